Source: an optimization exercise on an open RTL-to-GDS flow (aim: small area). Production flows keep margins and buffers that such runs may drop. The RTL was checked by simulation tests, not by an equivalence proof against the original design. Runs are listed by start time; runs that overlapped did not see each other's results, and the first one shown may already differ from the original design. The series may have gaps, and a smaller design here may also do less where the tests do not look. The clock cells of runs 12 and 13 come from the design's own scripts or RTL, not from TritonCTS. The clock input has no modelled driver; a real chip could not lean on it and would need a root buffer or a full tree. No activity file was given, so power comes from the tool's default toggle rates.

==> design.v <==
module Clk200kHzGenerator(
    input clk_100MHz,
    input rst,
    output tick_200kHz
    );
    localparam DIV = 2;    
    reg [1:0] counter;
    reg clk_reg;
    always @(posedge clk_100MHz) begin
        if (rst) begin
            counter <= 0;
            clk_reg <= 1'b1;
        end
        else if(counter == DIV) begin
            counter <= 0;
            clk_reg <= ~clk_reg;
        end
        else
            counter <= counter + 1;
    end
    assign tick_200kHz = (counter == DIV) & ~clk_reg;
endmodule
module Temperature(
    input clk,
    input tick_200kHz,
    input reset,
    input SDA_in,
    output SDA_out,
    output SCL,
    output [7:0] temp,
    output SDA_dir
    );
    reg [3:0] counter;
    reg clk_reg;
    always @(posedge clk)
        if(reset) begin
            counter <= 4'b0;
            clk_reg <= 1'b1;
        end
        else if(tick_200kHz) begin
            if(counter == 9) begin
                counter <= 4'b0;
                clk_reg <= ~clk_reg;
            end
            else
                counter <= counter + 1;
        end
    assign SCL = clk_reg;
    parameter [7:0] sensor_address_read = 8'b1001_0111;
    reg [7:0] tMSB;
    reg [7:0] tLSB;
    reg ack_bit;
    reg [11:0] count;
    reg [7:0] temp_data;
    localparam [4:0] POWER_UP   = 5'h00,
                     START      = 5'h01, 
                     SEND_ADDR6 = 5'h02,
                     SEND_ADDR5 = 5'h03,
                     SEND_ADDR4 = 5'h04,
                     SEND_ADDR3 = 5'h05,
                     SEND_ADDR2 = 5'h06,
                     SEND_ADDR1 = 5'h07,
                     SEND_ADDR0 = 5'h08,
                     SEND_RW    = 5'h09,
                     REC_ACK    = 5'h0A,
                     REC_MSB7   = 5'h0B,
                     REC_MSB6   = 5'h0C,
                     REC_MSB5   = 5'h0D,
                     REC_MSB4   = 5'h0E,
                     REC_MSB3   = 5'h0F,
                     REC_MSB2   = 5'h10,
                     REC_MSB1   = 5'h11,
                     REC_MSB0   = 5'h12,
                     SEND_ACK   = 5'h13,
                     REC_LSB7   = 5'h14,
                     REC_LSB6   = 5'h15,
                     REC_LSB5   = 5'h16,
                     REC_LSB4   = 5'h17,
                     REC_LSB3   = 5'h18,
                     REC_LSB2   = 5'h19,
                     REC_LSB1   = 5'h1A,
                     REC_LSB0   = 5'h1B,
                     NACK        = 5'h1C;
     reg [4:0] state_reg;
    wire i_bit = SDA_in;
     always @(posedge clk) begin
        if(reset) begin
            state_reg <= POWER_UP;
            count <= 12'd0;
            ack_bit <= 1'b1;
            tMSB <= 8'b0;
            tLSB <= 8'b0;
        end
        else if(tick_200kHz) begin
            count <= count + 1;
            case(state_reg)
                POWER_UP: begin
                    if(count == 12'd1999)
                        state_reg <= START;
                end
                START: begin
                    if(count == 12'd2004)
                        ack_bit <= 1'b0;
                    if(count == 12'd2013)
                        state_reg <= SEND_ADDR6;
                end
                SEND_ADDR6: begin
                    ack_bit <= sensor_address_read[7];
                    if(count == 12'd2033)
                        state_reg <= SEND_ADDR5;
                end
                SEND_ADDR5: begin
                    ack_bit <= sensor_address_read[6];
                    if(count == 12'd2053)
                        state_reg <= SEND_ADDR4;
                end
                SEND_ADDR4: begin
                    ack_bit <= sensor_address_read[5];
                    if(count == 12'd2073)
                        state_reg <= SEND_ADDR3;
                end
                SEND_ADDR3: begin
                    ack_bit <= sensor_address_read[4];
                    if(count == 12'd2093)
                        state_reg <= SEND_ADDR2;
                end
                SEND_ADDR2: begin
                    ack_bit <= sensor_address_read[3];
                    if(count == 12'd2113)
                        state_reg <= SEND_ADDR1;
                end
                SEND_ADDR1: begin
                    ack_bit <= sensor_address_read[2];
                    if(count == 12'd2133)
                        state_reg <= SEND_ADDR0;
                end
                SEND_ADDR0: begin
                    ack_bit <= sensor_address_read[1];
                    if(count == 12'd2153)
                        state_reg <= SEND_RW;
                end
                SEND_RW: begin
                    ack_bit <= sensor_address_read[0];
                    if(count == 12'd2169)
                        state_reg <= REC_ACK;
                end
                REC_ACK: begin
                    if(count == 12'd2189)
                        state_reg <= REC_MSB7;
                end
                REC_MSB7: begin
                    tMSB[7] <= i_bit;
                    if(count == 12'd2209)
                        state_reg <= REC_MSB6;
                end
                REC_MSB6: begin
                    tMSB[6] <= i_bit;
                    if(count == 12'd2229)
                        state_reg <= REC_MSB5;
                end
                REC_MSB5: begin
                    tMSB[5] <= i_bit;
                    if(count == 12'd2249)
                        state_reg <= REC_MSB4;
                end
                REC_MSB4: begin
                    tMSB[4] <= i_bit;
                    if(count == 12'd2269)
                        state_reg <= REC_MSB3;
                end
                REC_MSB3: begin
                    tMSB[3] <= i_bit;
                    if(count == 12'd2289)
                        state_reg <= REC_MSB2;
                end
                REC_MSB2: begin
                    tMSB[2] <= i_bit;
                    if(count == 12'd2309)
                        state_reg <= REC_MSB1;
                end
                REC_MSB1: begin
                    tMSB[1] <= i_bit;
                    if(count == 12'd2329)
                        state_reg <= REC_MSB0;
                end
                REC_MSB0: begin
                    tMSB[0] <= i_bit;
                    if(count == 12'd2349)
                        state_reg <= SEND_ACK;
                end
                SEND_ACK: begin
                    if(count == 12'd2369)
                        state_reg <= REC_LSB7;
                end
                REC_LSB7: begin
                    tLSB[7] <= i_bit;
                    if(count == 12'd2389)
                        state_reg <= REC_LSB6;
                end
                REC_LSB6: begin
                    tLSB[6] <= i_bit;
                    if(count == 12'd2409)
                        state_reg <= REC_LSB5;
                end
                REC_LSB5: begin
                    tLSB[5] <= i_bit;
                    if(count == 12'd2429)
                        state_reg <= REC_LSB4;
                end
                REC_LSB4: begin
                    tLSB[4] <= i_bit;
                    if(count == 12'd2449)
                        state_reg <= REC_LSB3;
                end
                REC_LSB3: begin
                    tLSB[3] <= i_bit;
                    if(count == 12'd2469)
                        state_reg <= REC_LSB2;
                end
                REC_LSB2: begin
                    tLSB[2] <= i_bit;
                    if(count == 12'd2489)
                        state_reg <= REC_LSB1;
                end
                REC_LSB1: begin
                    tLSB[1] <= i_bit;
                    if(count == 12'd2509)
                        state_reg <= REC_LSB0;
                end
                REC_LSB0: begin
                    tLSB[0] <= i_bit;
                    if(count == 12'd2529)
                        state_reg <= NACK;
                end
                NACK: begin
                    if(count == 12'd2559) begin
                        count <= 12'd2000;
                        state_reg <= START;
       	            end
                end
            endcase
        end
    end
    always @(posedge clk)
        if(reset)
            temp_data <= 8'b0;
        else if(tick_200kHz && state_reg == NACK)
            temp_data <= {tMSB[6:0], tLSB[7]};
    assign SDA_dir = (state_reg == POWER_UP || state_reg == START || state_reg == SEND_ADDR6 || state_reg == SEND_ADDR5 ||
                      state_reg == SEND_ADDR4 || state_reg == SEND_ADDR3 || state_reg == SEND_ADDR2 || state_reg == SEND_ADDR1 ||
                      state_reg == SEND_ADDR0 || state_reg == SEND_RW || state_reg == SEND_ACK || state_reg == NACK) ? 1:0;
    assign SDA_out = ack_bit;
    assign temp = temp_data;
endmodule
module sound(
    input clk,            
    input rst,
    input enable,         
    output reg buzzer     
);
    localparam SND_DIV = 149;    
    reg [7:0] counter;    
    reg [26:0] timer;     
    reg clk_2hz;          
    reg [31:0] state;     
    reg [31:0] count;     
    wire tick_2hz = (counter == SND_DIV) & ~clk_2hz;
    always @(posedge clk) begin
        if (rst) begin
            counter <= 0;
            clk_2hz <= 0;
        end else if (counter == SND_DIV) begin
            counter <= 0;
            clk_2hz <= ~clk_2hz;
        end else begin
            counter <= counter + 1;
        end
    end
    always @(posedge clk) begin
        if (rst) begin
            buzzer <= 0;
            state <= 0;
            timer <= 0;
            count <= 0;
        end else if (tick_2hz) begin
        if (enable) begin
            case (state)
                0: begin
                    buzzer <= 0;
                    timer <= 0;
                    count <= 0;
                    state <= 1;
                end
                1: begin
                    if (timer < 1) begin
                        buzzer <= 1;
                        timer <= timer + 1;
                    end else begin
                        timer <= 0;
                        buzzer <= 0;
                        state <= 2;
                        count <= count + 1;
                    end
                end
                2: begin
                    if (timer < 1) begin
                        timer <= timer + 1;
                    end else if (count == 3) begin
                        timer <= 0;
                        state <= 3;
                    end else begin
                        timer <= 0;
                        state <= 1;
                    end
                end
                3: begin
                    buzzer <= 0;
                    state <= 4;
                end
                default: begin
                    state <= 3;
                end
            endcase
        end else begin
            buzzer <= 0;
            state <= 0;
            timer <= 0;
            count <= 0;
        end
        end
    end
endmodule
module seg7_digit(input [3:0] d, output reg [6:0] seg);
always @(*)
    case(d)
        4'b0000: seg = 7'b1000000;  
        4'b0001: seg = 7'b1111001;  
        4'b0010: seg = 7'b0100100;  
        4'b0011: seg = 7'b0110000;  
        4'b0100: seg = 7'b0011001;  
        4'b0101: seg = 7'b0010010;  
        4'b0110: seg = 7'b0000010;  
        4'b0111: seg = 7'b1111000;  
        4'b1000: seg = 7'b0000000;  
        4'b1001: seg = 7'b0010000;  
        default: seg = 7'b1111111;  
    endcase
endmodule
module display_7seg_timer(sel, minutes, seconds, mode, temp_data, AN, DP, display);
   input [2:0] sel;
   input [5:0] minutes, seconds;
   input [1:0] mode;
   input [7:0] temp_data;           
   output reg [7:0] AN;
   output DP;
   output reg [6:0] display;
   wire [3:0] min_D1, min_D0, sec_D1, sec_D0, temp_D0, temp_D1;
   wire [6:0] display_min_D1, display_min_D0, display_sec_D1, display_sec_D0, display_temp_D0, display_temp_D1;
   reg [6:0] display_words_3, display_words_0;
    assign temp_D1 = temp_data / 10;            
    assign temp_D0 = temp_data % 10;            
    assign min_D1 = minutes / 10;  
    assign min_D0 = minutes % 10;  
    assign sec_D1 = seconds / 10;
    assign sec_D0 = seconds % 10;
    assign DP = 1'b1;
    seg7_digit u_min_D1(min_D1, display_min_D1);
    seg7_digit u_min_D0(min_D0, display_min_D0);
    seg7_digit u_sec_D1(sec_D1, display_sec_D1);
    seg7_digit u_sec_D0(sec_D0, display_sec_D0);
    seg7_digit u_temp_D1(temp_D1, display_temp_D1);
    seg7_digit u_temp_D0(temp_D0, display_temp_D0);
always @(*)
    begin
        case(mode)
            2'b01 : display_words_3 = 7'b1000111;  
            2'b10 : display_words_3 = 7'b0101011;  
            2'b11 : display_words_3 = 7'b0001001;  
            default : display_words_3 = 7'b0111111;
        endcase
        case(mode)
            2'b00 : display_words_0 = 7'b0111111;
            default : display_words_0 = 7'b0011100;  
        endcase
    end
always@(*)
    begin
        case(sel)
            3'b000: begin display = display_sec_D0;  AN = 8'b11111110; end
            3'b001: begin display = display_sec_D1;  AN = 8'b11111101; end
            3'b010: begin display = display_min_D0;  AN = 8'b11111011; end
            3'b011: begin display = display_min_D1;  AN = 8'b11110111; end
            3'b100: begin display = display_words_0; AN = 8'b11101111; end
            3'b101: begin display = display_temp_D0; AN = 8'b11011111; end
            3'b110: begin display = display_temp_D1; AN = 8'b10111111; end
            default: begin display = display_words_3; AN = 8'b01111111; end
        endcase
    end
endmodule
module min_sec_down_counter(pizza, potato, start, rst, clk, tick_1Hz, load_minutes, load_seconds, minutes, seconds, timerEnd);
input pizza;
input potato;
input start;  
input rst;
input clk;
input tick_1Hz;
input [5:0] load_minutes, load_seconds;  
output reg [5:0] minutes, seconds;
output reg timerEnd;
reg [31:0] i;  
reg [5:0] m1, s1;
always @(*)
    begin
        m1 = minutes;
        s1 = seconds;
        if(i == 0)
            begin
                if(pizza)    
                    m1 = load_minutes + 6'b000010;
                else if(potato)  
                    m1 = load_minutes + 6'b000101;
                else
                    m1 = load_minutes;
                s1 = load_seconds;
            end
    end
always @(posedge clk)
    begin
    if (rst)
        begin
            minutes <= 0;
            seconds <= 0;
            timerEnd <= 0;
            i <= 0;
        end
    else if (tick_1Hz)
        begin
        timerEnd <= 0;
        minutes <= m1;
        seconds <= s1;
        if(start)  
            begin
            if(m1 == 0 && s1 == 0)  
                begin
                    i <= 0;
                    timerEnd <= 1;  
                end
            else if(s1 == 6'b000000)  
                begin
                    seconds <= 6'b111011;  
                    minutes <= m1 - 1;  
                    i <= i + 2;
                end
            else
                begin
                    seconds <= s1 - 1;  
                    i <= i + 1;
                end
            end
        end
    end
endmodule
module counter_refresh(clk, rst, en, select);
input clk, rst, en;
output reg [2:0] select;
always @(posedge clk)
    if (rst)
        select <= 0;
    else if (en)  
        select <= select + 1;  
endmodule
module clk_frequency_change(clk, rst, tick_1Hz, tick_400Hz);
input clk, rst;
output tick_1Hz, tick_400Hz;
localparam SEC_HALF = 600;
localparam REF_HALF = 20;
reg clk_1Hz, clk_400Hz;
reg [9:0] counter1;
reg [4:0] counter2;
always@(posedge clk)  
    begin
    if (rst)
        begin
            counter1 <= 0;
            counter2 <= 0;
            clk_1Hz <= 0;
            clk_400Hz <= 0;
        end
    else
        begin
        counter1 <= counter1 + 1;
        counter2 <= counter2 + 1;
        if (counter1 == SEC_HALF)
            begin
                clk_1Hz <= ~clk_1Hz;  
                counter1 <= 0;   
            end
        if (counter2 == REF_HALF)
            begin
                clk_400Hz <= ~clk_400Hz;  
                counter2 <= 0;   
            end
        end
    end
assign tick_1Hz = (counter1 == SEC_HALF) & ~clk_1Hz;
assign tick_400Hz = (counter2 == REF_HALF) & ~clk_400Hz;
endmodule
module top_7seg_master(
    input sys_clk,
    input [1:0] mode,
    input rst,
    input [5:0] load_minutes,
    input [5:0] load_seconds,
    input start,
    input idle,
    input [7:0] temp_data,           
    input pizza,
    input potato,
    output [7:0] AN,
    output [6:0] display,
    output DP,
    output [5:0] minutes,
    output [5:0] seconds,
    output timerEnd
    );
wire tick_1Hz, tick_400Hz;
wire [2:0] sel;
clk_frequency_change slowerClock(sys_clk, rst, tick_1Hz, tick_400Hz);
counter_refresh refreshCounter(sys_clk, rst, tick_400Hz, sel);  
min_sec_down_counter timerCounter(pizza, potato, start, rst, sys_clk, tick_1Hz, load_minutes, load_seconds, minutes, seconds, timerEnd);
display_7seg_timer timerDisplay(sel, minutes, seconds, mode, temp_data, AN, DP, display);
endmodule
module foursixteendecoder(
    input [3:0]I,
    input start,
    input idle,
    input [1:0] mode,
    output [15:0]LED
    );
reg [15:0] tmp;
always @ (*)
begin
    if (start == 1'b1)
        begin
            case(I)
                4'b0000: tmp = 16'b0000000000000001;
                4'b0001: tmp = 16'b0000000000000010;
                4'b0010: tmp = 16'b0000000000000100;
                4'b0011: tmp = 16'b0000000000001000;
                4'b0100: tmp = 16'b0000000000010000;
                4'b0101: tmp = 16'b0000000000100000;
                4'b0110: tmp = 16'b0000000001000000;
                4'b0111: tmp = 16'b0000000010000000;
                4'b1000: tmp = 16'b0000000100000000;
                4'b1001: tmp = 16'b0000001000000000;
                4'b1010: tmp = 16'b0000010000000000;
                4'b1011: tmp = 16'b0000100000000000;
                4'b1100: tmp = 16'b0001000000000000;
                4'b1101: tmp = 16'b0010000000000000;
                4'b1110: tmp = 16'b0100000000000000;
                4'b1111: tmp = 16'b1000000000000000;
              default: tmp = 16'b0000000000000000;
            endcase
        end
    else
        begin
            case(mode)
                2'b01: tmp = 16'b0000000000000001;  
                2'b10: tmp = 16'b0000000000000011;  
                2'b11: tmp = 16'b0000000000000111;  
              default: tmp = 16'b0001111111111000;
            endcase
        end
end
assign LED = tmp;
endmodule
module udalt_counter(
    input Clk,
    input reset,en,
    output [3:0]count
    );
    reg [3:0]temp;
    reg UD;  
    always @(posedge Clk)
    begin
    if(reset)
        begin
        UD <= 1'b0;
        temp <= 4'd0;
        end
    else
        begin
        if(en)
            begin
            if(UD)
                begin
                if(temp > 4'd0)
                temp <= temp - 1;
                else
                    begin
                    UD <= 1'b0;
                    temp <= temp + 1;
                    end
                end
            else
                begin
                if(temp < 4'd15)
                temp <= temp + 1;
                else
                    begin
                    UD <= 1'b1;
                    temp <= temp - 1;
                    end
                end
            end
        end
    end
    assign count = temp;
endmodule
module mux_32to1(
    input [7:0]c,
    input [4:0]sw,
    output o
    );
    assign o = c[sw[2:0]];
endmodule
module sys_counter(
    input Clk,Rst,En,
    output [7:0]count
    );
    reg [7:0]temp;
    always @(posedge Clk)
    begin
    if(Rst)
    temp <= 8'd0;
    else
        if(En)
        temp <= temp + 8'd1;
    end
    assign count = temp;
endmodule
module clock_manage(
    input sys_clk,rst,en,
    input [4:0]sw,
    output out_clk
    );
    wire [7:0]inClk;
    sys_counter a(.Clk(sys_clk),.Rst(rst),.En(en),.count(inClk));
    mux_32to1 b(.c(inClk),.sw(sw),.o(out_clk));
endmodule
module led_mode_select(
    input [1:0]mode,
    output reg [4:0]compareNUM
    );
    always @(*)  
    begin
        case(mode)
        2'b01: compareNUM = 5'd7;  
        2'b10: compareNUM = 5'd6;  
        2'b11: compareNUM = 5'd5;  
        default: compareNUM = 5'd6;
        endcase
    end
endmodule
module top_LED_master(
    input sys_clk, sys_rst,
    input mini_rst,
    input start, idle,
    input [1:0]mode,  
    output [15:0]LED  
    );
    wire [4:0]compareSW;  
    wire out_clk;
    reg out_clk_q;
    led_mode_select A(.mode(mode),.compareNUM(compareSW));  
    clock_manage B(.sys_clk(sys_clk),.rst(sys_rst),.en(1'b1),.sw(compareSW),.out_clk(out_clk));  
    always @(posedge sys_clk)
        if (sys_rst) out_clk_q <= 1'b0;
        else out_clk_q <= out_clk;
    wire [3:0]i;
    udalt_counter C(.Clk(sys_clk),.reset(mini_rst),.en(out_clk & ~out_clk_q),.count(i));
    foursixteendecoder D(.I(i),.mode(mode),.start(start),.idle(idle),.LED(LED));
endmodule
module btn_mode_select(
    input clk,           
    input rst,           
    input start,         
    input idle,          
    input btn_up,        
    input btn_dwn,       
    output [1:0] mode    
    );
reg [1:0] modereg;                
reg [2:0] state;         
reg [2:0] next_state;    
assign mode = modereg;
always @ (posedge clk)           
begin
    if (rst)                     
        state <= 3'b010;         
    else if (idle)               
        state <= next_state;      
end
always @ (*)        
begin
next_state = state;
case (state)                                 
    3'b010:                                 
      begin
            if (btn_up)                          
                next_state = 3'b100;              
            else if (btn_dwn)                    
                next_state = 3'b001;               
      end
    3'b100:                                   
      begin
            if (btn_up)                          
                next_state = 3'b001;               
            else if (btn_dwn)                    
                next_state = 3'b010;            
      end
    3'b001:                                    
      begin
            if (btn_up)                          
                next_state = 3'b010;            
            else if (btn_dwn)                    
                next_state = 3'b100;              
      end
    default: next_state = 3'b010;
endcase
end
always @(*)                      
begin
case (state)                         
    3'b001: modereg = 2'b01;              
    3'b010: modereg = 2'b10;           
    3'b100: modereg = 2'b11;             
    default: modereg = 2'b10;
endcase
end
endmodule
module btn_start_button(
    input clk,               
    input rst,               
    input btn_start,         
    input timerEnd,          
    output start,            
    output idle              
    );
reg startreg;           
reg idlereg;            
always @ (posedge clk)           
begin
    if (rst)                         
        begin
            startreg <= 'b0;            
            idlereg <= 'b1;
        end
    else if (btn_start)          
        begin
            startreg <= ~startreg;       
            idlereg <= ~idlereg;
        end
    if (timerEnd)                
        begin
            startreg <= 'b0;        
            idlereg <= 'b1;
        end
end
assign start = startreg;
assign idle = idlereg;
endmodule
module edge_detector(
input clk,
    input rst,
    input level,
    output p_edge, n_edge, _edge
    );
reg state;
reg next_state;
parameter s0 = 0;
parameter s1 = 1;
always @(posedge clk)
begin
    if(rst)
        state <= s0;
    else
        state <= next_state;
end
always @(*)
begin
    case(state)
        s0:
            begin
                if(level)
                    next_state = s1;
                else
                    next_state = s0;
            end
        s1:
            begin
                if(level)
                    next_state = s1;
                else
                    next_state = s0;
            end
      default: next_state = s0;
    endcase
end
assign p_edge = (state == 0) & level;
assign n_edge = (state == s1) & ~level;
assign _edge = p_edge | n_edge;
endmodule
module timer_parameter #(parameter FINAL_VALUE = 1999999)(
    input clk,
    input rst,
    input en,
    output done
    );
    localparam BITS = $clog2(FINAL_VALUE);
reg [BITS - 1:0] Q_reg, Q_next;
always @ (posedge clk)
begin
    if (rst)
        Q_reg <= 'b0;
    else if(en)
        Q_reg <= Q_next;
    else
        Q_reg <= Q_reg;
end
assign done = Q_reg == FINAL_VALUE;
always @(*)
    Q_next = done? 'b0: Q_reg + 1;
endmodule
module debouncer_delayed_fsm(
    input clk,
    input rst,
    input noisy,
    input timer_done,
    output timer_reset,
    output debounced
    );
reg [1:0] state, next_state;
parameter s0 = 0, s1 = 1, s2 = 2, s3 = 3;
always @(posedge clk)
begin
    if(rst)
        state <= 0;
    else
        state <= next_state;
end
always @(*)
begin
    next_state = state;
    case(state)
        s0:
            begin
                if(~noisy)
                    next_state = s0;
                else if (noisy)
                    next_state = s1;
            end
        s1:
            begin
                if(~noisy)
                    next_state = s0;
                else if (noisy & ~timer_done)
                    next_state = s1;
                else if (noisy & timer_done)
                    next_state = s2;
            end
        s2:
            begin
                if(~noisy)
                    next_state = s3;
                else if (noisy)
                    next_state = s2;
            end
        s3:
            begin
                if(noisy)
                    next_state = s2;
                else if (~noisy & ~timer_done)
                    next_state = s3;
                else if (~noisy & timer_done)
                    next_state = s0;
            end
      default: next_state = s0;
    endcase
end
assign timer_reset = (state == s0) | (state == s2);
assign debounced = (state == s2) | (state == s3);
endmodule
module debouncer_delayed(
    input clk, rst,
    input noisy,
    output debounced
    );
wire timer_done, timer_reset;
debouncer_delayed_fsm FSM(
    .clk(clk),
    .rst(rst),
    .noisy(noisy),
    .timer_done(timer_done),
    .timer_reset(timer_reset),
    .debounced(debounced)
    );
timer_parameter #(.FINAL_VALUE(19)) T(
    .clk(clk),
    .rst(rst | timer_reset),
    .en(~timer_reset),
    .done(timer_done)
    );
endmodule
module posedge_button_debounced(
    input clk, rst,
    input btn,
    output debounced,
    output p_edge, n_edge, _edge
    );
debouncer_delayed DD(
    .clk(clk),
    .rst(rst),
    .noisy(btn),
    .debounced(debounced)
    );
edge_detector ED(
    .clk(clk),
    .rst(rst),
    .level(debounced),
    .p_edge(p_edge),
    .n_edge(n_edge),
    ._edge(_edge)
    );
endmodule
module top_button_master(
    input clk,
    input rst,
    input timerEnd,
    input btn_up,
    input btn_dwn,
    input btn_start,
    output [1:0] mode,
    output start,
    output idle
    );
wire s;
wire i;
assign start = s;
assign idle = i;
wire up_debounced, down_debounced, start_debounced;
posedge_button_debounced buttonUp(
    .clk(clk),
    .rst(rst),
    .btn(btn_up),
    .debounced(),
    .p_edge(up_debounced),
    .n_edge(),
    ._edge()
    );
posedge_button_debounced buttonDown(
    .clk(clk),
    .rst(rst),
    .btn(btn_dwn),
    .debounced(),
    .p_edge(down_debounced),
    .n_edge(),
    ._edge()
    );
posedge_button_debounced buttonStart(
    .clk(clk),
    .rst(rst),
    .btn(btn_start),
    .debounced(),
    .p_edge(start_debounced),
    .n_edge(),
    ._edge()
    );
btn_start_button startButton(
    .clk(clk),
    .rst(rst),
    .btn_start(start_debounced),
    .timerEnd(timerEnd),
    .start(s),
    .idle(i)
    );
btn_mode_select modeSelect(
    .clk(clk),
    .rst(rst),
    .start(s),
    .idle(i),
    .btn_up(up_debounced),
    .btn_dwn(down_debounced),
    .mode(mode)
    );
endmodule
module top_btn_LED_master(
    input sys_clk, sys_rst,
    input mini_rst,
    input timerEnd,
    input btn_up,
    input btn_dwn,
    input btn_start,
    output [15:0] LED,
    output [1:0] mode,
    output start,
    output idle
    );
wire s;
wire i;
wire [1:0] modes;
assign start = s;
assign idle = i;
assign mode = modes;
top_button_master btnMaster(
    .clk(sys_clk),
    .rst(sys_rst),
    .timerEnd(timerEnd),
    .btn_up(btn_up),
    .btn_dwn(btn_dwn),
    .btn_start(btn_start),
    .mode(modes),
    .start(s),
    .idle(i)
    );
top_LED_master LEDMaster(
    .sys_clk(sys_clk),
    .sys_rst(sys_rst),
    .mini_rst(mini_rst),
    .start(s),
    .idle(i),
    .mode(modes),
    .LED(LED)
    );
endmodule
module top_master(
    input sys_clk,
    input sys_rst,
    input btn_up,
    input btn_dwn,
    input btn_start,
    input pizza,
    input potato,
    input [5:0] load_minutes,     
    input [5:0] load_seconds,     
    input temp_SDA_in,            
    output [7:0] AN,              
    output [6:0] display,         
    output DP,                    
    output [15:0] LED,            
    output start,
    output idle,
    output temp_SDA_out,          
    output temp_SDA_oe,           
    output temp_SCL,              
    output buzzer                 
);
    wire timer_done;
    wire [1:0] modes;
    wire timerEnd;
    wire s;
    wire i;
    wire [5:0] minutes, seconds;
    wire tick_200kHz;                
    wire [7:0] temp_data;            
    assign start = s;
    assign idle = i;
    assign timer_done = (timerEnd == 1 && minutes == 6'd0 && seconds == 6'd0);   
    top_btn_LED_master btnLEDMaster (
        .sys_clk(sys_clk),
        .sys_rst(sys_rst),
        .mini_rst(sys_rst),
        .timerEnd(timerEnd),
        .btn_up(btn_up),
        .btn_dwn(btn_dwn),
        .btn_start(btn_start),
        .LED(LED),
        .mode(modes),
        .start(s),
        .idle(i)
    );
    top_7seg_master ssegMaster (
        .sys_clk(sys_clk),
        .mode(modes),
        .rst(sys_rst),
        .load_minutes(load_minutes),
        .load_seconds(load_seconds),
        .start(s),
        .idle(i),
        .AN(AN),
        .display(display),
        .DP(DP),
        .timerEnd(timerEnd),
        .minutes(minutes),
        .seconds(seconds),
        .pizza(pizza),
        .potato(potato),
        .temp_data(temp_data)
    );
    sound beep_generator (
        .clk(sys_clk),
        .rst(sys_rst),
        .enable(timer_done),    
        .buzzer(buzzer)
    );
    Temperature temp_sensor(
        .clk(sys_clk),
        .tick_200kHz(tick_200kHz),
        .reset(sys_rst),
        .temp(temp_data),
        .SDA_in(temp_SDA_in),
        .SDA_out(temp_SDA_out),
        .SDA_dir(temp_SDA_oe),
        .SCL(temp_SCL)
    );
    Clk200kHzGenerator cgen(
        .clk_100MHz(sys_clk),
        .rst(sys_rst),
        .tick_200kHz(tick_200kHz)
    );
endmodule
==> run.sh <==
#!/bin/bash
# synth_recipe.tcl (not shown) runs the flow's synth.tcl, then flattens the netlist and writes it again
# the make line also repeats each setting of config.mk as NAME=value (left out here)
make -C /OpenROAD-flow-scripts/flow DESIGN_CONFIG=/design/flow/config.mk WORK_HOME=/design/flow/orfs CLKGATE_MAP_FILE= SYNTH_SCRIPT=/design/flow/synth_recipe.tcl finish
==> config.mk <==
export PLATFORM = sky130hd
export DESIGN_NAME = top_master
export DESIGN_NICKNAME = top_master
export VERILOG_FILES = /design/flow/design.v
export SDC_FILE = /design/flow/constraint.sdc
export NUM_CORES = 4
export LEC_CHECK = 0
export CAP_MARGIN = 20
export CORE_MARGIN = 2
export CORE_UTILIZATION = 40
export SLEW_MARGIN = 20
==> constraint.sdc <==
create_clock -name core_clock -period 10.0 [get_ports {sys_clk}]
set_input_delay 2.0000 -clock core_clock [delete_from_list [all_inputs] [get_ports {sys_clk}]]
set_output_delay 2.0000 -clock core_clock [all_outputs]
set_load 0.01 [all_outputs]
==> flow_results.org, run 1 <==
** Synthesis
- Register bit count reported by yosys :: 238
- Total number of yosys warnings :: 18
- Number of standard cells after synthesis :: between 1500 and 2000
- Sequential element share of the synthesized area :: about a third
- In this run, distinct cell masters in the synthesized netlist total a little over 100.
- Top_reg_cell synth :: sky130_fd_sc_hd__dfxtp_1
- Netlist area before placement :: around 0.015 mm2
- Yosys mapped a number of flops with a built-in enable equal to 0.
- For this run, asynchronously set or reset flops after synthesis account for 0%.
- Synthesis produced a netlist with a net count of 2029.
- Avg Synthesized Cell Area :: between 7 and 8 um2

** Clock tree
- Setup bufs post-CTS :: 0
- TritonCTS created 26 clock buffers.
- In this run, post-CTS hold repair placed 0 buffers.
- Gates resized during post-CTS repair numbered 0.
- In this run the number of H-tree levels came out at 1.
- Longest Clk Path Bufs :: 3
- CTS tree :: done
- Number of clock sinks seen by CTS :: approximately 240
- Library cell used as clock root buffer :: sky130_fd_sc_hd__clkbuf_16
- Clock slew seen by the registers of the worst setup and hold paths :: roughly 0.06 ns
- Clock latency on the worst-skew pair :: between 0.5 and 0.6 ns

** Layout
- After filler insertion, the fill cell instance count of the layout stands at 3745.
- At the end of the flow the core is filled with cells to 44.8%.
- Number of cells in the finished layout apart from fillers :: around 2400
- The largest registers in the layout are beep_generator.count x32, ssegMaster.timerCounter.i x32, beep_generator.timer x27.
- For this run, the post-layout net count is slightly above 2000.
- Proportion of layout cells with a drive suffix above 1 :: under 10%
- Layout area overhead :: 11.0%
- Total inserted antenna cells :: 0

** Timing
- Across the routed clock network, the largest skew measured is about 0.015 ns.
- Unrepaired setup endpoints after global routing :: false
- The final hold violation count came to 0.
- Final worst setup slack :: roughly 2.6 ns
- Number of pins with negative max-slew slack in the final report :: 0
- Shortest period the worst path allows :: ~7.4 ns
- Maximum achievable frequency :: ~0.13 GHz
- Setup violations remaining at the end of the flow were counted as 0.
- Final period util :: between 70 and 80%
- Least-Margin Pin Slew :: a little over 1 ns
- Headroom to the max-slew limit came out at a little under a third.
- For the final routed database, the setup TNS stands at 0 ns.

** Power and ir drop
- For this design the ratio of total power to cell area is ~130 mW/mm2.
- Worst IR Drop VDD :: ~0.00011 V
- Leakage :: roughly 6.2 nW

** Global route
- The via count of the first global-routing pass was 12400.
- Remaining Overflow, GRT :: 0
- The first global-routing pass estimated 61.3 mm of wire.
- The number of antenna violations at the first check in global routing is 0.
- In the global route stage, overall resource usage came out at between 10% and 20%.
- Entering global routing, the biggest net connects between 70 and 80 pins.

** Die
- Initial Util :: 40.3%
- Floorplan die area :: just under 0.04 mm2
- Measured along the y axis, the die boundary spans 198 um.
- Std-Cell Core Area :: around 0.037 mm2
- Num ports :: 58
- In this run the core area contains between 70 and 80 standard-cell rows.
- Width of the die :: between 150 and 200 um

** Status
- Status :: timing/DRC/antenna clean

** Setup path
- Arrival @ worst endpoint :: 5.41 ns
- At the worst endpoint, the required time is about 8.0 ns.
- The critical path in this run is classified as reg -> out.
- The worst setup path is launched from a register.
- Along the worst path, the maximum fanout reaches 12.
- The worst setup path is captured at a primary output.

** Hold path
- Kind of path behind the tightest hold check :: reg -> reg

** Placed design
- Input and output buffers added on the ports amount to 56.
- At the placement stage, the worst setup path has a slack of between 3 and 4 ns.
- After legalization and detailed placement, the total HPWL measured between 20 and 30 mm.
- The congestion estimate from routability-driven global placement came to about 0.9.
- Cells after DPL :: between 2000 and 2500

** Route
- Wires add up to 36.3 mm.
- TritonRoute pass-1 iters :: 5
- Overall via count from detail_route :: between 10000 and 15000
- In the final routed layout, each cell accounts on average for around 15 um.
- Once detail routing completed, the nets flagged for antenna violations numbered 0.
- In the routed layout, each cell is associated on average with a via count of roughly 5.6.
- First DRT Iteration DRCs :: about 770
- Number of DRC violations after detailed routing :: 0

** Job
- Total of max-cap violations :: 0
## through the flow
stage / hold slack (ns) / power (mW) / area (um2)
2_1_floorplan: 0.397 / 1.10 / 15000
3_3_place_gp: 0.405 / 1.13 / 15800
3_5_place_dp: 0.413 / 1.13 / 15800
4_1_cts: 0.422 / 2.17 / 16700
5_1_grt: 0.440 / 2.23 / 16700
6_report: 0.421 / 2.14 / 16700
## worst paths after layout
| path | from | end | slack, ns | depth (start not counted) |
|---|---|---|---|---|
| max reg2reg | ssegMaster.timerCounter.i[1]$_SDFFE_PP0P_ | ssegMaster.timerCounter.i[21]$_SDFFE_PP0P_ | 5.13 | 15 |
| min reg2reg | cgen.counter[0]$_SDFF_PP0_ | cgen.counter[0]$_SDFF_PP0_ | 0.42 | 1 |
| min | cgen.counter[0]$_SDFF_PP0_ | cgen.counter[0]$_SDFF_PP0_ | 0.42 | 1 |
| max | temp_sensor.temp_data[5]$_SDFFE_PP0P_ | display[1] | 2.59 | 18 |
## cell usage in the layout (no fill, tap or decap), types with 10 or more instances in the layout
master                            instances
sky130_fd_sc_hd__mux2i_1                 35
sky130_fd_sc_hd__xnor2_1                 51
sky130_fd_sc_hd__clkbuf_16               27
sky130_fd_sc_hd__a22oi_1                 11
sky130_fd_sc_hd__o21ai_0                 73
sky130_fd_sc_hd__and3_1                  38
sky130_fd_sc_hd__nand2_1                159
sky130_fd_sc_hd__o22ai_1                 12
sky130_fd_sc_hd__and2_1                  17
sky130_fd_sc_hd__a31oi_1                 25
sky130_fd_sc_hd__o31ai_1                 10
sky130_fd_sc_hd__a21o_1                  10
sky130_fd_sc_hd__nand4_1                 36
sky130_fd_sc_hd__a21oi_1                113
sky130_fd_sc_hd__nor2_1                 274
sky130_fd_sc_hd__clkdlybuf4s50_1         55
sky130_fd_sc_hd__and4_1                  12
sky130_fd_sc_hd__nor3_1                  49
sky130_fd_sc_hd__o2111ai_1               10
sky130_fd_sc_hd__xor2_1                  72
sky130_fd_sc_hd__nor4_1                  33
sky130_fd_sc_hd__nand3_1                100
sky130_fd_sc_hd__buf_4                   10
sky130_fd_sc_hd__inv_1                   76
sky130_fd_sc_hd__ha_1                    74
sky130_fd_sc_hd__a211oi_1                25
sky130_fd_sc_hd__dfxtp_1                237
sky130_fd_sc_hd__or3_1                   19
sky130_fd_sc_hd__o211ai_1                16
sky130_fd_sc_hd__o21a_1                  10
sky130_fd_sc_hd__nand2b_1                30
sky130_fd_sc_hd__nor2b_1                 37
## cells by family (layout without fill, tap and decap cells)
family	after synthesis	in the layout	synth area share, %
compound gates	399	399	17.6
xor+xnor	123	123	7.16
fa+ha+maj	75	75	6.22
buf+inv	185	190	5.27
flops	238	238	31.7
mux	39	39	2.65
other cells	1	1	0.0249
simple gates	875	875	29.4
## critical path, cell delays in order (launching register included)
cell and delay, ns:
sky130_fd_sc_hd__dfxtp_1 0.31, sky130_fd_sc_hd__nor2_1 0.18, sky130_fd_sc_hd__inv_1 0.12, sky130_fd_sc_hd__ha_1 0.41
sky130_fd_sc_hd__nand2b_1 0.34, sky130_fd_sc_hd__o21ai_1 0.28, sky130_fd_sc_hd__a31oi_2 0.15, sky130_fd_sc_hd__o211ai_2 0.27
sky130_fd_sc_hd__a211o_2 0.24, sky130_fd_sc_hd__inv_2 0.12, sky130_fd_sc_hd__maj3_1 0.38, sky130_fd_sc_hd__o21ai_0 0.15
sky130_fd_sc_hd__nand2_1 0.17, sky130_fd_sc_hd__xnor2_1 0.38, sky130_fd_sc_hd__ha_1 0.30, sky130_fd_sc_hd__or2_1 0.22
sky130_fd_sc_hd__a21oi_1 0.15, sky130_fd_sc_hd__o22a_1 0.16, sky130_fd_sc_hd__clkdlybuf4s50_1 0.54
## where the power goes
group | switching, mW | total [mW] | internal (mW) | leakage [nW]
Sequential | 0.0195 | 0.983 | 0.964 | 1.92
Combinational | 0.0743 | 0.128 | 0.0539 | 3.82
Clock | 0.380 | 1.03 | 0.645 | 0.460
## routing by layer
| layer | share of wire [%] | GRT usage (%) | routed length, um |
|---|---|---|---|
| met1 | 49 | 25.9 | 17800 |
| met2 | 45 | 30.1 | 16200 |
| met3 | 4.3 | 2.10 | 1570 |
| met4 | 2.1 | 4.96 | 752 |
| met5 | 0 | 0 | 0 |
## area by class of cell
cell class              instances  area [um2]  share of cell area, %
multi-input cells            1512        9490                   56.8
inverters                      79         297                   1.78
clock inverters                 8         144                  0.862
repair buffers                 65         626                   3.75
clock buffers                  38         787                   4.71
flip-flops and latches        238        4770                   28.5
well taps                     474         593                   3.55
## cells in the mapped netlist (all sizes together), types with 38 or more instances
master	n	area share (%)
xnor2	51	3.0
nand3	100	3.3
clkbuf	75	1.9
nor2	277	7.0
and3	38	1.6
xor2	72	4.2
inv	77	1.9
ha	74	6.2
nor3	50	1.7
dfxtp	238	32
o21ai	77	2.6
a21oi	115	3.9
nand2	160	4.0
nor2b	38	1.6
==> run 2: changes to the inputs <==
==> design.v (replaced) <==
module top_master(
    input sys_clk,
    input sys_rst,
    input btn_up,
    input btn_dwn,
    input btn_start,
    input pizza,
    input potato,
    input [5:0] load_minutes,
    input [5:0] load_seconds,
    input temp_SDA_in,
    output [7:0] AN,
    output [6:0] display,
    output DP,
    output [15:0] LED,
    output start,
    output idle,
    output temp_SDA_out,
    output temp_SDA_oe,
    output temp_SCL,
    output buzzer
);
    reg [7:0] lc;
    reg [1:0] m3;
    reg [2:0] m5b, m5a;
    reg [2:0] m7;
    reg [9:0] m601;
    always @(posedge sys_clk) begin
        if (sys_rst) begin
            lc <= 8'd0; m3 <= 2'd0; m5b <= 3'd0; m5a <= 3'd0; m7 <= 3'd0; m601 <= 10'd0;
        end else begin
            lc <= lc + 8'd1;
            m3 <= (m3 == 2'd2) ? 2'd0 : m3 + 2'd1;
            m5b <= (m5b == 3'd4) ? 3'd0 : m5b + 3'd1;
            if (m5b == 3'd4) m5a <= (m5a == 3'd4) ? 3'd0 : m5a + 3'd1;
            m7 <= (m7 == 3'd6) ? 3'd0 : m7 + 3'd1;
            m601 <= (m601 == 10'd600) ? 10'd0 : m601 + 10'd1;
        end
    end
    wire m3is2   = (m3 == 2'd2);
    wire t_1hz   = ~lc[0] & (m601 == 10'd600);               
    wire t_400   = ~lc[0] & m3is2 & (m7 == 3'd6);            
    wire e_x4    = lc[0] & m3is2 & (m5b == 3'd4);            
    wire e_29    = e_x4 & ~lc[1];                            
    wire e_59    = e_x4 & lc[1];                             
    wire e_05    = lc[0] & ~lc[1] & m3is2 & (m5b == 3'd0);   
    wire t_2hz   = e_29 & (m5a == 3'd4);                     
    wire up_p, dn_p, st_p;
    mw_button bu(.clk(sys_clk), .rst(sys_rst), .noisy(btn_up),    .p_edge(up_p));
    mw_button bd(.clk(sys_clk), .rst(sys_rst), .noisy(btn_dwn),   .p_edge(dn_p));
    mw_button bs(.clk(sys_clk), .rst(sys_rst), .noisy(btn_start), .p_edge(st_p));
    reg s;
    reg timerEnd;
    reg [1:0] mode;    
    always @(posedge sys_clk) begin
        if (sys_rst | timerEnd) s <= 1'b0;
        else if (st_p) s <= ~s;
    end
    assign start = s;
    assign idle = ~s;
    always @(posedge sys_clk) begin
        if (sys_rst) mode <= 2'b10;
        else if (~s) begin
            if (up_p) mode <= (mode == 2'b10) ? 2'b11 : (mode == 2'b11) ? 2'b01 : 2'b10;
            else if (dn_p) mode <= (mode == 2'b10) ? 2'b01 : (mode == 2'b01) ? 2'b11 : 2'b10;
        end
    end
    reg [5:0] minutes, seconds;
    reg running;
    wire [5:0] m1 = running ? minutes : (load_minutes + (pizza ? 6'd2 : potato ? 6'd5 : 6'd0));
    wire [5:0] s1 = running ? seconds : load_seconds;
    always @(posedge sys_clk) begin
        if (sys_rst) begin
            minutes <= 6'd0; seconds <= 6'd0; timerEnd <= 1'b0; running <= 1'b0;
        end else if (t_1hz) begin
            timerEnd <= 1'b0;
            minutes <= m1;
            seconds <= s1;
            if (s) begin
                if (m1 == 6'd0 && s1 == 6'd0) begin
                    running <= 1'b0;
                    timerEnd <= 1'b1;
                end else if (s1 == 6'd0) begin
                    seconds <= 6'd59;
                    minutes <= m1 - 6'd1;
                    running <= 1'b1;
                end else begin
                    seconds <= s1 - 6'd1;
                    running <= 1'b1;
                end
            end
        end
    end
    reg [3:0] bp;
    always @(posedge sys_clk) begin
        if (sys_rst) bp <= 4'd2;
        else if (t_2hz) begin
            if (~timerEnd) bp <= 4'd2;
            else if (bp != 4'd15) bp <= bp + 4'd1;
        end
    end
    assign buzzer = ~bp[1] & ~bp[0];
    reg oq;
    reg [3:0] pos;
    reg ud;
    wire oc = (mode == 2'b01) ? lc[7] : (mode == 2'b10) ? lc[6] : lc[5];
    always @(posedge sys_clk) oq <= oc;
    wire len = oc & ~oq;
    always @(posedge sys_clk) begin
        if (sys_rst) begin
            pos <= 4'd0; ud <= 1'b0;
        end else if (len) begin
            if (ud) begin
                if (pos != 4'd0) pos <= pos - 4'd1;
                else begin ud <= 1'b0; pos <= 4'd1; end
            end else begin
                if (pos != 4'd15) pos <= pos + 4'd1;
                else begin ud <= 1'b1; pos <= 4'd14; end
            end
        end
    end
    assign LED = s ? (16'd1 << pos) : {13'd0, mode == 2'b11, mode[1], 1'b1};
    reg scl;
    reg [6:0] hi;
    reg ack;
    reg [3:0] aq, ar;      
    reg [3:0] tq, tr;      
    always @(posedge sys_clk) begin
        if (sys_rst) begin
            scl <= 1'b1; hi <= 7'd0;
        end else if (e_59) begin
            scl <= ~scl;
            if (~scl) hi <= (hi == 7'd127) ? 7'd100 : hi + 7'd1;
        end
    end
    assign temp_SCL = scl;
    assign temp_SDA_oe = (hi < 7'd108) | (hi == 7'd108 & scl) | (hi == 7'd117 & ~scl) |
                         (hi == 7'd118 & scl) | (hi == 7'd126 & ~scl) | (hi == 7'd127);
    always @(posedge sys_clk) begin
        if (sys_rst) ack <= 1'b1;
        else if (e_29) begin
            if (~scl) ack <= ~(hi == 7'd101 | hi == 7'd102 | hi == 7'd104);
            else if (hi == 7'd100) ack <= 1'b0;
        end
    end
    assign temp_SDA_out = ack;
    wire samp = e_59 & scl & ((hi >= 7'd111 && hi <= 7'd117) || hi == 7'd119);
    wire [3:0] rin = (hi == 7'd111) ? 4'd0 : ar;
    wire [4:0] sv = {rin, temp_SDA_in};
    wire sc = (sv >= 5'd10);
    wire [4:0] sr = sc ? sv - 5'd10 : sv;
    always @(posedge sys_clk)
        if (samp) begin
            ar <= sr[3:0];
            aq <= {aq[2:0], sc};
        end
    always @(posedge sys_clk) begin
        if (sys_rst) begin
            tq <= 4'd0; tr <= 4'd0;
        end else if (e_05 & ~scl & hi == 7'd126) begin
            tq <= aq; tr <= ar;
        end
    end
    reg [2:0] sel;
    always @(posedge sys_clk)
        if (sys_rst) sel <= 3'd0;
        else if (t_400) sel <= sel + 3'd1;
    wire [5:0] tv = sel[1] ? minutes : seconds;
    wire [2:0] tv1 = tv / 6'd10;
    wire [3:0] tv0 = tv % 6'd10;
    wire [3:0] dig = sel[2] ? (sel[0] ? tr : tq) : (sel[0] ? {1'b0, tv1} : tv0);
    reg [6:0] segd;
    always @(*)
        case (dig)
            4'd0: segd = 7'b1000000;
            4'd1: segd = 7'b1111001;
            4'd2: segd = 7'b0100100;
            4'd3: segd = 7'b0110000;
            4'd4: segd = 7'b0011001;
            4'd5: segd = 7'b0010010;
            4'd6: segd = 7'b0000010;
            4'd7: segd = 7'b1111000;
            4'd8: segd = 7'b0000000;
            4'd9: segd = 7'b0010000;
            default: segd = 7'b1111111;
        endcase
    reg [6:0] seg;
    always @(*)
        case (sel)
            3'd4: seg = 7'b0011100;
            3'd7: seg = (mode == 2'b01) ? 7'b1000111 : (mode == 2'b10) ? 7'b0101011 : 7'b0001001;
            default: seg = segd;
        endcase
    assign display = seg;
    assign AN = ~(8'd1 << sel);
    assign DP = 1'b1;
endmodule
module mw_button(
    input clk,
    input rst,
    input noisy,
    output p_edge
    );
    reg lvl;
    reg [4:0] q;
    reg prev;
    wire x = noisy ^ lvl;
    wire done = q[4] & q[2];    
    always @(posedge clk) begin
        if (rst) begin
            lvl <= 1'b0; q <= 5'd0;
        end else begin
            q <= (x & ~done) ? q + 5'd1 : 5'd0;
            if (x & done) lvl <= ~lvl;
        end
    end
    always @(posedge clk) prev <= lvl;
    assign p_edge = lvl & ~prev;
endmodule
==> run 2 against run 1 <==
Still clean. First-iteration DRC count decreased by 52%. Worst hold slack got worse by 0.014 ns. Global-route usage is 1.0 points lower. Combinational power fell by 58%. Highest routed layer unchanged.
==> flow_results.org, run 2 <==
** Route
- The detailed-route wire length per cell came to 14.6 um (-2.7%).
- Count of antenna-violating nets left after detailed routing :: 0 (unchanged)
- The number of violations reported at the end of detailed-routing iteration 0 was 374 (-52%).
- Routed vias/inst :: 5.45 (-2.3%)
- The via count of the routed design came to 5700 (-58%).
- The routed wire length is 15.3 mm (-58%).
- TritonRoute pass-1 iters :: 5 (unchanged)
- The post-route DRC violation count came to 0 (unchanged).

** Clock tree
- Clock tree synthesis selected as its root buffer the cell sky130_fd_sc_hd__clkbuf_16.
- Setup bufs post-CTS :: 0 (unchanged)
- CTS Hold Buffers Added :: 0 (unchanged)
- Number of clock sinks seen by CTS :: 105 (-56%)
- The latest clock arrival within the worst-skew pair was 0.35 ns (-0.18 ns).
- The number of instances resized during post-cts repair came to 0 (unchanged).
- The level count of the clock H-tree came to 3 (+2).
- Clock slew seen by the registers of the worst setup and hold paths :: 0.07 ns (about the same)
- TritonCTS built the clock tree.
- Longest Clk Path Bufs :: 2 (-1)
- Inserted Clock Buffers :: 9 (-65%)

** Synthesis
- The area share of the largest cell type after synthesis was 29.6% (-2.1 points).
- The count of mapped cells out of synthesis came to 788 (-59%).
- By area the synthesized netlist is led by sky130_fd_sc_hd__dfxtp_1, sky130_fd_sc_hd__ha_1, sky130_fd_sc_hd__nor2_1.
- Number of enable flip-flop cells after synthesis :: 8 (+8)
- Total number of yosys warnings :: 2 (-16)
- Netlist area before placement :: 0.00656 mm2 (-56%)
- The count of different cell masters after synthesis came to 78 (-24%).
- Sequential element share of the synthesized area :: 33.3% (+1.6 points)
- Register bit count reported by yosys :: 105 (-56%)
- For this run, the leading register cell type out of synthesis is sky130_fd_sc_hd__dfxtp_1.
- The async set or reset register ratio after synthesis was 0% (unchanged).
- Mapped Nets :: 859 (-58%)
- Cell accounting for the most synthesized area :: sky130_fd_sc_hd__dfxtp_1
- Leading post-synthesis cells by instance count :: sky130_fd_sc_hd__nor2_1, sky130_fd_sc_hd__dfxtp_1, sky130_fd_sc_hd__nand2_1
- The average footprint of a synthesized cell was 8.33 um2 (+7.2%).
- Most frequent cell after synthesis :: sky130_fd_sc_hd__nor2_1

** Layout
- Final standard cell area without fillers :: 0.00754 mm2 (-55%)
- The final antenna diode count was 0 (unchanged).
- The number of nets at the end of the flow came to 895 (-56%).
- m601 holds more flip-flops than any other register.
- The library cells used most frequently in the layout, excluding fill and tap cells, are sky130_fd_sc_hd__nor2_1, sky130_fd_sc_hd__dfxtp_1, sky130_fd_sc_hd__nand2_1.
- FILL cells :: 1529 (-59%)
- Flip-flop count of the largest register, all copies and words added :: 10
- Proportion of layout cells with a drive suffix above 1 :: 6.88% (+1.8 points)
- Largest registers ranked by flip-flop count :: m601 x10, lc x8, hi x7
- The library cell used most frequently in the layout, excluding fill and tap cells, is sky130_fd_sc_hd__nor2_1.
- Layout area overhead :: 14.9%

** Power and ir drop
- The relative contribution of sequential cells to total power came to 52.3% (+6.3 points).
- Part of the power in the clock network :: 41.2% (-6.8 points)
- Relative contribution of combinational cells to total power :: 6.5% (+0.5 points)
- Internal power consumption :: 0.627 mW (-62%)
- Areal power density over the cells :: 110 mW/mm2 (-14%)
- Switch Pwr :: 0.206 mW (-57%)
- Switching Share :: 24.7% (+2.5 points)
- Worst IR Drop VDD :: 0.0000840 V (-25%)
- The cell leakage power is 2.69 nW (-57%).

** Status
- The run finished with no timing, DRC or antenna violations.

** Die
- The die outline area is 0.0174 mm2 (-55%).
- Initial Util :: 41.2% (+0.86 points)
- Std-Cell Core Area :: 0.0159 mm2 (-57%)
- The vertical extent of the die came to 132 um (-33%).
- The number of ports placed on the die boundary is 58 (unchanged).
- The site row count is 46 (-35%).
- The chip width is 132 um (-33%).

** Job
- The total of max-cap violations came to 0 (unchanged).

** Global route
- Vias in the first global route :: 5335 (-57%)
- Initial antenna violation count :: 0 (unchanged)
- The pin count of the biggest net entering global routing is 62 (-19%).
- Overall Global Routing Usage :: 17.5% (-1.0 points)
- The wire length of the first global-routing pass was 25.6 mm (-58%).
- The total global routing overflow is 0 (unchanged).

** Timing
- Final worst setup slack :: 3.49 ns (+0.904 ns)
- Total negative slack for setup checks :: 0 ns (unchanged)
- The normalized max-slew margin was 38.3% (+6.7 points).
- Least-Margin Pin Slew :: 0.924 ns (-0.102 ns)
- Unrepaired setup endpoints after global routing :: false
- Number of pins with negative max-slew slack in the final report :: 0 (unchanged)
- The worst clock skew is 0.0123 ns (-0.00260 ns).
- # setup viols final :: 0 (unchanged)
- Maximum achievable frequency :: 0.154 GHz (+14%)
- Hold Violations, Final :: 0 (unchanged)
- The final critical delay including setup and external delays is 6.51 ns (-0.904 ns).
- The final clock period utilization by the worst path is 65.1% (-9.0 points).

** Setup path
- Largest fanout on the critical path :: 15 (+3)
- Arrival @ worst endpoint :: 4.51 ns (-0.90 ns)
- The worst setup path is of the reg -> out kind.
- Crit path capture type :: primary output
- The worst setup path is launched from a register.
- The data required time at the worst endpoint is 8.00 ns (about the same).

** Placed design
- Routability congestion estimate :: 0.863 (-3.7%)
- Standard cell area after detailed placement :: 0.00725 mm2 (-54%)
- The detailed-placement wirelength estimate is 11.2 mm (-57%).
- Count of input and output buffers :: 56 (unchanged)
- The setup slack after placement came to 3.88 ns (+0.648 ns).

** Hold path
- The path class of the tightest hold or removal check is reg -> reg.
run 2: final timing paths:
| path | start | endpoint | slack, ns | depth (start not counted) |
|---|---|---|---|---|
| min | bd.lvl$_SDFFE_PP0P_ | bd.prev$_DFF_P_ | 0.41 | 0 |
| max reg2reg | running$_SDFFE_PP0P_ | seconds[3]$_SDFFE_PP0P_ | 6.82 | 9 |
| max | sel[1]$_SDFFE_PP0P_ | display[1] | 3.49 | 12 |
| min reg2reg | bd.lvl$_SDFFE_PP0P_ | bd.prev$_DFF_P_ | 0.41 | 0 |
run 2: cell type report:
cell class	instances	area [um2]	area share (%)
sequential	105	2180	28.9
inverter	47	176	2.34
clock buffer	9	225	2.99
multi-input combinational	601	4040	53.6
tap	216	270	3.58
timing repair buffer	60	586	7.76
clock inverter	7	62.6	0.829
run 2: per-stage QoR:
stage	utilization [%]	cells	total power, mW	hold slack (ns)
finish	47.3	1045	0.833	0.406
global placement	45.4	1029	0.496	0.393
floorplan	-	788	0.479	0.371
CTS	47.3	1045	0.845	0.405
global route	47.3	1045	0.870	0.415
detailed placement	45.4	1029	0.500	0.395
run 2: power groups by stage:
stage	clock network (mW)	registers [mW]	logic [mW]
2_1_floorplan	0	0.444	0.0358
3_3_place_gp	0	0.445	0.0519
3_5_place_dp	0	0.445	0.0542
4_1_cts	0.355	0.435	0.0545
5_1_grt	0.373	0.437	0.0609
6_report	0.343	0.436	0.0542
run 2: cell families after synthesis:
family / Yosys count / share of synthesized area (%)
mux: 37 / 6.25
xor+xnor: 35 / 4.67
other cells: 1 / 0.0571
buf+inv: 82 / 5.41
fa+ha+maj: 51 / 9.84
compound gates: 158 / 17.6
simple gates: 319 / 22.9
flops: 105 / 33.3
run 2: critical path, cell delays in order (launching register included):
cell and delay, ns:
sky130_fd_sc_hd__dfxtp_1 0.81, sky130_fd_sc_hd__mux2_2 0.47, sky130_fd_sc_hd__inv_2 0.13, sky130_fd_sc_hd__ha_1 0.31, sky130_fd_sc_hd__nand2_1 0.16, sky130_fd_sc_hd__nand3_1 0.16, sky130_fd_sc_hd__or3_1 0.41, sky130_fd_sc_hd__o2111ai_1 0.20
sky130_fd_sc_hd__inv_1 0.16, sky130_fd_sc_hd__ha_1 0.34, sky130_fd_sc_hd__o21a_1 0.20, sky130_fd_sc_hd__a221oi_2 0.23, sky130_fd_sc_hd__clkdlybuf4s50_1 0.57
run 2: per-layer routing:
metal / wire [um] / global-route usage, % / vias up
met5: 0 / 0 / -
li1: - / - / 2862
met2: 7310 / 28.8 / 113
met3: 530 / 2.88 / 21
met4: 278 / 5.68 / 0
met1: 7150 / 23.3 / 2704
==> run 3: changes to the inputs <==
--- a/design.v
+++ b/design.v
@@ -21,30 +21,32 @@
     output buzzer
 );
     reg [7:0] lc;
-    reg [1:0] m3;
-    reg [2:0] m5b, m5a;
-    reg [2:0] m7;
-    reg [9:0] m601;
-    always @(posedge sys_clk) begin
-        if (sys_rst) begin
-            lc <= 8'd0; m3 <= 2'd0; m5b <= 3'd0; m5a <= 3'd0; m7 <= 3'd0; m601 <= 10'd0;
+    reg [1:0] m3;            
+    reg [2:0] m5b, m5a;      
+    reg [2:0] m7;            
+    reg [9:0] m601;          
+    wire m5b4 = m5b[2] & ~m5b[1];
+    wire m601_end = m601[0] & m601[2] & m601[3] & ~m601[4] & m601[6] & m601[9];
+    always @(posedge sys_clk) begin
+        if (sys_rst) begin
+            lc <= 8'd0; m3 <= 2'd0; m5b <= 3'd0; m5a <= 3'd0; m7 <= 3'b110; m601 <= 10'b0010110000;
         end else begin
             lc <= lc + 8'd1;
-            m3 <= (m3 == 2'd2) ? 2'd0 : m3 + 2'd1;
-            m5b <= (m5b == 3'd4) ? 3'd0 : m5b + 3'd1;
-            if (m5b == 3'd4) m5a <= (m5a == 3'd4) ? 3'd0 : m5a + 3'd1;
-            m7 <= (m7 == 3'd6) ? 3'd0 : m7 + 3'd1;
-            m601 <= (m601 == 10'd600) ? 10'd0 : m601 + 10'd1;
-        end
-    end
-    wire m3is2   = (m3 == 2'd2);
-    wire t_1hz   = ~lc[0] & (m601 == 10'd600);               
-    wire t_400   = ~lc[0] & m3is2 & (m7 == 3'd6);            
-    wire e_x4    = lc[0] & m3is2 & (m5b == 3'd4);            
+            m3 <= {m3[0], ~(m3[1] | m3[0])};
+            m5b <= {m5b[1:0], ~(m5b[2] | m5b[1])};
+            if (m5b4) m5a <= {m5a[1:0], ~(m5a[2] | m5a[1])};
+            m7 <= {m7[1:0], ~(m7[2] ^ m7[1])};
+            m601 <= m601_end ? 10'b0010110000 : {m601[8:0], ~(m601[9] ^ m601[6])};
+        end
+    end
+    wire m3is2   = m3[1];
+    wire t_1hz   = ~lc[0] & m601_end;               
+    wire t_400   = ~lc[0] & m3is2 & (m7[1] & m7[0]);            
+    wire e_x4    = lc[0] & m3is2 & m5b4;            
     wire e_29    = e_x4 & ~lc[1];                            
     wire e_59    = e_x4 & lc[1];                             
-    wire e_05    = lc[0] & ~lc[1] & m3is2 & (m5b == 3'd0);   
-    wire t_2hz   = e_29 & (m5a == 3'd4);                     
+    wire e_05    = lc[0] & ~lc[1] & m3is2 & (~m5b[2] & ~m5b[0]);   
+    wire t_2hz   = e_29 & (m5a[2] & ~m5a[1]);                     
     wire up_p, dn_p, st_p;
     mw_button bu(.clk(sys_clk), .rst(sys_rst), .noisy(btn_up),    .p_edge(up_p));
     mw_button bd(.clk(sys_clk), .rst(sys_rst), .noisy(btn_dwn),   .p_edge(dn_p));
@@ -202,15 +204,15 @@
     output p_edge
     );
     reg lvl;
-    reg [4:0] q;
+    reg [4:0] q;       
     reg prev;
     wire x = noisy ^ lvl;
-    wire done = q[4] & q[2];    
+    wire done = q[0] & ~q[1] & q[2];
     always @(posedge clk) begin
         if (rst) begin
-            lvl <= 1'b0; q <= 5'd0;
+            lvl <= 1'b0; q <= 5'b11010;
         end else begin
-            q <= (x & ~done) ? q + 5'd1 : 5'd0;
+            q <= (x & ~done) ? {q[3:0], ~(q[4] ^ q[2])} : 5'b11010;
             if (x & done) lvl <= ~lvl;
         end
     end
==> run 3 against run 2 <==
Still clean. Cell count fell by 13%. Clock-buffer cell count did not move. Die area fell by 9.8%. Power fell by 0.57%. Flip-flop and latch count did not move. Synthesized area fell by 10%. Cell area fell by 9.4%. Fmax rose by 4.5%. Utilization fell by 0.11 points. Non-clock buffer count fell by 2. Wire length fell by 14%. Critical endpoint is now display[3]. Largest cell class unchanged. Highest routed layer unchanged.
==> flow_results.org, run 3 <==
** Setup path
- Crit path capture type :: primary output
- The data arrival time of the worst path came to 4.23 ns (-0.28 ns).
- STA classifies the critical path startpoint as a register.
- Number of cells on the worst reg-to-reg path :: 7 (-2)
- The largest fanout on the critical path was 12 (-3).
- The data required time at the worst endpoint was 8.00 ns (about the same).
- Kind of critical path :: reg -> out

** Layout
- Final Util :: 47.2% (-0.11 points)
- The number of nets at the end of the flow came to 770 (-14%).
- Proportion of layout cells with a drive suffix above 1 :: 6.11% (-0.76 points)
- Leaving out fill and tap cells, the most frequent cell in the layout is sky130_fd_sc_hd__dfxtp_1.
- Layout area overhead :: 15.9%
- The final cell count without fillers was 904 (-13%).
- The register with the most flip-flops in the final layout is m601.
- The number of filler cells placed in the layout was 1361 (-11%).
- Largest registers ranked by flip-flop count :: m601 x10, lc x8, hi x7
- Final standard cell area without fillers :: 0.00684 mm2 (-9.4%)
- Flip-flop count of the largest register, all copies and words added :: 10 (unchanged)
- Most frequent cells in the layout :: sky130_fd_sc_hd__dfxtp_1, sky130_fd_sc_hd__nor2_1, sky130_fd_sc_hd__nand2_1
- The final antenna diode count came to 0 (unchanged).

** Synthesis
- The sequential fraction of the synthesis area is 37.0% (+3.7 points).
- sky130_fd_sc_hd__dfxtp_1 takes more of the synthesized area than any other cell.
- The count of different cell masters after synthesis came to 76 (-2.6%).
- Top_reg_cell synth :: sky130_fd_sc_hd__dfxtp_1
- In the post-synthesis netlist, the cell with the most instances is sky130_fd_sc_hd__dfxtp_1.
- The number of synthesized flops with an enable pin came to 8 (unchanged).
- Top post-synthesis cells by area :: sky130_fd_sc_hd__dfxtp_1, sky130_fd_sc_hd__ha_1, sky130_fd_sc_hd__mux2i_1
- Area share of the largest cell type after synthesis :: 32.9% (+3.3 points)
- The async set or reset register ratio after synthesis is 0% (unchanged).
- Leading post-synthesis cells by instance count :: sky130_fd_sc_hd__dfxtp_1, sky130_fd_sc_hd__nor2_1, sky130_fd_sc_hd__nand2_1
- The average footprint of a synthesized cell came to 8.69 um2 (+4.3%).
- The count of mapped cells out of synthesis came to 679 (-14%).
- Netlist area before placement :: 0.00590 mm2 (-10%)
- The net count of the mapped netlist was 734 (-15%).
- Register bit count reported by yosys :: 105 (unchanged)
- Total number of yosys warnings :: 2 (unchanged)

** Clock tree
- TritonCTS built the clock tree.
- Number of clock sinks seen by CTS :: 105 (unchanged)
- CTS Hold Buffers Added :: 0 (unchanged)
- Quantity of gates resized following cts :: 0 (unchanged)
- Clock tree synthesis selected as its root buffer the cell sky130_fd_sc_hd__clkbuf_16.
- Clock latency on the worst-skew pair :: 0.35 ns (about the same)
- The maximum buffer depth of the clock tree came to 2 (unchanged).
- The clock-pin slew of the registers on the worst-case setup and hold paths was 0.07 ns (about the same).
- H-Tree Level Count :: 3 (unchanged)
- Inserted Clock Buffers :: 9 (unchanged)
- Setup bufs post-CTS :: 0 (unchanged)

** Status
- Status :: timing/DRC/antenna clean

** Route
- Average wire length per cell after detail routing :: 14.5 um (-1.0%)
- Count of antenna-violating nets left after detailed routing :: 0 (unchanged)
- The via count of the routed design is 4914 (-14%).
- Routed vias/inst :: 5.44 (-0.34%)
- The number of violations reported at the end of detailed-routing iteration 0 came to 311 (-17%).
- Number of DRC violations after detailed routing :: 0 (unchanged)
- The iteration count of the initial detailed-routing pass is 4 (-1).
- Wire length after detailed routing :: 13.1 mm (-14%)

** Power and ir drop
- The cell leakage power was 2.47 nW (-8.0%).
- The power density over the cells came to 121 mW/mm2 (+9.7%).
- Worst IR Drop VDD :: 0.000109 V (+29%)

** Job
- The total of max-cap violations came to 0 (unchanged).

** Placed design
- The placer congestion estimate came to 0.851 (-1.3%).
- Count of input and output buffers :: 56 (unchanged)
- The cell total after placement was 888 (-14%).
- DP Wirelength :: 9.48 mm (-15%)
- The placed instance area was 0.00655 mm2 (-9.6%).

** Global route
- Vias in the first global route :: 4632 (-13%)
- The wire length of the first global-routing pass is 21.8 mm (-15%).
- Initial antenna violation count :: 0 (unchanged)
- Remaining Overflow, GRT :: 0 (unchanged)
- Maximum number of pins on one net before global-route repair :: 76 (+23%)
- The global router's overall resource usage came to 16.4% (-1.1 points).

** Die
- Die height :: 125 um (-5.0%)
- The die outline area came to 0.0157 mm2 (-9.8%).
- The initial standard-cell utilization of the core was 40.7% (-0.43 points).
- The core region area was 0.0145 mm2 (-9.2%).
- Rows :: 44 (-4.3%)
- The number of ports placed on the die boundary is 58 (unchanged).
- Width of the die :: 125 um (-5.0%)

** Timing
- The normalized max-slew margin came to 34.8% (-3.5 points).
- The final count of pins violating max slew is 0 (unchanged).
- The fmax was 0.161 GHz (+4.5%).
- The worst hold slack across all endpoints came to 0.394 ns (-0.0122 ns).
- # setup viols final :: 0 (unchanged)
- The final critical delay including setup and external delays was 6.23 ns (-0.280 ns).
- The final hold violation count was 0 (unchanged).
- Final period util :: 62.3% (-2.8 points)
- Total negative slack for setup checks :: 0 ns (unchanged)
- Least-Margin Pin Slew :: 0.951 ns (+0.0273 ns)
- The worst clock skew was 0.0113 ns (-0.00107 ns).
- Setup repair after global routing left no endpoint under its margin.

** Hold path
- The count of cells along the worst hold path was 0 (unchanged).
- The worst hold path belongs to the class reg -> reg.
## run 3: cell types whose count changed in the layout (fill, tap and decap cells not counted), sizes merged, moves of 10 or more
| cell | delta |
|---|---|
| nor2 | -35 |
| inv | -18 |
| nand2 | -17 |
| ha | -16 |
| nand3 | -16 |
| and2 | +12 |
| a21oi | -10 |
## run 3: critical path, cell delays in order, from the launching register on
cell and delay (ns):
sky130_fd_sc_hd__dfxtp_1 0.70, sky130_fd_sc_hd__mux2i_4 0.37, sky130_fd_sc_hd__inv_4 0.09, sky130_fd_sc_hd__ha_1 0.32, sky130_fd_sc_hd__o221a_2 0.36, sky130_fd_sc_hd__or2_2 0.31, sky130_fd_sc_hd__o221ai_1 0.18, sky130_fd_sc_hd__o221a_2 0.35
sky130_fd_sc_hd__ha_1 0.28, sky130_fd_sc_hd__o21a_1 0.19, sky130_fd_sc_hd__a31oi_1 0.14, sky130_fd_sc_hd__clkdlybuf4s50_1 0.56
## run 3: cells by family after synthesis
family / synth area share, %
and+or+nand+nor: 23.5
buffers and inverters: 4.33
xor gates and xnor gates: 4.60
other: 0.0636
AOI/OAI and AO/OA: 15.2
muxes: 7.68
adders and majority gates: 7.55
DFF: 37.0
## run 3: worst paths after layout
kind	start	end	slack, ns
max	sel[1]$_SDFFE_PP0P_	display[3]	3.77
min	bs.lvl$_SDFFE_PP0P_	bs.prev$_DFF_P_	0.39
max reg2reg	running$_SDFFE_PP0P_	minutes[1]$_SDFFE_PP0P_	6.76
min reg2reg	bs.lvl$_SDFFE_PP0P_	bs.prev$_DFF_P_	0.39
## run 3: final cells by class
class                      count  area [um2]  share of cell area, %
inverter                      28         108                   1.57
clock buffer                   9         225                   3.29
tap                          184         230                   3.37
sequential                   105        2180                   31.9
multi-input combinational    513        3470                   50.7
timing repair buffer          58         571                   8.35
clock inverter                 7        53.8                  0.787
## run 3: stage by stage
step	worst slack [ns]	power, mW
6_report	3.77	0.828
4_1_cts	3.79	0.840
3_3_place_gp	4.27	0.501
5_1_grt	3.54	0.863
2_1_floorplan	5.02	0.482
3_5_place_dp	4.18	0.503
## run 3: report_power, final
group | switching [mW] | internal (mW)
sequential | 0.00651 | 0.432
clock | 0.163 | 0.171
combinational | 0.0289 | 0.0270
## run 3: per-layer routing
layer  track usage [%]  share of wire [%]  up-vias
li1                  -                  -     2491
met1              22.0                 49     2313
met2              26.5                 46       87
met3              2.57                3.3       23
met4              6.80                2.5        0
met5                 0                  0        -
==> run 4: changes to the inputs <==
==> design.v (replaced) <==
module top_master(
    input sys_clk,
    input sys_rst,
    input btn_up,
    input btn_dwn,
    input btn_start,
    input pizza,
    input potato,
    input [5:0] load_minutes,
    input [5:0] load_seconds,
    input temp_SDA_in,
    output [7:0] AN,
    output [6:0] display,
    output DP,
    output [15:0] LED,
    output start,
    output idle,
    output temp_SDA_out,
    output temp_SDA_oe,
    output temp_SCL,
    output buzzer
);
    wire [7:0] lc;
    wire t_1hz, t_400, e_29, e_59, e_05, t_2hz;
    mw_timebase tb(.clk(sys_clk), .rst(sys_rst), .lc(lc), .t_1hz(t_1hz), .t_400(t_400),
                   .e_29(e_29), .e_59(e_59), .e_05(e_05), .t_2hz(t_2hz));
    wire up_p, dn_p, st_p;
    mw_button bu(.clk(sys_clk), .rst(sys_rst), .noisy(btn_up),    .p_edge(up_p));
    mw_button bd(.clk(sys_clk), .rst(sys_rst), .noisy(btn_dwn),   .p_edge(dn_p));
    mw_button bs(.clk(sys_clk), .rst(sys_rst), .noisy(btn_start), .p_edge(st_p));
    wire s, timerEnd;
    wire [1:0] mode;
    mw_ctrl ctrl(.clk(sys_clk), .rst(sys_rst), .up_p(up_p), .dn_p(dn_p), .st_p(st_p),
                 .timerEnd(timerEnd), .s(s), .mode(mode));
    assign start = s;
    assign idle = ~s;
    wire [5:0] minutes, seconds;
    mw_timer tmr(.clk(sys_clk), .rst(sys_rst), .tick(t_1hz), .s(s), .pizza(pizza), .potato(potato),
                 .load_minutes(load_minutes), .load_seconds(load_seconds),
                 .minutes(minutes), .seconds(seconds), .timerEnd(timerEnd));
    mw_buzzer bz(.clk(sys_clk), .rst(sys_rst), .tick(t_2hz), .en(timerEnd), .buzzer(buzzer));
    mw_led led(.clk(sys_clk), .rst(sys_rst), .lc(lc[7:5]), .mode(mode), .s(s), .LED(LED));
    wire [3:0] tq, tr;
    mw_i2c i2c(.clk(sys_clk), .rst(sys_rst), .e_29(e_29), .e_59(e_59), .e_05(e_05),
               .sda_in(temp_SDA_in), .sda_out(temp_SDA_out), .sda_oe(temp_SDA_oe), .scl(temp_SCL),
               .tq(tq), .tr(tr));
    mw_display disp(.clk(sys_clk), .rst(sys_rst), .tick(t_400), .minutes(minutes), .seconds(seconds),
                    .tq(tq), .tr(tr), .mode(mode), .AN(AN), .display(display));
    assign DP = 1'b1;
endmodule
module mw_timebase(
    input clk, rst,
    output reg [7:0] lc,
    output t_1hz,      
    output t_400,      
    output e_29,       
    output e_59,       
    output e_05,       
    output t_2hz       
    );
    reg [1:0] m3;            
    reg [2:0] m5b, m5a;      
    reg [2:0] m7;            
    reg [9:0] m601;          
    wire m5b4 = m5b[2] & ~m5b[1];
    wire m601_end = m601[0] & m601[2] & m601[3] & ~m601[4] & m601[6] & m601[9];
    always @(posedge clk) begin
        if (rst) begin
            lc <= 8'd0; m3 <= 2'd0; m5b <= 3'd0; m5a <= 3'd0; m7 <= 3'b110; m601 <= 10'b0010110000;
        end else begin
            lc <= lc + 8'd1;
            m3 <= {m3[0], ~(m3[1] | m3[0])};
            m5b <= {m5b[1:0], ~(m5b[2] | m5b[1])};
            if (m5b4) m5a <= {m5a[1:0], ~(m5a[2] | m5a[1])};
            m7 <= {m7[1:0], ~(m7[2] ^ m7[1])};
            m601 <= m601_end ? 10'b0010110000 : {m601[8:0], ~(m601[9] ^ m601[6])};
        end
    end
    wire m3is2 = m3[1];
    assign t_1hz = ~lc[0] & m601_end;
    assign t_400 = ~lc[0] & m3is2 & m7[1] & m7[0];
    wire e_x4 = lc[0] & m3is2 & m5b4;
    assign e_29 = e_x4 & ~lc[1];
    assign e_59 = e_x4 & lc[1];
    assign e_05 = lc[0] & ~lc[1] & m3is2 & ~m5b[2] & ~m5b[0];
    assign t_2hz = e_29 & m5a[2] & ~m5a[1];
endmodule
module mw_button(
    input clk,
    input rst,
    input noisy,
    output p_edge
    );
    reg lvl;
    reg [4:0] q;       
    reg prev;
    wire x = noisy ^ lvl;
    wire done = q[0] & ~q[1] & q[2];
    always @(posedge clk) begin
        if (rst) begin
            lvl <= 1'b0; q <= 5'b11010;
        end else begin
            q <= (x & ~done) ? {q[3:0], ~(q[4] ^ q[2])} : 5'b11010;
            if (x & done) lvl <= ~lvl;
        end
    end
    always @(posedge clk) prev <= lvl;
    assign p_edge = lvl & ~prev;
endmodule
module mw_ctrl(
    input clk, rst, up_p, dn_p, st_p, timerEnd,
    output reg s,
    output reg [1:0] mode    
    );
    always @(posedge clk) begin
        if (rst | timerEnd) s <= 1'b0;
        else if (st_p) s <= ~s;
    end
    always @(posedge clk) begin
        if (rst) mode <= 2'b10;
        else if (~s) begin
            if (up_p) mode <= (mode == 2'b10) ? 2'b11 : (mode == 2'b11) ? 2'b01 : 2'b10;
            else if (dn_p) mode <= (mode == 2'b10) ? 2'b01 : (mode == 2'b01) ? 2'b11 : 2'b10;
        end
    end
endmodule
module mw_timer(
    input clk, rst, tick, s, pizza, potato,
    input [5:0] load_minutes, load_seconds,
    output reg [5:0] minutes, seconds,
    output reg timerEnd
    );
    reg running;
    wire [5:0] m1 = running ? minutes : (load_minutes + (pizza ? 6'd2 : potato ? 6'd5 : 6'd0));
    wire [5:0] s1 = running ? seconds : load_seconds;
    always @(posedge clk) begin
        if (rst) begin
            minutes <= 6'd0; seconds <= 6'd0; timerEnd <= 1'b0; running <= 1'b0;
        end else if (tick) begin
            timerEnd <= 1'b0;
            minutes <= m1;
            seconds <= s1;
            if (s) begin
                if (m1 == 6'd0 && s1 == 6'd0) begin
                    running <= 1'b0;
                    timerEnd <= 1'b1;
                end else if (s1 == 6'd0) begin
                    seconds <= 6'd59;
                    minutes <= m1 - 6'd1;
                    running <= 1'b1;
                end else begin
                    seconds <= s1 - 6'd1;
                    running <= 1'b1;
                end
            end
        end
    end
endmodule
module mw_buzzer(
    input clk, rst, tick, en,
    output buzzer
    );
    reg [3:0] bp;
    always @(posedge clk) begin
        if (rst) bp <= 4'd2;
        else if (tick) begin
            if (~en) bp <= 4'd2;
            else if (bp != 4'd15) bp <= bp + 4'd1;
        end
    end
    assign buzzer = ~bp[1] & ~bp[0];
endmodule
module mw_led(
    input clk, rst, s,
    input [7:5] lc,
    input [1:0] mode,
    output [15:0] LED
    );
    reg oq;
    reg [3:0] pos;
    reg ud;
    wire oc = (mode == 2'b01) ? lc[7] : (mode == 2'b10) ? lc[6] : lc[5];
    always @(posedge clk) oq <= oc;
    wire len = oc & ~oq;
    always @(posedge clk) begin
        if (rst) begin
            pos <= 4'd0; ud <= 1'b0;
        end else if (len) begin
            if (ud) begin
                if (pos != 4'd0) pos <= pos - 4'd1;
                else begin ud <= 1'b0; pos <= 4'd1; end
            end else begin
                if (pos != 4'd15) pos <= pos + 4'd1;
                else begin ud <= 1'b1; pos <= 4'd14; end
            end
        end
    end
    assign LED = s ? (16'd1 << pos) : {13'd0, mode == 2'b11, mode[1], 1'b1};
endmodule
module mw_i2c(
    input clk, rst, e_29, e_59, e_05, sda_in,
    output sda_out, sda_oe, scl,
    output reg [3:0] tq, tr
    );
    reg sclr;
    reg [6:0] hi;
    reg ack;
    reg [3:0] aq, ar;
    always @(posedge clk) begin
        if (rst) begin
            sclr <= 1'b1; hi <= 7'd0;
        end else if (e_59) begin
            sclr <= ~sclr;
            if (~sclr) hi <= (hi == 7'd127) ? 7'd100 : hi + 7'd1;
        end
    end
    assign scl = sclr;
    assign sda_oe = (hi < 7'd108) | (hi == 7'd108 & sclr) | (hi == 7'd117 & ~sclr) |
                    (hi == 7'd118 & sclr) | (hi == 7'd126 & ~sclr) | (hi == 7'd127);
    always @(posedge clk) begin
        if (rst) ack <= 1'b1;
        else if (e_29) begin
            if (~sclr) ack <= ~(hi == 7'd101 | hi == 7'd102 | hi == 7'd104);
            else if (hi == 7'd100) ack <= 1'b0;
        end
    end
    assign sda_out = ack;
    wire samp = e_59 & sclr & ((hi >= 7'd111 && hi <= 7'd117) || hi == 7'd119);
    wire [3:0] rin = (hi == 7'd111) ? 4'd0 : ar;
    wire [4:0] sv = {rin, sda_in};
    wire sc = (sv >= 5'd10);
    wire [4:0] sr = sc ? sv - 5'd10 : sv;
    always @(posedge clk)
        if (samp) begin
            ar <= sr[3:0];
            aq <= {aq[2:0], sc};
        end
    always @(posedge clk) begin
        if (rst) begin
            tq <= 4'd0; tr <= 4'd0;
        end else if (e_05 & ~sclr & hi == 7'd126) begin
            tq <= aq; tr <= ar;
        end
    end
endmodule
module mw_display(
    input clk, rst, tick,
    input [5:0] minutes, seconds,
    input [3:0] tq, tr,
    input [1:0] mode,
    output [7:0] AN,
    output reg [6:0] display
    );
    reg [2:0] sel;
    always @(posedge clk)
        if (rst) sel <= 3'd0;
        else if (tick) sel <= sel + 3'd1;
    wire [5:0] tv = sel[1] ? minutes : seconds;
    wire [2:0] tv1 = tv / 6'd10;
    wire [3:0] tv0 = tv % 6'd10;
    wire [3:0] dig = sel[2] ? (sel[0] ? tr : tq) : (sel[0] ? {1'b0, tv1} : tv0);
    reg [6:0] segd;
    always @(*)
        case (dig)
            4'd0: segd = 7'b1000000;
            4'd1: segd = 7'b1111001;
            4'd2: segd = 7'b0100100;
            4'd3: segd = 7'b0110000;
            4'd4: segd = 7'b0011001;
            4'd5: segd = 7'b0010010;
            4'd6: segd = 7'b0000010;
            4'd7: segd = 7'b1111000;
            4'd8: segd = 7'b0000000;
            4'd9: segd = 7'b0010000;
            default: segd = 7'b1111111;
        endcase
    always @(*)
        case (sel)
            3'd4: display = 7'b0011100;
            3'd7: display = (mode == 2'b01) ? 7'b1000111 : (mode == 2'b10) ? 7'b0101011 : 7'b0001001;
            default: display = segd;
        endcase
    assign AN = ~(8'd1 << sel);
endmodule
--- a/config.mk
+++ b/config.mk
@@ -5,6 +5,7 @@
 export SDC_FILE = /design/flow/constraint.sdc
 export NUM_CORES = 4
 export LEC_CHECK = 0
+export ABC_AREA = 1
 export CAP_MARGIN = 20
 export CORE_MARGIN = 2
 export CORE_UTILIZATION = 40
==> run 4 against run 3 <==
Clock-buffer cell count increased by 2. Largest power group unchanged. Sequential power about the same. Highest routed layer unchanged. Cell count up 14%. Still clean on timing, DRC and antenna. Global-route usage increased by 1.4 points. Power grew 2.4%. Fmax grew 6.5%. Critical endpoint unchanged. First-iteration DRC count is 27% lower. Utilization rose by 1.1 points. Critical path depth rose by 11. Flip-flop and latch count unchanged. Wire length shrank 2.0%.
==> flow_results.org, run 4 <==
** Die
- The vertical extent of the die is 123 um (-1.7%).
- Num ports :: 58 (unchanged)
- The chip width was 123 um (-1.7%).
- Initial Util :: 41.0% (+0.25 points)
- The site row count was 43 (-2.3%).
- The die outline area is 0.0152 mm2 (-3.4%).
- The core region area came to 0.0139 mm2 (-4.1%).

** Layout
- Most frequent cells in the layout :: sky130_fd_sc_hd__nand2_1, sky130_fd_sc_hd__inv_1, sky130_fd_sc_hd__nor2_1, sky130_fd_sc_hd__dfxtp_1, sky130_fd_sc_hd__o21ai_0
- Most common cell after layout, fill and taps aside :: sky130_fd_sc_hd__nand2_1
- Largest registers ranked by flip-flop count :: tb.m601 x10, tb.lc x8, i2c.hi x7
- The post-layout instance area is 0.00671 mm2 (-1.8%).
- Proportion of layout cells with a drive suffix above 1 :: 7.07% (+0.96 points)
- Layout area overhead :: 18.0%
- Post-layout nets :: 900 (+17%)
- Largest register by flop count :: tb.m601
- The final antenna diode count was 0 (unchanged).
- The flip-flop count of the largest register, all copies and words added is 10 (unchanged).

** Placed design
- Routability congestion estimate :: 0.859 (+0.92%)
- The placed instance area was 0.00642 mm2 (-2.0%).
- Count of input and output buffers :: 56 (unchanged)
- DP Wirelength :: 9.77 mm (+3.0%)

** Power and ir drop
- The maximum ir drop on the vdd rail came to 0.000115 V (+6.2%).
- The power density over the cells is 126 mW/mm2 (+4.3%).
- Leakage :: 2.78 nW (+12%)

** Synthesis
- Mapped Nets :: 848 (+16%)
- The sequential fraction of the synthesis area was 38.4% (+1.4 points).
- The most used flip-flop cell after synthesis is sky130_fd_sc_hd__dfxtp_1.
- Top post-synthesis cells by area :: sky130_fd_sc_hd__dfxtp_1, sky130_fd_sc_hd__nand2_1, sky130_fd_sc_hd__inv_1
- The area share of the largest cell type after synthesis was 34.1% (+1.2 points).
- The most common cell in the synthesized netlist is sky130_fd_sc_hd__nand2_1.
- Cell accounting for the most synthesized area :: sky130_fd_sc_hd__dfxtp_1
- By count the netlist is led by sky130_fd_sc_hd__nand2_1, sky130_fd_sc_hd__inv_1, sky130_fd_sc_hd__dfxtp_1, sky130_fd_sc_hd__nor2_1, sky130_fd_sc_hd__o21ai_0.
- The count of different cell masters after synthesis is 47 (-38%).
- The number of synthesized flops with an enable pin came to 8 (unchanged).
- Netlist area before placement :: 0.00569 mm2 (-3.5%)
- Number of standard cells after synthesis :: 792 (+17%)
- Register bit count reported by yosys :: 105 (unchanged)
- The average footprint of a synthesized cell is 7.18 um2 (-17%).
- FFs w/ async S/R, synth :: 0% (unchanged)
- The total of warnings raised by yosys came to 8 (+6).

** Route
- First DRT Iteration DRCs :: 228 (-27%)
- The number of vias per cell after detailed routing came to 4.95 (-8.9%).
- The via count of the routed design was 5094 (+3.7%).
- Wire length after detailed routing :: 12.8 mm (-2.0%)
- The iteration count of the initial detailed-routing pass was 4 (unchanged).
- Average wire length per cell after detail routing :: 12.5 um (-14%)
- Count of antenna-violating nets left after detailed routing :: 0 (unchanged)
- The post-route DRC violation count was 0 (unchanged).

** Hold path
- Kind of path behind the tightest hold check :: reg -> reg
- The worst hold path terminates at bu.prev$_DFF_P_.
- Hold path startpoint :: bu.lvl$_SDFFE_PP0P_
- The count of cells along the worst hold path was 0 (unchanged).

** Setup path
- The worst reg2reg path depth came to 15 (+8).
- The endpoint identified for the worst register-to-register timing path is tmr.minutes[2]$_SDFFE_PP0P_.
- Source of the critical timing path :: disp.sel[1]$_SDFFE_PP0P_
- Worst flop-to-flop path startpoint :: tmr.running$_SDFFE_PP0P_
- The largest fanout on the critical path is 10 (-2).
- The worst setup path is captured at a primary output.
- Flop-to-flop setup slack :: 7.11 ns (+0.35 ns)
- Type of origin of the critical path :: register
- The critical path in this run is classified as reg -> out.
- The data arrival time of the worst path was 3.85 ns (-0.38 ns).
- The data required time at the worst endpoint was 8.00 ns (about the same).

** Clock tree
- The latest clock arrival within the worst-skew pair came to 0.35 ns (about the same).
- Number of clock sinks seen by CTS :: 105 (unchanged)
- The cell sitting at the root of the clock tree is a sky130_fd_sc_hd__clkbuf_16.
- H-Tree Level Count :: 3 (unchanged)
- CTS Hold Buffers Added :: 0 (unchanged)
- The clock-pin slew of the registers on the worst-case setup and hold paths came to 0.07 ns (about the same).
- TritonCTS built the clock tree.
- The number of buffers inserted by post-CTS setup repair was 0 (unchanged).
- Longest Clk Path Bufs :: 2 (unchanged)
- Inserted Clock Buffers :: 9 (unchanged)
- The number of instances resized during post-cts repair is 0 (unchanged).

** Timing
- The final count of pins violating max slew is 0 (unchanged).
- The number of endpoints failing setup at the final stage is 0 (unchanged).
- The final clock period utilization by the worst path was 58.5% (-3.8 points).
- The aggregate negative setup slack was 0 ns (unchanged).
- Least-Margin Pin Slew :: 1.05 ns (+0.0960 ns)
- The final critical delay including setup and external delays is 5.85 ns (-0.383 ns).
- Hold Violations, Final :: 0 (unchanged)
- Relative slew slack :: 30.0% (-4.7 points)
- Setup repair after global routing left no endpoint under its margin.
- Final clock skew :: 0.00912 ns (-0.00216 ns)
- The fmax came to 0.171 GHz (+6.5%).

** Global route
- Remaining Overflow, GRT :: 0 (unchanged)
- The number of antenna violations at the first check in global routing came to 0 (unchanged).
- Overall Global Routing Usage :: 17.8% (+1.4 points)
- The pin count of the biggest net entering global routing is 38 (-50%).
- Global-route wire length before repair :: 21.6 mm (-0.83%)
- Vias in the first global route :: 4730 (+2.1%)

** Job
- Total of max-cap violations :: 0 (unchanged)

** Status
- The run finished with no timing, DRC or antenna violations.
[run 4: stage by stage]
stage / hold WS (ns) / worst slack [ns] / utilization (%) / instances / power [mW]
after floorplan: 0.373 / 5.42 / - / 792 / 0.490
after global placement: 0.386 / 4.75 / 46.3 / 1013 / 0.516
after detailed placement: 0.394 / 4.55 / 46.3 / 1013 / 0.518
after CTS: 0.404 / 4.15 / 48.4 / 1029 / 0.861
after global routing: 0.406 / 3.87 / 48.4 / 1029 / 0.886
final: 0.407 / 4.15 / 48.4 / 1029 / 0.848
[run 4: metal layers]
layer	wire, um	GRT usage [%]	share of wire, %
met1	5980	22.2	47
met2	6310	30.8	49
met3	401	4.15	3.1
met4	133	4.83	1.0
met5	0	0	0
[run 4: how the worst max path moves through the flow]
stage | to | cells after the start | slack (ns)
6_report | display[3] | 22 | 4.15
5_1_grt | display[3] | 24 | 3.87
4_1_cts | display[3] | 22 | 4.15
3_5_place_dp | display[3] | 22 | 4.55
3_3_place_gp | display[3] | 22 | 4.75
2_1_floorplan | display[3] | 22 | 5.42
[run 4: power by group]
group / switching (mW) / internal, mW
Combinational: 0.0393 / 0.0312
Clock: 0.155 / 0.185
Sequential: 0.00573 / 0.432
[run 4: cell families after synthesis]
logic type | after synthesis | share of synthesized area (%)
buffers and inverters | 155 | 10.5
flip-flops | 105 | 38.4
multiplexers | 5 | 0.880
adder cells (fa/ha/maj) | 36 | 8.05
other | 1 | 0.0659
XOR/XNOR | 16 | 2.46
AO/OA/AOI/OAI | 154 | 15.2
AND/OR/NAND/NOR | 320 | 24.6
[run 4: cell type report]
cell class | instances | area, um2
Clock buffer | 11 | 254
Clock inverter | 5 | 36.3
Fill cell | 1392 | 7170
Inverter | 138 | 520
Multi-Input combinational cell | 532 | 2920
Sequential cell | 105 | 2180
Tap cell | 180 | 225
Timing Repair Buffer | 58 | 576
[run 4: worst max-delay path: stages (launching register included)]
cell                              delay (ns)
sky130_fd_sc_hd__dfxtp_1                0.58
sky130_fd_sc_hd__inv_4                  0.10
sky130_fd_sc_hd__nand2_1                0.09
sky130_fd_sc_hd__nand2_1                0.09
sky130_fd_sc_hd__inv_2                  0.09
sky130_fd_sc_hd__ha_1                   0.22
sky130_fd_sc_hd__inv_1                  0.05
sky130_fd_sc_hd__nand2_1                0.04
sky130_fd_sc_hd__nand2_1                0.08
sky130_fd_sc_hd__nor2_1                 0.05
sky130_fd_sc_hd__o21ai_1                0.17
sky130_fd_sc_hd__nand3_1                0.16
sky130_fd_sc_hd__nand2_2                0.15
sky130_fd_sc_hd__nand2_2                0.06
sky130_fd_sc_hd__nand2_1                0.08
sky130_fd_sc_hd__nand3_1                0.09
sky130_fd_sc_hd__nand2_2                0.14
sky130_fd_sc_hd__inv_1                  0.07
sky130_fd_sc_hd__ha_1                   0.29
sky130_fd_sc_hd__nand2_1                0.09
sky130_fd_sc_hd__nand3_1                0.08
sky130_fd_sc_hd__a21oi_1                0.17
sky130_fd_sc_hd__clkdlybuf4s50_1        0.56
==> run 5: changes to the inputs <==
==> flow/run.sh (new file) <==
#!/bin/bash
# Own layout flow: the standard flow (standard.sh) with
#  - combinational mapping by an area-oriented ABC script (flow/area.script) and no
#    adder extraction; registers are mapped exactly as in the standard synthesis;
#  - the smallest buffer cell for the port buffers.
set -euo pipefail
W=$(pwd)
cat > "$W/own_synth.tcl" <<EOT
proc abc {args} {
  set i [lsearch -exact \$args -script]
  if {\$i >= 0} { set args [lreplace \$args \$i [expr {\$i+1}]] }
  yosys abc -script $W/flow/area.script {*}\$args
}
source $W/synth_recipe.tcl
EOT
export BUFFER_PORTS_ARGS="-buffer_cell sky130_fd_sc_hd__buf_1"
bash "$W/standard.sh" SYNTH_SCRIPT="$W/own_synth.tcl" ADDER_MAP_FILE= finish > "$W/flow_make.log" 2>&1
==> flow/area.script (new file) <==
&get -n
&st
&dch
&nf -R 1000
&put
topo
==> standard.sh (new file) <==
#!/bin/bash
# synth_recipe.tcl (not shown) runs the flow's synth.tcl, then flattens the netlist and writes it again
# the make line also repeats each setting of config.mk as NAME=value (left out here)
make -C /OpenROAD-flow-scripts/flow DESIGN_CONFIG=/design/flow/config.mk WORK_HOME=/design/flow/orfs CLKGATE_MAP_FILE= SYNTH_SCRIPT=/design/flow/synth_recipe.tcl "${@:-finish}"
--- a/config.mk
+++ b/config.mk
@@ -5,7 +5,6 @@
 export SDC_FILE = /design/flow/constraint.sdc
 export NUM_CORES = 4
 export LEC_CHECK = 0
-export ABC_AREA = 1
 export CAP_MARGIN = 20
 export CORE_MARGIN = 2
 export CORE_UTILIZATION = 40
removed: run.sh
==> run 5 against run 4 <==
Still clean. Worst setup slack got worse by 1.0 ns. Die area decreased by 15%. Via count fell by 17%. Flip-flop and latch count stayed put. Wire length decreased by 22%. Largest cell class unchanged. Largest power group unchanged.
==> flow_results.org, run 5 <==
** Synthesis
- The number of synthesized flops with an enable pin is 8 (unchanged).
- Netlist area before placement :: 0.00483 mm2 (-15%)
- Mapped Nets :: 605 (-29%)
- Most frequent cell after synthesis :: sky130_fd_sc_hd__nor2_1
- The total of warnings raised by yosys came to 8 (unchanged).
- In the synthesized netlist the dominant register cell turns out to be sky130_fd_sc_hd__dfxtp_1.
- Leading post-synthesis cells by instance count :: sky130_fd_sc_hd__nor2_1, sky130_fd_sc_hd__dfxtp_1, sky130_fd_sc_hd__nand2_1
- The count of mapped cells out of synthesis was 585 (-26%).
- Cell accounting for the most synthesized area :: sky130_fd_sc_hd__dfxtp_1
- FFs w/ async S/R, synth :: 0% (unchanged)
- Sequential element share of the synthesized area :: 45.2% (+6.8 points)
- Post-synthesis cell type count :: 42 (-11%)
- The area share of the largest cell type after synthesis was 40.2% (+6.1 points).
- Avg Synthesized Cell Area :: 8.26 um2 (+15%)
- The post-synthesis register bit count is 105 (unchanged).
- After synthesis, the cell types taking the most area are sky130_fd_sc_hd__dfxtp_1, sky130_fd_sc_hd__nor2_1, sky130_fd_sc_hd__edfxtp_1.

** Route
- The iteration count of the initial detailed-routing pass was 4 (unchanged).
- The number of vias per cell after detailed routing was 5.25 (+6.0%).
- Wire length after detailed routing :: 10.0 mm (-22%)
- First DRT Iteration DRCs :: 223 (-2.2%)
- Count of antenna-violating nets left after detailed routing :: 0 (unchanged)
- The via count of the routed design is 4223 (-17%).
- Average wire length per cell after detail routing :: 12.5 um (about the same)
- Number of DRC violations after detailed routing :: 0 (unchanged)

** Timing
- Hold Violations, Final :: 0 (unchanged)
- The final count of pins violating max slew was 0 (unchanged).
- Relative slew slack :: 42.4% (+12 points)
- The fmax came to 0.146 GHz (-15%).
- The final clock period utilization by the worst path was 68.6% (+10 points).
- Least-Margin Pin Slew :: 0.863 ns (-0.184 ns)
- Setup repair after global routing left no endpoint under its margin.
- The worst clock skew is 0.0109 ns (+0.00182 ns).
- Shortest period the worst path allows :: 6.86 ns (+1.02 ns)
- Total negative slack for setup checks :: 0 ns (unchanged)
- The number of endpoints failing setup at the final stage is 0 (unchanged).

** Global route
- The global router's overall resource usage was 16.3% (-1.5 points).
- The total global routing overflow was 0 (unchanged).
- Maximum number of pins on one net before global-route repair :: 86 (+130%)
- The number of antenna violations at the first check in global routing is 0 (unchanged).
- Global-route wire length before repair :: 17.3 mm (-20%)
- Vias in the first global route :: 3865 (-18%)

** Placed design
- DP Wirelength :: 7.15 mm (-27%)
- The placed instance area came to 0.00524 mm2 (-18%).
- Routability congestion estimate :: 0.884 (+2.9%)
- Count of input and output buffers :: 56 (unchanged)
- Cells after DPL :: 789 (-22%)

** Die
- Std-Cell Core Area :: 0.0119 mm2 (-14%)
- The site row count was 40 (-7.0%).
- The vertical extent of the die was 114 um (-7.6%).
- Floorplan die area :: 0.0130 mm2 (-15%)
- The initial standard-cell utilization of the core was 40.6% (-0.43 points).
- Num ports :: 58 (unchanged)
- Width of the die :: 114 um (-7.6%)

** Hold path
- For hold timing, the worst endpoint is bu.prev$_DFF_P_.
- The count of cells along the worst hold path came to 0 (unchanged).
- In this run the most critical hold path is launched from bu.lvl$_SDFFE_PP0P_.
- Kind of path behind the tightest hold check :: reg -> reg

** Status
- The flow ran to the end and the layout has no timing, DRC or antenna violations.

** Clock tree
- CTS tree :: done
- Clock latency on the worst-skew pair :: 0.34 ns (about the same)
- The clock net sink count was 105 (unchanged).
- The clock-pin slew of the registers on the worst-case setup and hold paths is 0.07 ns (about the same).
- Library cell used as clock root buffer :: sky130_fd_sc_hd__clkbuf_16
- Quantity of gates resized following cts :: 0 (unchanged)
- Longest Clk Path Bufs :: 2 (unchanged)
- The number of buffers inserted by post-CTS setup repair was 0 (unchanged).
- The quantity of hold-fixing buffers added after cts came to 0 (unchanged).
- The TritonCTS buffer count is 9 (unchanged).
- H-Tree Level Count :: 3 (unchanged)

** Setup path
- Type of origin of the critical path :: register
- Number of cells on the worst reg-to-reg path :: 10 (-5)
- Arrival @ worst endpoint :: 4.86 ns (+1.01 ns)
- The largest fanout on the critical path is 17 (+7).
- Worst R2R End :: tmr.seconds[1]$_SDFFE_PP0P_
- The largest individual stage delay along the critical path comes from the cell sky130_fd_sc_hd__dfxtp_1.
- The worst register-to-register path begins at tmr.running$_SDFFE_PP0P_.
- Data required time of the worst path :: 8.00 ns (about the same)
- Buffers plus inverters on the worst setup path :: 2 (-3)
- The slack of the worst reg-to-reg path came to 7.11 ns (about the same).
- Stage delay of the slowest cell on the critical path :: 0.71 ns (+0.13 ns)
- Cell mode on critical path :: sky130_fd_sc_hd__a21oi_1
- By startpoint and endpoint, the worst setup path is classified as reg -> out.
- Traced cell by cell, the critical path runs through mux2i_1 > a21oi_1 > xor2_1 > nand2_1 > a21oi_1 > clkinv_1 > a21oi_1 > a21oi_1 > or2_0 > and2_0 > nor2_1 > xor2_1 > mux2i_1 > o22ai_1 > nand2b_1 > and2_0 > a31oi_1 > o22ai_1 > buf_1.
- Crit path capture type :: primary output
- Cell family with most CP delay :: compound AO/OA/AOI/OAI gates

** Layout
- Most common cell after layout, fill and taps aside :: sky130_fd_sc_hd__nor2_1
- FILL cells :: 1181 (-15%)
- The final antenna diode count came to 0 (unchanged).
- Most frequent cells in the layout :: sky130_fd_sc_hd__nor2_1, sky130_fd_sc_hd__dfxtp_1, sky130_fd_sc_hd__buf_1
- The largest registers in the layout are tb.m601 x10, tb.lc x8, i2c.hi x7.
- Compared with the post-synthesis result, the final layout area differs by 14.4%.
- The register with the most flip-flops in the final layout is tb.m601.
- Flip-flop count of the largest register, all copies and words added :: 10 (unchanged)
- The final cell count without fillers was 805 (-22%).
- The number of nets at the end of the flow is 673 (-25%).
- Proportion of layout cells with a drive suffix above 1 :: 2.89% (-4.2 points)
- Final standard cell area without fillers :: 0.00553 mm2 (-18%)

** Job
- The total of max-cap violations came to 0 (unchanged).

** Power and ir drop
- Worst IR Drop VDD :: 0.0000964 V (-16%)
- Areal power density over the cells :: 147 mW/mm2 (+16%)
- Post-layout total power :: 0.813 mW (-4.1%)
- The cell leakage power came to 1.87 nW (-33%).
[run 5: kinds of logic (layout without fill, tap and decap cells)]
family | after synthesis | count (layout) | synth area share [%]
flops | 105 | 105 | 45.2
xor+xnor | 35 | 35 | 6.35
mux | 15 | 15 | 3.13
compound gates | 108 | 108 | 13.2
buf+inv | 15 | 88 | 1.24
simple gates | 306 | 306 | 30.9
other cells | 1 | 1 | 0.0776
[run 5: per-layer routing]
layer  track usage (%)  part of all wire (%)  up-vias
li1                  -                     -     2205
met1              20.7                    48     1921
met2              27.9                    47       87
met3              3.24                   3.7       10
met4              5.61                   1.3        0
met5                 0                     0        -
[run 5: worst max-delay path by stage]
stage	from	to	cells past startpoint
2_1_floorplan	disp.sel[1]$_SDFFE_PP0P_	display[6]	18
3_3_place_gp	disp.sel[1]$_SDFFE_PP0P_	display[3]	19
3_5_place_dp	disp.sel[1]$_SDFFE_PP0P_	display[3]	19
4_1_cts	disp.sel[1]$_SDFFE_PP0P_	display[3]	19
5_1_grt	disp.sel[1]$_SDFFE_PP0P_	display[6]	19
6_report	disp.sel[1]$_SDFFE_PP0P_	display[1]	19
[run 5: area by class of cell]
cell class	instances	area, um2	area share (%)
clock buffer	12	246	4.46
clock inverter	4	35.0	0.634
inverter	14	52.6	0.951
multi-input combinational	465	2600	47.0
sequential	105	2180	39.5
tap	147	184	3.33
timing repair buffer	58	226	4.10
[run 5: through the flow]
stage / utilization, % / hold slack (ns) / setup WS [ns]
floorplan: - / 0.371 / 4.21
global placement: 44.0 / 0.387 / 3.80
detailed placement: 44.0 / 0.389 / 3.56
CTS: 46.4 / 0.399 / 3.18
global route: 46.4 / 0.419 / 2.63
finish: 46.4 / 0.396 / 3.14
[run 5: power by group]
part	total, mW	internal, mW	switching [mW]
sequential	0.439	0.432	0.00701
clock	0.335	0.179	0.156
combinational	0.0393	0.0165	0.0228
total	0.813	0.627	0.186
==> run 6: changes to the inputs <==
--- a/flow/run.sh
+++ b/flow/run.sh
@@ -14,4 +14,5 @@
 source $W/synth_recipe.tcl
 EOT
 export BUFFER_PORTS_ARGS="-buffer_cell sky130_fd_sc_hd__buf_1"
+export CTS_ARGS="-sink_clustering_enable -repair_clock_nets -buf_list sky130_fd_sc_hd__clkbuf_8 -sink_clustering_size 30 -dont_use_dummy_load"
 bash "$W/standard.sh" SYNTH_SCRIPT="$W/own_synth.tcl" ADDER_MAP_FILE= finish > "$W/flow_make.log" 2>&1
==> run 6 against run 5 <==
Non-clock buffer count stayed put. Critical endpoint is now display[3]. Cell area is 2.9% lower. Largest power group unchanged. Flip-flop and latch count stayed put. Sequential share of layout area is 1.2 points higher. Utilization is 1.3 points lower. Highest routed layer unchanged. First-iteration DRC count is 8.1% lower. Register-to-register slack worse by 0.02 ns. Global-route usage hardly changed. Critical path depth stayed put. Clock power is 39% lower.
==> flow_results.org, run 6 <==
** Placed design
- DP Wirelength :: 7.15 mm (unchanged)
- Routability congestion estimate :: 0.884 (unchanged)
- Count of input and output buffers :: 56 (unchanged)
- The placed instance area was 0.00524 mm2 (unchanged).
- The setup slack after placement was 3.56 ns (unchanged).
- Cells after DPL :: 789 (unchanged)

** Power and ir drop
- Areal power density over the cells :: 127 mW/mm2 (-14%)
- The maximum ir drop on the vdd rail came to 0.0000856 V (-11%).
- The total design power came to 0.683 mW (-16%).
- Leakage :: 1.80 nW (-3.9%)

** Setup path
- The worst setup path is launched from a register.
- Data required time of the worst path :: 8.00 ns (about the same)
- Kind of critical path :: reg -> out
- The largest fanout on the critical path came to 17 (unchanged).
- The data arrival time of the worst path came to 4.83 ns (-0.03 ns).
- STA classifies the critical path endpoint as a primary output.

** Timing
- Number of pins with negative max-slew slack in the final report :: 0 (unchanged)
- The final critical-path setup slack came to 3.17 ns (+0.0350 ns).
- The number of endpoints failing setup at the final stage was 0 (unchanged).
- The fmax came to 0.146 GHz (+0.51%).
- Hold Violations, Final :: 0 (unchanged)
- Least-Margin Pin Slew :: 0.853 ns (-0.0110 ns)
- The final critical delay including setup and external delays was 6.83 ns (-0.0350 ns).
- The final clock period utilization by the worst path came to 68.3% (-0.35 points).
- The worst clock skew is 0.0248 ns (+0.0139 ns).
- Relative slew slack :: 43.2% (+0.73 points)
- Unrepaired setup endpoints after global routing :: false
- The aggregate negative setup slack came to 0 ns (unchanged).

** Route
- The number of violations reported at the end of detailed-routing iteration 0 came to 205 (-8.1%).
- Average wire length per cell after detail routing :: 12.5 um (about the same)
- Number of DRC violations after detailed routing :: 0 (unchanged)
- Wire length after detailed routing :: 9.95 mm (-0.82%)
- TritonRoute pass-1 iters :: 4 (unchanged)
- Overall via count from detail_route :: 4179 (-1.0%)
- Routed vias/inst :: 5.24 (-0.17%)
- Count of antenna-violating nets left after detailed routing :: 0 (unchanged)

** Layout
- Flip-flop count of the largest register, all copies and words added :: 10 (unchanged)
- The final antenna diode count was 0 (unchanged).
- The total area of sequential cells is 0.00218 mm2 (unchanged).
- Most frequent cells in the layout :: sky130_fd_sc_hd__nor2_1, sky130_fd_sc_hd__dfxtp_1, sky130_fd_sc_hd__buf_1
- Compared with the post-synthesis result, the final layout area differs by 11.1%.
- The final cell count without fillers was 798 (-0.87%).
- The largest registers in the layout are tb.m601 x10, tb.lc x8, i2c.hi x7.
- The total area of multi-input combinational cells was 0.00260 mm2 (unchanged).
- Final standard cell area without fillers :: 0.00537 mm2 (-2.9%)
- Largest register by flop count :: tb.m601
- The number of nets at the end of the flow is 673 (unchanged).
- The share of final-layout standard cells stronger than drive strength 1 is 2.15% (-0.74 points).
- The number of filler cells placed in the layout is 1201 (+1.7%).
- Most common cell after layout, fill and taps aside :: sky130_fd_sc_hd__nor2_1

** Die
- The die outline area was 0.0130 mm2 (unchanged).
- The number of ports placed on the die boundary came to 58 (unchanged).
- The site row count was 40 (unchanged).
- The vertical extent of the die was 114 um (unchanged).
- The chip width was 114 um (unchanged).
- Initial Util :: 40.6% (unchanged)
- The core region area came to 0.0119 mm2 (unchanged).

** Clock tree
- The TritonCTS buffer count came to 9 (unchanged).
- Longest Clk Path Bufs :: 2 (unchanged)
- The latest clock arrival within the worst-skew pair is 0.35 ns (about the same).
- Library cell used as clock root buffer :: sky130_fd_sc_hd__clkbuf_8
- The level count of the clock H-tree came to 3 (unchanged).
- The clock net sink count is 105 (unchanged).
- The number of instances resized during post-cts repair is 0 (unchanged).
- Setup bufs post-CTS :: 0 (unchanged)
- CTS Hold Buffers Added :: 0 (unchanged)
- CTS tree :: done
- The clock-pin slew of the registers on the worst-case setup and hold paths was 0.10 ns (+0.03 ns).

** Global route
- Global-route wire length before repair :: 17.4 mm (+0.12%)
- The pin count of the biggest net entering global routing is 86 (unchanged).
- Overall Global Routing Usage :: 16.4% (+0.023 points)
- Remaining Overflow, GRT :: 0 (unchanged)
- The number of antenna violations at the first check in global routing was 0 (unchanged).
- Vias in the first global route :: 3854 (-0.28%)

** Synthesis
- Top post-synthesis cells by area :: sky130_fd_sc_hd__dfxtp_1, sky130_fd_sc_hd__nor2_1, sky130_fd_sc_hd__edfxtp_1
- In the synthesized netlist the dominant register cell turns out to be sky130_fd_sc_hd__dfxtp_1.
- Number of standard cells after synthesis :: 585 (unchanged)
- Basic-gate share of the synthesized area counting and, or, nand and nor cells :: 30.9% (unchanged)
- Avg Synthesized Cell Area :: 8.26 um2 (unchanged)
- The total of warnings raised by yosys was 8 (unchanged).
- The adder-cell share of the synthesized area is 0% (unchanged).
- Post-synthesis cell type count :: 42 (unchanged)
- FFs w/ async S/R, synth :: 0% (unchanged)
- The xor/xnor share of the synthesized area is 6.35% (unchanged).
- The share of the synthesized area in compound gates (AO/OA/AOI/OAI) is 13.2% (unchanged).
- Sequential element share of the synthesized area :: 45.2% (unchanged)
- The area share of the largest cell type after synthesis came to 40.2% (unchanged).
- Cell accounting for the most synthesized area :: sky130_fd_sc_hd__dfxtp_1
- The multiplexer fraction of the synthesized cell area was 3.13% (unchanged).
- The net count of the mapped netlist is 605 (unchanged).
- Netlist area before placement :: 0.00483 mm2 (unchanged)
- The number of synthesized flops with an enable pin came to 8 (unchanged).
- Most frequent cell after synthesis :: sky130_fd_sc_hd__nor2_1
- Largest family of logic cells by synthesized area :: simple AND/OR/NAND/NOR gates
- Leading post-synthesis cells by instance count :: sky130_fd_sc_hd__nor2_1, sky130_fd_sc_hd__dfxtp_1, sky130_fd_sc_hd__nand2_1
- The post-synthesis register bit count came to 105 (unchanged).

** Status
- The flow ran to the end and the layout has no timing, DRC or antenna violations.

** Hold path
- Kind of path behind the tightest hold check :: reg -> reg

** Job
- The total of max-cap violations is 0 (unchanged).
## run 6: cell counts after synthesis
Identical to the previous run, type by type.
## run 6: metrics by stage
stage                     hold slack [ns]  util, %
after global placement              0.387     44.0
final                               0.399     45.1
after global routing                0.423     45.1
after detailed placement            0.389     44.0
after CTS                           0.403     45.0
after floorplan                     0.371        -
## run 6: layout make-up
cell class	count	share of cell area, %
Inverter	14	0.979
Multi-Input combinational cell	465	48.4
Timing Repair Buffer	58	4.22
Clock buffer	9	2.31
Tap cell	147	3.43
Sequential cell	105	40.6
## run 6: path summary, 6_finish.rpt
path / end / cells after the start / startpoint / slack (ns)
worst max-delay path: display[3] / 19 / disp.sel[1]$_SDFFE_PP0P_ / 3.17
worst min-delay path: bu.prev$_DFF_P_ / 0 / bu.lvl$_SDFFE_PP0P_ / 0.40
worst max register to register: tmr.seconds[1]$_SDFFE_PP0P_ / 10 / tmr.running$_SDFFE_PP0P_ / 7.09
worst min register to register: bu.prev$_DFF_P_ / 0 / bu.lvl$_SDFFE_PP0P_ / 0.40
## run 6: power breakdown
part	switching [mW]	total (mW)	leakage [nW]	internal, mW
combinational	0.0227	0.0392	0.872	0.0165
clock	0.124	0.205	0.0647	0.0812
sequential	0.00700	0.439	0.862	0.432
total	0.153	0.683	1.80	0.530
## run 6: critical path: stages (launching register included)
cell,delay [ns]
sky130_fd_sc_hd__dfxtp_1,0.72
sky130_fd_sc_hd__mux2i_1,0.24
sky130_fd_sc_hd__a21oi_1,0.36
sky130_fd_sc_hd__xor2_1,0.26
sky130_fd_sc_hd__nand2_1,0.08
sky130_fd_sc_hd__a21oi_1,0.38
sky130_fd_sc_hd__clkinv_1,0.11
sky130_fd_sc_hd__a21oi_1,0.17
sky130_fd_sc_hd__a21oi_1,0.06
sky130_fd_sc_hd__or2_0,0.27
sky130_fd_sc_hd__and2_0,0.17
sky130_fd_sc_hd__nor2_1,0.15
sky130_fd_sc_hd__nor3_1,0.06
sky130_fd_sc_hd__a21oi_1,0.13
sky130_fd_sc_hd__o21ai_0,0.18
sky130_fd_sc_hd__or2_0,0.30
sky130_fd_sc_hd__nand2b_1,0.18
sky130_fd_sc_hd__or3_1,0.38
sky130_fd_sc_hd__o2111ai_1,0.11
sky130_fd_sc_hd__buf_1,0.17
## run 6: logic make-up (layout without fill, tap and decap cells)
kind of cell | after synthesis | in the layout
and+or+nand+nor | 306 | 306
AOI/OAI and AO/OA | 108 | 108
DFF | 105 | 105
xor gates and xnor gates | 35 | 35
muxes | 15 | 15
buffers and inverters | 15 | 81
other | 1 | 1
## run 6: routing by layer
layer	GRT usage, %	wire length, um	vias up
met5	0	0	-
met3	4.36	325	4
met1	20.7	4800	1899
met4	4.15	59	0
met2	27.9	4760	76
li1	-	-	2200
==> run 7: changes to the inputs <==
--- a/flow/run.sh
+++ b/flow/run.sh
@@ -14,5 +14,5 @@
 source $W/synth_recipe.tcl
 EOT
 export BUFFER_PORTS_ARGS="-buffer_cell sky130_fd_sc_hd__buf_1"
-export CTS_ARGS="-sink_clustering_enable -repair_clock_nets -buf_list sky130_fd_sc_hd__clkbuf_8 -sink_clustering_size 30 -dont_use_dummy_load"
+export CTS_ARGS="-sink_clustering_enable -repair_clock_nets -buf_list sky130_fd_sc_hd__clkbuf_16 -sink_clustering_size 50 -dont_use_dummy_load"
 bash "$W/standard.sh" SYNTH_SCRIPT="$W/own_synth.tcl" ADDER_MAP_FILE= finish > "$W/flow_make.log" 2>&1
==> run 7 against run 6 <==
Synthesized area stayed put. Combinational power about the same. Clock-buffer cell count did not move. Cell area increased by 1.9%. Utilization up 0.85 points. Clock power increased by 43%. Critical path type unchanged.
==> flow_results.org, run 7 <==
** Global route
- Remaining Overflow, GRT :: 0 (unchanged)
- Global-route wire length before repair :: 17.3 mm (-0.20%)
- The global router's overall resource usage came to 16.3% (-0.034 points).
- The via count of the first global-routing pass is 3857 (+0.078%).
- The number of antenna violations at the first check in global routing is 0 (unchanged).
- Maximum number of pins on one net before global-route repair :: 86 (unchanged)

** Placed design
- The detailed-placement wirelength estimate was 7.15 mm (unchanged).
- The count of buffers from port buffering was 56 (unchanged).
- Routability congestion estimate :: 0.884 (unchanged)

** Synthesis
- The net count of the mapped netlist came to 605 (unchanged).
- The average footprint of a synthesized cell came to 8.26 um2 (unchanged).
- The total of warnings raised by yosys came to 8 (unchanged).
- The cell area after synthesis came to 0.00483 mm2 (unchanged).
- Top_reg_cell synth :: sky130_fd_sc_hd__dfxtp_1
- Top post-synthesis cells by area :: sky130_fd_sc_hd__dfxtp_1, sky130_fd_sc_hd__nor2_1, sky130_fd_sc_hd__edfxtp_1
- The count of different cell masters after synthesis is 42 (unchanged).
- The async set or reset register ratio after synthesis came to 0% (unchanged).
- The sequential fraction of the synthesis area was 45.2% (unchanged).
- The post-synthesis register bit count was 105 (unchanged).
- sky130_fd_sc_hd__dfxtp_1 takes more of the synthesized area than any other cell.
- Number of enable flip-flop cells after synthesis :: 8 (unchanged)
- The count of mapped cells out of synthesis came to 585 (unchanged).
- Leading post-synthesis cells by instance count :: sky130_fd_sc_hd__nor2_1, sky130_fd_sc_hd__dfxtp_1, sky130_fd_sc_hd__nand2_1
- The area share of the largest cell type after synthesis is 40.2% (unchanged).
- Most frequent cell after synthesis :: sky130_fd_sc_hd__nor2_1

** Route
- The number of vias per cell after detailed routing was 5.26 (+0.50%).
- The via count of the routed design came to 4200 (+0.50%).
- Count of antenna-violating nets left after detailed routing :: 0 (unchanged)
- The routed wire length was 10.0 mm (+0.59%).
- Number of DRC violations after detailed routing :: 0 (unchanged)
- Average wire length per cell after detail routing :: 12.5 um (+0.59%)
- The number of violations reported at the end of detailed-routing iteration 0 is 214 (+4.4%).
- TritonRoute pass-1 iters :: 4 (unchanged)

** Timing
- Final clock skew :: 0.0178 ns (-0.00699 ns)
- The final critical delay including setup and external delays is 6.84 ns (+0.0146 ns).
- Unrepaired setup endpoints after global routing :: false
- Final hold slack :: 0.396 ns (-0.00321 ns)
- The final hold violation count was 0 (unchanged).
- The number of endpoints failing setup at the final stage came to 0 (unchanged).
- The slew of the pin with the lowest slew margin is 0.859 ns (+0.00606 ns).
- The fmax was 0.146 GHz (-0.21%).
- The final clock period utilization by the worst path was 68.4% (+0.15 points).
- The final count of pins violating max slew was 0 (unchanged).
- The normalized max-slew margin is 42.8% (-0.40 points).
- The aggregate negative setup slack came to 0 ns (unchanged).

** Die
- The initial standard-cell utilization of the core was 40.6% (unchanged).
- The die outline area is 0.0130 mm2 (unchanged).
- The chip width is 114 um (unchanged).
- The site row count was 40 (unchanged).
- The vertical extent of the die is 114 um (unchanged).
- The number of ports placed on the die boundary came to 58 (unchanged).
- The core region area came to 0.0119 mm2 (unchanged).

** Clock tree
- The clock-pin slew of the registers on the worst-case setup and hold paths is 0.07 ns (-0.03 ns).
- The maximum buffer depth of the clock tree is 2 (unchanged).
- The level count of the clock H-tree came to 3 (unchanged).
- The number of buffers inserted by post-CTS setup repair came to 0 (unchanged).
- Library cell used as clock root buffer :: sky130_fd_sc_hd__clkbuf_16
- Number of clock sinks seen by CTS :: 105 (unchanged)
- Clock latency on the worst-skew pair :: 0.34 ns (about the same)
- TritonCTS built the clock tree.
- Quantity of gates resized following cts :: 0 (unchanged)
- Inserted Clock Buffers :: 9 (unchanged)
- CTS Hold Buffers Added :: 0 (unchanged)

** Layout
- Largest register by flop count :: tb.m601
- Most common cell after layout, fill and taps aside :: sky130_fd_sc_hd__nor2_1
- The share of final-layout standard cells stronger than drive strength 1 was 2.15% (unchanged).
- Total inserted antenna cells :: 0 (unchanged)
- In the final layout, the registers with the most flip-flops are tb.m601 x10, tb.lc x8, i2c.hi x7.
- Layout area overhead :: 13.2%
- Flip-flop count of the largest register, all copies and words added :: 10 (unchanged)
- FILL cells :: 1185 (-1.3%)
- Post-layout nets :: 673 (unchanged)
- In the layout the commonest cells are sky130_fd_sc_hd__nor2_1, sky130_fd_sc_hd__dfxtp_1, sky130_fd_sc_hd__buf_1.

** Setup path
- Source of the critical timing path :: disp.sel[1]$_SDFFE_PP0P_
- The worst setup path is launched from a register.
- The worst setup path is captured at a primary output.
- The startpoint identified for the worst register-to-register timing path is tmr.running$_SDFFE_PP0P_.
- The data arrival time of the worst path is 4.84 ns (about the same).
- The most numerous cell type found on the critical path is sky130_fd_sc_hd__a21oi_1.
- Flop-to-flop setup slack :: 7.09 ns (about the same)
- Data required time of the worst path :: 8.00 ns (about the same)
- Traced cell by cell, the critical path runs through mux2i_1 > a21oi_1 > xor2_1 > nand2_1 > a21oi_1 > clkinv_1 > a21oi_1 > a21oi_1 > or2_0 > and2_0 > nor2_1 > xor2_1 > mux2i_1 > o22ai_1 > nand2b_1 > and2_0 > a31oi_1 > o22ai_1 > buf_1.
- Number of cells on the worst reg-to-reg path :: 10 (unchanged)
- Worst R2R End :: tmr.seconds[1]$_SDFFE_PP0P_
- Kind of critical path :: reg -> out
- The maximum single-stage delay on the critical path is 0.71 ns (about the same).
- Following the worst setup path forward leads to its endpoint at display[1].
- Among all stages on the critical path, the largest delay is contributed by sky130_fd_sc_hd__dfxtp_1.
- The largest fanout on the critical path is 17 (unchanged).

** Power and ir drop
- Leakage :: 1.84 nW (+2.6%)
- The maximum ir drop on the vdd rail is 0.0000818 V (-4.5%).
- Areal power density over the cells :: 141 mW/mm2 (+11%)

** Job
- Total of max-cap violations :: 0 (unchanged)

** Hold path
- Kind of path behind the tightest hold check :: reg -> reg

** Status
- The run finished with no timing, DRC or antenna violations.
run 7: how the worst min path moves through the flow:
| stage | start | to | slack, ns | cells after the start |
|---|---|---|---|---|
| global placement | bu.lvl$_SDFFE_PP0P_ | bu.prev$_DFF_P_ | 0.39 | 0 |
| finish | bu.lvl$_SDFFE_PP0P_ | bu.prev$_DFF_P_ | 0.40 | 0 |
| global route | bu.lvl$_SDFFE_PP0P_ | bu.prev$_DFF_P_ | 0.42 | 0 |
| floorplan | bs.lvl$_SDFFE_PP0P_ | bs.prev$_DFF_P_ | 0.37 | 0 |
| detailed placement | bu.lvl$_SDFFE_PP0P_ | bu.prev$_DFF_P_ | 0.39 | 0 |
| CTS | bu.lvl$_SDFFE_PP0P_ | bu.prev$_DFF_P_ | 0.40 | 0 |
run 7: worst max-delay path, delay by kind of cell (launching register included):
kind | cells | cell delay, ns
simple gates | 6 | 1.13
flops | 1 | 0.71
buf+inv | 2 | 0.29
mux | 2 | 0.33
xor+xnor | 2 | 0.44
compound gates | 7 | 1.62
run 7: per-stage QoR:
| step | cell area (um2) | utilization [%] | power, mW | instances | setup slack (ns) |
|---|---|---|---|---|---|
| floorplan | 4830 | - | 0.473 | 585 | 4.21 |
| global placement | 5240 | 44.0 | 0.487 | 789 | 3.80 |
| detailed placement | 5240 | 44.0 | 0.488 | 789 | 3.56 |
| CTS | 5470 | 45.9 | 0.785 | 798 | 3.20 |
| global route | 5470 | 45.9 | 0.805 | 798 | 2.65 |
| finish | 5470 | 45.9 | 0.773 | 798 | 3.16 |
run 7: power breakdown:
part           internal (mW)  total, mW  switching, mW
clock                  0.159      0.294          0.135
sequential             0.432      0.439        0.00700
combinational         0.0165     0.0393         0.0228
total                  0.608      0.773          0.165
run 7: logic make-up after synthesis:
group	count (synthesis)	synth area share [%]
AND/OR/NAND/NOR	306	30.9
AO/OA/AOI/OAI	108	13.2
flip-flops	105	45.2
XOR/XNOR	35	6.35
multiplexers	15	3.13
buffers and inverters	15	1.24
other	1	0.0776
run 7: final cells by class:
| class | instances | area (um2) | share of cell area (%) |
|---|---|---|---|
| clock buffers | 9 | 225 | 4.12 |
| inverters | 14 | 52.6 | 0.961 |
| multi-input cells | 465 | 2600 | 47.5 |
| flip-flops and latches | 105 | 2180 | 39.9 |
| well taps | 147 | 184 | 3.36 |
| repair buffers | 58 | 226 | 4.14 |
run 7: metal layers:
metal	global-route usage, %	share of wire (%)
met3	3.24	3.4
met1	20.7	49
met2	27.9	47
met5	0	0
met4	5.61	1.3
==> run 8: changes to the inputs <==
--- a/flow/run.sh
+++ b/flow/run.sh
@@ -14,5 +14,5 @@
 source $W/synth_recipe.tcl
 EOT
 export BUFFER_PORTS_ARGS="-buffer_cell sky130_fd_sc_hd__buf_1"
-export CTS_ARGS="-sink_clustering_enable -repair_clock_nets -buf_list sky130_fd_sc_hd__clkbuf_16 -sink_clustering_size 50 -dont_use_dummy_load"
+export CTS_ARGS="-sink_clustering_enable -repair_clock_nets -buf_list sky130_fd_sc_hd__clkbuf_8 -sink_clustering_size 30 -dont_use_dummy_load"
 bash "$W/standard.sh" SYNTH_SCRIPT="$W/own_synth.tcl" ADDER_MAP_FILE= finish > "$W/flow_make.log" 2>&1
==> flow/area.script (replaced) <==
strash
ifraig
dc2
dch -f
amap
topo
==> run 8 against run 7 <==
Sequential share of layout area grew 1.8 points. Clock-buffer cell count is the same. Combinational power shrank 2%. First-iteration DRC count grew 22%. Cell count grew 1.4%. Worst setup slack gained 0.43 ns. Register-to-register slack lost 1.1 ns. Non-clock buffer count shrank 1. Flip-flop and latch count is the same. Largest cell class unchanged.
==> flow_results.org, run 8 <==
** Clock tree
- Quantity of gates resized following cts :: 0 (unchanged)
- Library cell used as clock root buffer :: sky130_fd_sc_hd__clkbuf_8
- CTS Hold Buffers Added :: 0 (unchanged)
- Inserted Clock Buffers :: 9 (unchanged)
- Clock slew seen by the registers of the worst setup and hold paths :: 0.10 ns (+0.03 ns)
- Clock latency on the worst-skew pair :: 0.36 ns (+0.02 ns)
- Setup bufs post-CTS :: 0 (unchanged)
- Number of clock sinks seen by CTS :: 105 (unchanged)
- CTS tree :: done
- Longest Clk Path Bufs :: 2 (unchanged)
- H-Tree Level Count :: 3 (unchanged)

** Timing
- The final critical delay including setup and external delays was 6.41 ns (-0.432 ns).
- The normalized max-slew margin came to 40.5% (-2.2 points).
- Total negative slack for setup checks :: 0 ns (unchanged)
- Setup repair after global routing left no endpoint under its margin.
- Least-Margin Pin Slew :: 0.887 ns (+0.0282 ns)
- The final critical-path setup slack was 3.59 ns (+0.432 ns).
- # setup viols final :: 0 (unchanged)
- Final clock skew :: 0.0319 ns (+0.0141 ns)
- Maximum achievable frequency :: 0.156 GHz (+6.7%)
- Final period util :: 64.1% (-4.3 points)
- The final hold violation count is 0 (unchanged).
- The worst hold slack across all endpoints was 0.386 ns (-0.0100 ns).
- The final count of pins violating max slew came to 0 (unchanged).

** Layout
- Largest registers ranked by flip-flop count :: tb.m601 x10, tb.lc x8, i2c.hi x7
- The flip-flop count of the largest register, all copies and words added came to 10 (unchanged).
- The number of filler cells placed in the layout was 1142 (-3.6%).
- The share of final-layout standard cells stronger than drive strength 1 is 1.80% (-0.35 points).
- Total inserted antenna cells :: 0 (unchanged)
- The top cell types in the final layout, fill and taps aside, are sky130_fd_sc_hd__nor2_1, sky130_fd_sc_hd__dfxtp_1, sky130_fd_sc_hd__clkinv_1.
- Largest register by flop count :: tb.m601
- Post-layout nets :: 688 (+2.2%)
- The post-layout instance area was 0.00523 mm2 (-4.3%).
- Leaving out fill and tap cells, the most frequent cell in the layout is sky130_fd_sc_hd__nor2_1.
- From synthesis to final layout, the design area changed by 11.0%.

** Setup path
- By startpoint and endpoint, the worst setup path is classified as reg -> out.
- STA classifies the critical path endpoint as a primary output.
- The data arrival time of the worst path was 4.41 ns (-0.43 ns).
- The largest fanout on the critical path was 12 (-5).
- The worst setup path is launched from a register.
- The data required time at the worst endpoint was 8.00 ns (about the same).

** Global route
- The via count of the first global-routing pass is 3927 (+1.8%).
- Initial antenna violation count :: 0 (unchanged)
- The total global routing overflow was 0 (unchanged).
- The pin count of the biggest net entering global routing was 48 (-44%).
- Overall Global Routing Usage :: 17.7% (+1.3 points)
- The wire length of the first global-routing pass is 18.3 mm (+5.9%).

** Status
- Status :: timing/DRC/antenna clean

** Power and ir drop
- Leakage :: 1.75 nW (-5.0%)
- Switching Share :: 22.8% (+1.5 points)
- Relative contribution of combinational cells to total power :: 5.6% (+0.5 points)
- Worst IR Drop VDD :: 0.0000605 V (-26%)
- Switch Pwr :: 0.156 mW (-5.5%)
- The internal power summed over all cells is 0.527 mW (-13%).
- The power density over the cells was 130 mW/mm2 (-7.6%).
- Seq pwr share :: 63.9% (+7.1 points)
- Part of the power in the clock network :: 30.4% (-7.7 points)

** Route
- The via count of the routed design was 4385 (+4.4%).
- Topmost layer with routed signal wires :: met4
- The iteration count of the initial detailed-routing pass is 8 (+4).
- The routed wire length came to 11.2 mm (+12%).
- First DRT Iteration DRCs :: 262 (+22%)
- Metal1 wirelength :: 5.58 mm (+15%)
- The detailed-route wire length per cell was 13.8 um (+10%).
- The met2 layer wire length in the routed design came to 5.07 mm (+8.8%).
- Count of antenna-violating nets left after detailed routing :: 0 (unchanged)
- The post-route DRC violation count was 0 (unchanged).
- The number of vias per cell after detailed routing was 5.42 (+3.0%).
- The total length of routed met3 wires is 375 um (+9.0%).

** Placed design
- The detailed-placement wirelength estimate is 8.21 mm (+15%).
- Standard cell area after detailed placement :: 0.00510 mm2 (-2.6%)
- Count of input and output buffers :: 56 (unchanged)
- Pre-CTS setup slack :: 4.04 ns (+0.485 ns)
- Routability congestion estimate :: 0.927 (+4.9%)

** Synthesis
- Post-synthesis cell type count :: 40 (-4.8%)
- Top post-synthesis cells by area :: sky130_fd_sc_hd__dfxtp_1, sky130_fd_sc_hd__nor2_1, sky130_fd_sc_hd__clkinv_1
- The post-synthesis register bit count came to 105 (unchanged).
- Most frequent cell after synthesis :: sky130_fd_sc_hd__nor2_1
- Avg Synthesized Cell Area :: 7.84 um2 (-5.0%)
- Netlist area before placement :: 0.00471 mm2 (-2.4%)
- Sequential element share of the synthesized area :: 46.3% (+1.1 points)
- Mapped Nets :: 621 (+2.6%)
- Number of standard cells after synthesis :: 601 (+2.7%)
- Cell accounting for the most synthesized area :: sky130_fd_sc_hd__dfxtp_1
- Top_reg_cell synth :: sky130_fd_sc_hd__dfxtp_1
- The area share of the largest cell type after synthesis came to 41.2% (+0.99 points).
- Total number of yosys warnings :: 8 (unchanged)
- The async set or reset register ratio after synthesis is 0% (unchanged).
- After synthesis, the most frequently instantiated cells are sky130_fd_sc_hd__nor2_1, sky130_fd_sc_hd__dfxtp_1, sky130_fd_sc_hd__clkinv_1.
- Number of enable flip-flop cells after synthesis :: 8 (unchanged)

** Die
- Initial Util :: 41.1% (+0.56 points)
- The vertical extent of the die came to 113 um (-1.2%).
- The chip width was 113 um (-1.2%).
- Num ports :: 58 (unchanged)
- Std-Cell Core Area :: 0.0115 mm2 (-3.7%)
- Floorplan die area :: 0.0127 mm2 (-2.3%)
- Rows :: 39 (-2.5%)

** Hold path
- In this run the worst hold path is classified as reg -> reg.

** Job
- Total of max-cap violations :: 0 (unchanged)
-- run 8: path summary, 6_finish.rpt --
check / to / startpoint / slack, ns / cells after the start
max: display[1] / disp.sel[1]$_SDFFE_PP0P_ / 3.59 / 19
min: tb.m7[0]$_SDFF_PP0_ / tb.m7[2]$_SDFF_PP1_ / 0.39 / 1
max reg2reg: tmr.minutes[1]$_SDFFE_PP0P_ / tmr.running$_SDFFE_PP0P_ / 6.02 / 17
min reg2reg: tb.m7[0]$_SDFF_PP0_ / tb.m7[2]$_SDFF_PP1_ / 0.39 / 1
-- run 8: cells by family (layout without fill, tap and decap cells) --
family | after synthesis | after routing | share of synthesized area, %
AO/OA/AOI/OAI | 156 | 156 | 22.4
buffers and inverters | 70 | 135 | 5.65
flip-flops | 105 | 105 | 46.3
AND/OR/NAND/NOR | 269 | 269 | 25.6
other | 1 | 1 | 0.0795
-- run 8: power by group through the flow --
stage	clock network [mW]	logic, mW	registers [mW]
CTS	0.212	0.0388	0.437
detailed placement	0	0.0387	0.446
global placement	0	0.0378	0.446
finish	0.208	0.0384	0.437
global route	0.229	0.0442	0.438
floorplan	0	0.0251	0.445
-- run 8: area by class of cell --
cell class	count	area [um2]	share of cell area, %
inverter	69	259	4.95
tap	143	179	3.42
sequential	105	2180	41.7
clock buffer	9	124	2.37
multi-input combinational	426	2270	43.4
timing repair buffer	57	219	4.18
-- run 8: layer usage --
metal / GRT usage (%) / up-vias
li1: - / 2267
met1: 24.6 / 2028
met5: 0 / -
met3: 2.75 / 12
met4: 6.10 / 0
met2: 28.0 / 78
-- run 8: worst max-delay path, stage by stage, from the launching register on --
cell	delay (ns)
sky130_fd_sc_hd__dfxtp_1	0.56
sky130_fd_sc_hd__clkinv_1	0.26
sky130_fd_sc_hd__o22ai_1	0.31
sky130_fd_sc_hd__nor2_1	0.09
sky130_fd_sc_hd__nor2_1	0.12
sky130_fd_sc_hd__nor2_1	0.06
sky130_fd_sc_hd__o22ai_1	0.23
sky130_fd_sc_hd__nor2_1	0.11
sky130_fd_sc_hd__a21oi_1	0.17
sky130_fd_sc_hd__nor2b_1	0.22
sky130_fd_sc_hd__nor2_1	0.09
sky130_fd_sc_hd__nor2_1	0.20
sky130_fd_sc_hd__a21oi_1	0.10
sky130_fd_sc_hd__a221oi_1	0.26
sky130_fd_sc_hd__o21bai_1	0.22
sky130_fd_sc_hd__or2_0	0.33
sky130_fd_sc_hd__nand2_1	0.14
sky130_fd_sc_hd__o21a_1	0.16
sky130_fd_sc_hd__o22ai_1	0.24
sky130_fd_sc_hd__buf_1	0.20
-- run 8: per-stage QoR --
step | util, % | instances | power [mW]
2_1_floorplan | - | 601 | 0.470
3_3_place_gp | 44.5 | 800 | 0.484
3_5_place_dp | 44.5 | 800 | 0.485
4_1_cts | 45.6 | 809 | 0.688
5_1_grt | 45.6 | 809 | 0.711
6_report | 45.6 | 809 | 0.683
==> run 9: changes to the inputs <==
--- a/flow/run.sh
+++ b/flow/run.sh
@@ -14,5 +14,5 @@
 source $W/synth_recipe.tcl
 EOT
 export BUFFER_PORTS_ARGS="-buffer_cell sky130_fd_sc_hd__buf_1"
-export CTS_ARGS="-sink_clustering_enable -repair_clock_nets -buf_list sky130_fd_sc_hd__clkbuf_8 -sink_clustering_size 30 -dont_use_dummy_load"
+export CTS_ARGS="-sink_clustering_enable -repair_clock_nets -buf_list sky130_fd_sc_hd__clkbuf_8 -sink_clustering_size 35 -sink_clustering_max_diameter 300 -dont_use_dummy_load"
 bash "$W/standard.sh" SYNTH_SCRIPT="$W/own_synth.tcl" ADDER_MAP_FILE= finish > "$W/flow_make.log" 2>&1
==> run 9 against run 8 <==
Global-route usage did not move. First-iteration DRC count is the same. Critical endpoint unchanged. Power stayed put. Cell area unchanged. Sequential power about the same. Critical path depth unchanged. Largest cell class unchanged. Clock power about the same. Utilization stayed put. Still clean. Non-clock buffer count is the same.
==> flow_results.org, run 9 <==
** Setup path
- The critical path goes through clkinv_1 > o22ai_1 > nor2_1 > nor2_1 > nor2_1 > o22ai_1 > nor2_1 > a21oi_1 > nor2b_1 > nor2_1 > nor2_1 > a21oi_1 > a221oi_1 > o21bai_1 > or2_0 > nand2_1 > o21a_1 > o22ai_1 > buf_1.
- Flop-to-flop setup slack :: 6.02 ns (about the same)
- Data required time of the worst path :: 8.00 ns (about the same)
- In this run the critical register-to-register path is launched from tmr.running$_SDFFE_PP0P_.
- The maximum single-stage delay on the critical path was 0.56 ns (about the same).
- Largest fanout on the critical path :: 12 (unchanged)
- Cell count along the critical path :: 19 (unchanged)
- Grouping stages by cell kind, the critical path spends the most delay in compound AO/OA/AOI/OAI gates.
- The worst reg2reg path depth was 17 (unchanged).
- Type of origin of the critical path :: register
- The number of buffer and inverter instances along the worst setup path was 2 (unchanged).
- Kind of critical path :: reg -> out
- Arrival @ worst endpoint :: 4.41 ns (about the same)
- STA classifies the critical path endpoint as a primary output.
- Cell mode on critical path :: sky130_fd_sc_hd__nor2_1
- The endpoint identified for the worst register-to-register timing path is tmr.minutes[1]$_SDFFE_PP0P_.
- Among all stages on the critical path, the largest delay is contributed by sky130_fd_sc_hd__dfxtp_1.

** Global route
- Remaining Overflow, GRT :: 0 (unchanged)
- Overall Global Routing Usage :: 17.7% (unchanged)
- Vias in the first global route :: 3927 (unchanged)
- Global-route wire length before repair :: 18.3 mm (unchanged)
- Initial antenna violation count :: 0 (unchanged)
- Maximum number of pins on one net before global-route repair :: 48 (unchanged)

** Layout
- Largest register by flop count :: tb.m601
- Layout area overhead :: 11.0% (unchanged)
- Proportion of layout cells with a drive suffix above 1 :: 1.80% (unchanged)
- Flip-flop count of the largest register, all copies and words added :: 10 (unchanged)
- Most frequent cells in the layout :: sky130_fd_sc_hd__nor2_1, sky130_fd_sc_hd__dfxtp_1, sky130_fd_sc_hd__clkinv_1
- Footprint of the flip-flops and latches :: 0.00218 mm2 (unchanged)
- The largest registers in the layout are tb.m601 x10, tb.lc x8, i2c.hi x7.
- Total inserted antenna cells :: 0 (unchanged)
- The number of filler cells placed in the layout was 1142 (unchanged).
- Post-layout nets :: 688 (unchanged)
- Multi-input gate area in the final layout :: 0.00227 mm2 (unchanged)
- Leaving out fill and tap cells, the most frequent cell in the layout is sky130_fd_sc_hd__nor2_1.
- Final standard cell area without fillers :: 0.00523 mm2 (unchanged)

** Hold path
- Kind of path behind the tightest hold check :: reg -> reg
- Hold path startpoint :: tb.m7[2]$_SDFF_PP1_
- WHS Path Cells :: 1 (unchanged)
- For hold timing, the worst endpoint is tb.m7[0]$_SDFF_PP0_.

** Clock tree
- Setup bufs post-CTS :: 0 (unchanged)
- TritonCTS built the clock tree.
- Inserted Clock Buffers :: 9 (unchanged)
- Clock slew seen by the registers of the worst setup and hold paths :: 0.10 ns (about the same)
- H-Tree Level Count :: 3 (unchanged)
- CTS Hold Buffers Added :: 0 (unchanged)
- The clock net sink count came to 105 (unchanged).
- In this run the clock root is driven by a sky130_fd_sc_hd__clkbuf_8.
- The number of instances resized during post-cts repair was 0 (unchanged).
- The latest clock arrival within the worst-skew pair came to 0.36 ns (about the same).
- Longest Clk Path Bufs :: 2 (unchanged)

** Placed design
- The count of buffers from port buffering came to 56 (unchanged).
- Routability congestion estimate :: 0.927 (unchanged)
- The detailed-placement wirelength estimate came to 8.21 mm (unchanged).
- Pre-CTS setup slack :: 4.04 ns (unchanged)
- The placed instance area came to 0.00510 mm2 (unchanged).

** Route
- Overall via count from detail_route :: 4385 (unchanged)
- Count of antenna-violating nets left after detailed routing :: 0 (unchanged)
- Average wire length per cell after detail routing :: 13.8 um (unchanged)
- Number of DRC violations after detailed routing :: 0 (unchanged)
- The routed wire length came to 11.2 mm (unchanged).
- The iteration count of the initial detailed-routing pass was 8 (unchanged).
- First DRT Iteration DRCs :: 262 (unchanged)
- Routed vias/inst :: 5.42 (unchanged)

** Synthesis
- The synthesized design spends more area on one cell type than any other, namely sky130_fd_sc_hd__dfxtp_1.
- Post-synthesis cell type count :: 40 (unchanged)
- Among all cell types in the netlist, the one instantiated most often is sky130_fd_sc_hd__nor2_1.
- The total of warnings raised by yosys is 8 (unchanged).
- Top post-synthesis cells by area :: sky130_fd_sc_hd__dfxtp_1, sky130_fd_sc_hd__nor2_1, sky130_fd_sc_hd__clkinv_1
- Avg Synthesized Cell Area :: 7.84 um2 (unchanged)
- Number of standard cells after synthesis :: 601 (unchanged)
- Leading post-synthesis cells by instance count :: sky130_fd_sc_hd__nor2_1, sky130_fd_sc_hd__dfxtp_1, sky130_fd_sc_hd__clkinv_1
- FFs w/ async S/R, synth :: 0% (unchanged)
- Mapped Nets :: 621 (unchanged)
- Number of enable flip-flop cells after synthesis :: 8 (unchanged)
- Sequential element share of the synthesized area :: 46.3% (unchanged)
- Register bit count reported by yosys :: 105 (unchanged)
- The most used flip-flop cell after synthesis is sky130_fd_sc_hd__dfxtp_1.
- Area share of the largest cell type after synthesis :: 41.2% (unchanged)
- Netlist area before placement :: 0.00471 mm2 (unchanged)

** Timing
- The number of endpoints failing setup at the final stage was 0 (unchanged).
- Total negative slack for setup checks :: 0 ns (unchanged)
- The slew of the pin with the lowest slew margin was 0.887 ns (unchanged).
- The fmax was 0.156 GHz (unchanged).
- The final critical delay including setup and external delays was 6.41 ns (unchanged).
- The final count of pins violating max slew is 0 (unchanged).
- Final period util :: 64.1% (unchanged)
- The normalized max-slew margin is 40.5% (unchanged).
- The worst clock skew came to 0.0319 ns (unchanged).
- Final worst setup slack :: 3.59 ns (unchanged)
- Unrepaired setup endpoints after global routing :: false
- Hold Violations, Final :: 0 (unchanged)

** Die
- The vertical extent of the die came to 113 um (unchanged).
- The initial standard-cell utilization of the core came to 41.1% (unchanged).
- The die outline area was 0.0127 mm2 (unchanged).
- The number of ports placed on the die boundary was 58 (unchanged).
- The chip width was 113 um (unchanged).
- The core region area was 0.0115 mm2 (unchanged).
- The site row count came to 39 (unchanged).

** Power and ir drop
- Post-layout total power :: 0.683 mW (unchanged)
- Areal power density over the cells :: 130 mW/mm2 (unchanged)
- The maximum ir drop on the vdd rail was 0.0000605 V (unchanged).
- Leakage :: 1.75 nW (unchanged)

** Status
- Status :: timing/DRC/antenna clean

** Job
- The total of max-cap violations is 0 (unchanged).
==> run 9: per-layer routing <==
layer | vias to the layer above | part of all wire [%] | track usage (%)
li1 | 2267 | - | -
met1 | 2028 | 50 | 24.6
met2 | 78 | 45 | 28.0
met3 | 12 | 3.4 | 2.75
met4 | 0 | 1.4 | 6.10
met5 | - | 0 | 0
==> run 9: worst max-delay path by stage <==
stage / start / to / slack (ns)
4_1_cts: disp.sel[1]$_SDFFE_PP0P_ / display[0] / 3.66
3_5_place_dp: disp.sel[1]$_SDFFE_PP0P_ / display[0] / 4.04
6_report: disp.sel[1]$_SDFFE_PP0P_ / display[1] / 3.59
5_1_grt: disp.sel[1]$_SDFFE_PP0P_ / display[0] / 3.08
2_1_floorplan: disp.sel[1]$_SDFFE_PP0P_ / display[6] / 4.74
3_3_place_gp: disp.sel[1]$_SDFFE_PP0P_ / display[0] / 4.30
==> run 9: layout make-up <==
type / count / share of cell area [%]
multi-input cells: 426 / 43.4
flip-flops and latches: 105 / 41.7
inverters: 69 / 4.95
repair buffers: 57 / 4.18
well taps: 143 / 3.42
clock buffers: 9 / 2.37
==> run 9: power breakdown <==
part           internal (mW)  total [mW]  switching [mW]
clock network         0.0812       0.208           0.127
logic                 0.0146      0.0384          0.0239
registers              0.431       0.437         0.00536
total                  0.527       0.683           0.156
==> run 9: logic make-up (layout without fill, tap and decap cells) <==
logic type,after synthesis,in the layout,synth area share (%)
and+or+nand+nor,269,269,25.6
AOI/OAI and AO/OA,156,156,22.4
DFF,105,105,46.3
buffers and inverters,70,135,5.65
other,1,1,0.0795
==> run 9: per-stage QoR <==
stage	cells	utilization [%]	hold WS, ns
after floorplan	601	-	0.368
final	809	45.6	0.386
after detailed placement	800	44.5	0.381
after global placement	800	44.5	0.374
after global routing	809	45.6	0.411
after CTS	809	45.6	0.387
==> run 10: changes to the inputs <==
--- a/design.v
+++ b/design.v
@@ -92,20 +92,19 @@
     output p_edge
     );
     reg lvl;
-    reg [4:0] q;       
-    reg prev;
+    reg [4:0] q;    
     wire x = noisy ^ lvl;
     wire done = q[0] & ~q[1] & q[2];
-    always @(posedge clk) begin
-        if (rst) begin
-            lvl <= 1'b0; q <= 5'b11010;
+    wire f = (~q[1] & ~q[4]) | (q[1] & ~q[3] & q[4]);
+    always @(posedge clk) begin
+        if (rst) begin
+            lvl <= 1'b0; q <= 5'b01010;
         end else begin
-            q <= (x & ~done) ? {q[3:0], ~(q[4] ^ q[2])} : 5'b11010;
+            q <= (x & ~done) ? {q[3:0], f} : {x, 4'b1010};
             if (x & done) lvl <= ~lvl;
         end
     end
-    always @(posedge clk) prev <= lvl;
-    assign p_edge = lvl & ~prev;
+    assign p_edge = lvl & q[4] & q[3] & q[1];
 endmodule
 module mw_ctrl(
     input clk, rst, up_p, dn_p, st_p, timerEnd,
@@ -131,28 +130,21 @@
     output reg timerEnd
     );
     reg running;
-    wire [5:0] m1 = running ? minutes : (load_minutes + (pizza ? 6'd2 : potato ? 6'd5 : 6'd0));
+    wire [5:0] lm = load_minutes + {3'b000, potato & ~pizza, pizza, potato & ~pizza};
+    wire [5:0] m1 = running ? minutes : lm;
     wire [5:0] s1 = running ? seconds : load_seconds;
+    wire sz = (s1 == 6'd0);
+    wire mz = (m1 == 6'd0);
+    wire done = s & sz & mz;
+    wire bor = s & sz & ~mz;
     always @(posedge clk) begin
         if (rst) begin
             minutes <= 6'd0; seconds <= 6'd0; timerEnd <= 1'b0; running <= 1'b0;
         end else if (tick) begin
-            timerEnd <= 1'b0;
-            minutes <= m1;
-            seconds <= s1;
-            if (s) begin
-                if (m1 == 6'd0 && s1 == 6'd0) begin
-                    running <= 1'b0;
-                    timerEnd <= 1'b1;
-                end else if (s1 == 6'd0) begin
-                    seconds <= 6'd59;
-                    minutes <= m1 - 6'd1;
-                    running <= 1'b1;
-                end else begin
-                    seconds <= s1 - 6'd1;
-                    running <= 1'b1;
-                end
-            end
+            timerEnd <= done;
+            running <= s ? ~done : running;
+            minutes <= m1 - {5'd0, bor};
+            seconds <= bor ? 6'd59 : s1 - {5'd0, s & ~sz};
         end
     end
 endmodule
@@ -177,24 +169,20 @@
     output [15:0] LED
     );
     reg oq;
-    reg [3:0] pos;
+    reg [3:0] p;     
     reg ud;
     wire oc = (mode == 2'b01) ? lc[7] : (mode == 2'b10) ? lc[6] : lc[5];
     always @(posedge clk) oq <= oc;
     wire len = oc & ~oq;
     always @(posedge clk) begin
         if (rst) begin
-            pos <= 4'd0; ud <= 1'b0;
+            p <= 4'd0; ud <= 1'b0;
         end else if (len) begin
-            if (ud) begin
-                if (pos != 4'd0) pos <= pos - 4'd1;
-                else begin ud <= 1'b0; pos <= 4'd1; end
-            end else begin
-                if (pos != 4'd15) pos <= pos + 4'd1;
-                else begin ud <= 1'b1; pos <= 4'd14; end
-            end
-        end
-    end
+            if (p == 4'd15) begin p <= 4'd1; ud <= ~ud; end
+            else p <= p + 4'd1;
+        end
+    end
+    wire [3:0] pos = p ^ {4{ud}};
     assign LED = s ? (16'd1 << pos) : {13'd0, mode == 2'b11, mode[1], 1'b1};
 endmodule
 module mw_i2c(
--- a/flow/run.sh
+++ b/flow/run.sh
@@ -14,5 +14,5 @@
 source $W/synth_recipe.tcl
 EOT
 export BUFFER_PORTS_ARGS="-buffer_cell sky130_fd_sc_hd__buf_1"
-export CTS_ARGS="-sink_clustering_enable -repair_clock_nets -buf_list sky130_fd_sc_hd__clkbuf_8 -sink_clustering_size 35 -sink_clustering_max_diameter 300 -dont_use_dummy_load"
+export CTS_ARGS="-sink_clustering_enable -repair_clock_nets -buf_list sky130_fd_sc_hd__clkbuf_8 -sink_clustering_size 30 -dont_use_dummy_load"
 bash "$W/standard.sh" SYNTH_SCRIPT="$W/own_synth.tcl" ADDER_MAP_FILE= finish > "$W/flow_make.log" 2>&1
==> run 10 against run 9 <==
Die area down 2.3%. Register-to-register slack gained 0.69 ns. Combinational power up 1%. Clock-buffer cell count is the same. Still clean on timing, DRC and antenna. First-iteration DRC count fell by 0.76%. Critical endpoint is now display[0]. Cell count decreased by 2.3%. Largest cell class unchanged. Worst setup slack worse by 0.29 ns. Largest power group unchanged.
==> flow_results.org, run 10 <==
** Timing
- Setup repair after global routing left no endpoint under its margin.
- Hold Violations, Final :: 0 (unchanged)
- The number of endpoints failing setup at the final stage is 0 (unchanged).
- Number of pins with negative max-slew slack in the final report :: 0 (unchanged)
- Maximum achievable frequency :: 0.149 GHz (-4.4%)
- Final hold slack :: 0.418 ns (+0.0321 ns)
- Relative slew slack :: 31.8% (-8.8 points)
- Final clock skew :: 0.0162 ns (-0.0157 ns)
- The slew of the pin with the lowest slew margin was 1.02 ns (+0.133 ns).
- Total negative slack for setup checks :: 0 ns (unchanged)
- The final critical delay including setup and external delays is 6.70 ns (+0.294 ns).
- Final worst setup slack :: 3.30 ns (-0.294 ns)
- The final clock period utilization by the worst path came to 67.0% (+2.9 points).

** Synthesis
- The simple logic cell fraction of the synthesized area was 24.2% (-1.4 points).
- By area, the combinational part of the netlist is dominated by compound AO/OA/AOI/OAI gates.
- Area share of the largest cell type after synthesis :: 40.9% (-0.30 points)
- The number of synthesized flops with an enable pin is 8 (unchanged).
- The count of mapped cells out of synthesis is 582 (-3.2%).
- Total number of yosys warnings :: 8 (unchanged)
- The multiplexer fraction of the synthesized cell area is 0% (unchanged).
- Mapped Nets :: 602 (-3.1%)
- Sequential element share of the synthesized area :: 46.1% (-0.17 points)
- The average footprint of a synthesized cell is 7.91 um2 (+0.80%).
- The share of the synthesized area in compound gates (AO/OA/AOI/OAI) was 24.5% (+2.1 points).
- Leading post-synthesis cells by instance count :: sky130_fd_sc_hd__nor2_1, sky130_fd_sc_hd__dfxtp_1, sky130_fd_sc_hd__clkinv_1
- Cell accounting for the most synthesized area :: sky130_fd_sc_hd__dfxtp_1
- Yosys attributes the largest share of cell area to sky130_fd_sc_hd__dfxtp_1, sky130_fd_sc_hd__nor2_1, sky130_fd_sc_hd__edfxtp_1.
- The cell area after synthesis came to 0.00460 mm2 (-2.4%).
- The async set or reset register ratio after synthesis came to 0% (unchanged).
- Top_reg_cell synth :: sky130_fd_sc_hd__dfxtp_1
- The adder-cell share of the synthesized area was 0% (unchanged).
- Area share of xor/xnor cells in the synthesized design :: 0% (unchanged)
- Most frequent cell after synthesis :: sky130_fd_sc_hd__nor2_1
- Register bit count reported by yosys :: 102 (-2.9%)
- The count of different cell masters after synthesis was 43 (+7.5%).

** Clock tree
- The quantity of hold-fixing buffers added after cts came to 0 (unchanged).
- The maximum buffer depth of the clock tree came to 2 (unchanged).
- The number of buffers inserted by post-CTS setup repair came to 0 (unchanged).
- The clock net sink count was 102 (-2.9%).
- H-Tree Level Count :: 3 (unchanged)
- The latest clock arrival within the worst-skew pair was 0.36 ns (about the same).
- The number of instances resized during post-cts repair came to 0 (unchanged).
- Inserted Clock Buffers :: 9 (unchanged)
- CTS tree :: done
- Library cell used as clock root buffer :: sky130_fd_sc_hd__clkbuf_8
- The clock-pin slew of the registers on the worst-case setup and hold paths was 0.07 ns (-0.03 ns).

** Placed design
- The cell total after placement is 781 (-2.4%).
- The detailed-placement wirelength estimate was 7.90 mm (-3.8%).
- Count of input and output buffers :: 56 (unchanged)
- Pre-CTS setup slack :: 3.75 ns (-0.293 ns)
- Standard cell area after detailed placement :: 0.00499 mm2 (-2.2%)
- Routability congestion estimate :: 0.934 (+0.77%)

** Setup path
- The maximum single-stage delay on the critical path is 0.55 ns (about the same).
- The data required time at the worst endpoint was 8.00 ns (about the same).
- STA classifies the critical path startpoint as a register.
- Kind of critical path :: reg -> out
- Arrival @ worst endpoint :: 4.70 ns (+0.29 ns)
- Cell with the largest stage delay on the worst path :: sky130_fd_sc_hd__dfxtp_1
- The worst setup path is captured at a primary output.
- Sequence of cells on the critical path :: clkinv_1 > o22ai_1 > nand2_1 > a31o_1 > o311ai_0 > nand2_1 > o21ai_0 > nor2_1 > nor2_1 > nor2_1 > or2_0 > a221oi_1 > o22ai_1 > or2_0 > a211oi_1 > or2_0 > buf_1
- The largest fanout on the critical path was 13 (+1).

** Route
- The via count of the routed design was 4243 (-3.2%).
- The routed wire length is 10.8 mm (-3.4%).
- Average wire length per cell after detail routing :: 13.7 um (-1.1%)
- Routed vias/inst :: 5.37 (-0.91%)
- Number of DRC violations after detailed routing :: 0 (unchanged)
- Count of antenna-violating nets left after detailed routing :: 0 (unchanged)
- The iteration count of the initial detailed-routing pass was 4 (-4).
- The number of violations reported at the end of detailed-routing iteration 0 is 260 (-0.76%).

** Global route
- Initial antenna violation count :: 0 (unchanged)
- Global-route wire length before repair :: 17.9 mm (-2.4%)
- The total global routing overflow was 0 (unchanged).
- Overall Global Routing Usage :: 17.5% (-0.15 points)
- Vias in the first global route :: 3848 (-2.0%)
- The pin count of the biggest net entering global routing came to 46 (-4.2%).

** Layout
- Post-layout nets :: 669 (-2.8%)
- The flip-flop count of the largest register, all copies and words added is 10 (unchanged).
- The final antenna diode count was 0 (unchanged).
- Final Util :: 45.2% (-0.45 points)
- Layout area overhead :: 11.2%
- Most common cell after layout, fill and taps aside :: sky130_fd_sc_hd__nor2_1
- In the layout the commonest cells are sky130_fd_sc_hd__nor2_1, sky130_fd_sc_hd__dfxtp_1, sky130_fd_sc_hd__clkinv_1.
- The share of final-layout standard cells stronger than drive strength 1 was 1.70% (-0.10 points).
- Largest registers ranked by flip-flop count :: tb.m601 x10, tb.lc x8, i2c.hi x7
- Number of cells in the finished layout apart from fillers :: 790 (-2.3%)
- Final standard cell area without fillers :: 0.00512 mm2 (-2.2%)
- More flip-flops sit in one register than any other, and that register is tb.m601.

** Power and ir drop
- The cell leakage power was 1.67 nW (-4.8%).
- The power density over the cells was 131 mW/mm2 (+0.30%).
- Worst IR Drop VDD :: 0.0000790 V (+31%)
- Post-layout total power :: 0.670 mW (-2.0%)

** Die
- The core region area is 0.0113 mm2 (-1.3%).
- Floorplan die area :: 0.0124 mm2 (-2.3%)
- Initial Util :: 40.6% (-0.46 points)
- Width of the die :: 111 um (-1.2%)
- Num ports :: 58 (unchanged)
- The site row count is 39 (unchanged).
- Die height :: 111 um (-1.2%)

** Hold path
- The path class of the tightest hold or removal check is reg -> reg.

** Status
- Status :: timing/DRC/antenna clean

** Job
- The total of max-cap violations came to 0 (unchanged).
-- run 10: cell types whose count changed after synthesis, moves of 5 or more --
cell                        previous run  this run
sky130_fd_sc_hd__a2111oi_0             6         1
sky130_fd_sc_hd__a31oi_1               4         9
sky130_fd_sc_hd__and3_1               14         9
sky130_fd_sc_hd__clkinv_1             69        61
sky130_fd_sc_hd__nand2_1              43        50
sky130_fd_sc_hd__nand3_1              15        20
sky130_fd_sc_hd__nor2_1              130       103
sky130_fd_sc_hd__o21ai_0              28        41
-- run 10: cell families (layout without fill, tap and decap cells) --
family          Yosys count  count (layout)
buf+inv                  62             127
other cells               1               1
flops                   102             102
simple gates            247             247
compound gates          170             170
-- run 10: final timing paths --
check	startpoint	end	slack, ns	depth (start not counted)
setup / recovery	disp.sel[1]$_SDFFE_PP0P_	display[0]	3.30	17
hold / removal	tb.m3[0]$_SDFF_PP0_	tb.m3[0]$_SDFF_PP0_	0.42	1
setup reg to reg	tmr.running$_SDFFE_PP0P_	tmr.minutes[5]$_SDFFE_PP0P_	6.71	13
hold reg to reg	tb.m3[0]$_SDFF_PP0_	tb.m3[0]$_SDFF_PP0_	0.42	1
-- run 10: worst max-delay path, delay by kind of cell, from the launching register on --
family          cells  cell delay [ns]
flops               1             0.55
compound gates      7             2.05
simple gates        8             1.33
buf+inv             2             0.44
-- run 10: routing by layer --
metal | GRT usage, % | up-vias | routed length, um
met1 | 24.2 | 1927 | 5390
met3 | 2.41 | 13 | 369
met2 | 27.9 | 72 | 4870
met4 | 6.58 | 0 | 172
met5 | 0 | - | 0
li1 | - | 2231 | -
-- run 10: final cells by class --
class | count | area (um2)
inverter | 61 | 229
fill | 1149 | 6200
clock buffer | 9 | 124
multi-input combinational | 418 | 2240
tap | 143 | 179
sequential | 102 | 2120
timing repair buffer | 57 | 219
-- run 10: power breakdown --
group          leakage, nW  switching, mW  total [mW]  internal (mW)
registers            0.838        0.00568       0.425          0.419
logic                0.767         0.0239      0.0388         0.0150
clock network       0.0647          0.125       0.206         0.0811
==> run 11: changes to the inputs <==
--- a/design.v
+++ b/design.v
@@ -152,15 +152,15 @@
     input clk, rst, tick, en,
     output buzzer
     );
-    reg [3:0] bp;
-    always @(posedge clk) begin
-        if (rst) bp <= 4'd2;
+    reg [1:0] bp;
+    always @(posedge clk) begin
+        if (rst) bp <= 2'd0;
         else if (tick) begin
-            if (~en) bp <= 4'd2;
-            else if (bp != 4'd15) bp <= bp + 4'd1;
-        end
-    end
-    assign buzzer = ~bp[1] & ~bp[0];
+            if (~en) bp <= 2'd0;
+            else if (bp != 2'd3) bp <= bp + 2'd1;
+        end
+    end
+    assign buzzer = bp[1] & ~bp[0];
 endmodule
 module mw_led(
     input clk, rst, s,
==> flow/run.sh (replaced) <==
#!/bin/bash
# Own layout flow: the standard flow (standard.sh) with
#  - combinational mapping by the area-oriented ABC script (flow/abc_*.script) that gives the
#    least cell area, and no adder extraction; registers are mapped exactly as in the
#    standard synthesis;
#  - the smallest buffer cell for the port buffers;
#  - clkbuf_8 clock buffers and no dummy clock loads.
set -euo pipefail
W=$(pwd)
export OWN_FLOW_DIR="$W/flow"
cat > "$W/own_synth.tcl" <<EOT
source $W/flow/pick_abc.tcl
source $W/synth_recipe.tcl
EOT
export BUFFER_PORTS_ARGS="-buffer_cell sky130_fd_sc_hd__buf_1"
export CTS_ARGS="-sink_clustering_enable -repair_clock_nets -buf_list sky130_fd_sc_hd__clkbuf_8 -sink_clustering_size 35 -sink_clustering_max_diameter 300 -dont_use_dummy_load"
bash "$W/standard.sh" SYNTH_SCRIPT="$W/own_synth.tcl" ADDER_MAP_FILE= finish > "$W/flow_make.log" 2>&1
==> flow/abc_a3.script (new file) <==
&get -n
&st
&dch
&nf -R 1000
&put
topo
==> flow/abc_d3.script (new file) <==
strash
ifraig
dc2
dch -f
amap
topo
==> flow/abc_ds1.script (new file) <==
strash
&get -n
&deepsyn -T 45 -S 1
&put
dch -f
amap
topo
==> flow/abc_ds2.script (new file) <==
strash
&get -n
&deepsyn -T 45 -S 2
&put
dch -f
amap
topo
==> flow/abc_ds3.script (new file) <==
strash
&get -n
&deepsyn -T 45 -S 3
&put
dch -f
amap
topo
==> flow/abc_ds4.script (new file) <==
strash
&get -n
&deepsyn -T 45 -S 4
&put
dch -f
amap
topo
==> flow/pick_abc.tcl (new file) <==
# Sourced before synth_recipe.tcl: the synthesis's one abc call maps the combinational logic
# with each script in flow/abc_*.script and keeps the netlist with the least cell area.
# Registers are mapped before abc, so they are the standard synthesis's registers.
proc abc {args} {
  set i [lsearch -exact $args -script]
  if {$i >= 0} { set args [lreplace $args $i [expr {$i+1}]] }
  set libs {}
  foreach lib $::env(LIB_FILES) { lappend libs -liberty $lib }
  yosys design -save pre_abc
  set best ""
  set best_area 1e18
  foreach scr [lsort [glob $::env(OWN_FLOW_DIR)/abc_*.script]] {
    yosys design -load pre_abc
    yosys abc -script $scr {*}$args
    set f $::env(LOG_DIR)/abc_area_[file rootname [file tail $scr]].txt
    yosys tee -q -o $f stat {*}$libs
    set fh [open $f r]; set txt [read $fh]; close $fh
    if {[regexp {Chip area for module[^:]*:\s*([0-9.]+)} $txt -> area]} {
      puts "abc script [file tail $scr]: cell area $area"
      if {$area < $best_area} {
        set best_area $area
        set best $scr
        yosys design -save best_abc
      }
    }
  }
  puts "abc script chosen: [file tail $best] ($best_area)"
  yosys design -load best_abc
}
removed: flow/area.script
==> run 11 against run 10 <==
Cell area is 1.9% lower. Sequential share of layout area barely moved. Critical endpoint is now display[2]. Largest power group unchanged. Sequential power is 2% lower. Worst hold slack worse by 0.0082 ns. Global-route usage grew 0.71 points. Still clean. Synthesized area down 2.2%. Synthesized cell count is 0.34% higher.
==> flow_results.org, run 11 <==
** Layout
- The number of nets at the end of the flow came to 673 (+0.60%).
- The final cell count without fillers was 791 (+0.13%).
- The flip-flop count of the largest register, all copies and words added is 10 (unchanged).
- FILL cells :: 1117 (-2.8%)
- Most frequent cells in the layout :: sky130_fd_sc_hd__nor2_1, sky130_fd_sc_hd__dfxtp_1, sky130_fd_sc_hd__clkinv_1
- tb.m601 holds more flip-flops than any other register.
- Largest registers ranked by flip-flop count :: tb.m601 x10, tb.lc x8, i2c.hi x7
- The library cell used most frequently in the layout, excluding fill and tap cells, is sky130_fd_sc_hd__nor2_1.
- From synthesis to final layout, the design area changed by 11.6%.
- Total inserted antenna cells :: 0 (unchanged)
- The share of final-layout standard cells stronger than drive strength 1 was 1.84% (+0.14 points).

** Timing
- Final hold slack :: 0.410 ns (-0.00817 ns)
- Unrepaired setup endpoints after global routing :: false
- The normalized max-slew margin was 66.1% (+34 points).
- The final critical delay including setup and external delays came to 6.82 ns (+0.114 ns).
- The final count of pins violating max slew came to 0 (unchanged).
- Final worst setup slack :: 3.18 ns (-0.114 ns)
- The slew of the pin with the lowest slew margin was 0.501 ns (-0.518 ns).
- Final period util :: 68.2% (+1.1 points)
- Maximum achievable frequency :: 0.147 GHz (-1.7%)
- The aggregate negative setup slack was 0 ns (unchanged).
- The worst clock skew is 0.0155 ns (-0.000698 ns).
- # setup viols final :: 0 (unchanged)
- The final hold violation count was 0 (unchanged).

** Global route
- The total global routing overflow is 0 (unchanged).
- Global-route wire length before repair :: 17.2 mm (-4.0%)
- The global router's overall resource usage was 18.2% (+0.71 points).
- The via count of the first global-routing pass was 3709 (-3.6%).
- The pin count of the biggest net entering global routing was 39 (-15%).
- The number of antenna violations at the first check in global routing was 0 (unchanged).

** Clock tree
- H-Tree Level Count :: 3 (unchanged)
- The clock-pin slew of the registers on the worst-case setup and hold paths was 0.09 ns (+0.02 ns).
- Inserted Clock Buffers :: 9 (unchanged)
- Clock latency on the worst-skew pair :: 0.37 ns (about the same)
- Longest Clk Path Bufs :: 2 (unchanged)
- The number of instances resized during post-cts repair is 0 (unchanged).
- CTS Hold Buffers Added :: 0 (unchanged)
- The clock net sink count is 100 (-2.0%).
- Setup bufs post-CTS :: 0 (unchanged)
- Library cell used as clock root buffer :: sky130_fd_sc_hd__clkbuf_8
- TritonCTS built the clock tree.

** Placed design
- The placer congestion estimate was 0.910 (-2.6%).
- The detailed-placement wirelength estimate came to 7.90 mm (about the same).
- Count of input and output buffers :: 56 (unchanged)
- Cells after DPL :: 781 (unchanged)
- The setup slack after placement came to 3.73 ns (-0.0199 ns).

** Hold path
- The tightest min-delay check is of the reg -> reg type.
- The count of cells along the worst hold path is 1 (unchanged).

** Power and ir drop
- Worst IR Drop VDD :: 0.0000650 V (-18%)
- Relative contribution of combinational cells to total power :: 5.3% (-0.5 points)
- Part of the power in the clock network :: 31.0% (+0.3 points)
- The switching power as a share of total power came to 22.7% (-0.31 points).
- Leakage :: 1.69 nW (+1.2%)
- Post-layout total power :: 0.654 mW (-2.3%)
- Seq pwr share :: 63.7% (+0.2 points)
- Areal power density over the cells :: 130 mW/mm2 (-0.41%)
- Switch Pwr :: 0.149 mW (-3.6%)
- Internal power consumption :: 0.506 mW (-1.9%)

** Synthesis
- The number of synthesized flops with an enable pin was 8 (unchanged).
- Number of standard cells after synthesis :: 584 (+0.34%)
- Post-synthesis cell type count :: 44 (+2.3%)
- The cell area after synthesis came to 0.00450 mm2 (-2.2%).
- The async set or reset register ratio after synthesis was 0% (unchanged).
- The share of the synthesized area in compound gates (AO/OA/AOI/OAI) is 20.7% (-3.8 points).
- Cell accounting for the most synthesized area :: sky130_fd_sc_hd__dfxtp_1
- The area share of the largest cell type after synthesis was 40.9% (+0.043 points).
- Register bit count reported by yosys :: 100 (-2.0%)
- The total of warnings raised by yosys was 8 (unchanged).
- Basic-gate share of the synthesized area counting and, or, nand and nor cells :: 26.8% (+2.6 points)
- Largest family of logic cells by synthesized area :: simple AND/OR/NAND/NOR gates
- Yosys instantiated no cell more often than sky130_fd_sc_hd__nor2_1.
- The net count of the mapped netlist is 604 (+0.33%).
- Sorting the synthesized cells by how often they occur yields sky130_fd_sc_hd__nor2_1, sky130_fd_sc_hd__dfxtp_1, sky130_fd_sc_hd__clkinv_1.
- Avg Synthesized Cell Area :: 7.70 um2 (-2.6%)
- The multiplexer fraction of the synthesized cell area came to 0% (unchanged).
- In the synthesized netlist the dominant register cell turns out to be sky130_fd_sc_hd__dfxtp_1.
- Top post-synthesis cells by area :: sky130_fd_sc_hd__dfxtp_1, sky130_fd_sc_hd__nor2_1, sky130_fd_sc_hd__clkinv_1
- The xor/xnor share of the synthesized area came to 0% (unchanged).
- The sequential fraction of the synthesis area was 46.3% (+0.16 points).
- Adder-Cell Fraction of Synth Area :: 0% (unchanged)

** Setup path
- Crit path capture type :: primary output
- The largest fanout on the critical path was 12 (-1).
- Data required time of the worst path :: 8.00 ns (about the same)
- The data arrival time of the worst path came to 4.82 ns (+0.12 ns).
- The worst reg2reg path depth was 13 (unchanged).
- Kind of critical path :: reg -> out
- STA classifies the critical path startpoint as a register.

** Die
- Std-Cell Core Area :: 0.0109 mm2 (-3.8%)
- Initial Util :: 41.3% (+0.67 points)
- The number of ports placed on the die boundary came to 58 (unchanged).
- The vertical extent of the die is 110 um (-1.1%).
- The site row count came to 38 (-2.6%).
- Floorplan die area :: 0.0121 mm2 (-2.2%)
- The chip width was 110 um (-1.1%).

** Route
- TritonRoute pass-1 iters :: 4 (unchanged)
- The post-route DRC violation count was 0 (unchanged).
- First DRT Iteration DRCs :: 315 (+21%)
- Overall via count from detail_route :: 4144 (-2.3%)
- Routed vias/inst :: 5.24 (-2.5%)
- Count of antenna-violating nets left after detailed routing :: 0 (unchanged)
- The routed wire length is 10.4 mm (-3.9%).
- Average wire length per cell after detail routing :: 13.1 um (-4.0%)

** Status
- Status :: timing/DRC/antenna clean

** Job
- The total of max-cap violations came to 0 (unchanged).
run 11: changes by cell type in the layout (fill, tap and decap cells not counted), sizes merged, moves of 6 or more:
cell / before / now
o21ai: 41 / 23
nor2: 103 / 119
clkinv: 61 / 72
nand2: 50 / 61
o221a: 11 / 2
a22oi: 12 / 5
o22ai: 24 / 31
a21oi: 31 / 25
nand3: 20 / 14
run 11: per-layer routing:
| layer | share of wire (%) | vias to the layer above | global-route usage (%) |
|---|---|---|---|
| met5 | 0 | - | 0 |
| met4 | 1.1 | 0 | 5.97 |
| met3 | 4.8 | 8 | 4.23 |
| met2 | 45 | 83 | 30.3 |
| met1 | 49 | 1865 | 23.3 |
| li1 | - | 2188 | - |
run 11: kinds of logic after synthesis:
family                 Yosys count
other                            1
AO/OA/AOI/OAI                  139
flip-flops                     100
AND/OR/NAND/NOR                271
buffers and inverters           73
run 11: path summary, 6_finish.rpt:
kind,to,start,slack [ns]
max,display[2],disp.sel[1]$_SDFFE_PP0P_,3.18
min,tb.m3[0]$_SDFF_PP0_,tb.m3[0]$_SDFF_PP0_,0.41
max reg2reg,tmr.minutes[3]$_SDFFE_PP0P_,tmr.running$_SDFFE_PP0P_,6.69
min reg2reg,tb.m3[0]$_SDFF_PP0_,tb.m3[0]$_SDFF_PP0_,0.41
run 11: final cells by class:
type | instances | area (um2) | area share [%]
Multi-Input combinational cell | 411 | 2140 | 42.6
Sequential cell | 100 | 2080 | 41.5
Inverter | 72 | 270 | 5.38
Timing Repair Buffer | 59 | 230 | 4.59
Tap cell | 140 | 175 | 3.49
Clock buffer | 9 | 124 | 2.47
run 11: worst max-delay path: stages, from the launching register on:
cell	delay [ns]
sky130_fd_sc_hd__dfxtp_1	0.49
sky130_fd_sc_hd__clkinv_1	0.33
sky130_fd_sc_hd__o21ai_0	0.50
sky130_fd_sc_hd__nor2_1	0.16
sky130_fd_sc_hd__a21o_1	0.20
sky130_fd_sc_hd__nor2_1	0.15
sky130_fd_sc_hd__a211oi_1	0.09
sky130_fd_sc_hd__o21ai_0	0.19
sky130_fd_sc_hd__nor2b_1	0.24
sky130_fd_sc_hd__clkinv_1	0.11
sky130_fd_sc_hd__a21oi_1	0.23
sky130_fd_sc_hd__nor2_1	0.09
sky130_fd_sc_hd__or2_0	0.20
sky130_fd_sc_hd__a311oi_1	0.44
sky130_fd_sc_hd__nor2_1	0.18
sky130_fd_sc_hd__nor2_1	0.17
sky130_fd_sc_hd__nor2_1	0.07
sky130_fd_sc_hd__nor2_1	0.12
sky130_fd_sc_hd__nor3_1	0.04
sky130_fd_sc_hd__or3_1	0.30
sky130_fd_sc_hd__buf_1	0.13
run 11: metrics by stage:
stage          util (%)  instance area (um2)
4_1_cts            46.1                 5020
5_1_grt            46.1                 5020
2_1_floorplan         -                 4500
6_report           46.1                 5020
3_3_place_gp       44.9                 4890
3_5_place_dp       44.9                 4890
run 11: power groups by stage:
stage | sequential [mW] | combinational [mW] | clock [mW]
6_report | 0.417 | 0.0348 | 0.203
5_1_grt | 0.418 | 0.0401 | 0.226
4_1_cts | 0.417 | 0.0350 | 0.211
3_5_place_dp | 0.426 | 0.0349 | 0
3_3_place_gp | 0.426 | 0.0344 | 0
2_1_floorplan | 0.425 | 0.0234 | 0
==> run 12: changes to the inputs <==
==> flow/run.sh (replaced) <==
#!/bin/bash
# Own layout flow: the standard flow (standard.sh) with
#  - combinational mapping by the area-oriented ABC script (flow/abc_*.script) that gives the
#    least cell area, and no adder extraction; registers are mapped exactly as in the
#    standard synthesis;
#  - the smallest buffer cell for the port buffers;
#  - a two-level inverter clock tree (flow/manual_cts.tcl) in place of TritonCTS.
set -euo pipefail
W=$(pwd)
export OWN_FLOW_DIR="$W/flow"
cat > "$W/own_synth.tcl" <<EOT
source $W/flow/pick_abc.tcl
source $W/synth_recipe.tcl
EOT
export BUFFER_PORTS_ARGS="-buffer_cell sky130_fd_sc_hd__buf_1"
ARGS=(SYNTH_SCRIPT="$W/own_synth.tcl" ADDER_MAP_FILE=)
bash "$W/standard.sh" "${ARGS[@]}" place > "$W/flow_make_place.log" 2>&1
export OWN_RESULTS="$W/orfs/results/$FLOW_PLATFORM/top_master/base"
export OWN_NLEAF=6 OWN_LEAF_CELL=sky130_fd_sc_hd__inv_8 OWN_ROOT_CELL=sky130_fd_sc_hd__inv_6
export FLOW_CLOCK_NET=sys_clk
openroad -no_init -exit "$W/flow/manual_cts.tcl" > "$W/flow_manual_cts.log" 2>&1
cp "$W/flow_manual_cts.log" "$W/orfs/logs/$FLOW_PLATFORM/top_master/base/4_1_cts.log"
bash "$W/standard.sh" "${ARGS[@]}" finish > "$W/flow_make_finish.log" 2>&1
==> flow/manual_cts.tcl (new file) <==
# Clock tree in place of TritonCTS: the clock port drives one root inverter, which drives
# NLEAF leaf inverters, each placed at the centre of a cluster of flip-flops (k-means on
# the placed flip-flops) and driving that cluster's clock pins. Two inversions, so every
# register sees the clock with the same polarity and about the same delay.
set P $::env(FLOW_HOME)/platforms/sky130hd
set R $::env(OWN_RESULTS)
read_lef $P/lef/sky130_fd_sc_hd.tlef
read_lef $P/lef/sky130_fd_sc_hd_merged.lef
read_liberty $P/lib/sky130_fd_sc_hd__tt_025C_1v80.lib
read_db $R/3_place.odb
read_sdc $R/3_place.sdc
source $P/setRC.tcl

set K $::env(OWN_NLEAF)
set leaf_cell $::env(OWN_LEAF_CELL)
set root_cell $::env(OWN_ROOT_CELL)

set db [ord::get_db]
set blk [ord::get_db_block]
set clk [$blk findNet $::env(FLOW_CLOCK_NET)]
set pts {}
foreach it [$clk getITerms] {
  set b [[$it getInst] getBBox]
  lappend pts [list $it [expr {([$b xMin] + [$b xMax]) / 2}] [expr {([$b yMin] + [$b yMax]) / 2}]]
}
set n [llength $pts]
puts "clock sinks: $n"
set pts [lsort -real -index 1 $pts]
set centers {}
for {set k 0} {$k < $K} {incr k} {
  set p [lindex $pts [expr {int(($k + 0.5) * $n / $K)}]]
  lappend centers [list [lindex $p 1] [lindex $p 2]]
}
for {set iter 0} {$iter < 50} {incr iter} {
  for {set k 0} {$k < $K} {incr k} { set sx($k) 0.0; set sy($k) 0.0; set cnt($k) 0 }
  set assign {}
  foreach p $pts {
    set best 0
    set bd 1e18
    for {set k 0} {$k < $K} {incr k} {
      set c [lindex $centers $k]
      set d [expr {abs([lindex $p 1] - [lindex $c 0]) + abs([lindex $p 2] - [lindex $c 1])}]
      if {$d < $bd} { set bd $d; set best $k }
    }
    lappend assign $best
    set sx($best) [expr {$sx($best) + [lindex $p 1]}]
    set sy($best) [expr {$sy($best) + [lindex $p 2]}]
    incr cnt($best)
  }
  set centers {}
  for {set k 0} {$k < $K} {incr k} {
    if {$cnt($k) > 0} {
      lappend centers [list [expr {$sx($k) / $cnt($k)}] [expr {$sy($k) / $cnt($k)}]]
    } else {
      lappend centers [list 0 0]
    }
  }
}
set ssx 0.0
set ssy 0.0
foreach c $centers { set ssx [expr {$ssx + [lindex $c 0]}]; set ssy [expr {$ssy + [lindex $c 1]}] }
set rinst [odb::dbInst_create $blk [$db findMaster $root_cell] "clkroot_inv"]
set rnet [odb::dbNet_create $blk "clknet_root"]
$rnet setSigType CLOCK
$rinst setLocation [expr {int($ssx / $K)}] [expr {int($ssy / $K)}]
$rinst setPlacementStatus PLACED
[$rinst findITerm A] connect $clk
[$rinst findITerm Y] connect $rnet
for {set k 0} {$k < $K} {incr k} {
  set inst [odb::dbInst_create $blk [$db findMaster $leaf_cell] "clkleaf_inv_$k"]
  set net [odb::dbNet_create $blk "clknet_leaf_$k"]
  $net setSigType CLOCK
  set c [lindex $centers $k]
  $inst setLocation [expr {int([lindex $c 0])}] [expr {int([lindex $c 1])}]
  $inst setPlacementStatus PLACED
  [$inst findITerm A] connect $rnet
  [$inst findITerm Y] connect $net
  set leafnet($k) $net
  puts "leaf $k: $cnt($k) sinks"
}
foreach p $pts a $assign {
  set it [lindex $p 0]
  $it disconnect
  $it connect $leafnet($a)
}
detailed_placement
check_placement -verbose
set_propagated_clock [all_clocks]
estimate_parasitics -placement
set worst 0
foreach pin [get_pins -hierarchical */CLK] {
  set s [get_property $pin slew_max]
  if {$s > $worst} { set worst $s }
}
puts "worst flip-flop clock-pin slew (placement estimate): $worst"
report_worst_slack -min
report_worst_slack -max
report_clock_skew
write_db $R/4_1_cts.odb
write_sdc -no_timestamp $R/4_cts.sdc
==> run 12 against run 11 <==
Worst setup slack improved by 0.16 ns. Clock skew increased by 0.0053 ns. Clock power decreased by 17%. Via count increased by 0.94%. Power decreased by 5.3%. Die area unchanged. Flip-flop and latch count unchanged. Cell count decreased by 0.25%. Global-route usage decreased by 1.2 points. Wire length decreased by 0.65%. Critical path depth unchanged. Critical endpoint unchanged.
==> flow_results.org, run 12 <==
** Global route
- The wire length of the first global-routing pass came to 17.2 mm (-0.28%).
- The number of antenna violations at the first check in global routing is 0 (unchanged).
- Maximum number of pins on one net before global-route repair :: 39 (unchanged)
- The global router's overall resource usage is 17.0% (-1.2 points).
- Remaining Overflow, GRT :: 0 (unchanged)
- Vias in the first global route :: 3728 (+0.51%)

** Synthesis
- The async set or reset register ratio after synthesis is 0% (unchanged).
- The count of different cell masters after synthesis was 44 (unchanged).
- Among all flip-flop cells after synthesis, the most frequent one is sky130_fd_sc_hd__dfxtp_1.
- The count of mapped cells out of synthesis came to 584 (unchanged).
- Ranked by instance count, the synthesized netlist is headed by sky130_fd_sc_hd__nor2_1, sky130_fd_sc_hd__dfxtp_1, sky130_fd_sc_hd__clkinv_1.
- Number of enable flip-flop cells after synthesis :: 8 (unchanged)
- The sequential fraction of the synthesis area came to 46.3% (unchanged).
- Ranked by total cell area, the synthesized netlist is headed by sky130_fd_sc_hd__dfxtp_1, sky130_fd_sc_hd__nor2_1, sky130_fd_sc_hd__clkinv_1.
- The post-synthesis register bit count is 100 (unchanged).
- Netlist area before placement :: 0.00450 mm2 (unchanged)
- Area share of the largest cell type after synthesis :: 40.9% (unchanged)
- Mapped Nets :: 604 (unchanged)
- The largest total area in the synthesized netlist belongs to sky130_fd_sc_hd__dfxtp_1.
- Most frequent cell after synthesis :: sky130_fd_sc_hd__nor2_1
- The average footprint of a synthesized cell came to 7.70 um2 (unchanged).
- Total number of yosys warnings :: 8 (unchanged)

** Layout
- The share of final-layout standard cells stronger than drive strength 1 came to 1.54% (-0.30 points).
- The final cell count without fillers was 789 (-0.25%).
- Layout area overhead :: 10.5%
- The number of nets at the end of the flow was 671 (-0.30%).
- More flip-flops sit in one register than any other, and that register is tb.m601.
- Most common cell after layout, fill and taps aside :: sky130_fd_sc_hd__nor2_1
- The final antenna diode count is 0 (unchanged).
- The number of filler cells placed in the layout was 1117 (unchanged).
- The flip-flop count of the largest register, all copies and words added came to 10 (unchanged).
- Footprint of the flip-flops and latches :: 0.00208 mm2 (unchanged)
- Final standard cell area without fillers :: 0.00497 mm2 (-0.95%)
- Most frequent cells in the layout :: sky130_fd_sc_hd__nor2_1, sky130_fd_sc_hd__dfxtp_1, sky130_fd_sc_hd__clkinv_1
- Multi-input gate area in the final layout :: 0.00214 mm2 (unchanged)
- Largest registers ranked by flip-flop count :: tb.m601 x10, tb.lc x8, i2c.hi x7

** Route
- TritonRoute pass-1 iters :: 5 (+1)
- The via count of the routed design was 4183 (+0.94%).
- Number of DRC violations after detailed routing :: 0 (unchanged)
- Average wire length per cell after detail routing :: 13.1 um (-0.39%)
- Wire length after detailed routing :: 10.3 mm (-0.65%)
- Count of antenna-violating nets left after detailed routing :: 0 (unchanged)
- Routed vias/inst :: 5.30 (+1.2%)
- First DRT Iteration DRCs :: 253 (-20%)

** Clock tree
- Clock latency on the worst-skew pair :: 0.22 ns (-0.15 ns)
- Clock slew seen by the registers of the worst setup and hold paths :: 0.08 ns (about the same)

** Setup path
- STA classifies the critical path endpoint as a primary output.
- Largest fanout on the critical path :: 12 (unchanged)
- Data required time of the worst path :: 8.00 ns (about the same)
- Stage delay of the slowest cell on the critical path :: 0.50 ns (about the same)
- Cell with the largest stage delay on the worst path :: sky130_fd_sc_hd__o21ai_0
- The data arrival time of the worst path was 4.66 ns (-0.16 ns).
- Type of origin of the critical path :: register
- The worst reg2reg path depth was 13 (unchanged).
- Traced cell by cell, the critical path runs through clkinv_1 > o21ai_0 > nor2_1 > a21o_1 > nor2_1 > a211oi_1 > o21ai_0 > nor2b_1 > clkinv_1 > a21oi_1 > nor2_1 > or2_0 > a311oi_1 > nor2_1 > nor2_1 > nor2_1 > nor2_1 > nor3_1 > or3_1 > buf_1.
- Among the stages of the critical path, the cell type that occurs most often is sky130_fd_sc_hd__nor2_1.
- Worst R2R End :: tmr.minutes[3]$_SDFFE_PP0P_
- Worst flop-to-flop path startpoint :: tmr.running$_SDFFE_PP0P_
- The setup path with the least slack is of type reg -> out.
- Flop-to-flop setup slack :: 6.67 ns (-0.02 ns)

** Status
- The flow ran to the end and the layout has no timing, DRC or antenna violations.

** Timing
- Hold Violations, Final :: 0 (unchanged)
- The normalized max-slew margin came to 66.2% (+0.11 points).
- Maximum achievable frequency :: 0.150 GHz (+2.4%)
- The final critical delay including setup and external delays was 6.66 ns (-0.159 ns).
- Final clock skew :: 0.0208 ns (+0.00526 ns)
- Final hold slack :: 0.410 ns (+0.000586 ns)
- The final count of pins violating max slew was 0 (unchanged).
- Final period util :: 66.6% (-1.6 points)
- # setup viols final :: 0 (unchanged)
- Unrepaired setup endpoints after global routing :: false
- Total negative slack for setup checks :: 0 ns (unchanged)
- The slew of the pin with the lowest slew margin came to 0.500 ns (-0.00164 ns).

** Die
- Die height :: 110 um (unchanged)
- Floorplan die area :: 0.0121 mm2 (unchanged)
- Rows :: 38 (unchanged)
- The chip width came to 110 um (unchanged).
- Num ports :: 58 (unchanged)
- The core region area is 0.0109 mm2 (unchanged).
- The initial standard-cell utilization of the core was 41.3% (unchanged).

** Placed design
- Count of input and output buffers :: 56 (unchanged)
- Cells after DPL :: 781 (unchanged)
- The placer congestion estimate came to 0.910 (unchanged).
- The placed instance area came to 0.00489 mm2 (unchanged).
- DP Wirelength :: 7.90 mm (unchanged)

** Hold path
- Kind of path behind the tightest hold check :: reg -> reg
- The worst hold path begins at tb.m3[0]$_SDFF_PP0_.
- Destination of the worst hold path :: tb.m3[0]$_SDFF_PP0_
- WHS Path Cells :: 1 (unchanged)

** Power and ir drop
- The power density over the cells was 125 mW/mm2 (-4.3%).
- Worst IR Drop VDD :: 0.0000647 V (-0.43%)
- Leakage :: 1.66 nW (-1.4%)

** Job
- The total of max-cap violations came to 0 (unchanged).
run 12: cell counts after synthesis:
Identical to the previous run, type by type.
run 12: worst max-delay path, delay by kind of cell, from the launching register on:
family / cells / cell delay (ns)
AND/OR/NAND/NOR: 11 / 1.73
AO/OA/AOI/OAI: 6 / 1.66
buffers and inverters: 3 / 0.57
flip-flops: 1 / 0.49
run 12: stage by stage:
step                setup WS, ns  total power [mW]  util [%]
floorplan                   4.38             0.448         -
global placement            4.02             0.460      44.9
detailed placement          3.73             0.461      44.9
global route                3.02             0.648      45.7
finish                      3.34             0.620      45.7
run 12: how the worst max path moves through the flow:
stage | start | depth (start not counted) | end | slack [ns]
final | disp.sel[1]$_SDFFE_PP0P_ | 20 | display[2] | 3.34
after global routing | disp.sel[1]$_SDFFE_PP0P_ | 20 | display[2] | 3.02
after detailed placement | disp.sel[1]$_SDFFE_PP0P_ | 20 | display[2] | 3.73
after global placement | disp.sel[1]$_SDFFE_PP0P_ | 20 | display[2] | 4.02
after floorplan | disp.sel[1]$_SDFFE_PP0P_ | 19 | display[2] | 4.38
run 12: power breakdown:
part           leakage, nW  internal (mW)  switching [mW]
clock               0.0408         0.0235           0.145
combinational        0.803         0.0136          0.0212
sequential           0.821          0.412         0.00526
run 12: cell families (layout without fill, tap and decap cells):
| kind of cell | after synthesis | in the layout | synth area share [%] |
|---|---|---|---|
| other cells | 1 | 1 | 0.0833 |
| buf+inv | 73 | 138 | 6.17 |
| compound gates | 139 | 139 | 20.7 |
| simple gates | 271 | 271 | 26.8 |
| flops | 100 | 100 | 46.3 |
run 12: layout make-up:
class                      count  area share [%]
inverter                      79            6.97
multi-input combinational    411            43.0
sequential                   100            41.9
tap                          140            3.52
timing repair buffer          59            4.63
run 12: layer usage:
layer  global-route usage [%]  wire length (um)
met5                        0                 0
met4                     2.98               199
met3                     1.23               475
met2                     30.2              4640
met1                     23.0              5000
==> run 13: changes to the inputs <==
==> flow/abc_ds10.script (new file) <==
strash
&get -n
&deepsyn -T 45 -S 10
&put
dch -f
amap
topo
==> flow/abc_ds11.script (new file) <==
strash
&get -n
&deepsyn -T 45 -S 11
&put
dch -f
amap
topo
==> flow/abc_ds5.script (new file) <==
strash
&get -n
&deepsyn -T 45 -S 5
&put
dch -f
amap
topo
==> flow/abc_ds6.script (new file) <==
strash
&get -n
&deepsyn -T 45 -S 6
&put
dch -f
amap
topo
removed: flow/abc_a3.script
==> run 13 against run 12 <==
Still clean on timing, DRC and antenna. Fmax is 3.0% higher. Critical path depth is 1 higher. Synthesized area is 0.47% lower. Sequential power hardly changed. Clock power hardly changed. Worst setup slack better by 0.20 ns. Die area is 0.45% lower. Register-to-register slack better by 0.23 ns. Clock skew is 0.019 ns higher. Cell area is 0.28% lower. Global-route usage is 0.24 points higher. Critical path type unchanged. Critical endpoint is now display[4]. Largest power group unchanged.
==> flow_results.org, run 13 <==
** Synthesis
- Sequential element share of the synthesized area :: 46.5% (+0.22 points)
- Leading post-synthesis cells by instance count :: sky130_fd_sc_hd__nor2_1, sky130_fd_sc_hd__dfxtp_1, sky130_fd_sc_hd__clkinv_1
- In the post-synthesis netlist, the biggest area contributors are sky130_fd_sc_hd__dfxtp_1, sky130_fd_sc_hd__nor2_1, sky130_fd_sc_hd__clkinv_1.
- The average footprint of a synthesized cell was 7.80 um2 (+1.3%).
- Mapped Nets :: 594 (-1.7%)
- The most used flip-flop cell after synthesis is sky130_fd_sc_hd__dfxtp_1.
- The total of warnings raised by yosys is 8 (unchanged).
- The cell area after synthesis is 0.00448 mm2 (-0.47%).
- Cell accounting for the most synthesized area :: sky130_fd_sc_hd__dfxtp_1
- The async set or reset register ratio after synthesis was 0% (unchanged).
- Among all cell types in the netlist, the one instantiated most often is sky130_fd_sc_hd__nor2_1.
- The number of synthesized flops with an enable pin came to 8 (unchanged).
- Area share of the largest cell type after synthesis :: 41.1% (+0.19 points)
- The count of mapped cells out of synthesis was 574 (-1.7%).
- The count of different cell masters after synthesis was 39 (-11%).
- The post-synthesis register bit count is 100 (unchanged).

** Global route
- The total global routing overflow is 0 (unchanged).
- Overall Global Routing Usage :: 17.3% (+0.24 points)
- The via count of the first global-routing pass was 3777 (+1.3%).
- Initial antenna violation count :: 0 (unchanged)
- The pin count of the biggest net entering global routing is 39 (unchanged).
- Global-route wire length before repair :: 17.3 mm (+0.57%)

** Status
- Status :: timing/DRC/antenna clean

** Job
- Total of max-cap violations :: 0 (unchanged)

** Setup path
- Kind of critical path :: reg -> out
- STA classifies the critical path endpoint as a primary output.
- Data required time of the worst path :: 8.00 ns (about the same)
- The worst reg2reg path depth came to 13 (unchanged).
- Arrival @ worst endpoint :: 4.46 ns (-0.20 ns)
- The worst register-to-register path ends at tmr.minutes[4]$_SDFFE_PP0P_.
- The startpoint identified for the worst register-to-register timing path is tmr.running$_SDFFE_PP0P_.
- Largest fanout on the critical path :: 11 (-1)
- Type of origin of the critical path :: register
- Flop-to-flop setup slack :: 6.90 ns (+0.23 ns)

** Die
- The number of ports placed on the die boundary came to 58 (unchanged).
- Std-Cell Core Area :: 0.0109 mm2 (unchanged)
- The vertical extent of the die is 110 um (-0.23%).
- The die outline area was 0.0121 mm2 (-0.45%).
- The initial standard-cell utilization of the core was 41.1% (-0.20 points).
- Width of the die :: 110 um (-0.23%)
- The site row count was 38 (unchanged).

** Power and ir drop
- Leakage :: 1.63 nW (-2.3%)
- The power density over the cells came to 125 mW/mm2 (+0.56%).
- The total design power was 0.622 mW (+0.29%).
- The maximum ir drop on the vdd rail came to 0.0000610 V (-5.6%).

** Route
- The routed wire length was 10.6 mm (+2.4%).
- Average wire length per cell after detail routing :: 13.6 um (+3.7%)
- Overall via count from detail_route :: 4218 (+0.84%)
- The iteration count of the initial detailed-routing pass is 4 (-1).
- The number of vias per cell after detailed routing is 5.41 (+2.1%).
- Number of DRC violations after detailed routing :: 0 (unchanged)
- First DRT Iteration DRCs :: 258 (+2.0%)
- The remaining antenna violation count came to 0 (unchanged).

** Hold path
- WHS Path Cells :: 1 (unchanged)
- Kind of path behind the tightest hold check :: reg -> reg
- Hold path startpoint :: tb.m3[1]$_SDFF_PP0_
- Destination of the worst hold path :: tb.m3[0]$_SDFF_PP0_

** Layout
- Most common cell after layout, fill and taps aside :: sky130_fd_sc_hd__nor2_1
- Largest register by flop count :: tb.m601
- Flip-flop count of the largest register, all copies and words added :: 10 (unchanged)
- Layout area overhead :: 10.8%
- Proportion of layout cells with a drive suffix above 1 :: 1.72% (+0.18 points)
- The utilization after layout was 45.6% (-0.13 points).
- The largest registers in the layout are tb.m601 x10, tb.lc x8, i2c.hi x7.
- The number of nets at the end of the flow was 661 (-1.5%).
- The final cell count without fillers was 779 (-1.3%).
- Final standard cell area without fillers :: 0.00496 mm2 (-0.28%)
- Most frequent cells in the layout :: sky130_fd_sc_hd__nor2_1, sky130_fd_sc_hd__dfxtp_1, sky130_fd_sc_hd__clkinv_1
- Total inserted antenna cells :: 0 (unchanged)

** Placed design
- Standard cell area after detailed placement :: 0.00488 mm2 (-0.28%)
- The placer congestion estimate is 0.841 (-7.7%).
- Count of input and output buffers :: 56 (unchanged)
- Pre-CTS setup slack :: 3.85 ns (+0.122 ns)
- The cell total after placement is 772 (-1.2%).
- The detailed-placement wirelength estimate came to 7.88 mm (-0.27%).

** Timing
- The final critical-path setup slack was 3.54 ns (+0.195 ns).
- The normalized max-slew margin was 41.8% (-24 points).
- # setup viols final :: 0 (unchanged)
- Hold Violations, Final :: 0 (unchanged)
- Final hold slack :: 0.430 ns (+0.0196 ns)
- Setup repair after global routing left no endpoint under its margin.
- Number of pins with negative max-slew slack in the final report :: 0 (unchanged)
- The fmax came to 0.155 GHz (+3.0%).
- Final clock skew :: 0.0397 ns (+0.0189 ns)
- Shortest period the worst path allows :: 6.46 ns (-0.195 ns)
- Total negative slack for setup checks :: 0 ns (unchanged)
- Final period util :: 64.6% (-2.0 points)
- Least-Margin Pin Slew :: 0.865 ns (+0.366 ns)

** Clock tree
- The clock-pin slew of the registers on the worst-case setup and hold paths was 0.11 ns (+0.03 ns).
- The latest clock arrival within the worst-skew pair came to 0.23 ns (about the same).
## run 13: kinds of logic (layout without fill, tap and decap cells)
| group | after synthesis | after routing | synth area share, % |
|---|---|---|---|
| AND/OR/NAND/NOR | 255 | 255 | 25.2 |
| flip-flops | 100 | 100 | 46.5 |
| buffers and inverters | 72 | 137 | 6.12 |
| other | 1 | 1 | 0.0837 |
| AO/OA/AOI/OAI | 146 | 146 | 22.1 |
## run 13: worst max path at each step
stage | startpoint | end | cells past startpoint
3_3_place_gp | disp.sel[1]$_SDFFE_PP0P_ | display[4] | 21
5_1_grt | disp.sel[1]$_SDFFE_PP0P_ | display[4] | 21
2_1_floorplan | disp.sel[1]$_SDFFE_PP0P_ | display[2] | 17
6_report | disp.sel[1]$_SDFFE_PP0P_ | display[4] | 21
3_5_place_dp | disp.sel[1]$_SDFFE_PP0P_ | display[4] | 21
## run 13: worst max-delay path, stage by stage (launching register included)
cell,delay [ns]
sky130_fd_sc_hd__dfxtp_1,0.53
sky130_fd_sc_hd__clkinv_1,0.35
sky130_fd_sc_hd__o22ai_1,0.41
sky130_fd_sc_hd__nand2_1,0.10
sky130_fd_sc_hd__nand2_1,0.10
sky130_fd_sc_hd__o21ai_0,0.11
sky130_fd_sc_hd__o22ai_1,0.27
sky130_fd_sc_hd__o22ai_1,0.15
sky130_fd_sc_hd__o21ai_0,0.25
sky130_fd_sc_hd__nor2_1,0.09
sky130_fd_sc_hd__o21bai_1,0.23
sky130_fd_sc_hd__nand2_1,0.11
sky130_fd_sc_hd__a311oi_1,0.27
sky130_fd_sc_hd__nor2_1,0.07
sky130_fd_sc_hd__o21ai_0,0.17
sky130_fd_sc_hd__nor2b_1,0.30
sky130_fd_sc_hd__nor2_1,0.08
sky130_fd_sc_hd__a21oi_1,0.16
sky130_fd_sc_hd__nand3_1,0.16
sky130_fd_sc_hd__nor2_1,0.14
sky130_fd_sc_hd__nor2_1,0.08
sky130_fd_sc_hd__buf_1,0.15
## run 13: per-layer routing
layer | wire length, um | GRT usage, % | vias up
met2 | 4820 | 30.5 | 101
met4 | 209 | 3.16 | 0
li1 | - | - | 2165
met3 | 545 | 1.78 | 17
met1 | 4980 | 22.9 | 1935
met5 | 0 | 0 | -
## run 13: area by class of cell
class                           count  area [um2]
Fill cell                        1124        5930
Timing Repair Buffer               59         233
Inverter                           78         343
Multi-Input combinational cell    402        2130
Sequential cell                   100        2080
Tap cell                          140         175
## run 13: where the power goes
part	switching, mW	internal [mW]
Sequential	0.00525	0.412
Clock	0.146	0.0236
Combinational	0.0218	0.0135

[static timing again, ports no longer ideal]
The results above use ideal ports. As a check the final layouts listed here were re-extracted and re-timed, cells and wires unchanged. Step 1: set_driving_cell puts a clkbuf_16 on sys_clk and a buf_2 on each other input, an assumption about the parent block. Step 2 also shifts input and output timing later by t, the mid clock arrival at the registers, as if the neighbouring blocks saw the same clock. Three values: no drivers, after step 1, after step 2; two values: the first two.
run | t (ns) | slack for setup (ns) | hold slack, ns | worst setup path after step 2
run 1 | 0.577 | 2.588 / 2.536 / 3.114 | 0.421 / 0.421 / 0.421 | register to output
run 2 | 0.388 | 3.492 / 3.451 / 3.839 | 0.406 / 0.406 / 0.406 | register to output
run 3 | 0.380 | 3.772 / 3.734 / 4.114 | 0.394 / 0.394 / 0.394 | register to output
run 4 | 0.386 | 4.155 / 4.115 / 4.500 | 0.407 / 0.407 / 0.407 | register to output
run 5 | 0.373 | 3.139 / 3.102 / 3.475 | 0.396 / 0.396 / 0.396 | register to output
run 6 | 0.374 | 3.174 / 3.141 / 3.515 | 0.399 / 0.399 / 0.399 | register to output
run 7 | 0.366 | 3.159 / 3.122 / 3.488 | 0.396 / 0.396 / 0.396 | register to output
run 8 | 0.383 | 3.591 / 3.557 / 3.940 | 0.386 / 0.386 / 0.386 | register to output
run 9 | 0.383 | 3.591 / 3.557 / 3.940 | 0.386 / 0.386 / 0.386 | register to output
run 10 | 0.381 | 3.297 / 3.264 / 3.645 | 0.418 / 0.418 / 0.418 | register to output
run 11 | 0.397 | 3.183 / 3.152 / 3.549 | 0.410 / 0.410 / 0.410 | register to output
run 12 | 0.249 | 3.341 / 3.299 / 3.549 | 0.410 / 0.410 / 0.410 | register to output
run 13 | 0.255 | 3.536 / 3.492 / 3.746 | 0.430 / 0.430 / 0.430 | register to output
After both steps every run listed still meets setup and hold.
